Background: an optimization exercise with open tools, aiming at small area. Do not read the settings as production practice. Only simulation tests tie the RTL to the original design; equivalence was not proved. Runs are listed by start time; runs that overlapped did not see each other's results, and the first one shown may already differ from the original design. Some runs may be left out. An edit can pass the tests and still lose a function that they never use.

## config.mk

```make
export PLATFORM = sky130hd
export DESIGN_NAME = vga_colorbar
export DESIGN_NICKNAME = vga_colorbar
export VERILOG_FILES = /design/flow/design.v
export SDC_FILE = /design/flow/constraint.sdc
export NUM_CORES = 4
export LEC_CHECK = 0
export CAP_MARGIN = 20
export CORE_MARGIN = 2
export CORE_UTILIZATION = 40
export PLACE_DENSITY = 0.6
export SLEW_MARGIN = 20
```

## constraint.sdc

```tcl
create_clock -name core_clock -period 20.0 [get_ports {sys_clk}]
set_input_delay 4.0000 -clock core_clock [delete_from_list [all_inputs] [get_ports {sys_clk}]]
set_output_delay 4.0000 -clock core_clock [all_outputs]
set_load 0.01 [all_outputs]
```

## design.v

```verilog
`timescale 1ns / 1ns
module pll(
    input wire sys_clk , 
    input wire sys_rst_n , 
    output wire vga_en 
);
reg clk_25;
always @(posedge sys_clk or negedge sys_rst_n) begin
    if (!sys_rst_n) begin
        clk_25 <= 0;
    end else begin
        clk_25 <= ~clk_25;
    end
end
assign vga_en = ~clk_25;
endmodule
`timescale 1ns / 1ns
module vga_ctrl(
    input  wire        vga_clk,     
    input  wire        vga_en,
    input  wire        sys_rst_n,   
    input  wire [15:0] pix_data,    
    output wire [9:0]  pix_x,       
    output wire [9:0]  pix_y,       
    output wire        hsync,       
    output wire        vsync,       
    output wire [15:0] rgb          
);
localparam H_SYNC_PULSE  = 10'd96;   
localparam H_BACK_PORCH  = 10'd40;  
localparam H_LEFT_BORDER = 10'd8;   
localparam H_ACTIVE      = 10'd640;  
localparam H_RIGHT_BORDER= 10'd8;    
localparam H_FRONT_PORCH = 10'd8;   
localparam H_TOTAL_CYCLES= 10'd800;  
localparam V_SYNC_PULSE  = 10'd2;   
localparam V_BACK_PORCH  = 10'd25;   
localparam V_TOP_BORDER  = 10'd8;    
localparam V_ACTIVE      = 10'd480;  
localparam V_BOTTOM_BORDER=10'd8;   
localparam V_FRONT_PORCH = 10'd2;   
localparam V_TOTAL_LINES = 10'd525;  
localparam H_SYNC_END   = H_SYNC_PULSE;
localparam H_BP_END     = H_SYNC_END + H_BACK_PORCH;
localparam H_BORDER_END = H_BP_END + H_LEFT_BORDER;
localparam H_ACTIVE_END = H_BORDER_END + H_ACTIVE;
localparam H_FP_START   = H_ACTIVE_END + H_RIGHT_BORDER;
localparam V_SYNC_END   = V_SYNC_PULSE;
localparam V_BP_END     = V_SYNC_END + V_BACK_PORCH;
localparam V_BORDER_END = V_BP_END + V_TOP_BORDER;
localparam V_ACTIVE_END = V_BORDER_END + V_ACTIVE;
localparam V_FP_START   = V_ACTIVE_END + V_BOTTOM_BORDER;
reg [9:0] h_counter;    
reg [9:0] v_counter;   
wire in_h_active_region;  
wire in_v_active_region;  
wire in_active_display;  
wire data_request_region; 
always @(posedge vga_clk or negedge sys_rst_n) begin
    if (!sys_rst_n) begin
        h_counter <= 10'd0;
    end else if (vga_en) begin
        if (h_counter == H_TOTAL_CYCLES - 1'd1) begin
            h_counter <= 10'd0;  
        end else begin
            h_counter <= h_counter + 1'd1;  
        end
    end
end
always @(posedge vga_clk or negedge sys_rst_n) begin
    if (!sys_rst_n) begin
        v_counter <= 10'd0;
    end else if (vga_en) begin
        if (h_counter == H_TOTAL_CYCLES - 1'd1) begin
            if (v_counter == V_TOTAL_LINES - 1'd1) begin
                v_counter <= 10'd0;  
            end else begin
                v_counter <= v_counter + 1'd1;  
            end
        end
    end
end
assign hsync = (h_counter < H_SYNC_PULSE) ? 1'b1 : 1'b0;
assign vsync = (v_counter < V_SYNC_PULSE) ? 1'b1 : 1'b0;
assign in_h_active_region = (h_counter >= H_BORDER_END) && 
                           (h_counter < H_ACTIVE_END);
assign in_v_active_region = (v_counter >= V_BORDER_END) && 
                           (v_counter < V_ACTIVE_END);
assign in_active_display = in_h_active_region && in_v_active_region;
assign data_request_region = ((h_counter >= H_BORDER_END - 1'd1) && 
                             (h_counter < H_ACTIVE_END - 1'd1)) &&
                             in_v_active_region;
assign pix_x = data_request_region ? 
              (h_counter - (H_BORDER_END - 1'd1)) : 10'h3FF;
assign pix_y = data_request_region ? 
              (v_counter - V_BORDER_END) : 10'h3FF;
assign rgb = in_active_display ? pix_data : 16'h0000;
endmodule
`timescale 1ns / 1ns
module vga_pic(
    input  wire        vga_clk,
    input  wire        vga_en,
    input  wire        sys_rst_n,
    input  wire [9:0]  pix_x,
    input  wire [9:0]  pix_y,
    output reg  [15:0] pix_data
);
    localparam BLACK  = 16'h0000;
    localparam WHITE  = 16'hFFFF;
    localparam X_START  = 10'd120;  
    localparam Y_START  = 10'd190;
    localparam LETTER_H = 10'd90;   
    localparam LETTER_W = 10'd90;   
    localparam GAP      = 10'd25;   
    localparam STROKE   = 10'd15;      
    localparam MID_STROKE = 10'd22;
    wire in_m_box = (pix_x >= X_START) &&
                    (pix_x <  X_START + LETTER_W) &&
                    (pix_y >= Y_START) &&
                    (pix_y <  Y_START + LETTER_H);
    wire [9:0] m_x_off = pix_x - X_START;
    wire [9:0] m_y_off = pix_y - Y_START;
    wire m_left_bar   = (m_x_off < STROKE + 2); 
    wire m_right_bar  = (m_x_off >= LETTER_W - STROKE - 2); 
    wire m_slope1     = (m_x_off >= STROKE - 2) && (m_x_off < LETTER_W/2) && 
                        (m_y_off >= (LETTER_H * (m_x_off - (STROKE - 2))) / (LETTER_W/2 - (STROKE - 2)) - STROKE/2) &&
                        (m_y_off <= (LETTER_H * (m_x_off - (STROKE - 2))) / (LETTER_W/2 - (STROKE - 2)) + STROKE/2) &&
                        (m_y_off >= 0);
    wire m_slope2     = (m_x_off >= LETTER_W/2) && (m_x_off < LETTER_W - STROKE + 2) && 
                        (m_y_off >= LETTER_H - (LETTER_H * (m_x_off - LETTER_W/2)) / (LETTER_W/2 - (STROKE - 2)) - STROKE/2) &&
                        (m_y_off <= LETTER_H - (LETTER_H * (m_x_off - LETTER_W/2)) / (LETTER_W/2 - (STROKE - 2)) + STROKE/2) &&
                        (m_y_off >= 0);
    wire draw_m = in_m_box && (m_left_bar || m_right_bar || m_slope1 || m_slope2);
    localparam U_X_START = X_START + LETTER_W + GAP;
    wire in_u_box = (pix_x >= U_X_START) &&
                    (pix_x < U_X_START + LETTER_W) &&
                    (pix_y >= Y_START) &&
                    (pix_y < Y_START + LETTER_H);
    wire [9:0] u_x_off = pix_x - U_X_START;
    wire [9:0] u_y_off = pix_y - Y_START;
    wire u_left_bar   = (u_x_off < STROKE);                            
    wire u_right_bar  = (u_x_off >= LETTER_W - STROKE);               
    wire u_bottom_bar = (u_y_off >= LETTER_H - STROKE) &&              
                        (u_x_off >= 0) && (u_x_off < LETTER_W);
    wire draw_u = in_u_box && (u_left_bar || u_right_bar || u_bottom_bar);
    localparam S_X_START = U_X_START + LETTER_W + GAP;
    wire in_s_box = (pix_x >= S_X_START) &&
                    (pix_x < S_X_START + LETTER_W) &&
                    (pix_y >= Y_START) &&
                    (pix_y < Y_START + LETTER_H);
    wire [9:0] s_x_off = pix_x - S_X_START;
    wire [9:0] s_y_off = pix_y - Y_START;
    wire s_top_bar = (s_y_off < STROKE) && 
                     (s_x_off >= STROKE);
    wire s_mid_bar = (s_y_off >= LETTER_H/2 - STROKE/2) &&
                     (s_y_off <= LETTER_H/2 + STROKE/2) &&
                     (s_x_off >= (s_y_off < LETTER_H/2 ? 0 : STROKE)) &&
                     (s_x_off <= (s_y_off < LETTER_H/2 ? LETTER_W - STROKE : LETTER_W));
    wire s_bottom_bar = (s_y_off > LETTER_H - STROKE) &&
                        (s_x_off <= LETTER_W - STROKE);
    wire s_left_top = (s_x_off < STROKE) &&
                      (s_y_off >= STROKE) &&
                      (s_y_off < LETTER_H/2);
    wire s_right_bottom = (s_x_off > LETTER_W - STROKE) &&
                          (s_y_off > LETTER_H/2) &&
                          (s_y_off <= LETTER_H - STROKE);
    wire draw_s = in_s_box && (s_top_bar || s_mid_bar || s_bottom_bar || s_left_top || s_right_bottom);
    localparam T_X_START = S_X_START + LETTER_W + GAP;
    wire in_t_box = (pix_x >= T_X_START) &&
                    (pix_x < T_X_START + LETTER_W) &&
                    (pix_y >= Y_START) &&
                    (pix_y < Y_START + LETTER_H);
    wire [9:0] t_x_off = pix_x - T_X_START;
    wire [9:0] t_y_off = pix_y - Y_START;
    wire t_horizontal = (t_y_off < STROKE) &&                        
                        (t_x_off >= 0) && (t_x_off < LETTER_W);
    wire t_vertical   = (t_x_off >= LETTER_W/2 - STROKE/2) &&       
                        (t_x_off <= LETTER_W/2 + STROKE/2) &&
                        (t_y_off >= STROKE);
    wire draw_t = in_t_box && (t_horizontal || t_vertical);
    always @(posedge vga_clk or negedge sys_rst_n) begin
        if (!sys_rst_n)
            pix_data <= BLACK;
        else if (vga_en)
            pix_data <= (draw_m || draw_u || draw_s || draw_t) ? WHITE : BLACK;
    end
endmodule
`timescale 1ns / 1ns
module vga_colorbar(
input wire sys_clk , 
input wire sys_rst_n , 
output wire hsync , 
output wire vsync , 
output wire [15:0] rgb 
);
 wire vga_en ; 
 wire [9:0] pix_x ; 
 wire [9:0] pix_y ; 
 wire [15:0] pix_data;
 pll pll_inst
 (
 .sys_clk(sys_clk),
 .sys_rst_n(sys_rst_n),
 .vga_en(vga_en)
 );
 vga_pic vga_pic_inst
 (
 .vga_clk (sys_clk ), 
 .vga_en (vga_en ), 
 .sys_rst_n (sys_rst_n ), 
 .pix_x (pix_x ), 
 .pix_y (pix_y ), 
 .pix_data (pix_data ) 
 );
 vga_ctrl vga_ctrl_inst
 (
 .vga_clk (sys_clk ), 
 .vga_en (vga_en ), 
 .sys_rst_n (sys_rst_n ), 
 .pix_data (pix_data ), 
 .pix_x (pix_x ), 
 .pix_y (pix_y ), 
 .hsync (hsync ), 
 .vsync (vsync ), 
 .rgb (rgb ) 
 );
 endmodule
```

## run.sh

```bash
#!/bin/bash
# synth_recipe.tcl (not shown) runs the flow's synth.tcl, then flattens the netlist and writes it again
# the make line also repeats each setting of config.mk as NAME=value (left out here)
make -C /OpenROAD-flow-scripts/flow DESIGN_CONFIG=/design/flow/config.mk WORK_HOME=/design/flow/orfs CLKGATE_MAP_FILE= SYNTH_SCRIPT=/design/flow/synth_recipe.tcl finish
```

==> metrics.cfg, run 1 <==
[sta]
rsz0062_at_grt=false
fin_skew_ns=0.0124
timing.final.crit_share=0.509
finalSetupViolCount=0
tightest_slew_ns=0.905
maxSlewViolCount=0
finalHoldViolCount=0
timing.slew.headroom=0.392
fin_tns_setup_ns=0
layout_min_cycle_time_ns=10.18
fmax_mhz=98.2
whs_ns=0.619

[worst_setup_path]
end_kind=register
crit_required_ns=20.19
cp_slowest_cell=dfrtp_1
crit_top_cell=ha_1
path_max_fanout=14
crit_path_start_kind=register
max_stage_delay_ns=0.68
crit_arrival_ns=10.37
critical_path_class=register to register

[routing]
avgRoutedWirePerCell_um=16.8
drtIter0Drc=713
firstDrtPassIters=5
ant_nets=0
drc_errors=0
drt_wl_total_um=22600
via_per_inst=5.80
routed-via-count=7795

[clock_tree]
clk_pin_slew_ns=0.07
htree_levels=1
clk_latency_ns=0.26
cts_buffer_depth=2
cts.repair.resized=0
cts_setup_buffers=0
hold_buffers=0
cts_root_buf=clkbuf_16
cts_tree=done
cts_buffers=3
cts_sinks=22

[logic_synthesis]
yosys_warnings=3
synth-seq-cells=22
synth-async-reset-ratio=1.00
seq_area_frac_synth=0.0653
synth_top_area_cell=ha_1
synth.most_common_cell=ha_1
synth_common_cells=ha_1, inv_1, xnor2_1
synth_fp_nets=1258
ys_top_cells_by_area=ha_1, fa_1, xnor2_1
synth-main-ff-cell=dfrtp_1
synth_edf_count=0
synthCells=1099
synth.top_cell.area_share=0.175
synth_area_um2=8430
avgSynthCellArea_um2=7.67
yosys.cell_types.count=89

[floorplan]
core_area_um2=20800
io_pins=20
die-height_um=149
initial_core_util=0.405
dieArea_um2=22300
rows=53
die_w_um=149

[grt]
antenna_found_initial=0
overflow=0
globalRouteTotalUtil=0.204
grt_pass1_vias=7370
grt_first_pass_wirelength_um=37400
grt_max_degree=23

[cells_and_area]
stdcell_area_um2=8770
diodes=0
layout-drive-gt1-share=0.0430
fin_nets=1231
areaGrowthSynthToFinish_pct=4.07

[min_path]
hp-class=register to register

[place]
gp_congestion=0.956
io_buffers=19
placed_area_um2=8700
dp_hpwl_um=18600

[outcome]
outcome=complete, no violations

[run]
maxCapViolCount=0

cell type report:
cell class,instances,area [um^2]
Timing Repair Buffer,28,253
Tap cell,275,344
Fill cell,2134,12000
Multi-Input combinational cell,914,7160
Inverter,103,387
Sequential cell,22,551
Clock buffer,3,75.1
placed cells by master (no fill, tap or decap), types with 10 or more instances in the layout:
cell type	netlist	final
or3_1	10	10
nand2_1	84	84
xnor2_1	86	86
nor3_1	37	37
a21oi_1	62	62
nor2_1	65	65
ha_1	118	118
a21o_1	18	18
nand4_1	19	19
clkdlybuf4s50_1	0	18
nand2b_1	12	12
xor2_1	36	36
a31oi_1	13	13
dfrtp_1	22	22
o21ai_0	55	55
a211oi_1	17	17
and2_1	10	10
inv_1	102	102
nand3_1	37	37
fa_1	39	39
nor4_1	16	16
state kept, by name (all words and copies together), names as in the netlist:
register	flops
vga_pic_inst.pix_data	1
vga_ctrl_inst.v_counter	10
pll_inst.clk_25	1
vga_ctrl_inst.h_counter	10
critical path, delay by kind of cell, from the launching register on:
kind,cells,cell delay [ns]
buf+inv,4,0.47
flops,1,0.68
simple gates,9,2.03
xor+xnor,3,0.82
fa+ha+maj,7,3.05
compound gates,11,3.05
per-layer routing:
metal | track usage | up-vias | routed length (um)
met3 | 0.0260 | 28 | 1270
met4 | 0.0295 | 0 | 310
met2 | 0.329 | 222 | 9930
li1 | - | 3877 | -
met1 | 0.297 | 3668 | 11100
met5 | 0 | - | 0
metrics by stage:
stage	setup slack (ns)	std cells	utilization
after floorplan	11.55	1099	-
after global placement	10.31	1342	0.418
after detailed placement	9.99	1342	0.418
after CTS	9.94	1345	0.422
after global routing	8.84	1345	0.421
final	9.82	1345	0.421
cell families (layout without fill, tap and decap cells):
group | count (synthesis) | after routing | share of synthesized area
flops | 22 | 22 | 0.0653
xor+xnor | 123 | 123 | 0.130
simple gates | 351 | 351 | 0.217
mux | 9 | 9 | 0.0125
fa+ha+maj | 157 | 157 | 0.268
compound gates | 274 | 274 | 0.223
buf+inv | 163 | 134 | 0.0849
path summary, 6_finish.rpt:
check                           cells after the start                  startpoint  slack, ns                          to
worst min register to register                      2   vga_pic_inst.pix_data[14]       0.62   vga_pic_inst.pix_data[14]
worst min-delay path                                2   vga_pic_inst.pix_data[14]       0.62   vga_pic_inst.pix_data[14]
min in group asynchronous                           1                   sys_rst_n       3.71  vga_ctrl_inst.h_counter[3]
max in group asynchronous                           1                   sys_rst_n      15.91  vga_ctrl_inst.v_counter[9]
worst max-delay path                               34  vga_ctrl_inst.h_counter[0]       9.82   vga_pic_inst.pix_data[14]
worst max register to register                     34  vga_ctrl_inst.h_counter[0]       9.82   vga_pic_inst.pix_data[14]
Power of run 1 is not shown: the default activity estimate is doubtful for this run.
==> inputs of run 2 (changes only) <==
==> design.v (replaced) <==
`timescale 1ns / 1ns
module pll(
    input wire sys_clk ,
    input wire sys_rst_n ,
    output wire vga_en
);
reg clk_25;
always @(posedge sys_clk or negedge sys_rst_n) begin
    if (!sys_rst_n) begin
        clk_25 <= 0;
    end else begin
        clk_25 <= ~clk_25;
    end
end
assign vga_en = ~clk_25;
endmodule
`timescale 1ns / 1ns
module vga_ctrl(
    input  wire        vga_clk,
    input  wire        vga_en,
    input  wire        sys_rst_n,
    output reg  [9:0]  h_counter,
    output reg  [9:0]  v_counter,
    output wire        hsync,
    output wire        vsync
);
wire h_end = (h_counter == 10'd810);
always @(posedge vga_clk or negedge sys_rst_n) begin
    if (!sys_rst_n) begin
        h_counter <= 10'd11;
    end else if (vga_en) begin
        if (h_end) h_counter <= 10'd11;
        else       h_counter <= h_counter + 1'd1;
    end
end
always @(posedge vga_clk or negedge sys_rst_n) begin
    if (!sys_rst_n) begin
        v_counter <= 10'd31;
    end else if (vga_en && h_end) begin
        if (v_counter == 10'd555) v_counter <= 10'd31;
        else                      v_counter <= v_counter + 1'd1;
    end
end
assign hsync = (h_counter < 10'd107);
assign vsync = (v_counter < 10'd33);
endmodule
`timescale 1ns / 1ns
module vga_pic(
    input  wire [9:0] h,
    input  wire [9:0] v,
    output wire       draw
);
    wire in_band = (v >= 10'd256) && (v < 10'd346);
    wire [6:0] yo = v[6:0];
    wire in_m = (h >= 10'd275) && (h < 10'd365);
    wire [4:0] t = h[4:0];
    wire side = (h >= 10'd320);
    reg band;
    always @(*) begin
        case ({side, t})
            6'd0: band = (yo >= 7'd0) && (yo <= 7'd7);
            6'd1: band = (yo >= 7'd0) && (yo <= 7'd9);
            6'd2: band = (yo >= 7'd0) && (yo <= 7'd12);
            6'd3: band = (yo >= 7'd1) && (yo <= 7'd15);
            6'd4: band = (yo >= 7'd4) && (yo <= 7'd18);
            6'd5: band = (yo >= 7'd7) && (yo <= 7'd21);
            6'd6: band = (yo >= 7'd9) && (yo <= 7'd23);
            6'd7: band = (yo >= 7'd12) && (yo <= 7'd26);
            6'd8: band = (yo >= 7'd15) && (yo <= 7'd29);
            6'd9: band = (yo >= 7'd18) && (yo <= 7'd32);
            6'd10: band = (yo >= 7'd21) && (yo <= 7'd35);
            6'd11: band = (yo >= 7'd23) && (yo <= 7'd37);
            6'd12: band = (yo >= 7'd26) && (yo <= 7'd40);
            6'd13: band = (yo >= 7'd29) && (yo <= 7'd43);
            6'd14: band = (yo >= 7'd32) && (yo <= 7'd46);
            6'd15: band = (yo >= 7'd35) && (yo <= 7'd49);
            6'd16: band = (yo >= 7'd38) && (yo <= 7'd52);
            6'd17: band = (yo >= 7'd40) && (yo <= 7'd54);
            6'd18: band = (yo >= 7'd43) && (yo <= 7'd57);
            6'd19: band = (yo >= 7'd46) && (yo <= 7'd60);
            6'd20: band = (yo >= 7'd49) && (yo <= 7'd63);
            6'd21: band = (yo >= 7'd52) && (yo <= 7'd66);
            6'd22: band = (yo >= 7'd54) && (yo <= 7'd68);
            6'd23: band = (yo >= 7'd57) && (yo <= 7'd71);
            6'd24: band = (yo >= 7'd60) && (yo <= 7'd74);
            6'd25: band = (yo >= 7'd63) && (yo <= 7'd77);
            6'd26: band = (yo >= 7'd66) && (yo <= 7'd80);
            6'd27: band = (yo >= 7'd68) && (yo <= 7'd82);
            6'd28: band = (yo >= 7'd71) && (yo <= 7'd85);
            6'd29: band = (yo >= 7'd74) && (yo <= 7'd88);
            6'd30: band = (yo >= 7'd77) && (yo <= 7'd89);
            6'd31: band = (yo >= 7'd80) && (yo <= 7'd89);
            6'd32: band = (yo >= 7'd83) && (yo <= 7'd89);
            6'd33: band = (yo >= 7'd81) && (yo <= 7'd89);
            6'd34: band = (yo >= 7'd78) && (yo <= 7'd89);
            6'd35: band = (yo >= 7'd75) && (yo <= 7'd89);
            6'd36: band = (yo >= 7'd72) && (yo <= 7'd86);
            6'd37: band = (yo >= 7'd69) && (yo <= 7'd83);
            6'd38: band = (yo >= 7'd67) && (yo <= 7'd81);
            6'd39: band = (yo >= 7'd64) && (yo <= 7'd78);
            6'd40: band = (yo >= 7'd61) && (yo <= 7'd75);
            6'd41: band = (yo >= 7'd58) && (yo <= 7'd72);
            6'd42: band = (yo >= 7'd55) && (yo <= 7'd69);
            6'd43: band = (yo >= 7'd53) && (yo <= 7'd67);
            6'd44: band = (yo >= 7'd50) && (yo <= 7'd64);
            6'd45: band = (yo >= 7'd47) && (yo <= 7'd61);
            6'd46: band = (yo >= 7'd44) && (yo <= 7'd58);
            6'd47: band = (yo >= 7'd41) && (yo <= 7'd55);
            6'd48: band = (yo >= 7'd38) && (yo <= 7'd52);
            6'd49: band = (yo >= 7'd36) && (yo <= 7'd50);
            6'd50: band = (yo >= 7'd33) && (yo <= 7'd47);
            6'd51: band = (yo >= 7'd30) && (yo <= 7'd44);
            6'd52: band = (yo >= 7'd27) && (yo <= 7'd41);
            6'd53: band = (yo >= 7'd24) && (yo <= 7'd38);
            6'd54: band = (yo >= 7'd22) && (yo <= 7'd36);
            6'd55: band = (yo >= 7'd19) && (yo <= 7'd33);
            6'd56: band = (yo >= 7'd16) && (yo <= 7'd30);
            6'd57: band = (yo >= 7'd13) && (yo <= 7'd27);
            6'd58: band = (yo >= 7'd10) && (yo <= 7'd24);
            6'd59: band = (yo >= 7'd8) && (yo <= 7'd22);
            6'd60: band = (yo >= 7'd5) && (yo <= 7'd19);
            6'd61: band = (yo >= 7'd2) && (yo <= 7'd16);
            6'd62: band = (yo >= 7'd0) && (yo <= 7'd13);
            6'd63: band = (yo >= 7'd0) && (yo <= 7'd10);
            default: band = 1'b0;
        endcase
    end
    wire draw_m = in_m && ((h < 10'd292) || (h >= 10'd348) || band);
    wire in_u = (h >= 10'd390) && (h < 10'd480);
    wire draw_u = in_u && ((h < 10'd405) || (h >= 10'd465) || (yo >= 7'd75));
    wire in_s = (h >= 10'd505) && (h < 10'd595);
    wire s_l = (h < 10'd520);
    wire s_r = (h >= 10'd581);
    wire draw_s = in_s && (
        ((yo < 7'd15) && !s_l) ||
        ((yo >= 7'd15) && (yo < 7'd38) && s_l) ||
        ((yo >= 7'd38) && (yo < 7'd45) && !s_r) ||
        ((yo >= 7'd45) && (yo < 7'd53) && !s_l) ||
        ((yo >= 7'd53) && (yo < 7'd76) && s_r) ||
        ((yo >= 7'd76) && !s_r));
    wire in_t = (h >= 10'd620) && (h < 10'd710);
    wire draw_t = in_t && ((yo < 7'd15) || ((h >= 10'd658) && (h < 10'd673)));
    assign draw = in_band && (draw_m || draw_u || draw_s || draw_t);
endmodule
`timescale 1ns / 1ns
module vga_colorbar(
input wire sys_clk ,
input wire sys_rst_n ,
output wire hsync ,
output wire vsync ,
output wire [15:0] rgb
);
 wire vga_en;
 wire [9:0] h;
 wire [9:0] v;
 wire draw;
 pll pll_inst (.sys_clk(sys_clk), .sys_rst_n(sys_rst_n), .vga_en(vga_en));
 vga_ctrl vga_ctrl_inst (
 .vga_clk(sys_clk), .vga_en(vga_en), .sys_rst_n(sys_rst_n),
 .h_counter(h), .v_counter(v), .hsync(hsync), .vsync(vsync));
 vga_pic vga_pic_inst (.h(h), .v(v), .draw(draw));
 assign rgb = {16{draw}};
endmodule
==> metrics.cfg, run 2 <==
[worst_setup_path]
critical_path_class=register to output port
crit_arrival_ns=4.89  ; -5.48 ns
crit_path_start_kind=register
crit_family=compound AO/OA/AOI/OAI gates
cp_slowest_cell=dfstp_2
end_kind=output port
r2r_slack_ns=16.69  ; +6.87 ns
cp_cell_sequence=clkinv_1 > nor3_2 > a31oi_1 > o32ai_1 > o21ai_0 > a22oi_1 > o311ai_0 > a21oi_1 > clkdlybuf4s50_1
crit_required_ns=16.00  ; -4.19 ns
path_max_fanout=30  ; +16
critPathBufInv=2  ; -2
max_stage_delay_ns=0.91  ; +0.23 ns

[logic_synthesis]
synth_edf_count=0  ; unchanged
synth.top_cell.area_share=0.0892  ; -0.0859
synth_top_family_by_area=compound AO/OA/AOI/OAI gates
yosys.cell_types.count=75  ; -16%
synthMuxAreaShare=0.00824  ; -0.00423
seq_area_frac_synth=0.147  ; +0.0816
synth-xor-area-share=0.0288  ; -0.101
synth-async-reset-ratio=1.00  ; unchanged
synth_compound_area_frac=0.349  ; +0.126
ys_top_cells_by_area=dfrtp_1, a21oi_1, dfstp_2
synth_fp_nets=553  ; -56%
synth_area_um2=3650  ; -57%
synth_simple_gate_area_share=0.329  ; +0.112
yosys_warnings=3  ; unchanged
synth-main-ff-cell=dfrtp_1
synthAdderAreaFrac=0.0240  ; -0.244
synth_common_cells=nand2_1, nor2_1, a21oi_1, o21ai_0, clkbuf_1
synth-seq-cells=21  ; -4.5%
synthCells=544  ; -51%
avgSynthCellArea_um2=6.70  ; -13%
synth_top_area_cell=dfrtp_1

[place]
gp_congestion=1.04  ; +8.5%
dp_hpwl_um=10600  ; -43%
io_buffers=19  ; unchanged

[sta]
timing.final.crit_share=0.445  ; -0.0646
finalHoldViolCount=0  ; unchanged
layout_min_cycle_time_ns=8.89  ; -1.29 ns
maxSlewViolCount=0  ; unchanged
tightest_slew_ns=1.06  ; +0.156 ns
fin_tns_setup_ns=0  ; unchanged
fin_skew_ns=0.00287  ; -0.00955 ns
timing.slew.headroom=0.283  ; -0.109
rsz0062_at_grt=false
finalSetupViolCount=0  ; unchanged
fmax_mhz=112  ; +15%

[clock_tree]
cts_sinks=21  ; -4.5%
htree_levels=1  ; unchanged
cts_root_buf=clkbuf_8
cts.repair.resized=0  ; unchanged
hold_buffers=0  ; unchanged
cts_setup_buffers=0  ; unchanged
cts_buffer_depth=2  ; unchanged
cts_buffers=3  ; unchanged
clk_latency_ns=0.26  ; about the same
clk_pin_slew_ns=0.07  ; about the same
cts_tree=done

[cells_and_area]
fillers=948  ; -56%
layout.cells.most_common_list=nor2_1, nand2_1, a21oi_1, o21ai_0
areaGrowthSynthToFinish_pct=1.13
top_regs=vga_ctrl_inst.h_counter x10, vga_ctrl_inst.v_counter x10, pll_inst.clk_25 x1
layout-drive-gt1-share=0.0673  ; +0.0243
diodes=0  ; unchanged
fin_nets=515  ; -58%

[grt]
grt_pass1_vias=4043  ; -45%
grt_max_degree=40  ; +74%
antenna_found_initial=0  ; unchanged
grt_first_pass_wirelength_um=22700  ; -39%
overflow=0  ; unchanged
globalRouteTotalUtil=0.292  ; +0.0880

[routing]
ant_nets=0  ; unchanged
firstDrtPassIters=5  ; unchanged
via_per_inst=7.19  ; +24%
routed-via-count=4405  ; -43%
avgRoutedWirePerCell_um=23.9  ; +42%
drc_errors=0  ; unchanged
drt_wl_total_um=14600  ; -35%
drtIter0Drc=771  ; +8.1%

[floorplan]
core_area_um2=8760  ; -58%
rows=34  ; -36%
die_w_um=99.5  ; -33%
dieArea_um2=9890  ; -56%
io_pins=20  ; unchanged
die-height_um=99.5  ; -33%
initial_core_util=0.416  ; +0.0112

[min_path]
hp-class=register to register

[outcome]
outcome=complete, no violations

[run]
maxCapViolCount=0  ; unchanged

[run 2: per-layer routing]
| metal | share of wire | vias to the layer above | GRT usage |
|---|---|---|---|
| met5 | 0 | - | 0 |
| met4 | 0.062 | 0 | 0.159 |
| met2 | 0.43 | 330 | 0.440 |
| met1 | 0.40 | 2047 | 0.401 |
| li1 | - | 1953 | - |
| met3 | 0.11 | 75 | 0.0429 |
[run 2: worst register-to-register path: stages, from the launching register on]
cell	delay, ns
dfstp_2	0.91
clkinv_1	0.44
nor3_2	0.72
nand2_1	0.19
nor4_2	0.51
or4b_2	0.30
nor2_1	0.05
a21oi_1	0.12
[run 2: layout make-up]
type / count / area [um^2] / share of cell area
multi-input combinational: 441 / 2690 / 0.731
sequential: 21 / 536 / 0.145
timing repair buffer: 22 / 213 / 0.0577
tap: 108 / 135 / 0.0366
inverter: 17 / 63.8 / 0.0173
clock buffer: 3 / 41.3 / 0.0112
clock inverter: 1 / 5.00 / 0.00136
[run 2: cell families (layout without fill, tap and decap cells)]
kind of cell	Yosys count	in the layout
AOI/OAI and AO/OA	189	189
xor gates and xnor gates	12	12
buffers and inverters	82	43
and+or+nand+nor	230	230
muxes	3	3
DFF	21	21
adders and majority gates	7	7
[run 2: metrics by stage]
stage / hold WS, ns / utilization / area [um^2] / std cells / worst slack, ns
after floorplan: 0.487 / - / 3650 / 544 / 12.81
after global placement: 0.533 / 0.415 / 3640 / 609 / 11.46
after detailed placement: 0.523 / 0.415 / 3640 / 609 / 11.51
after CTS: 0.541 / 0.421 / 3690 / 613 / 11.23
after global routing: 0.568 / 0.421 / 3690 / 613 / 10.76
final: 0.539 / 0.421 / 3690 / 613 / 11.11
[run 2: path summary, 6_finish.rpt]
check                      depth (start not counted)                         end                  startpoint
max reg2reg                                        7  vga_ctrl_inst.v_counter[1]  vga_ctrl_inst.v_counter[3]
min                                                1  vga_ctrl_inst.v_counter[9]  vga_ctrl_inst.v_counter[9]
min reg2reg                                        1  vga_ctrl_inst.v_counter[9]  vga_ctrl_inst.v_counter[9]
max in group asynchronous                          1  vga_ctrl_inst.h_counter[9]                   sys_rst_n
max                                                9                      rgb[9]  vga_ctrl_inst.v_counter[3]
min in group asynchronous                          1  vga_ctrl_inst.v_counter[5]                   sys_rst_n
Power of run 2 is not shown: the default activity estimate is doubtful for this run.
==> inputs of run 3 (changes only) <==
==> design.v (replaced) <==
`timescale 1ns / 1ns
module pll(
    input wire sys_clk ,
    input wire sys_rst_n ,
    output wire vga_en
);
reg clk_25;
always @(posedge sys_clk or negedge sys_rst_n) begin
    if (!sys_rst_n) begin
        clk_25 <= 0;
    end else begin
        clk_25 <= ~clk_25;
    end
end
assign vga_en = ~clk_25;
endmodule
`timescale 1ns / 1ns
module vga_ctrl(
    input  wire        vga_clk,
    input  wire        vga_en,
    input  wire        sys_rst_n,
    output reg  [9:0]  h_counter,
    output reg  [9:0]  v_counter,
    output wire        hsync,
    output wire        vsync
);
wire h_end = (h_counter == 10'd810);
always @(posedge vga_clk or negedge sys_rst_n) begin
    if (!sys_rst_n) begin
        h_counter <= 10'd11;
    end else if (vga_en) begin
        if (h_end) h_counter <= 10'd11;
        else       h_counter <= h_counter + 1'd1;
    end
end
always @(posedge vga_clk or negedge sys_rst_n) begin
    if (!sys_rst_n) begin
        v_counter <= 10'd31;
    end else if (vga_en && h_end) begin
        if (v_counter == 10'd555) v_counter <= 10'd31;
        else                      v_counter <= v_counter + 1'd1;
    end
end
assign hsync = (h_counter < 10'd107);
assign vsync = (v_counter < 10'd33);
endmodule
`timescale 1ns / 1ns
module vga_pic(
    input  wire [9:0] h,
    input  wire [9:0] v,
    output wire       draw
);
    wire in_band = (v >= 10'd256) && (v < 10'd346);
    wire [6:0] yo = v[6:0];
    wire in_m = (h >= 10'd275) && (h < 10'd365);
    wire [4:0] t = h[4:0];
    wire side = (h >= 10'd320);
    reg [6:0] fv;
    always @(*) begin
        case (t)
            5'd0: fv = 7'd0;
            5'd1: fv = 7'd2;
            5'd2: fv = 7'd5;
            5'd3: fv = 7'd8;
            5'd4: fv = 7'd11;
            5'd5: fv = 7'd14;
            5'd6: fv = 7'd16;
            5'd7: fv = 7'd19;
            5'd8: fv = 7'd22;
            5'd9: fv = 7'd25;
            5'd10: fv = 7'd28;
            5'd11: fv = 7'd30;
            5'd12: fv = 7'd33;
            5'd13: fv = 7'd36;
            5'd14: fv = 7'd39;
            5'd15: fv = 7'd42;
            5'd16: fv = 7'd45;
            5'd17: fv = 7'd47;
            5'd18: fv = 7'd50;
            5'd19: fv = 7'd53;
            5'd20: fv = 7'd56;
            5'd21: fv = 7'd59;
            5'd22: fv = 7'd61;
            5'd23: fv = 7'd64;
            5'd24: fv = 7'd67;
            5'd25: fv = 7'd70;
            5'd26: fv = 7'd73;
            5'd27: fv = 7'd75;
            5'd28: fv = 7'd78;
            5'd29: fv = 7'd81;
            5'd30: fv = 7'd84;
            5'd31: fv = 7'd87;
            default: fv = 7'd0;
        endcase
    end
    wire [7:0] z = side ? (8'd90 - {1'b0, yo}) : {1'b0, yo};
    wire [7:0] d = z + 8'd7 - {1'b0, fv};
    wire band = (d < 8'd15);
    wire draw_m = in_m && ((h < 10'd292) || (h >= 10'd348) || band);
    wire in_u = (h >= 10'd390) && (h < 10'd480);
    wire draw_u = in_u && ((h < 10'd405) || (h >= 10'd465) || (yo >= 7'd75));
    wire in_s = (h >= 10'd505) && (h < 10'd595);
    wire s_l = (h < 10'd520);
    wire s_r = (h >= 10'd581);
    wire draw_s = in_s && (
        ((yo < 7'd15) && !s_l) ||
        ((yo >= 7'd15) && (yo < 7'd38) && s_l) ||
        ((yo >= 7'd38) && (yo < 7'd45) && !s_r) ||
        ((yo >= 7'd45) && (yo < 7'd53) && !s_l) ||
        ((yo >= 7'd53) && (yo < 7'd76) && s_r) ||
        ((yo >= 7'd76) && !s_r));
    wire in_t = (h >= 10'd620) && (h < 10'd710);
    wire draw_t = in_t && ((yo < 7'd15) || ((h >= 10'd658) && (h < 10'd673)));
    assign draw = in_band && (draw_m || draw_u || draw_s || draw_t);
endmodule
`timescale 1ns / 1ns
module vga_colorbar(
input wire sys_clk ,
input wire sys_rst_n ,
output wire hsync ,
output wire vsync ,
output wire [15:0] rgb
);
 wire vga_en;
 wire [9:0] h;
 wire [9:0] v;
 wire draw;
 pll pll_inst (.sys_clk(sys_clk), .sys_rst_n(sys_rst_n), .vga_en(vga_en));
 vga_ctrl vga_ctrl_inst (
 .vga_clk(sys_clk), .vga_en(vga_en), .sys_rst_n(sys_rst_n),
 .h_counter(h), .v_counter(v), .hsync(hsync), .vsync(vsync));
 vga_pic vga_pic_inst (.h(h), .v(v), .draw(draw));
 assign rgb = {16{draw}};
endmodule
==> flow/run.sh (new file) <==
#!/bin/bash
# Own layout flow: the standard flow (standard.sh), with two changes to synthesis only:
#  - the final ABC mapping uses flow/map.abc (deeper area-oriented optimisation) instead of
#    ORFS's speed script, through the abc override in flow/my_synth.tcl;
#  - Yosys's adder extraction (ADDER_MAP_FILE) is skipped so ABC optimises that logic too.
# Registers, their names and cell types are the standard synthesis's.
set -euo pipefail
W=$(pwd)
export MY_ABC_SCRIPT=$W/flow/map.abc
export FLOW_SYNTH_TCL=$W/synth_recipe.tcl
bash standard.sh SYNTH_SCRIPT=$W/flow/my_synth.tcl ADDER_MAP_FILE= finish > $W/flow_make.log 2>&1
==> flow/map.abc (new file) <==
strash
&get -n
&deepsyn -T 30
&put
dch
amap
topo
stime -c
==> flow/my_synth.tcl (new file) <==
# Standard synthesis (synth_recipe.tcl) with only the final ABC mapping script replaced:
# ORFS calls abc with its speed script and -D set from the SDC; this runs MY_ABC_SCRIPT with
# -D 20000 (ps) and the same liberty, dont_use and constraint arguments.
set my_dir [file dirname [file normalize [info script]]]
proc abc {args} {
  global my_dir
  set a [list]
  set skip 0
  foreach x $args {
    if {$skip} { set skip 0; continue }
    if {$x eq "-script" || $x eq "-D"} { set skip 1; continue }
    lappend a $x
  }
  yosys abc -script $::env(MY_ABC_SCRIPT) -D 20000 {*}$a
}
source $::env(FLOW_SYNTH_TCL)
==> standard.sh (new file) <==
#!/bin/bash
# synth_recipe.tcl (not shown) runs the flow's synth.tcl, then flattens the netlist and writes it again
# the make line also repeats each setting of config.mk as NAME=value (left out here)
make -C /OpenROAD-flow-scripts/flow DESIGN_CONFIG=/design/flow/config.mk WORK_HOME=/design/flow/orfs CLKGATE_MAP_FILE= SYNTH_SCRIPT=/design/flow/synth_recipe.tcl "${@:-finish}"
removed: run.sh
==> metrics.cfg, run 3 <==
[grt]
grt_pass1_vias=1733  ; -57%
top_usage_layer=met2
met2_usage=0.288  ; -0.151
grt_use_met1=0.277  ; -0.124
grt_first_pass_wirelength_um=7870  ; -65%
grt_max_degree=22  ; -45%
grt.met3_usage=0.0139  ; -0.0290
globalRouteTotalUtil=0.187  ; -0.105
overflow=0  ; unchanged
antenna_found_initial=0  ; unchanged

[clock_tree]
cts_root_buf=clkbuf_8
clk_latency_ns=0.26  ; about the same
cts.repair.resized=0  ; unchanged
hold_buffers=0  ; unchanged
clk_pin_slew_ns=0.08  ; about the same
cts_buffers=3  ; unchanged
cts_buffer_depth=2  ; unchanged
cts_sinks=21  ; unchanged
htree_levels=1  ; unchanged
cts_setup_buffers=0  ; unchanged
cts_tree=done

[sta]
layout_min_cycle_time_ns=9.16  ; +0.266 ns
maxSlewViolCount=0  ; unchanged
finalHoldViolCount=0  ; unchanged
fin_tns_setup_ns=0  ; unchanged
rsz0062_at_grt=false
timing.final.crit_share=0.458  ; +0.0133
whs_ns=0.447  ; -0.0916 ns
finalSetupViolCount=0  ; unchanged
timing.slew.headroom=0.403  ; +0.119
fin_skew_ns=0.00528  ; +0.00241 ns
fmax_mhz=109  ; -2.9%
tightest_slew_ns=0.893  ; -0.168 ns

[logic_synthesis]
synth-seq-cells=21  ; unchanged
synth-main-ff-cell=dfrtp_1
synth_common_cells=nor2_1, clkinv_1, a21oi_1
synth_edf_count=0  ; unchanged
avgSynthCellArea_um2=6.64  ; -0.90%
synth_area_um2=1850  ; -49%
synthCells=279  ; -49%
yosys.cell_types.count=34  ; -55%
synth_top_area_cell=dfrtp_1
seq_area_frac_synth=0.289  ; +0.142
synth-async-reset-ratio=1.00  ; unchanged
synth_fp_nets=281  ; -49%
synth.most_common_cell=nor2_1
yosys_warnings=3  ; unchanged
synth.top_cell.area_share=0.176  ; +0.0863
ys_top_cells_by_area=dfrtp_1, nor2_1, dfstp_2

[worst_setup_path]
max_stage_delay_ns=0.67  ; -0.24 ns
cp_cell_sequence=clkinv_1 > nor2_1 > clkinv_1 > nor2_1 > nor2_1 > nor2_1 > clkinv_1 > o21ai_0 > nor2_1 > a21oi_1 > nor2_1 > a21oi_1 > o21ai_0 > o31ai_1 > a21oi_1 > nor2_1 > o41ai_1 > nor3_1 > nor3b_1 > a2111oi_0 > nor4_1 > nor4_4 > clkdlybuf4s50_1
path_max_fanout=16  ; -47%
crit_top_cell=nor2_1
cp_slowest_cell=clkdlybuf4s50_1
end_kind=output port
crit_arrival_ns=5.16  ; +0.27 ns
crit_required_ns=16.00  ; about the same
crit_path_start_kind=register
critical_path_class=register to output port

[routing]
drt_wl_total_um=4540  ; -69%
ant_nets=0  ; unchanged
avgRoutedWirePerCell_um=13.4  ; -44%
drc_errors=0  ; unchanged
via_per_inst=5.56  ; -23%
drtIter0Drc=157  ; -80%
routed-via-count=1879  ; -57%
firstDrtPassIters=4  ; -1

[min_path]
hp-class=register to register

[place]
dp_hpwl_um=3640  ; -66%
io_buffers=19  ; unchanged
gp_congestion=0.868  ; -16%

[cells_and_area]
areaGrowthSynthToFinish_pct=10.6
top_regs=vga_ctrl_inst.h_counter x10, vga_ctrl_inst.v_counter x10, pll_inst.clk_25 x1
multiInputGateArea_um2=1070  ; -60%
fillers=465  ; -51%
layout-drive-gt1-share=0.0455  ; -0.0219
diodes=0  ; unchanged
layout.cells.most_common_list=nor2_1, clkinv_1, a21oi_1
final_common_cell=nor2_1
seqCellArea_um2=536  ; unchanged
fin_nets=289  ; -44%

[floorplan]
initial_core_util=0.420  ; +0.00374
dieArea_um2=5190  ; -48%
rows=24  ; -29%
die_w_um=72.1  ; -28%
core_area_um2=4410  ; -50%
io_pins=20  ; unchanged
die-height_um=72.1  ; -28%

[run]
maxCapViolCount=0  ; unchanged

[outcome]
outcome=complete, no violations

run 3: cell families (layout without fill, tap and decap cells):
logic type      Yosys count  in the layout  share of synthesized area
simple gates            123            123                      0.290
compound gates           82             82                      0.282
buf+inv                  53             60                      0.140
flops                    21             21                      0.289
run 3: final cells by class:
cell class | count | share of cell area
clock buffers | 3 | 0.0201
clock inverters | 1 | 0.00244
well taps | 52 | 0.0317
repair buffers | 19 | 0.0928
flip-flops and latches | 21 | 0.261
inverters | 37 | 0.0678
multi-input cells | 205 | 0.524
run 3: worst max-delay path, delay by kind of cell, from the launching register on:
kind                   cells  cell delay [ns]
AO/OA/AOI/OAI              8             1.33
buffers and inverters      4             1.05
flip-flops                 1             0.58
AND/OR/NAND/NOR           11             1.91
run 3: metrics by stage:
step,area (um^2),instances,utilization,setup WS (ns)
after floorplan,1850,279,-,11.44
after global placement,1990,334,0.452,10.92
after detailed placement,1990,334,0.452,10.79
after CTS,2040,338,0.462,10.47
after global routing,2050,338,0.464,10.20
final,2050,338,0.464,10.84
run 3: final timing paths:
kind                                             from                          to  cells after the start  slack, ns
setup / recovery           vga_ctrl_inst.h_counter[1]                      rgb[6]                     23      10.84
hold / removal                        pll_inst.clk_25  vga_ctrl_inst.h_counter[0]                      1       0.45
setup reg to reg           vga_ctrl_inst.h_counter[1]  vga_ctrl_inst.v_counter[7]                     11      16.87
hold reg to reg                       pll_inst.clk_25  vga_ctrl_inst.h_counter[0]                      1       0.45
max in group asynchronous                   sys_rst_n  vga_ctrl_inst.v_counter[9]                      1      15.21
min in group asynchronous                   sys_rst_n  vga_ctrl_inst.h_counter[4]                      1       4.24
run 3: layer usage:
metal | up-vias | routed length, um
met5 | - | 0
met4 | 0 | 46
met3 | 5 | 213
met2 | 46 | 2050
met1 | 842 | 2230
li1 | 986 | -
Power of run 3 is not shown: the default activity estimate is doubtful for this run.
==> inputs of run 4 (changes only) <==
--- a/flow/run.sh
+++ b/flow/run.sh
@@ -5,2 +5,3 @@
 #  - Yosys's adder extraction (ADDER_MAP_FILE) is skipped so ABC optimises that logic too.
+# Port buffers (one per input and output port, as in the standard flow) use buf_1.
 # Registers, their names and cell types are the standard synthesis's.
@@ -10,2 +11,2 @@
 export FLOW_SYNTH_TCL=$W/synth_recipe.tcl
-bash standard.sh SYNTH_SCRIPT=$W/flow/my_synth.tcl ADDER_MAP_FILE= finish > $W/flow_make.log 2>&1
+bash standard.sh SYNTH_SCRIPT=$W/flow/my_synth.tcl ADDER_MAP_FILE= "BUFFER_PORTS_ARGS=-buffer_cell sky130_fd_sc_hd__buf_1" finish > $W/flow_make.log 2>&1
--- a/config.mk
+++ b/config.mk
@@ -10,2 +10,3 @@
 export CORE_UTILIZATION = 40
+export CTS_BUF_LIST = sky130_fd_sc_hd__clkbuf_4
 export PLACE_DENSITY = 0.6
==> metrics.cfg, run 4 <==
[outcome]
outcome=complete, no violations

[logic_synthesis]
synth-seq-cells=21  ; unchanged
synth_simple_gate_area_share=0.290  ; unchanged
synth-async-reset-ratio=1.00  ; unchanged
synth_fp_nets=281  ; unchanged
synthMuxAreaShare=0  ; unchanged
synth_top_family_by_area=simple AND/OR/NAND/NOR gates
synth_compound_area_frac=0.282  ; unchanged
synth_edf_count=0  ; unchanged
synth.most_common_cell=nor2_1
synth_common_cells=nor2_1, clkinv_1, a21oi_1
synth-main-ff-cell=dfrtp_1
yosys.cell_types.count=34  ; unchanged
synth-xor-area-share=0  ; unchanged
synth_top_area_cell=dfrtp_1
ys_top_cells_by_area=dfrtp_1, nor2_1, dfstp_2
synthAdderAreaFrac=0  ; unchanged
synth_area_um2=1850  ; unchanged
synthCells=279  ; unchanged
synth.top_cell.area_share=0.176  ; unchanged
avgSynthCellArea_um2=6.64  ; unchanged
seq_area_frac_synth=0.289  ; unchanged
yosys_warnings=3  ; unchanged

[min_path]
hp-class=register to register

[floorplan]
io_pins=20  ; unchanged
initial_core_util=0.420  ; unchanged
die_w_um=72.1  ; unchanged
core_area_um2=4410  ; unchanged
rows=24  ; unchanged
die-height_um=72.1  ; unchanged
dieArea_um2=5190  ; unchanged

[sta]
finalHoldViolCount=0  ; unchanged
layout_min_cycle_time_ns=8.96  ; -0.191 ns
timing.slew.headroom=0.335  ; -0.0673
rsz0062_at_grt=false
tightest_slew_ns=0.989  ; +0.0956 ns
timing.final.crit_share=0.448  ; -0.00957
maxSlewViolCount=0  ; unchanged
finalSetupViolCount=0  ; unchanged
fmax_mhz=112  ; +2.1%
fin_tns_setup_ns=0  ; unchanged
fin_skew_ns=0.0107  ; +0.00540 ns

[routing]
ant_nets=0  ; unchanged
routed-via-count=1899  ; +1.1%
drt_wl_total_um=4440  ; -2.2%
firstDrtPassIters=5  ; +1
drc_errors=0  ; unchanged
avgRoutedWirePerCell_um=13.1  ; -2.5%
drtIter0Drc=191  ; +22%
via_per_inst=5.60  ; +0.77%

[clock_tree]
cts.repair.resized=0  ; unchanged
htree_levels=1  ; unchanged
cts_buffer_depth=2  ; unchanged
clk_pin_slew_ns=0.11  ; +0.03 ns
cts_tree=done
cts_sinks=21  ; unchanged
cts_root_buf=clkbuf_4
clk_latency_ns=0.30  ; +0.04 ns
cts_setup_buffers=0  ; unchanged
hold_buffers=0  ; unchanged
cts_buffers=3  ; unchanged

[grt]
grt_pass1_vias=1661  ; -4.2%
grt_max_degree=22  ; unchanged
grt_first_pass_wirelength_um=7560  ; -4.0%
overflow=0  ; unchanged
antenna_found_initial=0  ; unchanged
globalRouteTotalUtil=0.176  ; -0.0105

[worst_setup_path]
end_kind=output port
crit_required_ns=16.00  ; about the same
critical_path_class=register to output port
crit_path_start_kind=register
path_max_fanout=16  ; unchanged
crit_arrival_ns=4.96  ; -0.20 ns

[cells_and_area]
layout.cells.most_common_list=nor2_1, clkinv_1, a21oi_1
seqCellArea_um2=536  ; unchanged
multiInputGateArea_um2=1060  ; -0.82%
fin_nets=290  ; +0.35%
fillers=474  ; +1.9%
layout-drive-gt1-share=0.0488  ; +0.00333
areaGrowthSynthToFinish_pct=3.11
top_regs=vga_ctrl_inst.h_counter x10, vga_ctrl_inst.v_counter x10, pll_inst.clk_25 x1
final_common_cell=nor2_1
diodes=0  ; unchanged

[run]
maxCapViolCount=0  ; unchanged

[place]
io_buffers=19  ; unchanged
dp_hpwl_um=3530  ; -3.1%
gp_congestion=0.948  ; +9.3%

[run 4: cells by family (layout without fill, tap and decap cells)]
logic type             Yosys count  count (layout)
buffers and inverters           53              61
AND/OR/NAND/NOR                123             123
AO/OA/AOI/OAI                   82              82
flip-flops                      21              21
[run 4: through the flow]
step                      setup slack, ns  cell area (um^2)  instances  hold slack [ns]   util
after floorplan                     11.44              1850        279            0.419      -
after global placement              11.46              1880        335            0.434  0.427
after detailed placement            11.38              1880        335            0.441  0.427
after CTS                           11.01              1910        339            0.457  0.433
after global routing                10.42              1910        339            0.493  0.433
final                               11.04              1910        339            0.454  0.433
[run 4: final cells by class]
cell class                      count  share of cell area
Clock buffer                        3              0.0118
Clock inverter                      1             0.00262
Inverter                           37              0.0727
Multi-Input combinational cell    205               0.557
Sequential cell                    21               0.280
Tap cell                           52              0.0341
Timing Repair Buffer               20              0.0413
[run 4: critical path: stages, from the launching register on]
cell and delay (ns):
dfstp_2 0.66, clkinv_1 0.25, o32ai_1 0.45, a21oi_1 0.13, a221oi_1 0.36, nor2_1 0.12
a21oi_1 0.19, and2_0 0.18, nor2_1 0.05, o21ai_0 0.22, clkinv_1 0.10, o22ai_1 0.19
nor3_1 0.07, nor3_1 0.23, nor3b_1 0.08, a2111oi_0 0.31, nor4_1 0.12, nor4_2 0.76
buf_1 0.22
[run 4: final timing paths]
| check | start | cells after the start | slack, ns | end |
|---|---|---|---|---|
| setup / recovery | vga_ctrl_inst.h_counter[3] | 18 | 11.04 | rgb[11] |
| hold / removal | pll_inst.clk_25 | 1 | 0.45 | vga_ctrl_inst.h_counter[0] |
| setup reg to reg | vga_ctrl_inst.h_counter[1] | 11 | 16.81 | vga_ctrl_inst.v_counter[8] |
| hold reg to reg | pll_inst.clk_25 | 1 | 0.45 | vga_ctrl_inst.h_counter[0] |
| max in group asynchronous | sys_rst_n | 2 | 16.09 | vga_ctrl_inst.h_counter[0] |
| min in group asynchronous | sys_rst_n | 2 | 3.63 | vga_ctrl_inst.h_counter[9] |
[run 4: routing by layer]
layer | share of wire | track usage | wire [um]
met1 | 0.51 | 0.267 | 2240
met3 | 0.053 | 0.0167 | 237
met2 | 0.44 | 0.265 | 1930
met5 | 0 | 0 | 0
met4 | 0.0056 | 0.0524 | 25
Power of run 4 is not shown: the default activity estimate is doubtful for this run.
==> inputs of run 5 (changes only) <==
--- a/config.mk
+++ b/config.mk
@@ -11,2 +11,3 @@
 export CTS_BUF_LIST = sky130_fd_sc_hd__clkbuf_4
+export CTS_CLUSTER_SIZE = 8
 export PLACE_DENSITY = 0.6
==> metrics.cfg, run 5 <==
[outcome]
outcome=complete, no violations

[cells_and_area]
seqCellArea_um2=536  ; unchanged
multiInputGateArea_um2=1060  ; unchanged
fin_nets=290  ; unchanged
final_common_cell=nor2_1
layout-drive-gt1-share=0.0488  ; unchanged
fillers=474  ; unchanged
layout.cells.most_common_list=nor2_1, clkinv_1, a21oi_1
diodes=0  ; unchanged
areaGrowthSynthToFinish_pct=3.11  ; unchanged
top_regs=vga_ctrl_inst.h_counter x10, vga_ctrl_inst.v_counter x10, pll_inst.clk_25 x1
stdcell_area_um2=1910  ; unchanged

[sta]
rsz0062_at_grt=false
finalSetupViolCount=0  ; unchanged
fin_skew_ns=0.0107  ; unchanged
fmax_mhz=112  ; unchanged
layout_min_cycle_time_ns=8.96  ; unchanged
tightest_slew_ns=0.989  ; unchanged
finalHoldViolCount=0  ; unchanged
fin_tns_setup_ns=0  ; unchanged
timing.final.crit_share=0.448  ; unchanged
whs_ns=0.454  ; unchanged
timing.slew.headroom=0.335  ; unchanged
maxSlewViolCount=0  ; unchanged

[worst_setup_path]
crit_arrival_ns=4.96  ; about the same
max_stage_delay_ns=0.76  ; about the same
timing.rr.end=vga_ctrl_inst.v_counter[8]
cp_slowest_cell=nor4_2
r2r_slack_ns=16.81  ; about the same
critical_path_class=register to output port
end_kind=output port
worstRegToRegCells=11  ; unchanged
path_max_fanout=16  ; unchanged
crit-reg2reg-launch=vga_ctrl_inst.h_counter[1]
crit_path_start_kind=register
cp_cell_sequence=clkinv_1 > o32ai_1 > a21oi_1 > a221oi_1 > nor2_1 > a21oi_1 > and2_0 > nor2_1 > o21ai_0 > clkinv_1 > o22ai_1 > nor3_1 > nor3_1 > nor3b_1 > a2111oi_0 > nor4_1 > nor4_2 > buf_1
crit_required_ns=16.00  ; about the same

[run]
maxCapViolCount=0  ; unchanged

[clock_tree]
cts_tree=done
cts_sinks=21  ; unchanged
cts_root_buf=clkbuf_4
cts.repair.resized=0  ; unchanged
htree_levels=1  ; unchanged
cts_buffer_depth=2  ; unchanged
clk_latency_ns=0.30  ; about the same
cts_setup_buffers=0  ; unchanged
hold_buffers=0  ; unchanged
clk_pin_slew_ns=0.11  ; about the same
cts_buffers=3  ; unchanged

[logic_synthesis]
synth-main-ff-cell=dfrtp_1
yosys.cell_types.count=34  ; unchanged
synth-seq-cells=21  ; unchanged
avgSynthCellArea_um2=6.64  ; unchanged
synth_top_area_cell=dfrtp_1
synth-async-reset-ratio=1.00  ; unchanged
synth.most_common_cell=nor2_1
ys_top_cells_by_area=dfrtp_1, nor2_1, dfstp_2
synth_edf_count=0  ; unchanged
synth_fp_nets=281  ; unchanged
seq_area_frac_synth=0.289  ; unchanged
synth_common_cells=nor2_1, clkinv_1, a21oi_1
synth_area_um2=1850  ; unchanged
yosys_warnings=3  ; unchanged
synthCells=279  ; unchanged
synth.top_cell.area_share=0.176  ; unchanged

[grt]
globalRouteTotalUtil=0.176  ; unchanged
grt_pass1_vias=1661  ; unchanged
grt_max_degree=22  ; unchanged
antenna_found_initial=0  ; unchanged
grt_first_pass_wirelength_um=7560  ; unchanged
overflow=0  ; unchanged

[routing]
via_per_inst=5.60  ; unchanged
drtIter0Drc=191  ; unchanged
drc_errors=0  ; unchanged
drt_wl_total_um=4440  ; unchanged
firstDrtPassIters=5  ; unchanged
avgRoutedWirePerCell_um=13.1  ; unchanged
routed-via-count=1899  ; unchanged
ant_nets=0  ; unchanged

[place]
placed_area_um2=1880  ; unchanged
dp_hpwl_um=3530  ; unchanged
gp_congestion=0.948  ; unchanged
io_buffers=19  ; unchanged

[floorplan]
initial_core_util=0.420  ; unchanged
io_pins=20  ; unchanged
core_area_um2=4410  ; unchanged
dieArea_um2=5190  ; unchanged
rows=24  ; unchanged
die_w_um=72.1  ; unchanged
die-height_um=72.1  ; unchanged

[min_path]
hp-class=register to register
min_to=vga_ctrl_inst.h_counter[0]
whs_path_depth=1  ; unchanged
hold_start=pll_inst.clk_25

==> run 5: cell counts after synthesis <==
Identical to the previous run, type by type.
==> run 5: area by class of cell <==
| type | count | area share |
|---|---|---|
| Clock buffer | 3 | 0.0118 |
| Clock inverter | 1 | 0.00262 |
| Inverter | 37 | 0.0727 |
| Multi-Input combinational cell | 205 | 0.557 |
| Sequential cell | 21 | 0.280 |
| Tap cell | 52 | 0.0341 |
| Timing Repair Buffer | 20 | 0.0413 |
==> run 5: critical path, delay by kind of cell, from the launching register on <==
family | cells | cell delay (ns)
simple gates | 8 | 1.61
flops | 1 | 0.66
compound gates | 7 | 1.85
buf+inv | 3 | 0.57
==> run 5: metrics by stage <==
stage                     setup slack (ns)  instances  utilization
after global placement               11.46        335        0.427
after CTS                            11.01        339        0.433
after global routing                 10.42        339        0.433
after floorplan                      11.44        279            -
final                                11.04        339        0.433
after detailed placement             11.38        335        0.427
==> run 5: cells by family after synthesis <==
logic type             share of synthesized area
buffers and inverters                      0.140
AND/OR/NAND/NOR                            0.290
AO/OA/AOI/OAI                              0.282
flip-flops                                 0.289
==> run 5: worst max path at each step <==
stage                          startpoint  endpoint  cells past startpoint
2_1_floorplan  vga_ctrl_inst.h_counter[1]    rgb[0]                     20
3_3_place_gp   vga_ctrl_inst.h_counter[3]   rgb[11]                     18
3_5_place_dp   vga_ctrl_inst.h_counter[3]   rgb[14]                     18
4_1_cts        vga_ctrl_inst.h_counter[3]   rgb[14]                     18
5_1_grt        vga_ctrl_inst.h_counter[3]    rgb[6]                     18
6_report       vga_ctrl_inst.h_counter[3]   rgb[11]                     18
==> run 5: routing by layer <==
| layer | GRT usage | part of all wire | vias up | routed length, um |
|---|---|---|---|---|
| li1 | - | - | 992 | - |
| met1 | 0.267 | 0.51 | 844 | 2240 |
| met2 | 0.265 | 0.44 | 61 | 1930 |
| met3 | 0.0167 | 0.053 | 2 | 237 |
| met4 | 0.0524 | 0.0056 | 0 | 25 |
| met5 | 0 | 0 | - | 0 |
Power of run 5 is not shown: the default activity estimate is doubtful for this run.
==> inputs of run 6 (changes only) <==
==> design.v (replaced) <==
`timescale 1ns / 1ns
module pll(
    input wire sys_clk ,
    input wire sys_rst_n ,
    output wire vga_en
);
reg clk_25;
always @(posedge sys_clk or negedge sys_rst_n) begin
    if (!sys_rst_n) begin
        clk_25 <= 0;
    end else begin
        clk_25 <= ~clk_25;
    end
end
assign vga_en = ~clk_25;
endmodule
`timescale 1ns / 1ns
module vga_ctrl(
    input  wire        vga_clk,
    input  wire        vga_en,
    input  wire        sys_rst_n,
    output reg  [6:0]  col,
    output reg  [2:0]  slot,
    output reg  [9:0]  v_counter,
    output wire        hsync,
    output wire        vsync
);
wire col_end  = (col == 7'd114);
wire line_end = (slot == 3'd7) && (col == 7'd75);
always @(posedge vga_clk or negedge sys_rst_n) begin
    if (!sys_rst_n) begin
        col  <= 7'd81;
        slot <= 3'd0;
    end else if (vga_en) begin
        if (line_end) begin
            col  <= 7'd81;
            slot <= 3'd0;
        end else if (col_end) begin
            col  <= 7'd0;
            slot <= slot + 1'd1;
        end else begin
            col  <= col + 1'd1;
        end
    end
end
always @(posedge vga_clk or negedge sys_rst_n) begin
    if (!sys_rst_n) begin
        v_counter <= 10'd31;
    end else if (vga_en && line_end) begin
        if (v_counter == 10'd555) v_counter <= 10'd31;
        else                      v_counter <= v_counter + 1'd1;
    end
end
assign hsync = (slot == 3'd0) || ((slot == 3'd1) && (col < 7'd62));
assign vsync = (v_counter < 10'd33);
endmodule
`timescale 1ns / 1ns
module vga_pic(
    input  wire [6:0] col,
    input  wire [2:0] slot,
    input  wire [9:0] v,
    output wire       draw
);
    wire in_band = (v >= 10'd256) && (v < 10'd346);
    wire [6:0] yo = v[6:0];
    wire in_box = (col >= 7'd0) && (col < 7'd90);
    wire side = (col >= 7'd45);
    reg [6:0] fv;    
    always @(*) begin
        case (col[4:0])
            5'd0: fv = 7'd53;
            5'd1: fv = 7'd56;
            5'd2: fv = 7'd59;
            5'd3: fv = 7'd61;
            5'd4: fv = 7'd64;
            5'd5: fv = 7'd67;
            5'd6: fv = 7'd70;
            5'd7: fv = 7'd73;
            5'd8: fv = 7'd75;
            5'd9: fv = 7'd78;
            5'd10: fv = 7'd81;
            5'd11: fv = 7'd84;
            5'd12: fv = 7'd87;
            5'd13: fv = 7'd0;
            5'd14: fv = 7'd2;
            5'd15: fv = 7'd5;
            5'd16: fv = 7'd8;
            5'd17: fv = 7'd11;
            5'd18: fv = 7'd14;
            5'd19: fv = 7'd16;
            5'd20: fv = 7'd19;
            5'd21: fv = 7'd22;
            5'd22: fv = 7'd25;
            5'd23: fv = 7'd28;
            5'd24: fv = 7'd30;
            5'd25: fv = 7'd33;
            5'd26: fv = 7'd36;
            5'd27: fv = 7'd39;
            5'd28: fv = 7'd42;
            5'd29: fv = 7'd45;
            5'd30: fv = 7'd47;
            5'd31: fv = 7'd50;
            default: fv = 7'd0;
        endcase
    end
    wire [7:0] z = side ? (8'd90 - {1'b0, yo}) : {1'b0, yo};
    wire [7:0] d = z + 8'd7 - {1'b0, fv};
    wire band = (d < 8'd15);
    wire draw_m = (col < 7'd17) || (col >= 7'd73) || band;
    wire draw_u = (col < 7'd15) || (col >= 7'd75) || (yo >= 7'd75);
    wire s_l = (col < 7'd15);
    wire s_r = (col >= 7'd76);
    wire draw_s =
        ((yo < 7'd15) && !s_l) ||
        ((yo >= 7'd15) && (yo < 7'd38) && s_l) ||
        ((yo >= 7'd38) && (yo < 7'd45) && !s_r) ||
        ((yo >= 7'd45) && (yo < 7'd53) && !s_l) ||
        ((yo >= 7'd53) && (yo < 7'd76) && s_r) ||
        ((yo >= 7'd76) && !s_r);
    wire draw_t = (yo < 7'd15) || ((col >= 7'd38) && (col < 7'd53));
    reg letter;
    always @(*) begin
        case (slot)
            3'd3: letter = draw_m;
            3'd4: letter = draw_u;
            3'd5: letter = draw_s;
            3'd6: letter = draw_t;
            default: letter = 1'b0;
        endcase
    end
    assign draw = in_band && in_box && letter;
endmodule
`timescale 1ns / 1ns
module vga_colorbar(
input wire sys_clk ,
input wire sys_rst_n ,
output wire hsync ,
output wire vsync ,
output wire [15:0] rgb
);
 wire vga_en;
 wire [6:0] col;
 wire [2:0] slot;
 wire [9:0] v;
 wire draw;
 pll pll_inst (.sys_clk(sys_clk), .sys_rst_n(sys_rst_n), .vga_en(vga_en));
 vga_ctrl vga_ctrl_inst (
 .vga_clk(sys_clk), .vga_en(vga_en), .sys_rst_n(sys_rst_n),
 .col(col), .slot(slot), .v_counter(v), .hsync(hsync), .vsync(vsync));
 vga_pic vga_pic_inst (.col(col), .slot(slot), .v(v), .draw(draw));
 assign rgb = {16{draw}};
endmodule
--- a/config.mk
+++ b/config.mk
@@ -11,3 +11,2 @@
 export CTS_BUF_LIST = sky130_fd_sc_hd__clkbuf_4
-export CTS_CLUSTER_SIZE = 8
 export PLACE_DENSITY = 0.6
==> metrics.cfg, run 6 <==
[logic_synthesis]
synth_fp_nets=264  ; -6.0%
synthCells=262  ; -6.1%
ys_top_cells_by_area=dfrtp_1, nor2_1, dfstp_2
synth-async-reset-ratio=1.00  ; unchanged
synth-seq-cells=21  ; unchanged
synth_common_cells=nor2_1, clkinv_1, a21oi_1
yosys_warnings=3  ; unchanged
synth-main-ff-cell=dfrtp_1
synth.most_common_cell=nor2_1
seq_area_frac_synth=0.309  ; +0.0205
synth.top_cell.area_share=0.188  ; +0.0124
yosys.cell_types.count=30  ; -12%
avgSynthCellArea_um2=6.60  ; -0.56%
synth_area_um2=1730  ; -6.6%
synth_edf_count=0  ; unchanged
synth_top_area_cell=dfrtp_1

[sta]
fin_skew_ns=0.00112  ; -0.00956 ns
timing.final.crit_share=0.438  ; -0.0104
maxSlewViolCount=0  ; unchanged
finalHoldViolCount=0  ; unchanged
fin_tns_setup_ns=0  ; unchanged
rsz0062_at_grt=false
fmax_mhz=114  ; +2.4%
finalSetupViolCount=0  ; unchanged
timing.slew.headroom=0.456  ; +0.121
layout_min_cycle_time_ns=8.76  ; -0.209 ns
tightest_slew_ns=0.814  ; -0.175 ns

[cells_and_area]
fin_nets=273  ; -5.9%
areaGrowthSynthToFinish_pct=3.90
fillers=446  ; -5.9%
layout-drive-gt1-share=0.0519  ; +0.00307
diodes=0  ; unchanged
largest_reg_flops=10
final_common_cell=nor2_1
top_regs=vga_ctrl_inst.v_counter x10, vga_ctrl_inst.col x7, vga_ctrl_inst.slot x3
stdcell_area_um2=1800  ; -5.9%
layout.cells.most_common_list=nor2_1, clkinv_1, a21oi_1
regMostFlops=vga_ctrl_inst.v_counter

[place]
io_buffers=19  ; unchanged
dp_hpwl_um=3330  ; -5.7%
placed_area_um2=1760  ; -6.6%
gp_congestion=0.904  ; -4.6%

[worst_setup_path]
path_max_fanout=16  ; unchanged
cp_slowest_cell=a2111oi_1
critPathBufInv=2  ; -1
critical_path_class=register to output port
max_stage_delay_ns=0.72  ; -0.04 ns
cp_cell_sequence=clkinv_1 > a21oi_1 > o22ai_1 > nand2_1 > nor3_1 > a2111oi_1 > nor2_1 > a31oi_1 > a21oi_1 > a2111oi_0 > a31oi_1 > nor2b_1 > nor3_1 > nor2b_1 > nor2_1 > a311oi_1 > nor4b_4 > buf_1
r2r_slack_ns=16.57  ; -0.24 ns
crit_required_ns=16.00  ; about the same
crit_path_start_kind=register
end_kind=output port
worstRegToRegCells=17  ; +6
crit_family=compound AO/OA/AOI/OAI gates
crit_arrival_ns=4.76  ; -0.20 ns
timing.rr.end=vga_ctrl_inst.v_counter[9]
crit-reg2reg-launch=vga_ctrl_inst.col[3]

[clock_tree]
hold_buffers=0  ; unchanged
cts_buffers=3  ; unchanged
cts_buffer_depth=2  ; unchanged
clk_pin_slew_ns=0.12  ; about the same
cts_setup_buffers=0  ; unchanged
htree_levels=1  ; unchanged
cts_tree=done
cts.repair.resized=0  ; unchanged
clk_latency_ns=0.31  ; about the same
cts_root_buf=clkbuf_4
cts_sinks=21  ; unchanged

[routing]
wl_met3_um=275  ; +16%
drt_wl_total_um=4420  ; -0.54%
ant_nets=0  ; unchanged
avgRoutedWirePerCell_um=13.8  ; +5.4%
via_per_inst=5.55  ; -0.98%
route.met2.wl_um=2000  ; +3.4%
firstDrtPassIters=5  ; unchanged
routed-via-count=1775  ; -6.5%
drtIter0Drc=179  ; -6.3%
drc_errors=0  ; unchanged
dr.max_layer_used=met4
wl_met1_um=1980  ; -12%

[floorplan]
initial_core_util=0.423  ; +0.00367
io_pins=20  ; unchanged
dieArea_um2=4870  ; -6.3%
core_area_um2=4090  ; -7.4%
rows=23  ; -4.2%
die_w_um=69.8  ; -3.2%
die-height_um=69.8  ; -3.2%

[grt]
grt_first_pass_wirelength_um=7470  ; -1.2%
grt_pass1_vias=1616  ; -2.7%
overflow=0  ; unchanged
grt_max_degree=22  ; unchanged
antenna_found_initial=0  ; unchanged
globalRouteTotalUtil=0.187  ; +0.0106

[min_path]
hp-class=register to register
min_to=pll_inst.clk_25
hold_start=pll_inst.clk_25
whs_path_depth=1  ; unchanged

[run]
maxCapViolCount=0  ; unchanged

[outcome]
outcome=complete, no violations

==> run 6: cell types whose count changed after synthesis, moves of 2 or more <==
cell and change:
a211oi_1 -2, a21oi_1 -2, a221oi_1 -2, clkinv_1 +5, nand2_1 -9, nand3_1 -5, nor2b_1 -2, nor3_1 +7
nor4_1 -6, o21a_1 -2, o21ai_0 +8, o221a_1 -2, o221ai_1 -2, or3_1 -2
==> run 6: worst max path at each step <==
stage / startpoint / end / slack (ns) / cells after the start
2_1_floorplan: vga_ctrl_inst.col[0] / rgb[0] / 11.48 / 17
3_3_place_gp: vga_ctrl_inst.col[0] / rgb[14] / 11.47 / 17
3_5_place_dp: vga_ctrl_inst.col[2] / rgb[9] / 11.38 / 18
4_1_cts: vga_ctrl_inst.col[2] / rgb[9] / 10.99 / 18
5_1_grt: vga_ctrl_inst.col[2] / rgb[11] / 10.64 / 18
6_report: vga_ctrl_inst.col[2] / rgb[9] / 11.24 / 18
==> run 6: area by class of cell <==
| class | count | area [um^2] | area share |
|---|---|---|---|
| multi-input cells | 183 | 933 | 0.519 |
| repair buffers | 20 | 78.8 | 0.0438 |
| well taps | 50 | 62.6 | 0.0348 |
| inverters | 42 | 158 | 0.0877 |
| clock buffers | 4 | 30.0 | 0.0167 |
| flip-flops and latches | 21 | 536 | 0.298 |
==> run 6: per-layer routing <==
metal,up-vias,global-route usage
met5,-,0
met2,65,0.286
met4,0,0.0876
met1,780,0.252
met3,21,0.0378
li1,909,-
==> run 6: through the flow <==
step | instances | utilization | hold WS [ns] | setup slack [ns]
final | 320 | 0.440 | 0.510 | 11.24
after global routing | 320 | 0.440 | 0.523 | 10.64
after CTS | 320 | 0.438 | 0.513 | 10.99
after detailed placement | 316 | 0.430 | 0.482 | 11.38
after global placement | 316 | 0.430 | 0.482 | 11.47
after floorplan | 262 | - | 0.453 | 11.48
==> run 6: worst reg2reg max path, stage by stage, from the launching register on <==
cell and delay (ns):
dfrtp_1 0.49, clkinv_1 0.24, nor2_1 0.25, and3_1 0.18, nand4_1 0.15, nor2_1 0.22
clkinv_1 0.12, nor2_1 0.14, clkinv_1 0.12, nor2_1 0.15, clkinv_1 0.12, nor2_1 0.18
nand2_1 0.10, nor2_1 0.19, nand2_1 0.13, nor3_1 0.32, or2_0 0.16, a21oi_1 0.06
==> run 6: logic make-up (layout without fill, tap and decap cells) <==
logic type,Yosys count,after routing,synth area share
compound gates,81,81,0.282
simple gates,102,102,0.248
buf+inv,58,66,0.161
flops,21,21,0.309
Power of run 6 is not shown: the default activity estimate is doubtful for this run.
==> inputs of run 7 (changes only) <==
--- a/config.mk
+++ b/config.mk
@@ -10,3 +10,3 @@
 export CORE_UTILIZATION = 40
-export CTS_BUF_LIST = sky130_fd_sc_hd__clkbuf_4
+export CTS_BUF_LIST = sky130_fd_sc_hd__clkbuf_4 sky130_fd_sc_hd__clkbuf_8
 export PLACE_DENSITY = 0.6
==> metrics.cfg, run 7 <==
[floorplan]
dieArea_um2=4870  ; unchanged
initial_core_util=0.423  ; unchanged
die-height_um=69.8  ; unchanged
rows=23  ; unchanged
die_w_um=69.8  ; unchanged
io_pins=20  ; unchanged
core_area_um2=4090  ; unchanged

[logic_synthesis]
avgSynthCellArea_um2=6.60  ; unchanged
synth_edf_count=0  ; unchanged
yosys_warnings=3  ; unchanged
synth.top_cell.area_share=0.188  ; unchanged
synth_top_area_cell=dfrtp_1
synth_fp_nets=264  ; unchanged
synth_common_cells=nor2_1, clkinv_1, a21oi_1
synth-main-ff-cell=dfrtp_1
synth-seq-cells=21  ; unchanged
synth-async-reset-ratio=1.00  ; unchanged
synth.most_common_cell=nor2_1
yosys.cell_types.count=30  ; unchanged
ys_top_cells_by_area=dfrtp_1, nor2_1, dfstp_2
seq_area_frac_synth=0.309  ; unchanged
synth_area_um2=1730  ; unchanged
synthCells=262  ; unchanged

[worst_setup_path]
crit_path_start_kind=register
critical_path_class=register to output port
crit_arrival_ns=4.68  ; -0.08 ns
worstRegToRegCells=17  ; unchanged
crit-reg2reg-launch=vga_ctrl_inst.col[3]
path_max_fanout=16  ; unchanged
end_kind=output port
r2r_slack_ns=16.61  ; +0.04 ns
crit_required_ns=16.00  ; about the same
timing.rr.end=vga_ctrl_inst.v_counter[9]

[sta]
finalHoldViolCount=0  ; unchanged
fin_skew_ns=0.00155  ; +0.000423 ns
finalSetupViolCount=0  ; unchanged
timing.final.crit_share=0.434  ; -0.00371
tightest_slew_ns=0.802  ; -0.0116 ns
maxSlewViolCount=0  ; unchanged
layout_min_cycle_time_ns=8.68  ; -0.0743 ns
fin_tns_setup_ns=0  ; unchanged
rsz0062_at_grt=false
timing.slew.headroom=0.464  ; +0.00777
fmax_mhz=115  ; +0.86%

[clock_tree]
hold_buffers=0  ; unchanged
cts_setup_buffers=0  ; unchanged
cts_root_buf=clkbuf_8
cts_tree=done
cts_buffers=3  ; unchanged
cts_sinks=21  ; unchanged
htree_levels=1  ; unchanged
clk_pin_slew_ns=0.08  ; -0.04 ns
clk_latency_ns=0.26  ; -0.05 ns
cts_buffer_depth=2  ; unchanged
cts.repair.resized=0  ; unchanged

[routing]
avgRoutedWirePerCell_um=13.8  ; +0.25%
drc_errors=0  ; unchanged
drt_wl_total_um=4430  ; +0.25%
drtIter0Drc=184  ; +2.8%
routed-via-count=1753  ; -1.2%
firstDrtPassIters=5  ; unchanged
via_per_inst=5.48  ; -1.2%
ant_nets=0  ; unchanged

[grt]
grt_first_pass_wirelength_um=7470  ; about the same
overflow=0  ; unchanged
grt_max_degree=22  ; unchanged
grt_pass1_vias=1617  ; +0.062%
globalRouteTotalUtil=0.187  ; +0.000303
antenna_found_initial=0  ; unchanged

[cells_and_area]
largest_reg_flops=10  ; unchanged
layout-drive-gt1-share=0.0519  ; unchanged
regMostFlops=vga_ctrl_inst.v_counter
final_common_cell=nor2_1
diodes=0  ; unchanged
seqCellArea_um2=536  ; unchanged
fillers=444  ; -0.45%
areaGrowthSynthToFinish_pct=4.99
fin_nets=273  ; unchanged
layout.cells.most_common_list=nor2_1, clkinv_1, a21oi_1
stdcell_area_um2=1820  ; +1.0%
top_regs=vga_ctrl_inst.v_counter x10, vga_ctrl_inst.col x7, vga_ctrl_inst.slot x3
multiInputGateArea_um2=933  ; unchanged

[min_path]
whs_path_depth=1  ; unchanged
hold_start=pll_inst.clk_25
hp-class=register to register
min_to=pll_inst.clk_25

[outcome]
outcome=complete, no violations

[place]
gp_congestion=0.904  ; unchanged
io_buffers=19  ; unchanged
dp_hpwl_um=3330  ; unchanged
placed_area_um2=1760  ; unchanged

[run]
maxCapViolCount=0  ; unchanged

==> run 7: cell count changes in the layout (fill, tap and decap cells not counted) <==
cell,previous run,this run
clkbuf_4,4,1
clkbuf_8,0,3
==> run 7: cell type report <==
class                      instances  share of cell area
tap                               50              0.0344
clock buffer                       4              0.0269
multi-input combinational        183               0.514
sequential                        21               0.295
inverter                          42              0.0868
timing repair buffer              20              0.0434
==> run 7: worst max-delay path by stage <==
stage                     cells past startpoint      end                 start  slack, ns
after floorplan                              17   rgb[0]  vga_ctrl_inst.col[0]      11.48
after detailed placement                     18   rgb[9]  vga_ctrl_inst.col[2]      11.38
after global routing                         18  rgb[11]  vga_ctrl_inst.col[2]      10.71
final                                        18   rgb[9]  vga_ctrl_inst.col[2]      11.32
after global placement                       17  rgb[14]  vga_ctrl_inst.col[0]      11.47
after CTS                                    18   rgb[9]  vga_ctrl_inst.col[2]      11.06
==> run 7: layer usage <==
layer	track usage	wire, um	vias up
met5	0	0	-
li1	-	-	906
met2	0.287	2050	57
met4	0.0876	133	0
met1	0.252	2030	777
met3	0.0378	213	13
==> run 7: cells by family (layout without fill, tap and decap cells) <==
group | after synthesis | count (layout) | share of synthesized area
AOI/OAI and AO/OA | 81 | 81 | 0.282
buffers and inverters | 58 | 66 | 0.161
DFF | 21 | 21 | 0.309
and+or+nand+nor | 102 | 102 | 0.248
==> run 7: critical path, cell delays in order (launching register included) <==
cell       delay [ns]
dfrtp_1          0.50
clkinv_1         0.31
a21oi_1          0.26
o22ai_1          0.11
nand2_1          0.09
nor3_1           0.05
a2111oi_1        0.71
nor2_1           0.11
a31oi_1          0.22
a21oi_1          0.13
a2111oi_0        0.42
a31oi_1          0.12
nor2b_1          0.13
nor3_1           0.05
nor2b_1          0.14
nor2_1           0.11
a311oi_1         0.09
nor4b_4          0.65
buf_1            0.22
==> run 7: through the flow <==
stage	util	instances	setup WS, ns	hold slack (ns)
4_1_cts	0.442	320	11.06	0.502
3_3_place_gp	0.430	316	11.47	0.482
5_1_grt	0.445	320	10.71	0.512
3_5_place_dp	0.430	316	11.38	0.482
6_report	0.445	320	11.32	0.500
2_1_floorplan	-	262	11.48	0.453
Power of run 7 is not shown: the default activity estimate is doubtful for this run.
==> inputs of run 8 (changes only) <==
--- a/config.mk
+++ b/config.mk
@@ -10,3 +10,5 @@
 export CORE_UTILIZATION = 40
-export CTS_BUF_LIST = sky130_fd_sc_hd__clkbuf_4 sky130_fd_sc_hd__clkbuf_8
+export CTS_BUF_LIST = sky130_fd_sc_hd__clkbuf_8
+export CTS_CLUSTER_DIAMETER = 200
+export CTS_CLUSTER_SIZE = 30
 export PLACE_DENSITY = 0.6
==> metrics.cfg, run 8 <==
[grt]
overflow=0  ; unchanged
grt_first_pass_wirelength_um=7470  ; unchanged
antenna_found_initial=0  ; unchanged
grt_max_degree=22  ; unchanged
grt_pass1_vias=1617  ; unchanged
globalRouteTotalUtil=0.187  ; unchanged

[clock_tree]
htree_levels=1  ; unchanged
hold_buffers=0  ; unchanged
cts_tree=done
clk_pin_slew_ns=0.08  ; about the same
cts_sinks=21  ; unchanged
cts_setup_buffers=0  ; unchanged
cts.repair.resized=0  ; unchanged
cts_buffers=3  ; unchanged
cts_buffer_depth=2  ; unchanged
cts_root_buf=clkbuf_8
clk_latency_ns=0.26  ; about the same

[place]
gp_congestion=0.904  ; unchanged
io_buffers=19  ; unchanged
pre_cts_slack_ns=11.38  ; unchanged
dp_hpwl_um=3330  ; unchanged
dp.cells=316  ; unchanged
placed_area_um2=1760  ; unchanged

[routing]
drt_wl_total_um=4450  ; +0.45%
routed-via-count=1778  ; +1.4%
ant_nets=0  ; unchanged
drc_errors=0  ; unchanged
drtIter0Drc=184  ; unchanged
firstDrtPassIters=5  ; unchanged
avgRoutedWirePerCell_um=13.9  ; +0.45%
via_per_inst=5.56  ; +1.4%

[logic_synthesis]
ys_top_cells_by_area=dfrtp_1, nor2_1, dfstp_2
avgSynthCellArea_um2=6.60  ; unchanged
synth_edf_count=0  ; unchanged
synth-async-reset-ratio=1.00  ; unchanged
synth-seq-cells=21  ; unchanged
synth_top_area_cell=dfrtp_1
synth.top_cell.area_share=0.188  ; unchanged
seq_area_frac_synth=0.309  ; unchanged
synth.most_common_cell=nor2_1
synthCells=262  ; unchanged
yosys.cell_types.count=30  ; unchanged
synth_fp_nets=264  ; unchanged
synth_common_cells=nor2_1, clkinv_1, a21oi_1
synth_area_um2=1730  ; unchanged
synth-main-ff-cell=dfrtp_1
yosys_warnings=3  ; unchanged

[sta]
maxSlewViolCount=0  ; unchanged
timing.slew.headroom=0.425  ; -0.0387
timing.final.crit_share=0.438  ; +0.00348
fin_ws_ns=11.25  ; -0.0697 ns
layout_min_cycle_time_ns=8.75  ; +0.0697 ns
finalSetupViolCount=0  ; unchanged
fmax_mhz=114  ; -0.80%
finalHoldViolCount=0  ; unchanged
rsz0062_at_grt=false
fin_tns_setup_ns=0  ; unchanged
tightest_slew_ns=0.860  ; +0.0578 ns
fin_skew_ns=0.00183  ; +0.000283 ns

[floorplan]
initial_core_util=0.423  ; unchanged
rows=23  ; unchanged
io_pins=20  ; unchanged
die_w_um=69.8  ; unchanged
core_area_um2=4090  ; unchanged
dieArea_um2=4870  ; unchanged
die-height_um=69.8  ; unchanged

[worst_setup_path]
path_max_fanout=16  ; unchanged
cp_cell_sequence=clkinv_1 > a21oi_1 > o22ai_1 > nand2_1 > nor3_1 > a2111oi_1 > nor2_1 > a31oi_1 > a21oi_1 > a2111oi_0 > a31oi_1 > nor2b_1 > nor3_1 > nor2b_1 > nor2_1 > a311oi_1 > nor4b_4 > buf_1
end_kind=output port
critPathBufInv=2  ; unchanged
max_stage_delay_ns=0.75  ; +0.04 ns
critical_path_class=register to output port
crit_path_start_kind=register
cp_slowest_cell=a2111oi_1
crit_required_ns=16.00  ; about the same
crit_family=compound AO/OA/AOI/OAI gates
crit_arrival_ns=4.75  ; +0.07 ns

[cells_and_area]
stdcell_area_um2=1810  ; -0.21%
top_regs=vga_ctrl_inst.v_counter x10, vga_ctrl_inst.col x7, vga_ctrl_inst.slot x3
areaGrowthSynthToFinish_pct=4.77
layout-drive-gt1-share=0.0481  ; -0.00370
largest_reg_flops=10  ; unchanged
diodes=0  ; unchanged
regMostFlops=vga_ctrl_inst.v_counter
layoutNonFillerInstCount=320  ; unchanged
final_common_cell=nor2_1
fin_nets=273  ; unchanged
layout.cells.most_common_list=nor2_1, clkinv_1, a21oi_1

[run]
maxCapViolCount=0  ; unchanged

[min_path]
hp-class=register to register

[outcome]
outcome=complete, no violations

[run 8: cell families (layout without fill, tap and decap cells)]
| family | after synthesis | in the layout | synth area share |
|---|---|---|---|
| compound gates | 81 | 81 | 0.282 |
| flops | 21 | 21 | 0.309 |
| buf+inv | 58 | 66 | 0.161 |
| simple gates | 102 | 102 | 0.248 |
[run 8: worst register-to-register path: stages, from the launching register on]
cell and delay, ns:
dfrtp_1 0.47, clkinv_1 0.24, nor2_1 0.25, and3_1 0.18, nand4_1 0.16, nor2_1 0.22, clkinv_1 0.12, nor2_1 0.13
clkinv_1 0.12, nor2_1 0.15, clkinv_1 0.12, nor2_1 0.18, nand2_1 0.10, nor2_1 0.19, nand2_1 0.13, nor3_1 0.32
or2_0 0.16, a21oi_1 0.06
[run 8: routing by layer]
metal / vias up / track usage / wire length, um
met5: - / 0 / 0
met4: 0 / 0.0876 / 135
met3: 17 / 0.0378 / 247
met2: 70 / 0.287 / 2050
met1: 785 / 0.252 / 2020
li1: 906 / - / -
[run 8: worst paths after layout]
path | startpoint | endpoint | slack (ns) | cells past startpoint
worst min register to register | pll_inst.clk_25 | pll_inst.clk_25 | 0.50 | 1
worst max register to register | vga_ctrl_inst.col[3] | vga_ctrl_inst.v_counter[9] | 16.59 | 17
worst max-delay path | vga_ctrl_inst.col[2] | rgb[9] | 11.25 | 18
max in group asynchronous | sys_rst_n | vga_ctrl_inst.col[6] | 16.03 | 2
min in group asynchronous | sys_rst_n | vga_ctrl_inst.col[1] | 3.69 | 2
worst min-delay path | pll_inst.clk_25 | pll_inst.clk_25 | 0.50 | 1
[run 8: final cells by class]
| cell class | instances | area [um^2] |
|---|---|---|
| clock buffers | 3 | 41.3 |
| well taps | 50 | 62.6 |
| inverters | 42 | 158 |
| multi-input cells | 183 | 933 |
| fillers | 446 | 2270 |
| repair buffers | 20 | 78.8 |
| flip-flops and latches | 21 | 536 |
| clock inverters | 1 | 3.75 |
[run 8: metrics by stage]
| stage | hold WS (ns) | utilization |
|---|---|---|
| CTS | 0.502 | 0.441 |
| global route | 0.512 | 0.444 |
| finish | 0.500 | 0.444 |
| detailed placement | 0.482 | 0.430 |
| global placement | 0.482 | 0.430 |
| floorplan | 0.453 | - |
Power of run 8 is not shown: the default activity estimate is doubtful for this run.
==> inputs of run 9 (changes only) <==
==> design.v (replaced) <==
`timescale 1ns / 1ns
module pll(
    input wire sys_clk ,
    input wire sys_rst_n ,
    output wire vga_en
);
reg clk_25;
always @(posedge sys_clk or negedge sys_rst_n) begin
    if (!sys_rst_n) begin
        clk_25 <= 0;
    end else begin
        clk_25 <= ~clk_25;
    end
end
assign vga_en = ~clk_25;
endmodule
`timescale 1ns / 1ns
module vga_ctrl(
    input  wire        vga_clk,
    input  wire        vga_en,
    input  wire        sys_rst_n,
    output reg  [6:0]  col,
    output reg  [2:0]  slot,
    output reg  [9:0]  v_counter,
    output wire        hsync,
    output wire        vsync
);
wire col_end  = (col == 7'd114);
wire line_end = (slot == 3'd7) && (col == 7'd94);
always @(posedge vga_clk or negedge sys_rst_n) begin
    if (!sys_rst_n) begin
        col  <= 7'd100;
        slot <= 3'd0;
    end else if (vga_en) begin
        if (line_end) begin
            col  <= 7'd100;
            slot <= 3'd0;
        end else if (col_end) begin
            col  <= 7'd0;
            slot <= slot + 1'd1;
        end else begin
            col  <= col + 1'd1;
        end
    end
end
always @(posedge vga_clk or negedge sys_rst_n) begin
    if (!sys_rst_n) begin
        v_counter <= 10'd50;
    end else if (vga_en && line_end) begin
        if (v_counter == 10'd574) v_counter <= 10'd50;
        else                      v_counter <= v_counter + 1'd1;
    end
end
assign hsync = (slot == 3'd0) || ((slot == 3'd1) && (col < 7'd81));
assign vsync = (v_counter < 10'd52);
endmodule
`timescale 1ns / 1ns
module vga_pic(
    input  wire [6:0] col,
    input  wire [2:0] slot,
    input  wire [9:0] v,
    output wire       draw
);
    wire in_band = (v >= 10'd275) && (v < 10'd365);
    wire [6:0] yrow = v[6:0];
    wire in_box = (col >= 7'd19) && (col < 7'd109);
    wire side = col[6];    
    reg [7:0] fv;
    always @(*) begin
        case (col[4:0])
            5'd0: fv = 8'd26;
            5'd1: fv = 8'd28;
            5'd2: fv = 8'd31;
            5'd3: fv = 8'd34;
            5'd4: fv = 8'd37;
            5'd5: fv = 8'd40;
            5'd6: fv = 8'd42;
            5'd7: fv = 8'd45;
            5'd8: fv = 8'd48;
            5'd9: fv = 8'd51;
            5'd10: fv = 8'd54;
            5'd11: fv = 8'd56;
            5'd12: fv = 8'd59;
            5'd13: fv = 8'd62;
            5'd14: fv = 8'd65;
            5'd15: fv = 8'd68;
            5'd16: fv = 8'd71;
            5'd17: fv = 8'd73;
            5'd18: fv = 8'd76;
            5'd19: fv = 8'd79;
            5'd20: fv = 8'd82;
            5'd21: fv = 8'd85;
            5'd22: fv = 8'd87;
            5'd23: fv = 8'd90;
            5'd24: fv = 8'd93;
            5'd25: fv = 8'd96;
            5'd26: fv = 8'd99;
            5'd27: fv = 8'd101;
            5'd28: fv = 8'd104;
            5'd29: fv = 8'd107;
            5'd30: fv = 8'd110;
            5'd31: fv = 8'd113;
            default: fv = 8'd0;
        endcase
    end
    wire [7:0] z = {1'b0, yrow ^ {7{side}}} + {7'd0, side} + 8'd14;
    wire [7:0] d = z - fv;        
    wire band = (d < 8'd15);
    wire draw_m = (col < 7'd36) || (col >= 7'd92) || band;
    wire draw_u = (col < 7'd34) || (col >= 7'd94) || (yrow >= 7'd94);
    wire s_l = (col < 7'd34);
    wire s_r = (col >= 7'd95);
    wire draw_s =
        ((yrow < 7'd34) && !s_l) ||
        ((yrow >= 7'd34) && (yrow < 7'd57) && s_l) ||
        ((yrow >= 7'd57) && (yrow < 7'd64) && !s_r) ||
        ((yrow >= 7'd64) && (yrow < 7'd72) && !s_l) ||
        ((yrow >= 7'd72) && (yrow < 7'd95) && s_r) ||
        ((yrow >= 7'd95) && !s_r);
    wire draw_t = (yrow < 7'd34) || ((col >= 7'd57) && (col < 7'd72));
    reg letter;
    always @(*) begin
        case (slot)
            3'd3: letter = draw_m;
            3'd4: letter = draw_u;
            3'd5: letter = draw_s;
            3'd6: letter = draw_t;
            default: letter = 1'b0;
        endcase
    end
    assign draw = in_band && in_box && letter;
endmodule
`timescale 1ns / 1ns
module vga_colorbar(
input wire sys_clk ,
input wire sys_rst_n ,
output wire hsync ,
output wire vsync ,
output wire [15:0] rgb
);
 wire vga_en;
 wire [6:0] col;
 wire [2:0] slot;
 wire [9:0] v;
 wire draw;
 pll pll_inst (.sys_clk(sys_clk), .sys_rst_n(sys_rst_n), .vga_en(vga_en));
 vga_ctrl vga_ctrl_inst (
 .vga_clk(sys_clk), .vga_en(vga_en), .sys_rst_n(sys_rst_n),
 .col(col), .slot(slot), .v_counter(v), .hsync(hsync), .vsync(vsync));
 vga_pic vga_pic_inst (.col(col), .slot(slot), .v(v), .draw(draw));
 assign rgb = {16{draw}};
endmodule
==> flow/run.sh (replaced) <==
#!/bin/bash
# Own layout flow: the standard flow (standard.sh) with these changes:
#  - synthesis: the final ABC mapping runs flow/map.abc (deepsyn, then area mapping) with
#    several random seeds and keeps the smallest result, through the abc override in
#    flow/my_synth.tcl, instead of ORFS's speed script;
#  - synthesis: Yosys's adder extraction (ADDER_MAP_FILE) is skipped so ABC optimises that
#    logic too;
#  - placement: the port buffers (one per input and output port, as in the standard flow)
#    use buf_1.
# Registers, their names and cell types are the standard synthesis's.
set -euo pipefail
W=$(pwd)
export MY_ABC_SCRIPT=$W/flow/map.abc
export MY_ABC_SEEDS="1 2 3 4 5 6"
export FLOW_SYNTH_TCL=$W/synth_recipe.tcl
bash standard.sh SYNTH_SCRIPT=$W/flow/my_synth.tcl ADDER_MAP_FILE= \
  "BUFFER_PORTS_ARGS=-buffer_cell sky130_fd_sc_hd__buf_1" finish > $W/flow_make.log 2>&1
==> flow/map.abc (replaced) <==
strash
&get -n
&deepsyn -T 30 -S @SEED@
&put
dch
amap
topo
stime -c
==> flow/my_synth.tcl (replaced) <==
# Standard synthesis (synth_recipe.tcl) with only the final ABC mapping replaced: ORFS calls abc
# with its speed script and -D set from the SDC; this runs flow/map.abc (deepsyn, then area
# mapping) with -D 20000 (ps) and the same liberty, dont_use and constraint arguments, once per
# seed in MY_ABC_SEEDS, and keeps the result with the smallest cell area.
proc abc {args} {
  set a [list]
  set skip 0
  foreach x $args {
    if {$skip} { set skip 0; continue }
    if {$x eq "-script" || $x eq "-D"} { set skip 1; continue }
    lappend a $x
  }
  set libs [list]
  foreach lib $::env(LIB_FILES) { lappend libs -liberty $lib }
  set template [read [open $::env(MY_ABC_SCRIPT)]]
  yosys design -save pre_abc
  set best ""
  set best_area 0
  foreach seed $::env(MY_ABC_SEEDS) {
    yosys design -load pre_abc
    set f $::env(OBJECTS_DIR)/map_$seed.abc
    set fh [open $f w]
    puts $fh [string map [list @SEED@ $seed] $template]
    close $fh
    yosys abc -script $f -D 20000 {*}$a
    set st [tee -q -s result.string stat {*}$libs]
    regexp {Chip area for module[^:]*:\s*([0-9.]+)} $st -> area
    puts "abc seed $seed: area $area"
    if {$best eq "" || $area < $best_area} {
      set best $seed
      set best_area $area
      yosys design -save abc_best
    }
  }
  puts "abc: keeping seed $best, area $best_area"
  yosys design -load abc_best
}
source $::env(FLOW_SYNTH_TCL)
--- a/config.mk
+++ b/config.mk
@@ -11,4 +11,2 @@
 export CTS_BUF_LIST = sky130_fd_sc_hd__clkbuf_8
-export CTS_CLUSTER_DIAMETER = 200
-export CTS_CLUSTER_SIZE = 30
 export PLACE_DENSITY = 0.6
==> metrics.cfg, run 9 <==
[routing]
route.met2.wl_um=1680  ; -18%
drtIter0Drc=93  ; -49%
firstDrtPassIters=5  ; unchanged
via_per_inst=5.63  ; +1.3%
wl_met1_um=2010  ; -0.55%
wl_met3_um=264  ; +6.9%
avgRoutedWirePerCell_um=13.1  ; -5.8%
routed-via-count=1734  ; -2.5%
ant_nets=0  ; unchanged
dr.max_layer_used=met4
drc_errors=0  ; unchanged
drt_wl_total_um=4030  ; -9.3%

[sta]
finalHoldViolCount=0  ; unchanged
fmax_mhz=123  ; +7.2%
finalSetupViolCount=0  ; unchanged
fin_skew_ns=0.0107  ; +0.00882 ns
tightest_slew_ns=0.688  ; -0.172 ns
timing.slew.headroom=0.537  ; +0.112
layout_min_cycle_time_ns=8.16  ; -0.591 ns
fin_tns_setup_ns=0  ; unchanged
rsz0062_at_grt=false
maxSlewViolCount=0  ; unchanged
timing.final.crit_share=0.408  ; -0.0296

[place]
io_buffers=19  ; unchanged
dp_hpwl_um=3130  ; -6.1%
gp_congestion=0.886  ; -2.0%

[logic_synthesis]
ys_top_cells_by_area=dfrtp_1, nor2_1, dfstp_2
synth-async-reset-ratio=1.00  ; unchanged
synth-main-ff-cell=dfrtp_1
synth_area_um2=1690  ; -2.5%
synth_common_cells=nor2_1, clkinv_1, a21oi_1
yosys.cell_types.count=29  ; -3.3%
synth-seq-cells=21  ; unchanged
synthCells=249  ; -5.0%
avgSynthCellArea_um2=6.77  ; +2.6%
synth_top_area_cell=dfrtp_1
synth.most_common_cell=nor2_1
synth_fp_nets=251  ; -4.9%
seq_area_frac_synth=0.316  ; +0.00655
synth.top_cell.area_share=0.223  ; +0.0346
yosys_warnings=3  ; unchanged
synth_edf_count=0  ; unchanged

[worst_setup_path]
crit_path_start_kind=register
crit_family=compound AO/OA/AOI/OAI gates
critical_path_class=register to output port
end_kind=output port
max_stage_delay_ns=0.58  ; -0.17 ns
crit_required_ns=16.00  ; about the same
path_max_fanout=16  ; unchanged
cp_cell_sequence=clkinv_1 > nor2_1 > clkinv_1 > o21ai_0 > a21oi_1 > o221ai_1 > nor2_1 > a21oi_1 > nor2_1 > a21oi_1 > nor2_1 > a21oi_1 > a31oi_1 > or2_0 > o221ai_1 > a31oi_1 > nor2_1 > a21oi_1 > nor3b_1 > buf_4 > buf_1
critPathBufInv=4  ; +2
cp_slowest_cell=dfstp_2
crit_arrival_ns=4.16  ; -0.59 ns

[cells_and_area]
seqCellArea_um2=533  ; -0.47%
top_regs=vga_ctrl_inst.v_counter x10, vga_ctrl_inst.col x7, vga_ctrl_inst.slot x3
final_common_cell=nor2_1
multiInputGateArea_um2=917  ; -1.7%
fillers=437  ; -2.0%
regMostFlops=vga_ctrl_inst.v_counter
fin_nets=261  ; -4.4%
layout.cells.most_common_list=nor2_1, clkinv_1, a21oi_1
layout-drive-gt1-share=0.0465  ; -0.00164
areaGrowthSynthToFinish_pct=4.45
diodes=0  ; unchanged
largest_reg_flops=10  ; unchanged

[clock_tree]
cts_setup_buffers=0  ; unchanged
cts_buffer_depth=2  ; unchanged
cts_root_buf=clkbuf_8
cts_buffers=3  ; unchanged
clk_latency_ns=0.27  ; about the same
hold_buffers=0  ; unchanged
clk_pin_slew_ns=0.07  ; about the same
htree_levels=1  ; unchanged
cts.repair.resized=0  ; unchanged
cts_tree=done
cts_sinks=21  ; unchanged

[grt]
antenna_found_initial=0  ; unchanged
overflow=0  ; unchanged
globalRouteTotalUtil=0.194  ; +0.00623
grt_max_degree=22  ; unchanged
grt_pass1_vias=1490  ; -7.9%
grt_first_pass_wirelength_um=6980  ; -6.6%

[outcome]
outcome=complete, no violations

[floorplan]
die-height_um=68.9  ; -1.2%
die_w_um=68.9  ; -1.2%
core_area_um2=4030  ; -1.4%
rows=23  ; unchanged
io_pins=20  ; unchanged
initial_core_util=0.419  ; -0.00482
dieArea_um2=4750  ; -2.4%

[run]
maxCapViolCount=0  ; unchanged

[min_path]
hp-class=register to register

-- run 9: layout make-up --
type | instances | area share
Tap cell | 50 | 0.0355
Clock inverter | 1 | 0.00284
Multi-Input combinational cell | 181 | 0.521
Timing Repair Buffer | 21 | 0.0490
Clock buffer | 3 | 0.0234
Sequential cell | 21 | 0.303
Inverter | 31 | 0.0661
-- run 9: worst paths after layout --
path                                       from                    endpoint  slack (ns)  depth (start not counted)
min in group asynchronous             sys_rst_n       vga_ctrl_inst.slot[2]        3.68                          2
min reg2reg                     pll_inst.clk_25             pll_inst.clk_25        0.49                          1
max in group asynchronous             sys_rst_n        vga_ctrl_inst.col[6]       16.04                          2
min                             pll_inst.clk_25             pll_inst.clk_25        0.49                          1
max reg2reg                vga_ctrl_inst.col[4]  vga_ctrl_inst.v_counter[9]       16.76                         13
max                        vga_ctrl_inst.col[2]                      rgb[1]       11.84                         21
-- run 9: logic make-up after synthesis --
group / share of synthesized area
and+or+nand+nor: 0.286
AOI/OAI and AO/OA: 0.257
buffers and inverters: 0.140
DFF: 0.316
-- run 9: through the flow --
stage               instances   util  hold WS (ns)  cell area [um^2]  setup slack [ns]
floorplan                 249      -         0.458              1690             12.00
global placement          304  0.426         0.475              1720             12.21
detailed placement        304  0.426         0.474              1720             12.19
CTS                       308  0.437         0.496              1760             11.86
global route              308  0.437         0.524              1760             11.32
finish                    308  0.437         0.490              1760             11.84
-- run 9: layer usage --
| metal | global-route usage | up-vias |
|---|---|---|
| met5 | 0 | - |
| met4 | 0.0686 | 0 |
| met3 | 0.0195 | 10 |
| met2 | 0.279 | 74 |
| met1 | 0.297 | 760 |
| li1 | - | 890 |
Power of run 9 is not shown: the default activity estimate is doubtful for this run.
==> inputs of run 10 (changes only) <==
--- a/config.mk
+++ b/config.mk
@@ -9,5 +9,5 @@
 export CORE_MARGIN = 2
-export CORE_UTILIZATION = 40
-export CTS_BUF_LIST = sky130_fd_sc_hd__clkbuf_8
-export PLACE_DENSITY = 0.6
+export CORE_UTILIZATION = 65
+export CTS_BUF_LIST = sky130_fd_sc_hd__clkbuf_4
+export PLACE_DENSITY = 0.8
 export SLEW_MARGIN = 20
==> metrics.cfg, run 10 <==
[cells_and_area]
top_regs=vga_ctrl_inst.v_counter x10, vga_ctrl_inst.col x7, vga_ctrl_inst.slot x3
layout-drive-gt1-share=0.0467  ; +0.000181
final_common_cell=nor2_1
seqCellArea_um2=533  ; unchanged
fillers=215  ; -51%
diodes=0  ; unchanged
layout.cells.most_common_list=nor2_1, clkinv_1, a21oi_1
fin_nets=260  ; -0.38%
regMostFlops=vga_ctrl_inst.v_counter
multiInputGateArea_um2=917  ; unchanged
largest_reg_flops=10  ; unchanged
areaGrowthSynthToFinish_pct=1.63

[worst_setup_path]
startpoint=vga_ctrl_inst.col[2]
crit_arrival_ns=4.15  ; about the same
r2r_slack_ns=16.76  ; about the same
critPathBufInv=4  ; unchanged
cp_slowest_cell=dfstp_2
crit-reg2reg-launch=vga_ctrl_inst.col[4]
worstRegToRegCells=13  ; unchanged
cp_cell_sequence=clkinv_1 > nor2_1 > clkinv_1 > o21ai_0 > a21oi_1 > o221ai_1 > nor2_1 > a21oi_1 > nor2_1 > a21oi_1 > nor2_1 > a21oi_1 > a31oi_1 > or2_0 > o221ai_1 > a31oi_1 > nor2_1 > a21oi_1 > nor3b_1 > buf_4 > buf_1
crit_family=compound AO/OA/AOI/OAI gates
crit_path_start_kind=register
timing.rr.end=vga_ctrl_inst.v_counter[9]
critical_path_class=register to output port
path_max_fanout=16  ; unchanged
max_stage_delay_ns=0.60  ; +0.02 ns
crit_required_ns=16.00  ; about the same
end_kind=output port

[grt]
grt_pass1_vias=1396  ; -6.3%
antenna_found_initial=0  ; unchanged
globalRouteTotalUtil=0.283  ; +0.0896
grt_max_degree=22  ; unchanged
overflow=0  ; unchanged
grt_first_pass_wirelength_um=6200  ; -11%

[clock_tree]
cts.repair.resized=0  ; unchanged
cts_tree=done
cts_setup_buffers=0  ; unchanged
cts_buffer_depth=2  ; unchanged
htree_levels=1  ; unchanged
clk_latency_ns=0.30  ; +0.03 ns
cts_root_buf=clkbuf_4
cts_buffers=3  ; unchanged
hold_buffers=0  ; unchanged
cts_sinks=21  ; unchanged
clk_pin_slew_ns=0.11  ; +0.04 ns

[logic_synthesis]
synth_fp_nets=251  ; unchanged
synth.top_cell.area_share=0.223  ; unchanged
ys_top_cells_by_area=dfrtp_1, nor2_1, dfstp_2
yosys_warnings=3  ; unchanged
synth_area_um2=1690  ; unchanged
seq_area_frac_synth=0.316  ; unchanged
synth_common_cells=nor2_1, clkinv_1, a21oi_1
synth-main-ff-cell=dfrtp_1
synth_edf_count=0  ; unchanged
synth.most_common_cell=nor2_1
yosys.cell_types.count=29  ; unchanged
synthCells=249  ; unchanged
synth-async-reset-ratio=1.00  ; unchanged
synth_top_area_cell=dfrtp_1
avgSynthCellArea_um2=6.77  ; unchanged
synth-seq-cells=21  ; unchanged

[routing]
drtIter0Drc=67  ; -28%
via_per_inst=6.13  ; +8.9%
avgRoutedWirePerCell_um=13.4  ; +2.1%
drt_wl_total_um=3840  ; -4.9%
ant_nets=0  ; unchanged
firstDrtPassIters=5  ; unchanged
routed-via-count=1760  ; +1.5%
drc_errors=0  ; unchanged

[sta]
fin_skew_ns=0.00591  ; -0.00474 ns
timing.slew.headroom=0.552  ; +0.0149
maxSlewViolCount=0  ; unchanged
fmax_mhz=123  ; +0.10%
tightest_slew_ns=0.666  ; -0.0221 ns
layout_min_cycle_time_ns=8.15  ; -0.00810 ns
fin_tns_setup_ns=0  ; unchanged
rsz0062_at_grt=false
finalHoldViolCount=0  ; unchanged
finalSetupViolCount=0  ; unchanged
timing.final.crit_share=0.408  ; about the same

[floorplan]
core_area_um2=2480  ; -39%
initial_core_util=0.681  ; +0.262
rows=18  ; -22%
dieArea_um2=3020  ; -36%
die-height_um=54.9  ; -20%
die_w_um=54.9  ; -20%
io_pins=20  ; unchanged

[min_path]
whs_path_depth=1  ; unchanged
hp-class=register to register
hold_start=pll_inst.clk_25
min_to=pll_inst.clk_25

[place]
dp_hpwl_um=2950  ; -5.6%
gp_congestion=1.00  ; +13%
io_buffers=19  ; unchanged

[outcome]
outcome=complete, no violations

[run]
maxCapViolCount=0  ; unchanged

[run 10: cells by family after synthesis]
logic type / after synthesis / synth area share
AO/OA/AOI/OAI: 70 / 0.257
AND/OR/NAND/NOR: 111 / 0.286
buffers and inverters: 47 / 0.140
flip-flops: 21 / 0.316
[run 10: layout make-up]
cell class | count | share of cell area
inverters | 31 | 0.0679
flip-flops and latches | 21 | 0.311
clock buffers | 4 | 0.0175
multi-input cells | 181 | 0.535
repair buffers | 20 | 0.0467
well taps | 30 | 0.0219
[run 10: stage by stage]
| step | hold WS, ns | instances | setup WS (ns) | util | cell area (um^2) |
|---|---|---|---|---|---|
| global placement | 0.475 | 283 | 12.28 | 0.679 | 1680 |
| global route | 0.538 | 287 | 11.31 | 0.692 | 1710 |
| floorplan | 0.458 | 249 | 12.00 | - | 1690 |
| detailed placement | 0.485 | 283 | 12.28 | 0.679 | 1680 |
| CTS | 0.510 | 287 | 11.91 | 0.691 | 1710 |
| finish | 0.512 | 287 | 11.85 | 0.692 | 1710 |
[run 10: worst reg2reg max path, stage by stage (launching register included)]
cell and delay [ns]:
dfrtp_1 0.47, clkinv_1 0.31, nor2_1 0.21, nand3_1 0.12, nor2_1 0.22, nand4_1 0.32, nor2_1 0.27, nand3_1 0.13
nor3_1 0.36, nand2_1 0.14, nor2_1 0.18, nand2_1 0.10, a22oi_1 0.18, nor2_1 0.07
[run 10: how the worst max path moves through the flow]
| stage | endpoint | slack [ns] | cells after the start |
|---|---|---|---|
| 2_1_floorplan | rgb[0] | 12.00 | 20 |
| 3_3_place_gp | rgb[3] | 12.28 | 21 |
| 3_5_place_dp | rgb[9] | 12.28 | 21 |
| 4_1_cts | rgb[9] | 11.91 | 21 |
| 5_1_grt | rgb[5] | 11.31 | 21 |
| 6_report | rgb[9] | 11.85 | 21 |
[run 10: layer usage]
| metal | wire length, um | global-route usage |
|---|---|---|
| met1 | 1800 | 0.426 |
| met2 | 1650 | 0.425 |
| met3 | 314 | 0.0349 |
| met4 | 68 | 0.0854 |
| met5 | 0 | 0 |
Power of run 10 is not shown: the default activity estimate is doubtful for this run.
==> inputs of run 11 (changes only) <==
--- a/config.mk
+++ b/config.mk
@@ -10,3 +10,3 @@
 export CORE_UTILIZATION = 65
-export CTS_BUF_LIST = sky130_fd_sc_hd__clkbuf_4
+export CTS_BUF_LIST = sky130_fd_sc_hd__clkbuf_8
 export PLACE_DENSITY = 0.8
==> metrics.cfg, run 11 <==
[outcome]
outcome=complete, no violations

[clock_tree]
htree_levels=1  ; unchanged
cts_buffers=3  ; unchanged
cts.repair.resized=0  ; unchanged
cts_buffer_depth=2  ; unchanged
cts_tree=done
clk_pin_slew_ns=0.07  ; -0.04 ns
cts_root_buf=clkbuf_8
hold_buffers=0  ; unchanged
cts_sinks=21  ; unchanged
clk_latency_ns=0.26  ; -0.04 ns
cts_setup_buffers=0  ; unchanged

[routing]
firstDrtPassIters=5  ; unchanged
via_per_inst=6.15  ; +0.28%
drtIter0Drc=58  ; -13%
avgRoutedWirePerCell_um=13.5  ; +0.70%
drt_wl_total_um=3860  ; +0.70%
drc_errors=0  ; unchanged
routed-via-count=1765  ; +0.28%
ant_nets=0  ; unchanged

[place]
io_buffers=19  ; unchanged
gp_congestion=1.00  ; unchanged
dp_hpwl_um=2950  ; unchanged

[logic_synthesis]
yosys_warnings=3  ; unchanged
ys_top_cells_by_area=dfrtp_1, nor2_1, dfstp_2
synth_edf_count=0  ; unchanged
yosys.cell_types.count=29  ; unchanged
synth_area_um2=1690  ; unchanged
synth_common_cells=nor2_1, clkinv_1, a21oi_1
synth-async-reset-ratio=1.00  ; unchanged
synth_top_area_cell=dfrtp_1
synth_fp_nets=251  ; unchanged
synth.most_common_cell=nor2_1
seq_area_frac_synth=0.316  ; unchanged
synthCells=249  ; unchanged
synth-main-ff-cell=dfrtp_1
avgSynthCellArea_um2=6.77  ; unchanged
synth-seq-cells=21  ; unchanged
synth.top_cell.area_share=0.223  ; unchanged

[sta]
layout_min_cycle_time_ns=8.12  ; -0.0313 ns
rsz0062_at_grt=false
tightest_slew_ns=0.663  ; -0.00283 ns
timing.final.crit_share=0.406  ; -0.00156
fmax_mhz=123  ; +0.39%
fin_tns_setup_ns=0  ; unchanged
maxSlewViolCount=0  ; unchanged
fin_skew_ns=0.00394  ; -0.00197 ns
timing.slew.headroom=0.554  ; +0.00190
finalHoldViolCount=0  ; unchanged
finalSetupViolCount=0  ; unchanged

[cells_and_area]
top_regs=vga_ctrl_inst.v_counter x10, vga_ctrl_inst.col x7, vga_ctrl_inst.slot x3
final_common_cell=nor2_1
diodes=0  ; unchanged
fillers=212  ; -1.4%
areaGrowthSynthToFinish_pct=2.52
layout-drive-gt1-share=0.0428  ; -0.00389
layout.cells.most_common_list=nor2_1, clkinv_1, a21oi_1
multiInputGateArea_um2=917  ; unchanged
largest_reg_flops=10  ; unchanged
seqCellArea_um2=533  ; unchanged
fin_nets=260  ; unchanged
regMostFlops=vga_ctrl_inst.v_counter

[floorplan]
dieArea_um2=3020  ; unchanged
initial_core_util=0.681  ; unchanged
io_pins=20  ; unchanged
die_w_um=54.9  ; unchanged
rows=18  ; unchanged
core_area_um2=2480  ; unchanged
die-height_um=54.9  ; unchanged

[grt]
overflow=0  ; unchanged
antenna_found_initial=0  ; unchanged
globalRouteTotalUtil=0.281  ; -0.00228
grt_max_degree=22  ; unchanged
grt_pass1_vias=1390  ; -0.43%
grt_first_pass_wirelength_um=6180  ; -0.45%

[min_path]
hp-class=register to register

[worst_setup_path]
cp_cell_sequence=clkinv_1 > nor2_1 > clkinv_1 > o21ai_0 > a21oi_1 > o221ai_1 > nor2_1 > a21oi_1 > nor2_1 > a21oi_1 > nor2_1 > a21oi_1 > a31oi_1 > or2_0 > o221ai_1 > a31oi_1 > nor2_1 > a21oi_1 > nor3b_1 > buf_4 > buf_1
cp_slowest_cell=dfstp_2
crit_path_start_kind=register
critical_path_class=register to output port
end_kind=output port
max_stage_delay_ns=0.58  ; -0.02 ns
crit_arrival_ns=4.12  ; -0.03 ns
crit_family=compound AO/OA/AOI/OAI gates
path_max_fanout=16  ; unchanged
critPathBufInv=4  ; unchanged
crit_required_ns=16.00  ; about the same

[run]
maxCapViolCount=0  ; unchanged

==> run 11: cell counts after synthesis <==
No cell type changed its count.
==> run 11: per-stage QoR <==
step	cells	util	worst slack [ns]	instance area, um^2	hold WS, ns
after floorplan	249	-	12.00	1690	0.458
after global placement	283	0.679	12.28	1680	0.475
after detailed placement	283	0.679	12.28	1680	0.485
after CTS	287	0.697	11.98	1730	0.501
after global routing	287	0.698	11.37	1730	0.527
final	287	0.698	11.88	1730	0.497
==> run 11: logic make-up (layout without fill, tap and decap cells) <==
| kind of cell | Yosys count | after routing | synth area share |
|---|---|---|---|
| compound gates | 70 | 70 | 0.257 |
| buf+inv | 47 | 55 | 0.140 |
| flops | 21 | 21 | 0.316 |
| simple gates | 111 | 111 | 0.286 |
==> run 11: layout make-up <==
cell class / instances / share of cell area
clock inverter: 1 / 0.00217
clock buffer: 3 / 0.0239
multi-input combinational: 181 / 0.530
inverter: 31 / 0.0673
timing repair buffer: 20 / 0.0463
sequential: 21 / 0.308
tap: 30 / 0.0217
==> run 11: worst paths after layout <==
path,start,end,slack (ns),depth (start not counted)
min reg2reg,pll_inst.clk_25,pll_inst.clk_25,0.50,1
min,pll_inst.clk_25,pll_inst.clk_25,0.50,1
max reg2reg,vga_ctrl_inst.col[4],vga_ctrl_inst.v_counter[9],16.77,13
min in group asynchronous,sys_rst_n,vga_ctrl_inst.col[4],3.69,1
max,vga_ctrl_inst.col[2],rgb[9],11.88,21
max in group asynchronous,sys_rst_n,vga_ctrl_inst.v_counter[4],15.94,1
==> run 11: layer usage <==
layer,up-vias,track usage,share of wire
met5,-,0,0
met4,0,0.0732,0.012
met3,7,0.0349,0.079
met2,89,0.425,0.43
met1,783,0.424,0.48
li1,886,-,-
Power of run 11 is not shown: the default activity estimate is doubtful for this run.
==> inputs of run 12 (changes only) <==
--- a/design.v
+++ b/design.v
@@ -21,5 +21,5 @@
     input  wire        sys_rst_n,
-    output reg  [6:0]  col,
+    output wire [6:0]  col,
     output reg  [2:0]  slot,
-    output reg  [9:0]  v_counter,
+    output wire [9:0]  v_counter,
     output wire        hsync,
@@ -27,2 +27,6 @@
 );
+reg [6:0] col_x;
+reg [9:0] v_x;
+assign col = col_x ^ 7'd100;
+assign v_counter = v_x ^ 10'd50;
 wire col_end  = (col == 7'd114);
@@ -31,13 +35,13 @@
     if (!sys_rst_n) begin
-        col  <= 7'd100;
-        slot <= 3'd0;
+        col_x <= 7'd0;
+        slot  <= 3'd0;
     end else if (vga_en) begin
         if (line_end) begin
-            col  <= 7'd100;
-            slot <= 3'd0;
+            col_x <= 7'd0;
+            slot  <= 3'd0;
         end else if (col_end) begin
-            col  <= 7'd0;
-            slot <= slot + 1'd1;
+            col_x <= 7'd100;
+            slot  <= slot + 1'd1;
         end else begin
-            col  <= col + 1'd1;
+            col_x <= (col + 1'd1) ^ 7'd100;
         end
@@ -47,6 +51,6 @@
     if (!sys_rst_n) begin
-        v_counter <= 10'd50;
+        v_x <= 10'd0;
     end else if (vga_en && line_end) begin
-        if (v_counter == 10'd574) v_counter <= 10'd50;
-        else                      v_counter <= v_counter + 1'd1;
+        if (v_counter == 10'd574) v_x <= 10'd0;
+        else                      v_x <= (v_counter + 1'd1) ^ 10'd50;
     end
==> flow/run.sh (replaced) <==
#!/bin/bash
# Own layout flow: the standard flow (standard.sh) with these changes:
#  - synthesis: the final ABC mapping runs flow/map.abc (chains of deepsyn runs, then area
#    mapping) for each seed chain in MY_ABC_SEEDS and keeps the smallest result, through the
#    abc override in flow/my_synth.tcl, instead of ORFS's speed script;
#  - synthesis: Yosys's adder extraction (ADDER_MAP_FILE) is skipped so ABC optimises that
#    logic too;
#  - placement: the port buffers (one per input and output port, as in the standard flow)
#    use buf_1.
# Registers, their names and cell types are the standard synthesis's. The make output goes to
# flow_make.log; each ORFS step's log is under orfs/logs/.
set -euo pipefail
W=$(pwd)
export MY_ABC_SCRIPT=$W/flow/map.abc
export MY_ABC_TIME=15
export MY_ABC_SEEDS="1,21,41,61 2,22,42,62 3,23,43,63 4,24,44,64 5,25,45,65 6,26,46,66 7,27,47,67 8,28,48,68"
export FLOW_SYNTH_TCL=$W/synth_recipe.tcl
bash standard.sh SYNTH_SCRIPT=$W/flow/my_synth.tcl ADDER_MAP_FILE= \
  "BUFFER_PORTS_ARGS=-buffer_cell sky130_fd_sc_hd__buf_1" finish > $W/flow_make.log 2>&1
==> flow/map.abc (replaced) <==
strash
&get -n
@CHAIN@&put
dch
amap
topo
stime -c
==> flow/my_synth.tcl (replaced) <==
# Standard synthesis (synth_recipe.tcl) with only the final ABC mapping replaced. ORFS calls abc
# with its speed script and -D set from the SDC; instead this runs flow/map.abc (deepsyn, then
# area mapping) with -D 20000 (ps) and the same liberty, dont_use and constraint arguments.
# MY_ABC_SEEDS lists the runs, each a comma-separated chain of deepsyn seeds (each deepsyn
# starts from the previous one's result); every run starts from the same logic, and the run
# with the smallest cell area is kept.
proc abc {args} {
  set a [list]
  set skip 0
  foreach x $args {
    if {$skip} { set skip 0; continue }
    if {$x eq "-script" || $x eq "-D"} { set skip 1; continue }
    lappend a $x
  }
  set libs [list]
  foreach lib $::env(LIB_FILES) { lappend libs -liberty $lib }
  set fh [open $::env(MY_ABC_SCRIPT)]
  set template [read $fh]
  close $fh
  yosys design -save pre_abc
  set best ""
  set best_area 0
  set n 0
  foreach run $::env(MY_ABC_SEEDS) {
    incr n
    set chain ""
    foreach seed [split $run ","] {
      append chain "&deepsyn -T $::env(MY_ABC_TIME) -S $seed\n"
    }
    yosys design -load pre_abc
    set f $::env(OBJECTS_DIR)/map_$n.abc
    set fh [open $f w]
    puts $fh [string map [list @CHAIN@ $chain] $template]
    close $fh
    yosys abc -script $f -D 20000 {*}$a
    set st [tee -q -s result.string stat {*}$libs]
    regexp {Chip area for module[^:]*:\s*([0-9.]+)} $st -> area
    puts "abc run $n (seeds $run): area $area"
    if {$best eq "" || $area < $best_area} {
      set best $n
      set best_area $area
      yosys design -save abc_best
    }
  }
  puts "abc: keeping run $best, area $best_area"
  yosys design -load abc_best
}
source $::env(FLOW_SYNTH_TCL)
--- a/config.mk
+++ b/config.mk
@@ -9,5 +9,5 @@
 export CORE_MARGIN = 2
-export CORE_UTILIZATION = 65
-export CTS_BUF_LIST = sky130_fd_sc_hd__clkbuf_8
-export PLACE_DENSITY = 0.8
+export CORE_UTILIZATION = 40
+export CTS_BUF_LIST = sky130_fd_sc_hd__clkbuf_4
+export PLACE_DENSITY = 0.85
 export SLEW_MARGIN = 20
==> metrics.cfg, run 12 <==
[routing]
drc_errors=0  ; unchanged
drtIter0Drc=189  ; +230%
avgRoutedWirePerCell_um=12.9  ; -4.3%
via_per_inst=5.74  ; -6.7%
firstDrtPassIters=5  ; unchanged
ant_nets=0  ; unchanged
routed-via-count=1744  ; -1.2%
drt_wl_total_um=3910  ; +1.3%

[cells_and_area]
fin_nets=257  ; -1.2%
layout.cells.most_common_list=nor2_1, clkinv_1, nand2_1
final_common_cell=nor2_1
layout-drive-gt1-share=0.0236  ; -0.0192
diodes=0  ; unchanged
regMostFlops=vga_ctrl_inst.v_x
areaGrowthSynthToFinish_pct=4.50
fillers=398  ; +88%
stdcell_area_um2=1740  ; +0.87%
top_regs=vga_ctrl_inst.v_x x10, vga_ctrl_inst.col_x x7, vga_ctrl_inst.slot x3
largest_reg_flops=10  ; unchanged

[floorplan]
die-height_um=68.6  ; +25%
io_pins=20  ; unchanged
rows=23  ; +5
dieArea_um2=4710  ; +56%
core_area_um2=4000  ; +61%
die_w_um=68.6  ; +25%
initial_core_util=0.417  ; -0.264

[grt]
grt_first_pass_wirelength_um=6800  ; +10%
grt_max_degree=17  ; -23%
globalRouteTotalUtil=0.188  ; -0.0932
overflow=0  ; unchanged
antenna_found_initial=0  ; unchanged
grt_pass1_vias=1591  ; +14%

[logic_synthesis]
synth-async-reset-ratio=1.00  ; unchanged
synth.top_cell.area_share=0.315  ; +0.0923
synthMuxAreaShare=0  ; unchanged
ys_top_cells_by_area=dfrtp_1, nor2_1, buf_4
seq_area_frac_synth=0.315  ; -0.00118
synthAdderAreaFrac=0  ; unchanged
synthCells=246  ; -1.2%
synth-main-ff-cell=dfrtp_1
synth_compound_area_frac=0.272  ; +0.0147
synth_simple_gate_area_share=0.276  ; -0.0105
synth-xor-area-share=0  ; unchanged
synth_top_area_cell=dfrtp_1
avgSynthCellArea_um2=6.78  ; +0.17%
synth-seq-cells=21  ; unchanged
yosys_warnings=3  ; unchanged
yosys.cell_types.count=33  ; +14%
synth_common_cells=nor2_1, clkinv_1, nand2_1
synth_fp_nets=248  ; -1.2%
synth.most_common_cell=nor2_1
synth_top_family_by_area=simple AND/OR/NAND/NOR gates
synth_area_um2=1670  ; -1.0%
synth_edf_count=0  ; unchanged

[worst_setup_path]
crit_arrival_ns=5.08  ; +0.96 ns
crit-reg2reg-launch=vga_ctrl_inst.col_x[1]
worstRegToRegCells=14  ; +1
r2r_slack_ns=17.06  ; +0.29 ns
critical_path_class=register to output port
timing.rr.end=vga_ctrl_inst.v_x[9]
end_kind=output port
crit_required_ns=16.00  ; about the same
path_max_fanout=16  ; unchanged
crit_path_start_kind=register

[clock_tree]
cts.repair.resized=0  ; unchanged
clk_latency_ns=0.31  ; +0.05 ns
cts_tree=done
hold_buffers=0  ; unchanged
htree_levels=1  ; unchanged
cts_setup_buffers=0  ; unchanged
cts_root_buf=clkbuf_4
clk_pin_slew_ns=0.12  ; +0.05 ns
cts_buffers=3  ; unchanged
cts_sinks=21  ; unchanged
cts_buffer_depth=2  ; unchanged

[outcome]
outcome=complete, no violations

[min_path]
hp-class=register to register
whs_path_depth=1  ; unchanged
hold_start=pll_inst.clk_25
min_to=vga_ctrl_inst.col_x[0]

[sta]
tightest_slew_ns=0.869  ; +0.205 ns
fin_tns_setup_ns=0  ; unchanged
rsz0062_at_grt=false
timing.slew.headroom=0.406  ; -0.148
fmax_mhz=110  ; -11%
finalSetupViolCount=0  ; unchanged
fin_skew_ns=0.0132  ; +0.00927 ns
maxSlewViolCount=0  ; unchanged
timing.final.crit_share=0.454  ; +0.0479
finalHoldViolCount=0  ; unchanged
layout_min_cycle_time_ns=9.08  ; +0.958 ns

[place]
gp_congestion=0.970  ; -3.1%
dp_hpwl_um=3080  ; +4.5%
placed_area_um2=1700  ; +1.3%
io_buffers=19  ; unchanged

[run]
maxCapViolCount=0  ; unchanged

==> run 12: changes by cell type after synthesis, sizes merged, moves of 3 or more <==
cell and delta:
a211oi -3, a21oi -9, dfrtp +6, dfstp -6, nand2 +10, nand3 -4, nor3 -7, o21a +3
o21ai +5, or2 -4
==> run 12: how the worst max path moves through the flow <==
stage | startpoint | to | slack, ns | cells after the start
2_1_floorplan | vga_ctrl_inst.col_x[4] | rgb[0] | 10.99 | 22
3_3_place_gp | vga_ctrl_inst.col_x[4] | rgb[5] | 11.15 | 22
3_5_place_dp | vga_ctrl_inst.col_x[4] | rgb[4] | 10.85 | 22
4_1_cts | vga_ctrl_inst.col_x[4] | rgb[4] | 10.47 | 22
5_1_grt | vga_ctrl_inst.col_x[4] | rgb[2] | 10.13 | 22
6_report | vga_ctrl_inst.col_x[3] | rgb[4] | 10.92 | 20
==> run 12: cell families after synthesis <==
family / Yosys count
compound gates: 72
buf+inv: 45
simple gates: 108
flops: 21
==> run 12: stage by stage <==
step	hold slack (ns)	utilization	instances	setup slack, ns
2_1_floorplan	0.448	-	246	10.99
3_3_place_gp	0.476	0.422	299	11.15
3_5_place_dp	0.498	0.426	300	10.85
4_1_cts	0.514	0.434	304	10.47
5_1_grt	0.527	0.436	304	10.13
6_report	0.511	0.436	304	10.92
==> run 12: layer usage <==
| layer | GRT usage | vias up | share of wire |
|---|---|---|---|
| li1 | - | 882 | - |
| met1 | 0.243 | 784 | 0.43 |
| met2 | 0.304 | 69 | 0.47 |
| met3 | 0.0519 | 9 | 0.083 |
| met4 | 0.0550 | 0 | 0.013 |
| met5 | 0 | - | 0 |
==> run 12: worst max-delay path, cell delays in order, from the launching register on <==
cell and delay (ns):
dfrtp_1 0.50, clkinv_1 0.30, nand2_1 0.23, nor2_1 0.09, o32ai_1 0.53, nor2_1 0.12, a2111oi_1 0.63, nor2_1 0.13
a21oi_1 0.17, o21ai_0 0.14, a221oi_1 0.30, nand2_1 0.08, o21ai_0 0.11, o21bai_1 0.14, nand2_1 0.06, nand2b_1 0.13
nor4bb_1 0.12, nor4_1 0.20, nor2_1 0.12, nor4_4 0.46, buf_1 0.22
==> run 12: final cells by class <==
class / count / area [um^2] / area share
Multi-Input combinational cell: 180 / 931 / 0.534
Clock buffer: 4 / 30.0 / 0.0172
Tap cell: 50 / 62.6 / 0.0359
Sequential cell: 21 / 526 / 0.301
Inverter: 29 / 109 / 0.0624
Timing Repair Buffer: 20 / 86.3 / 0.0495
Power of run 12 is not shown: the default activity estimate is doubtful for this run.
==> inputs of run 13 (changes only) <==
--- a/config.mk
+++ b/config.mk
@@ -10,4 +10,4 @@
 export CORE_UTILIZATION = 40
-export CTS_BUF_LIST = sky130_fd_sc_hd__clkbuf_4
-export PLACE_DENSITY = 0.85
+export CTS_BUF_LIST = sky130_fd_sc_hd__clkbuf_8
+export PLACE_DENSITY = 0.6
 export SLEW_MARGIN = 20
==> metrics.cfg, run 13 <==
[sta]
fmax_mhz=109  ; -0.90%
layout_min_cycle_time_ns=9.16  ; +0.0825 ns
finalSetupViolCount=0  ; unchanged
fin_ws_ns=10.84  ; -0.0825 ns
timing.final.crit_share=0.458  ; +0.00412
finalHoldViolCount=0  ; unchanged
fin_skew_ns=0.00274  ; -0.0105 ns
maxSlewViolCount=0  ; unchanged
fin_tns_setup_ns=0  ; unchanged
timing.slew.headroom=0.325  ; -0.0810
tightest_slew_ns=0.987  ; +0.118 ns
rsz0062_at_grt=false

[place]
pre_cts_slack_ns=10.93  ; +0.0841 ns
dp_hpwl_um=3200  ; +3.7%
io_buffers=19  ; unchanged
gp_congestion=0.873  ; -10%

[floorplan]
die_w_um=68.6  ; unchanged
die-height_um=68.6  ; unchanged
io_pins=20  ; unchanged
rows=23  ; unchanged
initial_core_util=0.417  ; unchanged
core_area_um2=4000  ; unchanged
dieArea_um2=4710  ; unchanged

[logic_synthesis]
synth.most_common_cell=nor2_1
synth_common_cells=nor2_1, clkinv_1, nand2_1
yosys_warnings=3  ; unchanged
yosys.cell_types.count=33  ; unchanged
synth-main-ff-cell=dfrtp_1
synth.top_cell.area_share=0.315  ; unchanged
synth_fp_nets=248  ; unchanged
synth-seq-cells=21  ; unchanged
synth_edf_count=0  ; unchanged
avgSynthCellArea_um2=6.78  ; unchanged
synthCells=246  ; unchanged
synth_area_um2=1670  ; unchanged
ys_top_cells_by_area=dfrtp_1, nor2_1, buf_4
synth-async-reset-ratio=1.00  ; unchanged
seq_area_frac_synth=0.315  ; unchanged
synth_top_area_cell=dfrtp_1

[routing]
via_per_inst=5.56  ; -3.0%
firstDrtPassIters=4  ; -1
drtIter0Drc=211  ; +12%
drc_errors=0  ; unchanged
routed-via-count=1691  ; -3.0%
ant_nets=0  ; unchanged
avgRoutedWirePerCell_um=13.3  ; +3.1%
drt_wl_total_um=4040  ; +3.1%

[grt]
grt_first_pass_wirelength_um=6920  ; +1.8%
globalRouteTotalUtil=0.194  ; +0.00617
overflow=0  ; unchanged
antenna_found_initial=0  ; unchanged
grt_pass1_vias=1545  ; -2.9%
grt_max_degree=22  ; +5

[cells_and_area]
regMostFlops=vga_ctrl_inst.v_x
largest_reg_flops=10  ; unchanged
fin_nets=257  ; unchanged
areaGrowthSynthToFinish_pct=4.87
seqCellArea_um2=526  ; unchanged
multiInputGateArea_um2=930  ; -0.13%
top_regs=vga_ctrl_inst.v_x x10, vga_ctrl_inst.col_x x7, vga_ctrl_inst.slot x3
layout.cells.most_common_list=nor2_1, clkinv_1, nand2_1
final_common_cell=nor2_1
fillers=411  ; +3.3%
diodes=0  ; unchanged
layout-drive-gt1-share=0.0197  ; -0.00394

[worst_setup_path]
cp_slowest_cell=a2111oi_0
max_stage_delay_ns=0.78  ; +0.15 ns
worstRegToRegCells=14  ; unchanged
end_kind=output port
cp_cell_sequence=clkinv_1 > nand2_1 > nor2_1 > o32ai_1 > nor2_1 > a2111oi_0 > nor2_1 > a21oi_1 > o21ai_0 > a221oi_1 > nand2_1 > o21ai_0 > o21bai_1 > nand2_1 > nand2b_1 > nor4bb_1 > nor4_1 > nor2_1 > nor4_4 > buf_1
crit_top_cell=nor2_1
path_max_fanout=16  ; unchanged
crit-reg2reg-launch=vga_ctrl_inst.col_x[1]
crit_arrival_ns=5.16  ; +0.08 ns
timing.rr.end=vga_ctrl_inst.v_x[9]
startpoint=vga_ctrl_inst.col_x[3]
critical_path_class=register to output port
crit_path_start_kind=register
critPathBufInv=2  ; unchanged
r2r_slack_ns=17.05  ; about the same
crit_required_ns=16.00  ; about the same
crit_family=compound AO/OA/AOI/OAI gates

[clock_tree]
cts_tree=done
hold_buffers=0  ; unchanged
cts_setup_buffers=0  ; unchanged
cts_buffer_depth=2  ; unchanged
cts_root_buf=clkbuf_8
clk_latency_ns=0.27  ; -0.04 ns
cts_sinks=21  ; unchanged
cts_buffers=3  ; unchanged
cts.repair.resized=0  ; unchanged
htree_levels=1  ; unchanged
clk_pin_slew_ns=0.08  ; -0.04 ns

[min_path]
min_to=vga_ctrl_inst.col_x[0]
whs_path_depth=1  ; unchanged
hold_start=pll_inst.clk_25
hp-class=register to register

[run]
maxCapViolCount=0  ; unchanged

[outcome]
outcome=complete, no violations

[run 13: how the worst max path moves through the flow]
stage	endpoint	slack, ns	cells past startpoint
after floorplan	rgb[0]	10.99	22
after global placement	rgb[11]	11.04	22
after detailed placement	rgb[12]	10.93	20
after CTS	rgb[12]	10.62	20
after global routing	rgb[4]	9.94	22
final	rgb[12]	10.84	20
[run 13: cell families after synthesis]
logic type	share of synthesized area
compound gates	0.272
simple gates	0.276
flops	0.315
buf+inv	0.137
[run 13: cell type report]
class                   instances  area share
multi-input cells             180       0.531
inverters                      29      0.0622
flip-flops and latches         21       0.300
repair buffers                 20      0.0450
clock inverters                 1     0.00214
clock buffers                   3      0.0236
well taps                      50      0.0357
[run 13: stage by stage]
step	hold slack, ns	cell area [um^2]	utilization	cells
5_1_grt	0.534	1750	0.438	304
3_3_place_gp	0.480	1700	0.424	300
6_report	0.486	1750	0.438	304
3_5_place_dp	0.476	1700	0.424	300
2_1_floorplan	0.448	1670	-	246
4_1_cts	0.494	1740	0.435	304
[run 13: worst register-to-register path, cell delays in order, from the launching register on]
cell and delay [ns]:
dfrtp_1 0.50, clkinv_1 0.17, nor2_1 0.21, nand2_1 0.11, or4_1 0.51, nor2_1 0.20, nand2_1 0.13, nor2_1 0.19
nand2_1 0.13, nor2_1 0.17, nand2_1 0.11, nor2_1 0.17, nor2_1 0.06, a21oi_1 0.12, nor2_1 0.06
[run 13: routing by layer]
metal | vias to the layer above | part of all wire | track usage
met4 | 0 | 0.012 | 0.0550
met5 | - | 0 | 0
met1 | 760 | 0.45 | 0.245
li1 | 879 | - | -
met3 | 6 | 0.038 | 0.0341
met2 | 46 | 0.49 | 0.337
Power of run 13 is not shown: the default activity estimate is doubtful for this run.
==> inputs of run 14 (changes only) <==
--- a/config.mk
+++ b/config.mk
@@ -7,3 +7,3 @@
 export LEC_CHECK = 0
-export CAP_MARGIN = 20
+export CAP_MARGIN = 0
 export CORE_MARGIN = 2
@@ -12,2 +12,2 @@
 export PLACE_DENSITY = 0.6
-export SLEW_MARGIN = 20
+export SLEW_MARGIN = 0
==> metrics.cfg, run 14 <==
[cells_and_area]
areaGrowthSynthToFinish_pct=4.35
utilization=0.435  ; -0.00219
final_common_cell=nor2_1
top_regs=vga_ctrl_inst.v_x x10, vga_ctrl_inst.col_x x7, vga_ctrl_inst.slot x3
fin_nets=257  ; unchanged
layout-drive-gt1-share=0.0197  ; unchanged
diodes=0  ; unchanged
layout.cells.most_common_list=nor2_1, clkinv_1, nand2_1
largest_reg_flops=10  ; unchanged
regMostFlops=vga_ctrl_inst.v_x
fillers=413  ; +0.49%

[clock_tree]
htree_levels=1  ; unchanged
clk_latency_ns=0.27  ; about the same
cts.repair.resized=0  ; unchanged
cts_tree=done
cts_root_buf=clkbuf_8
cts_buffer_depth=2  ; unchanged
cts_buffers=3  ; unchanged
hold_buffers=0  ; unchanged
cts_sinks=21  ; unchanged
clk_pin_slew_ns=0.08  ; about the same
cts_setup_buffers=0  ; unchanged

[routing]
drc_errors=0  ; unchanged
via_per_inst=5.56  ; unchanged
avgRoutedWirePerCell_um=13.3  ; unchanged
ant_nets=0  ; unchanged
firstDrtPassIters=4  ; unchanged
drt_wl_total_um=4040  ; unchanged
routed-via-count=1691  ; unchanged
drtIter0Drc=211  ; unchanged

[worst_setup_path]
crit_arrival_ns=5.40  ; +0.24 ns
r2r_slack_ns=17.05  ; about the same
startpoint=vga_ctrl_inst.col_x[3]
critical_path_class=register to output port
crit-reg2reg-launch=vga_ctrl_inst.col_x[1]
crit_path_end=rgb[12]
path_max_fanout=16  ; unchanged
crit_required_ns=16.00  ; about the same
timing.rr.end=vga_ctrl_inst.v_x[9]
crit_path_start_kind=register
worstRegToRegCells=14  ; unchanged
end_kind=output port

[logic_synthesis]
yosys_warnings=3  ; unchanged
synth_common_cells=nor2_1, clkinv_1, nand2_1
synth_fp_nets=248  ; unchanged
synth-main-ff-cell=dfrtp_1
yosys.cell_types.count=33  ; unchanged
synth_edf_count=0  ; unchanged
ys_top_cells_by_area=dfrtp_1, nor2_1, buf_4
synth_top_area_cell=dfrtp_1
synth_area_um2=1670  ; unchanged
synth.top_cell.area_share=0.315  ; unchanged
avgSynthCellArea_um2=6.78  ; unchanged
seq_area_frac_synth=0.315  ; unchanged
synthCells=246  ; unchanged
synth-async-reset-ratio=1.00  ; unchanged
synth.most_common_cell=nor2_1
synth-seq-cells=21  ; unchanged

[grt]
overflow=0  ; unchanged
grt_pass1_vias=1545  ; unchanged
antenna_found_initial=0  ; unchanged
grt_first_pass_wirelength_um=6920  ; unchanged
grt_max_degree=22  ; unchanged
globalRouteTotalUtil=0.194  ; unchanged

[sta]
timing.final.crit_share=0.470  ; +0.0119
maxSlewViolCount=0  ; unchanged
fin_skew_ns=0.00274  ; unchanged
tightest_slew_ns=0.987  ; unchanged
timing.slew.headroom=0.325  ; unchanged
rsz0062_at_grt=false
layout_min_cycle_time_ns=9.40  ; +0.237 ns
fmax_mhz=106  ; -2.5%
finalSetupViolCount=0  ; unchanged
finalHoldViolCount=0  ; unchanged
fin_tns_setup_ns=0  ; unchanged

[floorplan]
initial_core_util=0.417  ; unchanged
dieArea_um2=4710  ; unchanged
die-height_um=68.6  ; unchanged
die_w_um=68.6  ; unchanged
core_area_um2=4000  ; unchanged
rows=23  ; unchanged
io_pins=20  ; unchanged

[place]
gp_congestion=0.873  ; unchanged
dp_hpwl_um=3200  ; unchanged
io_buffers=19  ; unchanged

[outcome]
outcome=complete, no violations

[min_path]
hp-class=register to register

[run]
maxCapViolCount=0  ; unchanged

==> run 14: cell count changes in the layout (fill, tap and decap cells not counted) <==
cell,previous run,this run
nor4_2,0,1
nor4_4,1,0
==> run 14: cell families after synthesis <==
logic type	Yosys count	synth area share
and+or+nand+nor	108	0.276
AOI/OAI and AO/OA	72	0.272
buffers and inverters	45	0.137
DFF	21	0.315
==> run 14: cell type report <==
| cell class | instances | area [um^2] | share of cell area |
|---|---|---|---|
| Multi-Input combinational cell | 180 | 921 | 0.529 |
| Clock buffer | 3 | 41.3 | 0.0237 |
| Clock inverter | 1 | 3.75 | 0.00216 |
| Timing Repair Buffer | 20 | 78.8 | 0.0453 |
| Inverter | 29 | 109 | 0.0625 |
| Tap cell | 50 | 62.6 | 0.0359 |
| Sequential cell | 21 | 526 | 0.302 |
==> run 14: metal layers <==
metal	global-route usage	wire [um]
met1	0.245	1840
met2	0.337	2000
met3	0.0341	155
met4	0.0550	48
met5	0	0
==> run 14: worst min-delay path by stage <==
stage                     cells after the start       startpoint                     end
after global routing                          1  pll_inst.clk_25  vga_ctrl_inst.col_x[0]
after global placement                        1  pll_inst.clk_25  vga_ctrl_inst.col_x[0]
after CTS                                     1  pll_inst.clk_25  vga_ctrl_inst.col_x[0]
after floorplan                               1  pll_inst.clk_25  vga_ctrl_inst.col_x[0]
final                                         1  pll_inst.clk_25  vga_ctrl_inst.col_x[0]
after detailed placement                      1  pll_inst.clk_25  vga_ctrl_inst.col_x[0]
==> run 14: stage by stage <==
step,hold slack [ns],std cells,instance area (um^2),setup WS (ns)
after floorplan,0.448,246,1670,10.99
after global placement,0.480,300,1700,11.04
after detailed placement,0.476,300,1700,10.93
after CTS,0.494,304,1740,10.62
after global routing,0.534,304,1740,9.61
final,0.486,304,1740,10.60
==> run 14: worst max-delay path, cell delays in order (launching register included) <==
cell       delay (ns)
dfrtp_1          0.49
clkinv_1         0.31
nand2_1          0.23
nor2_1           0.09
o32ai_1          0.54
nor2_1           0.11
a2111oi_0        0.78
nor2_1           0.13
a21oi_1          0.18
o21ai_0          0.14
a221oi_1         0.30
nand2_1          0.08
o21ai_0          0.10
o21bai_1         0.13
nand2_1          0.05
nand2b_1         0.14
nor4bb_1         0.12
nor4_1           0.19
nor2_1           0.09
nor4_2           0.71
buf_1            0.23
Power of run 14 is not shown: the default activity estimate is doubtful for this run.
==> inputs of run 15 (changes only) <==
--- a/flow/run.sh
+++ b/flow/run.sh
@@ -15,3 +15,3 @@
 export MY_ABC_TIME=15
-export MY_ABC_SEEDS="1,21,41,61 2,22,42,62 3,23,43,63 4,24,44,64 5,25,45,65 6,26,46,66 7,27,47,67 8,28,48,68"
+export MY_ABC_SEEDS="1,21,41,61 2,22,42,62 3,23,43,63 4,24,44,64 5,25,45,65 6,26,46,66 7,27,47,67 8,28,48,68 9,29,49,69 10,30,50,70 11,31,51,71 12,32,52,72 13,33,53,73 14,34,54,74 15,35,55,75 16,36,56,76"
 export FLOW_SYNTH_TCL=$W/synth_recipe.tcl
==> metrics.cfg, run 15 <==
[logic_synthesis]
synth_fp_nets=244  ; -1.6%
yosys.cell_types.count=32  ; -3.0%
avgSynthCellArea_um2=6.85  ; +0.97%
synth-main-ff-cell=dfrtp_1
seq_area_frac_synth=0.317  ; +0.00214
synth-async-reset-ratio=1.00  ; unchanged
ys_top_cells_by_area=dfrtp_1, nor2_1, o21ai_0
synth-seq-cells=21  ; unchanged
synthCells=242  ; -1.6%
synth.top_cell.area_share=0.317  ; +0.00214
synth_common_cells=nor2_1, clkinv_1, o21ai_0
synth.most_common_cell=nor2_1
synth_top_area_cell=dfrtp_1
yosys_warnings=3  ; unchanged
synth_area_um2=1660  ; -0.67%
synth_edf_count=0  ; unchanged

[worst_setup_path]
r2r_slack_ns=16.03  ; -1.02 ns
end_kind=output port
crit_arrival_ns=4.41  ; -0.99 ns
path_max_fanout=16  ; unchanged
crit_required_ns=16.00  ; about the same
critical_path_class=register to output port
crit_path_start_kind=register

[routing]
ant_nets=0  ; unchanged
via_per_inst=5.63  ; +1.2%
firstDrtPassIters=4  ; unchanged
routed-via-count=1688  ; -0.18%
drt_wl_total_um=3940  ; -2.5%
drc_errors=0  ; unchanged
avgRoutedWirePerCell_um=13.1  ; -1.2%
drtIter0Drc=95  ; -55%

[grt]
grt_max_degree=22  ; unchanged
grt_pass1_vias=1443  ; -6.6%
globalRouteTotalUtil=0.184  ; -0.00984
grt_first_pass_wirelength_um=6570  ; -5.1%
overflow=0  ; unchanged
antenna_found_initial=0  ; unchanged

[clock_tree]
cts_root_buf=clkbuf_8
cts_setup_buffers=0  ; unchanged
hold_buffers=0  ; unchanged
clk_latency_ns=0.26  ; about the same
cts.repair.resized=0  ; unchanged
cts_sinks=21  ; unchanged
cts_tree=done
htree_levels=1  ; unchanged
cts_buffers=3  ; unchanged
clk_pin_slew_ns=0.08  ; about the same
cts_buffer_depth=2  ; unchanged

[cells_and_area]
layout-drive-gt1-share=0.0240  ; +0.00431
stdcell_area_um2=1730  ; -0.57%
utilization=0.433  ; -0.00250
fin_nets=253  ; -1.6%
fillers=421  ; +1.9%
areaGrowthSynthToFinish_pct=4.45
final_common_cell=nor2_1
seqCellArea_um2=526  ; unchanged
top_regs=vga_ctrl_inst.v_x x10, vga_ctrl_inst.col_x x7, vga_ctrl_inst.slot x3
diodes=0  ; unchanged
regMostFlops=vga_ctrl_inst.v_x
largest_reg_flops=10  ; unchanged
layout.cells.most_common_list=nor2_1, clkinv_1, o21ai_0
multiInputGateArea_um2=895  ; -2.9%

[min_path]
hp-class=register to register

[sta]
timing.final.crit_share=0.420  ; -0.0496
fin_tns_setup_ns=0  ; unchanged
finalSetupViolCount=0  ; unchanged
tightest_slew_ns=1.03  ; +0.0387 ns
maxSlewViolCount=0  ; unchanged
rsz0062_at_grt=false
finalHoldViolCount=0  ; unchanged
fmax_mhz=119  ; +12%
fin_skew_ns=0.00507  ; +0.00234 ns
timing.slew.headroom=0.310  ; -0.0145
layout_min_cycle_time_ns=8.41  ; -0.991 ns

[place]
placed_area_um2=1690  ; -0.66%
io_buffers=19  ; unchanged
dp_hpwl_um=3100  ; -3.0%
gp_congestion=0.830  ; -4.9%

[floorplan]
core_area_um2=4000  ; unchanged
initial_core_util=0.414  ; -0.00282
die-height_um=68.4  ; -0.31%
io_pins=20  ; unchanged
dieArea_um2=4680  ; -0.63%
rows=23  ; unchanged
die_w_um=68.4  ; -0.31%

[outcome]
outcome=complete, no violations

[run]
maxCapViolCount=0  ; unchanged

[run 15: cells by family after synthesis]
logic type	count (synthesis)	share of synthesized area
flip-flops	21	0.317
AO/OA/AOI/OAI	79	0.294
buffers and inverters	49	0.147
AND/OR/NAND/NOR	93	0.242
[run 15: path summary, 6_finish.rpt]
kind	from	endpoint	cells after the start
worst max-delay path	vga_ctrl_inst.col_x[4]	rgb[11]	19
worst min-delay path	pll_inst.clk_25	pll_inst.clk_25	1
worst max register to register	vga_ctrl_inst.col_x[2]	vga_ctrl_inst.v_x[9]	18
worst min register to register	pll_inst.clk_25	pll_inst.clk_25	1
max in group asynchronous	sys_rst_n	vga_ctrl_inst.slot[0]	2
min in group asynchronous	sys_rst_n	vga_ctrl_inst.slot[1]	2
[run 15: cell type report]
| class | count | area share |
|---|---|---|
| clock inverters | 1 | 0.00289 |
| multi-input cells | 172 | 0.517 |
| repair buffers | 20 | 0.0455 |
| inverters | 33 | 0.0715 |
| clock buffers | 3 | 0.0238 |
| flip-flops and latches | 21 | 0.303 |
| well taps | 50 | 0.0361 |
[run 15: per-stage QoR]
stage	hold WS, ns	cells	setup WS, ns
6_report	0.487	300	11.59
5_1_grt	0.530	300	10.85
4_1_cts	0.491	300	11.55
3_5_place_dp	0.474	296	11.84
3_3_place_gp	0.465	296	12.03
2_1_floorplan	0.452	242	11.74
[run 15: critical path, stage by stage (launching register included)]
cell,delay (ns)
dfrtp_1,0.49
clkinv_1,0.21
nor2_1,0.08
nor2_1,0.17
clkinv_1,0.13
o32a_1,0.40
nor2_1,0.10
o22ai_1,0.09
o21ai_0,0.30
clkinv_1,0.14
a22oi_1,0.20
o22ai_1,0.13
o21a_1,0.11
o21ai_0,0.12
o311ai_0,0.16
nand3_1,0.12
and3_1,0.15
nor2_1,0.05
nor4_2,0.78
buf_1,0.22
[run 15: routing by layer]
| layer | up-vias | share of wire | GRT usage |
|---|---|---|---|
| met5 | - | 0 | 0 |
| met3 | 9 | 0.052 | 0.0313 |
| met2 | 52 | 0.41 | 0.266 |
| met4 | 0 | 0.017 | 0.0625 |
| li1 | 883 | - | - |
| met1 | 744 | 0.52 | 0.274 |
Power of run 15 is not shown: the default activity estimate is doubtful for this run.

[afterwards: timing with drivers on the ports]
In the flow no input, the clock included, has a driving cell. The finished layouts below were timed again as built, in two steps. Step 1 assumes that a clkbuf_16 drives the clock port and a buf_2 every other input. Step 2, shift: input delay + t, output delay - t, t = (earliest + latest rising clock arrival at the registers) / 2. This alone moves slack from input paths to output paths. Slacks: ideal / step 1 / step 2; pairs: ideal / step 1.
| run | shift t [ns] | setup WS [ns] | pins driven straight from the clock port |
|---|---|---|---|
| run 1 | 0.285 | 9.819 / 9.819 / 9.819 | 1 |
| run 2 | 0.284 | 11.110 / 11.082 / 11.366 | 1 |
| run 3 | 0.284 | 10.844 / 10.819 / 11.104 | 1 |
| run 4 | 0.319 | 11.036 / 11.014 / 11.333 | 1 |
| run 5 | 0.319 | 11.036 / 11.014 / 11.333 | 1 |
| run 6 | 0.342 | 11.245 / 11.217 / 11.559 | 1 |
| run 7 | 0.291 | 11.319 / 11.291 / 11.582 | 1 |
| run 8 | 0.292 | 11.249 / 11.221 / 11.513 | 1 |
| run 9 | 0.289 | 11.840 / 11.815 / 12.104 | 1 |
| run 10 | 0.321 | 11.848 / 11.826 / 12.147 | 1 |
| run 11 | 0.279 | 11.880 / 11.858 / 12.137 | 1 |
| run 12 | 0.332 | 10.921 / 10.898 / 11.230 | 1 |
| run 13 | 0.292 | 10.839 / 10.811 / 11.104 | 1 |
| run 14 | 0.292 | 10.602 / 10.574 / 10.867 | 1 |
| run 15 | 0.287 | 11.593 / 11.567 / 11.854 | 1 |
After both steps setup and hold are still met in every run listed.
